Context: an optimization exercise on an open-source flow, tuned for small area and a short achievable clock period. The choices shown serve that exercise and are no tape-out recipe.
At most, simulation tests tie the RTL to the original design; equivalence was not proved.
The runs stand in the order in which they began. Some may have run side by side, so a run need not build on the results above it, and the first need not be the original design.
Not every run is shown, and edits may drop behaviour that the tests do not exercise.
The RTL of runs 2 to 9 was laid out without a check of its function.
No activity file was given, so power comes from the tool's default toggle rates.

**design.v**
```verilog
module Decoder (
input  wire [1:0] IN ,
output reg  [3:0] OUT
);
always @(*)
  begin
  OUT = 4'b0000 ;
    case (IN)
     2'b00 : OUT = 4'b0001 ;
     2'b01 : OUT = 4'b0010 ;          
     2'b10 : OUT = 4'b0100 ;     
     2'b11 : OUT = 4'b1000 ;     
   endcase
 end 
 endmodule
module ARITHMETIC_UNIT  
#( parameter  IN_DATA_WIDTH =16 , OUT_DATA_WIDTH =32  )
(
input  wire  signed [IN_DATA_WIDTH-1:0]   A   ,
input  wire  signed [IN_DATA_WIDTH-1:0]   B   ,
input  wire         [1:0]      		      ALU_FUNC ,
input  wire                       		  CLK ,
input  wire                      		  RST ,
input  wire                       		  Arith_enable ,
output reg          [OUT_DATA_WIDTH-1:0]  Arith_OUT,
output reg                        		  Arith_Flag
);
reg  [OUT_DATA_WIDTH-1:0]  Arith_OUT_comb  ;
reg                        Arith_Flag_comb ;
   always @ (posedge CLK or negedge RST)
 begin 
   if (!RST)
     begin
      Arith_OUT  <= 'b0 ;
      Arith_Flag <= 'b0 ;		  
	 end
   else
     begin   
      Arith_OUT  <= Arith_OUT_comb ;
      Arith_Flag <= Arith_Flag_comb ;
	 end
 end
always @(*) begin
     Arith_OUT_comb = 1'b0 ;
    Arith_Flag_comb = 1'b0 ;
if(Arith_enable)
      case (ALU_FUNC)
      2'b00 : begin
              Arith_OUT_comb = A + B ;
              Arith_Flag_comb = 1'b1 ;              
		      end
      2'b01 : begin
              Arith_OUT_comb = A - B ;
              Arith_Flag_comb = 1'b1 ;           
		      end
      2'b10 : begin
              Arith_OUT_comb = A * B ;
              Arith_Flag_comb = 1'b1 ;           
		      end
      2'b11 : begin
            if (B != 0) Arith_OUT_comb = A / B ;
              Arith_Flag_comb = 1'b1 ;           
		      end
      endcase
    else 
    begin
Arith_OUT_comb = 'b0 ; 
Arith_Flag_comb = 1'b0 ;
    end
end
endmodule
module LOGIC_UNIT 
#( parameter IN_DATA_WIDTH = 16 , OUT_DATA_WIDTH = 16 )
 (
  input  wire [IN_DATA_WIDTH-1:0]  A   ,
input  wire [IN_DATA_WIDTH-1:0]  B   ,
input  wire [1:0]                ALU_FUNC ,
input  wire                      CLK ,
input  wire                      RST ,
input  wire                      Logic_enable ,
output reg [OUT_DATA_WIDTH-1:0]  Logic_OUT,
output reg                       Logic_Flag
);
reg [OUT_DATA_WIDTH-1:0]  Logic_OUT_comb  ;
reg                       Logic_Flag_comb ;
always @ (posedge CLK or negedge RST)
 begin 
   if (!RST)
     begin
      Logic_OUT  <= 'b0 ;
      Logic_Flag <= 'b0 ;	
	 end
   else
     begin   
      Logic_OUT  <= Logic_OUT_comb ;
      Logic_Flag <= Logic_Flag_comb ;
	 end
 end	 
 always @ (*)
 begin 
    Logic_OUT_comb = 1'b0 ;
    Logic_Flag_comb = 1'b0 ;
	if(Logic_enable)
      case (ALU_FUNC)
      2'b00 : begin
              Logic_OUT_comb = A & B ;
              Logic_Flag_comb = 1'b1 ;              
		      end
      2'b01 : begin
              Logic_OUT_comb = A | B ;
              Logic_Flag_comb = 1'b1 ;           
		      end
      2'b10 : begin
              Logic_OUT_comb = ~(A & B) ;
              Logic_Flag_comb = 1'b1 ;           
		      end
      2'b11 : begin
              Logic_OUT_comb = ~(A | B) ;
              Logic_Flag_comb = 1'b1 ;           
		      end
      endcase
	else
	 begin
      Logic_OUT_comb = 1'b0 ;
      Logic_Flag_comb = 1'b0 ;
     end
 end
endmodule
module SHIFT_UNIT 
#( parameter IN_DATA_WIDTH = 16 , OUT_DATA_WIDTH = 17)
(
input  wire [IN_DATA_WIDTH-1:0]  A   ,
input  wire [IN_DATA_WIDTH-1:0]  B   ,
input  wire [1:0]                ALU_FUNC ,
input  wire                      CLK ,
input  wire                      RST ,
input  wire                      Shift_enable ,
output reg  [OUT_DATA_WIDTH-1:0] Shift_OUT,
output reg                       Shift_Flag
);
reg [OUT_DATA_WIDTH-1:0]  Shift_OUT_comb  ;
reg                       Shift_Flag_comb ;
always @ (posedge CLK or negedge RST)
 begin 
   if (!RST)
     begin
      Shift_OUT  <= 'b0 ;
      Shift_Flag <= 'b0 ;	
	 end
   else
     begin   
      Shift_OUT  <= Shift_OUT_comb ;
      Shift_Flag <= Shift_Flag_comb ;
	 end
 end	
always @ (*)
 begin 
    Shift_OUT_comb = 1'b0 ;
    Shift_Flag_comb = 1'b0 ;
	if(Shift_enable)
      case (ALU_FUNC)
      2'b00 : begin
              Shift_OUT_comb = A >> 1  ;
              Shift_Flag_comb = 1'b1 ;              
		      end
      2'b01 : begin
              Shift_OUT_comb = A << 1 ;
              Shift_Flag_comb = 1'b1 ;           
		      end
      2'b10 : begin
              Shift_OUT_comb = B >> 1 ;
              Shift_Flag_comb = 1'b1 ;           
		      end
      2'b11 : begin
              Shift_OUT_comb = B << 1 ;
              Shift_Flag_comb = 1'b1 ;           
		      end
      endcase
	else
	 begin
      Shift_OUT_comb = 'b0 ;
      Shift_Flag_comb = 1'b0 ;
     end
 end
 endmodule
module CMP_UNIT 
#(parameter IN_DATA_WIDTH = 16 , OUT_DATA_WIDTH = 2)
(
input  wire [IN_DATA_WIDTH-1:0]   A   ,
input  wire [IN_DATA_WIDTH-1:0]   B   ,
input  wire [1:0]                 ALU_FUNC ,
input  wire                       CLK ,
input  wire                       RST ,
input  wire                       CMP_enable ,
output reg  [OUT_DATA_WIDTH-1:0]  CMP_OUT ,
output reg                        CMP_Flag
);
reg [OUT_DATA_WIDTH-1:0]  CMP_OUT_comb  ;
reg                       CMP_Flag_comb ;
always @ (posedge CLK or negedge RST)
 begin 
   if (!RST)
     begin
      CMP_OUT  <= 'b0 ;
      CMP_Flag <= 'b0 ;	
	 end
   else
     begin   
      CMP_OUT  <= CMP_OUT_comb ;
      CMP_Flag <= CMP_Flag_comb ;
	 end
 end	
 always @(*) begin
    CMP_OUT_comb = 1'b0 ;
    CMP_Flag_comb = 1'b0 ;
    if(CMP_enable)
      case (ALU_FUNC)
      2'b00 : begin
              CMP_OUT_comb = 'b0  ;
              CMP_Flag_comb = 1'b1 ;              
		      end
      2'b01 : begin
              CMP_Flag_comb = 1'b1 ;  
              if (A==B)
                CMP_OUT_comb = 'b1;
              else
                CMP_OUT_comb = 'b0;			  
		      end
      2'b10 : begin
              CMP_Flag_comb = 1'b1 ;  
              if (A>B)
                CMP_OUT_comb = 'b10;
              else
                CMP_OUT_comb = 'b0;			  
		      end
      2'b11 : begin
              CMP_Flag_comb = 1'b1 ; 
              if (A<B)
                CMP_OUT_comb = 'b11;
              else
                CMP_OUT_comb = 'b0;			  
		      end
      endcase
	else
	 begin
      CMP_OUT_comb = 'b0 ;
      CMP_Flag_comb = 1'b0 ;
     end
 end
endmodule
module ALU_TOP
#( parameter OP_DATA_WIDTH = 16 ,
             Arith_OUT_WIDTH = OP_DATA_WIDTH + OP_DATA_WIDTH ,
             Logic_OUT_WIDTH = OP_DATA_WIDTH ,
             Shift_OUT_WIDTH = OP_DATA_WIDTH + 1 ,
             CMP_OUT_WIDTH = 2 
)
 (
    input  wire [OP_DATA_WIDTH-1:0]    A   ,
input  wire [OP_DATA_WIDTH-1:0]    B   ,
input  wire [3:0]                  ALU_FUNC ,
input  wire                        CLK ,
input  wire                        RST ,
output wire [Arith_OUT_WIDTH-1:0]  Arith_OUT,
output wire                        Arith_Flag,
output wire [Logic_OUT_WIDTH-1:0]  Logic_OUT,
output wire                        Logic_Flag,
output wire [Shift_OUT_WIDTH-1:0]  Shift_OUT,
output wire                        Shift_Flag,
output wire [CMP_OUT_WIDTH-1:0]    CMP_OUT,
output wire                        CMP_Flag
);
wire                  CMP_enable ;
wire                  Shift_enable ;
wire                  Logic_enable ;
wire                  Arith_enable ;
Decoder U0 (
.IN(ALU_FUNC[3:2]), 
.OUT({Shift_enable,CMP_enable,Logic_enable,Arith_enable})
);
ARITHMETIC_UNIT # ( .IN_DATA_WIDTH(OP_DATA_WIDTH), .OUT_DATA_WIDTH(Arith_OUT_WIDTH)) U0_ARITHMETIC_UNIT (
.A(A),
.B(B),
.ALU_FUNC(ALU_FUNC[1:0]),
.CLK(CLK),
.RST(RST),
.Arith_enable(Arith_enable),
.Arith_OUT(Arith_OUT),
.Arith_Flag(Arith_Flag)
);
LOGIC_UNIT # ( .IN_DATA_WIDTH(OP_DATA_WIDTH), .OUT_DATA_WIDTH(Logic_OUT_WIDTH)) U0_LOGIC_UNIT (
.A(A),
.B(B),
.ALU_FUNC(ALU_FUNC[1:0]),
.CLK(CLK),
.RST(RST),
.Logic_enable(Logic_enable),
.Logic_OUT(Logic_OUT),
.Logic_Flag(Logic_Flag)
);
SHIFT_UNIT # ( .IN_DATA_WIDTH(OP_DATA_WIDTH), .OUT_DATA_WIDTH(Shift_OUT_WIDTH)) U0_SHIFT_UNIT (
.A(A),
.B(B),
.ALU_FUNC(ALU_FUNC[1:0]),
.CLK(CLK),
.RST(RST),
.Shift_enable(Shift_enable),
.Shift_OUT(Shift_OUT),
.Shift_Flag(Shift_Flag)
);
CMP_UNIT # ( .IN_DATA_WIDTH(OP_DATA_WIDTH), .OUT_DATA_WIDTH(CMP_OUT_WIDTH)) U0_CMP_UNIT (
.A(A),
.B(B),
.ALU_FUNC(ALU_FUNC[1:0]),
.CLK(CLK),
.RST(RST),
.CMP_enable(CMP_enable),
.CMP_OUT(CMP_OUT),
.CMP_Flag(CMP_Flag)
);
endmodule
```
**run.sh**
```bash
#!/bin/bash
# synth_recipe.tcl (not shown) runs the flow's synth.tcl, then flattens the netlist and writes it again
# the make line also repeats each setting of config.mk as NAME=value (left out here)
make -C /OpenROAD-flow-scripts/flow DESIGN_CONFIG=/design/flow/config.mk WORK_HOME=/design/flow/orfs CLKGATE_MAP_FILE= SYNTH_SCRIPT=/design/flow/synth_recipe.tcl finish
```
**config.mk**
```make
export PLATFORM = sky130hd
export DESIGN_NAME = ALU_TOP
export DESIGN_NICKNAME = ALU_TOP
export VERILOG_FILES = /design/flow/design.v
export SDC_FILE = /design/flow/constraint.sdc
export NUM_CORES = 4
export LEC_CHECK = 0
export CAP_MARGIN = 20
export CORE_MARGIN = 2
export CORE_UTILIZATION = 40
export SLEW_MARGIN = 20
```
**constraint.sdc**
```tcl
create_clock -name core_clock -period 90.0 [get_ports {CLK}]
set_input_delay 18.0000 -clock core_clock [delete_from_list [all_inputs] [get_ports {CLK}]]
set_output_delay 18.0000 -clock core_clock [all_outputs]
set_load 0.01 [all_outputs]
```
==> results by group, run 1 <==
Outcome
  – Status: no timing/DRC/antenna violations

Cells and area
  – Share of post-route cells with drive strength above 1: a little under an eighth
  – Area grow syn2layout: 15.67%
  – # diodes: 0
  – Final #Nets: 7320
  – Non-Filler Instances: 7837

Worst setup path
  – CP required: around 90 ns
  – Crit-path max cell delay: about 0.66 ns
  – Slowest cell on crit path: or4b_2
  – Top Family by Delay on Critical Path: compound AO/OA/AOI/OAI gates
  – CP most frequent cell: ha_1
  – Critical path buffers and inverters: 38
  – Critical Path Fanout Max: 24
  – CP Capture Type: flip-flop
  – CP startpoint kind: input port
  – CP Data Arrival Time: 87.03 ns
  – Worst Setup Path Type: input port to flip-flop

Clock tree
  – CTS tree: yes
  – Clock sinks: a little over 70
  – Clk slew on worst S/H paths: ~0.070 ns
  – # H-tree levels: 3
  – Clock Path Buffers: 2
  – Root Buffer: clkbuf_16
  – Cts bufs inserted: 9

Global route
  – Met1 usage: 44.00%
  – Most used routing layer: met2
  – Initial antenna violation count: 1
  – GR Layer Usage met3: 3.039%
  – Total track usage: 31.51%
  – Grt met2 use: 50.64%
  – First-pass GRT wire length: 274.9 mm
  – Largest net degree at the start of global routing: 57
  – Vias in the first global route: about 45000
  – Gr ovfl total: 0

Timing
  – Final period utilization: a little over nine tenths
  – Slew Limit Fails: 0
  – Final Hold Vio Count: 0
  – Normalized max-slew margin: 23.59%
  – F_max: about 12 MHz
  – Setup Viol. Count Final: 0
  – Pin slew with the least headroom to its limit: 1.138 ns
  – Fin crit period: approximately 87 ns
  – Hold slack: 17.58 ns

Synthesis
  – Most common cell in the netlist: ha_1
  – Yosys reg bits: 71
  – Ys async rst share: 100.0%
  – Synth cell types: 116
  – Mapped Avg Cell Area: roughly 7.4 µm²
  – Synth Instances: roughly 6000
  – Synth area leader: ha_1
  – Area of the mapped netlist: 0.04409 mm²
  – Register area share after synthesis: 4.030%
  – Post-synth EDFFs: 0
  – Yosys warnings: 5
  – Most common flop cell mapped by yosys: dfrtp_1
  – Commonest cells in the netlist: 662 x ha_1, 605 x nor2_1, 577 x nand2_1
  – Synth top area cells: ha_1 19%, fa_1 12%, xnor2_1 6.2%
  – Synth top area share: about a fifth

Place
  – Port buffer count: approximately 110
  – Placed wire-length estimate: 146.5 mm
  – DP Cell Count: 7788
  – Placer Congestion: around 1.0

Detailed routing
  – Drt first pass iters: 6
  – DR WL/cell: between 20 and 25 µm
  – Starting DRC count in detailed routing: 4703
  – Routed Antenna Nets: 0
  – DR DRC count: 0
  – Post-DR vias/cell: approximately 6
  – Vias: roughly 47000
  – Final wirelength: 182.5 mm

Floorplan
  – Initial Util: 40.39%
  – FP Rows: 121
  – Core Footprint: roughly 0.11 mm²
  – Ports: ~110
  – Die H: 336 µm
  – Die span in x: approximately 340 µm
  – Full die area: 0.1129 mm²

Job
  – Max Cap Viol: 0

Worst hold path
  – Worst Hold Class: input port to asynchronous set/reset pin
## kinds of logic after synthesis
| family | after synthesis | share of synthesized area [%] |
|---|---|---|
| buffers and inverters | 706 | 6.099 |
| flip-flops | 71 | 4.030 |
| adder cells (fa/ha/maj) | 926 | 30.77 |
| AND/OR/NAND/NOR | 1945 | 20.66 |
| XOR/XNOR | 455 | 9.039 |
| multiplexers | 97 | 2.744 |
| AO/OA/AOI/OAI | 1748 | 26.64 |
| other | 2 | 0.01703 |
## how the worst max path moves through the flow
stage | from | end | slack [ns] | cells past startpoint
after floorplan | B[1] | U0_ARITHMETIC_UNIT.Arith_OUT[31] | 0.07 | 328
after global placement | B[5] | U0_ARITHMETIC_UNIT.Arith_OUT[8] | -1.81 | 295
after detailed placement | B[2] | U0_ARITHMETIC_UNIT.Arith_OUT[8] | -2.37 | 296
after CTS | B[5] | U0_ARITHMETIC_UNIT.Arith_OUT[20] | 0.005 | 302
after global routing | B[1] | U0_ARITHMETIC_UNIT.Arith_OUT[31] | -0.53 | 314
final | B[1] | U0_ARITHMETIC_UNIT.Arith_OUT[6] | 3.23 | 307
## what timing repair did
action                                  4_1_cts  5_1_grt
resized for setup                            28      193
pin swaps                                     2       27
setup buffers                                 5       27
endpoints found under the setup margin       32       32
gates cloned                                  0        1
hold buffers                                  0        0
## metrics by stage
| step | area, µm² | utilization [%] | setup slack [ns] | TNS [ns] |
|---|---|---|---|---|
| detailed placement | 49370 | 45.23 | -2.375 | -52.64 |
| global placement | 49370 | 45.23 | -1.812 | -30.80 |
| global route | 51000 | 46.72 | -0.5306 | -9.882 |
| CTS | 49830 | 45.65 | 0.005265 | 0 |
| floorplan | 44690 | - | 0.06798 | 0 |
| finish | 51000 | 46.72 | 3.233 | 0 |
## layout by cell type, fill, tap and decap left out, types with 55 or more instances in the layout
master | Yosys | layout
a31oi_1 | 76 | 68
xnor2_1 | 310 | 299
dfrtp_1 | 71 | 71
o21ai_0 | 276 | 262
o211ai_1 | 62 | 62
and3_1 | 56 | 55
inv_1 | 473 | 470
or3_1 | 71 | 71
nor3_1 | 141 | 133
xor2_1 | 145 | 145
nor2b_1 | 71 | 71
clkdlybuf4s50_1 | 0 | 101
nand2_1 | 577 | 571
nand3_1 | 127 | 123
nor2_1 | 605 | 590
conb_1 | 2 | 152
a21oi_1 | 464 | 441
fa_1 | 264 | 264
a21o_1 | 174 | 174
buf_4 | 3 | 338
o21a_1 | 133 | 129
ha_1 | 662 | 658
## final cells by class
type | instances | area [µm²]
clock buffer | 12 | 266.5
clock inverter | 4 | 51.30
fill | 11143 | 58160
inverter | 488 | 1836
multi-input combinational | 5324 | 41380
sequential | 71 | 1777
tap | 1476 | 1847
timing repair buffer | 462 | 3839
## registers in the layout, indices dropped and copies added (netlist names)
| name | cells |
|---|---|
| U0_ARITHMETIC_UNIT.Arith_OUT | 32 |
| U0_SHIFT_UNIT.Shift_OUT | 17 |
| U0_LOGIC_UNIT.Logic_OUT | 16 |
| U0_CMP_UNIT.CMP_OUT | 2 |
| U0_ARITHMETIC_UNIT.Arith_Flag | 1 |
| U0_CMP_UNIT.CMP_Flag | 1 |
| U0_LOGIC_UNIT.Logic_Flag | 1 |
| U0_SHIFT_UNIT.Shift_Flag | 1 |
## metal layers
metal  wire, µm  share of wire (%)  vias up
li1           -                  -    22035
met1      80710                 44    22662
met2      80610                 44     1953
met3      13640                7.5      339
met4       7572                4.1        0
met5          0                  0        -
Power of run 1 is not shown: default switching activity piles up to over one toggle a cycle in this logic, so the estimate is an artifact.
==> run 2, diff against run 1 <==
==> design.v (replaced) <==
module Decoder (
  input  wire [1:0] IN,
  output wire [3:0] OUT
);
assign OUT = {IN[1] & IN[0], IN[1] & ~IN[0], ~IN[1] & IN[0], ~IN[1] & ~IN[0]};
endmodule
module ARITHMETIC_UNIT (
  input  wire [15:0] A,
  input  wire [15:0] B,
  input  wire [1:0]  ALU_FUNC,
  input  wire        CLK,
  input  wire        RST,
  input  wire        Arith_enable,
  output reg  [31:0] Arith_OUT,
  output reg         Arith_Flag
);
wire        sub = ALU_FUNC[0];
wire [16:0] sum = {A[15], A} + ({B[15], B} ^ {17{sub}}) + {16'b0, sub};
wire [31:0] prod;
MUL16 u_mul (.A(A), .B(B), .P(prod));
wire        sa = A[15];
wire        sb = B[15];
wire [15:0] ua = sa ? -A : A;
wire [15:0] bx = sb ? B : ~B;
wire        ci = ~sb;
wire [15:0] uq;
wire [16*16-1:0] rem;    
genvar k;
generate
  for (k = 15; k >= 0; k = k - 1) begin : row
    localparam W = 16 - k;
    wire [W-1:0] p;
    if (k == 15) begin : first
      assign p = ua[15];
    end else begin : next
      assign p = {rem[16*(k+1) +: W-1], ua[k]};
    end
    wire [W:0] s = {1'b0, p} + {1'b0, bx[W-1:0]} + {{W{1'b0}}, ci};
    wire hi;
    if (k == 0) begin : nohi
      assign hi = 1'b1;
    end else begin : yeshi
      assign hi = &bx[15:W];
    end
    assign uq[k] = s[W] & hi;
    assign rem[16*k +: W] = uq[k] ? s[W-1:0] : p;
    if (W < 16) begin : pad
      assign rem[16*k+W +: 16-W] = {16-W{1'b0}};
    end
  end
endgenerate
wire [16:0] q  = (sa ^ sb) ? -{1'b0, uq} : {1'b0, uq};
wire        bz = (B == 16'b0);
reg  [31:0] r;
always @(*)
  case (ALU_FUNC)
    2'b00, 2'b01: r = {{15{sum[16]}}, sum};
    2'b10:        r = prod;
    2'b11:        r = bz ? 32'b0 : {{15{q[16]}}, q};
  endcase
always @(posedge CLK or negedge RST)
  if (!RST) begin
    Arith_OUT  <= 32'b0;
    Arith_Flag <= 1'b0;
  end else begin
    Arith_OUT  <= Arith_enable ? r : 32'b0;
    Arith_Flag <= Arith_enable;
  end
endmodule
module MUL16 (
  input  wire [15:0] A,
  input  wire [15:0] B,
  output wire [31:0] P
);
wire pp_0_0 = ~(A[0] & B[0]);
wire pp_0_1 = ~(A[0] & B[1]);
wire pp_0_2 = ~(A[0] & B[2]);
wire pp_0_3 = ~(A[0] & B[3]);
wire pp_0_4 = ~(A[0] & B[4]);
wire pp_0_5 = ~(A[0] & B[5]);
wire pp_0_6 = ~(A[0] & B[6]);
wire pp_0_7 = ~(A[0] & B[7]);
wire pp_0_8 = ~(A[0] & B[8]);
wire pp_0_9 = ~(A[0] & B[9]);
wire pp_0_10 = ~(A[0] & B[10]);
wire pp_0_11 = ~(A[0] & B[11]);
wire pp_0_12 = ~(A[0] & B[12]);
wire pp_0_13 = ~(A[0] & B[13]);
wire pp_0_14 = ~(A[0] & B[14]);
wire pp_0_15 = A[0] & B[15];
wire pp_1_0 = ~(A[1] & B[0]);
wire pp_1_1 = ~(A[1] & B[1]);
wire pp_1_2 = ~(A[1] & B[2]);
wire pp_1_3 = ~(A[1] & B[3]);
wire pp_1_4 = ~(A[1] & B[4]);
wire pp_1_5 = ~(A[1] & B[5]);
wire pp_1_6 = ~(A[1] & B[6]);
wire pp_1_7 = ~(A[1] & B[7]);
wire pp_1_8 = ~(A[1] & B[8]);
wire pp_1_9 = ~(A[1] & B[9]);
wire pp_1_10 = ~(A[1] & B[10]);
wire pp_1_11 = ~(A[1] & B[11]);
wire pp_1_12 = ~(A[1] & B[12]);
wire pp_1_13 = ~(A[1] & B[13]);
wire pp_1_14 = ~(A[1] & B[14]);
wire pp_1_15 = A[1] & B[15];
wire pp_2_0 = ~(A[2] & B[0]);
wire pp_2_1 = ~(A[2] & B[1]);
wire pp_2_2 = ~(A[2] & B[2]);
wire pp_2_3 = ~(A[2] & B[3]);
wire pp_2_4 = ~(A[2] & B[4]);
wire pp_2_5 = ~(A[2] & B[5]);
wire pp_2_6 = ~(A[2] & B[6]);
wire pp_2_7 = ~(A[2] & B[7]);
wire pp_2_8 = ~(A[2] & B[8]);
wire pp_2_9 = ~(A[2] & B[9]);
wire pp_2_10 = ~(A[2] & B[10]);
wire pp_2_11 = ~(A[2] & B[11]);
wire pp_2_12 = ~(A[2] & B[12]);
wire pp_2_13 = ~(A[2] & B[13]);
wire pp_2_14 = ~(A[2] & B[14]);
wire pp_2_15 = A[2] & B[15];
wire pp_3_0 = ~(A[3] & B[0]);
wire pp_3_1 = ~(A[3] & B[1]);
wire pp_3_2 = ~(A[3] & B[2]);
wire pp_3_3 = ~(A[3] & B[3]);
wire pp_3_4 = ~(A[3] & B[4]);
wire pp_3_5 = ~(A[3] & B[5]);
wire pp_3_6 = ~(A[3] & B[6]);
wire pp_3_7 = ~(A[3] & B[7]);
wire pp_3_8 = ~(A[3] & B[8]);
wire pp_3_9 = ~(A[3] & B[9]);
wire pp_3_10 = ~(A[3] & B[10]);
wire pp_3_11 = ~(A[3] & B[11]);
wire pp_3_12 = ~(A[3] & B[12]);
wire pp_3_13 = ~(A[3] & B[13]);
wire pp_3_14 = ~(A[3] & B[14]);
wire pp_3_15 = A[3] & B[15];
wire pp_4_0 = ~(A[4] & B[0]);
wire pp_4_1 = ~(A[4] & B[1]);
wire pp_4_2 = ~(A[4] & B[2]);
wire pp_4_3 = ~(A[4] & B[3]);
wire pp_4_4 = ~(A[4] & B[4]);
wire pp_4_5 = ~(A[4] & B[5]);
wire pp_4_6 = ~(A[4] & B[6]);
wire pp_4_7 = ~(A[4] & B[7]);
wire pp_4_8 = ~(A[4] & B[8]);
wire pp_4_9 = ~(A[4] & B[9]);
wire pp_4_10 = ~(A[4] & B[10]);
wire pp_4_11 = ~(A[4] & B[11]);
wire pp_4_12 = ~(A[4] & B[12]);
wire pp_4_13 = ~(A[4] & B[13]);
wire pp_4_14 = ~(A[4] & B[14]);
wire pp_4_15 = A[4] & B[15];
wire pp_5_0 = ~(A[5] & B[0]);
wire pp_5_1 = ~(A[5] & B[1]);
wire pp_5_2 = ~(A[5] & B[2]);
wire pp_5_3 = ~(A[5] & B[3]);
wire pp_5_4 = ~(A[5] & B[4]);
wire pp_5_5 = ~(A[5] & B[5]);
wire pp_5_6 = ~(A[5] & B[6]);
wire pp_5_7 = ~(A[5] & B[7]);
wire pp_5_8 = ~(A[5] & B[8]);
wire pp_5_9 = ~(A[5] & B[9]);
wire pp_5_10 = ~(A[5] & B[10]);
wire pp_5_11 = ~(A[5] & B[11]);
wire pp_5_12 = ~(A[5] & B[12]);
wire pp_5_13 = ~(A[5] & B[13]);
wire pp_5_14 = ~(A[5] & B[14]);
wire pp_5_15 = A[5] & B[15];
wire pp_6_0 = ~(A[6] & B[0]);
wire pp_6_1 = ~(A[6] & B[1]);
wire pp_6_2 = ~(A[6] & B[2]);
wire pp_6_3 = ~(A[6] & B[3]);
wire pp_6_4 = ~(A[6] & B[4]);
wire pp_6_5 = ~(A[6] & B[5]);
wire pp_6_6 = ~(A[6] & B[6]);
wire pp_6_7 = ~(A[6] & B[7]);
wire pp_6_8 = ~(A[6] & B[8]);
wire pp_6_9 = ~(A[6] & B[9]);
wire pp_6_10 = ~(A[6] & B[10]);
wire pp_6_11 = ~(A[6] & B[11]);
wire pp_6_12 = ~(A[6] & B[12]);
wire pp_6_13 = ~(A[6] & B[13]);
wire pp_6_14 = ~(A[6] & B[14]);
wire pp_6_15 = A[6] & B[15];
wire pp_7_0 = ~(A[7] & B[0]);
wire pp_7_1 = ~(A[7] & B[1]);
wire pp_7_2 = ~(A[7] & B[2]);
wire pp_7_3 = ~(A[7] & B[3]);
wire pp_7_4 = ~(A[7] & B[4]);
wire pp_7_5 = ~(A[7] & B[5]);
wire pp_7_6 = ~(A[7] & B[6]);
wire pp_7_7 = ~(A[7] & B[7]);
wire pp_7_8 = ~(A[7] & B[8]);
wire pp_7_9 = ~(A[7] & B[9]);
wire pp_7_10 = ~(A[7] & B[10]);
wire pp_7_11 = ~(A[7] & B[11]);
wire pp_7_12 = ~(A[7] & B[12]);
wire pp_7_13 = ~(A[7] & B[13]);
wire pp_7_14 = ~(A[7] & B[14]);
wire pp_7_15 = A[7] & B[15];
wire pp_8_0 = ~(A[8] & B[0]);
wire pp_8_1 = ~(A[8] & B[1]);
wire pp_8_2 = ~(A[8] & B[2]);
wire pp_8_3 = ~(A[8] & B[3]);
wire pp_8_4 = ~(A[8] & B[4]);
wire pp_8_5 = ~(A[8] & B[5]);
wire pp_8_6 = ~(A[8] & B[6]);
wire pp_8_7 = ~(A[8] & B[7]);
wire pp_8_8 = ~(A[8] & B[8]);
wire pp_8_9 = ~(A[8] & B[9]);
wire pp_8_10 = ~(A[8] & B[10]);
wire pp_8_11 = ~(A[8] & B[11]);
wire pp_8_12 = ~(A[8] & B[12]);
wire pp_8_13 = ~(A[8] & B[13]);
wire pp_8_14 = ~(A[8] & B[14]);
wire pp_8_15 = A[8] & B[15];
wire pp_9_0 = ~(A[9] & B[0]);
wire pp_9_1 = ~(A[9] & B[1]);
wire pp_9_2 = ~(A[9] & B[2]);
wire pp_9_3 = ~(A[9] & B[3]);
wire pp_9_4 = ~(A[9] & B[4]);
wire pp_9_5 = ~(A[9] & B[5]);
wire pp_9_6 = ~(A[9] & B[6]);
wire pp_9_7 = ~(A[9] & B[7]);
wire pp_9_8 = ~(A[9] & B[8]);
wire pp_9_9 = ~(A[9] & B[9]);
wire pp_9_10 = ~(A[9] & B[10]);
wire pp_9_11 = ~(A[9] & B[11]);
wire pp_9_12 = ~(A[9] & B[12]);
wire pp_9_13 = ~(A[9] & B[13]);
wire pp_9_14 = ~(A[9] & B[14]);
wire pp_9_15 = A[9] & B[15];
wire pp_10_0 = ~(A[10] & B[0]);
wire pp_10_1 = ~(A[10] & B[1]);
wire pp_10_2 = ~(A[10] & B[2]);
wire pp_10_3 = ~(A[10] & B[3]);
wire pp_10_4 = ~(A[10] & B[4]);
wire pp_10_5 = ~(A[10] & B[5]);
wire pp_10_6 = ~(A[10] & B[6]);
wire pp_10_7 = ~(A[10] & B[7]);
wire pp_10_8 = ~(A[10] & B[8]);
wire pp_10_9 = ~(A[10] & B[9]);
wire pp_10_10 = ~(A[10] & B[10]);
wire pp_10_11 = ~(A[10] & B[11]);
wire pp_10_12 = ~(A[10] & B[12]);
wire pp_10_13 = ~(A[10] & B[13]);
wire pp_10_14 = ~(A[10] & B[14]);
wire pp_10_15 = A[10] & B[15];
wire pp_11_0 = ~(A[11] & B[0]);
wire pp_11_1 = ~(A[11] & B[1]);
wire pp_11_2 = ~(A[11] & B[2]);
wire pp_11_3 = ~(A[11] & B[3]);
wire pp_11_4 = ~(A[11] & B[4]);
wire pp_11_5 = ~(A[11] & B[5]);
wire pp_11_6 = ~(A[11] & B[6]);
wire pp_11_7 = ~(A[11] & B[7]);
wire pp_11_8 = ~(A[11] & B[8]);
wire pp_11_9 = ~(A[11] & B[9]);
wire pp_11_10 = ~(A[11] & B[10]);
wire pp_11_11 = ~(A[11] & B[11]);
wire pp_11_12 = ~(A[11] & B[12]);
wire pp_11_13 = ~(A[11] & B[13]);
wire pp_11_14 = ~(A[11] & B[14]);
wire pp_11_15 = A[11] & B[15];
wire pp_12_0 = ~(A[12] & B[0]);
wire pp_12_1 = ~(A[12] & B[1]);
wire pp_12_2 = ~(A[12] & B[2]);
wire pp_12_3 = ~(A[12] & B[3]);
wire pp_12_4 = ~(A[12] & B[4]);
wire pp_12_5 = ~(A[12] & B[5]);
wire pp_12_6 = ~(A[12] & B[6]);
wire pp_12_7 = ~(A[12] & B[7]);
wire pp_12_8 = ~(A[12] & B[8]);
wire pp_12_9 = ~(A[12] & B[9]);
wire pp_12_10 = ~(A[12] & B[10]);
wire pp_12_11 = ~(A[12] & B[11]);
wire pp_12_12 = ~(A[12] & B[12]);
wire pp_12_13 = ~(A[12] & B[13]);
wire pp_12_14 = ~(A[12] & B[14]);
wire pp_12_15 = A[12] & B[15];
wire pp_13_0 = ~(A[13] & B[0]);
wire pp_13_1 = ~(A[13] & B[1]);
wire pp_13_2 = ~(A[13] & B[2]);
wire pp_13_3 = ~(A[13] & B[3]);
wire pp_13_4 = ~(A[13] & B[4]);
wire pp_13_5 = ~(A[13] & B[5]);
wire pp_13_6 = ~(A[13] & B[6]);
wire pp_13_7 = ~(A[13] & B[7]);
wire pp_13_8 = ~(A[13] & B[8]);
wire pp_13_9 = ~(A[13] & B[9]);
wire pp_13_10 = ~(A[13] & B[10]);
wire pp_13_11 = ~(A[13] & B[11]);
wire pp_13_12 = ~(A[13] & B[12]);
wire pp_13_13 = ~(A[13] & B[13]);
wire pp_13_14 = ~(A[13] & B[14]);
wire pp_13_15 = A[13] & B[15];
wire pp_14_0 = ~(A[14] & B[0]);
wire pp_14_1 = ~(A[14] & B[1]);
wire pp_14_2 = ~(A[14] & B[2]);
wire pp_14_3 = ~(A[14] & B[3]);
wire pp_14_4 = ~(A[14] & B[4]);
wire pp_14_5 = ~(A[14] & B[5]);
wire pp_14_6 = ~(A[14] & B[6]);
wire pp_14_7 = ~(A[14] & B[7]);
wire pp_14_8 = ~(A[14] & B[8]);
wire pp_14_9 = ~(A[14] & B[9]);
wire pp_14_10 = ~(A[14] & B[10]);
wire pp_14_11 = ~(A[14] & B[11]);
wire pp_14_12 = ~(A[14] & B[12]);
wire pp_14_13 = ~(A[14] & B[13]);
wire pp_14_14 = ~(A[14] & B[14]);
wire pp_14_15 = A[14] & B[15];
wire pp_15_0 = A[15] & B[0];
wire pp_15_1 = A[15] & B[1];
wire pp_15_2 = A[15] & B[2];
wire pp_15_3 = A[15] & B[3];
wire pp_15_4 = A[15] & B[4];
wire pp_15_5 = A[15] & B[5];
wire pp_15_6 = A[15] & B[6];
wire pp_15_7 = A[15] & B[7];
wire pp_15_8 = A[15] & B[8];
wire pp_15_9 = A[15] & B[9];
wire pp_15_10 = A[15] & B[10];
wire pp_15_11 = A[15] & B[11];
wire pp_15_12 = A[15] & B[12];
wire pp_15_13 = A[15] & B[13];
wire pp_15_14 = A[15] & B[14];
wire pp_15_15 = ~(A[15] & B[15]);
wire hs0 = ~(pp_0_13 ^ pp_1_12);
wire hc0 = pp_0_13 | pp_1_12;
wire fs1 = pp_0_14 ^ pp_1_13 ^ pp_2_12;
wire fc1 = (pp_0_14 & pp_1_13) | (pp_0_14 & pp_2_12) | (pp_1_13 & pp_2_12);
wire hs2 = ~(pp_3_11 ^ pp_4_10);
wire hc2 = pp_3_11 | pp_4_10;
wire fs3 = pp_0_15 ^ pp_1_14 ^ pp_2_13;
wire fc3 = (pp_0_15 & pp_1_14) | (pp_0_15 & pp_2_13) | (pp_1_14 & pp_2_13);
wire fs4 = pp_3_12 ^ pp_4_11 ^ pp_5_10;
wire fc4 = (pp_3_12 & pp_4_11) | (pp_3_12 & pp_5_10) | (pp_4_11 & pp_5_10);
wire hs5 = ~(pp_6_9 ^ pp_7_8);
wire hc5 = pp_6_9 | pp_7_8;
wire fs6 = pp_1_15 ^ pp_2_14 ^ pp_3_13;
wire fc6 = (pp_1_15 & pp_2_14) | (pp_1_15 & pp_3_13) | (pp_2_14 & pp_3_13);
wire fs7 = pp_4_12 ^ pp_5_11 ^ pp_6_10;
wire fc7 = (pp_4_12 & pp_5_11) | (pp_4_12 & pp_6_10) | (pp_5_11 & pp_6_10);
wire fs8 = pp_7_9 ^ pp_8_8 ^ pp_9_7;
wire fc8 = (pp_7_9 & pp_8_8) | (pp_7_9 & pp_9_7) | (pp_8_8 & pp_9_7);
wire fs9 = pp_2_15 ^ pp_3_14 ^ pp_4_13;
wire fc9 = (pp_2_15 & pp_3_14) | (pp_2_15 & pp_4_13) | (pp_3_14 & pp_4_13);
wire fs10 = pp_5_12 ^ pp_6_11 ^ pp_7_10;
wire fc10 = (pp_5_12 & pp_6_11) | (pp_5_12 & pp_7_10) | (pp_6_11 & pp_7_10);
wire fs11 = pp_3_15 ^ pp_4_14 ^ pp_5_13;
wire fc11 = (pp_3_15 & pp_4_14) | (pp_3_15 & pp_5_13) | (pp_4_14 & pp_5_13);
wire hs12 = ~(pp_0_9 ^ pp_1_8);
wire hc12 = pp_0_9 | pp_1_8;
wire fs13 = pp_0_10 ^ pp_1_9 ^ pp_2_8;
wire fc13 = (pp_0_10 & pp_1_9) | (pp_0_10 & pp_2_8) | (pp_1_9 & pp_2_8);
wire hs14 = ~(pp_3_7 ^ pp_4_6);
wire hc14 = pp_3_7 | pp_4_6;
wire fs15 = pp_0_11 ^ pp_1_10 ^ pp_2_9;
wire fc15 = (pp_0_11 & pp_1_10) | (pp_0_11 & pp_2_9) | (pp_1_10 & pp_2_9);
wire fs16 = pp_3_8 ^ pp_4_7 ^ pp_5_6;
wire fc16 = (pp_3_8 & pp_4_7) | (pp_3_8 & pp_5_6) | (pp_4_7 & pp_5_6);
wire hs17 = ~(pp_6_5 ^ pp_7_4);
wire hc17 = pp_6_5 | pp_7_4;
wire fs18 = pp_0_12 ^ pp_1_11 ^ pp_2_10;
wire fc18 = (pp_0_12 & pp_1_11) | (pp_0_12 & pp_2_10) | (pp_1_11 & pp_2_10);
wire fs19 = pp_3_9 ^ pp_4_8 ^ pp_5_7;
wire fc19 = (pp_3_9 & pp_4_8) | (pp_3_9 & pp_5_7) | (pp_4_8 & pp_5_7);
wire fs20 = pp_6_6 ^ pp_7_5 ^ pp_8_4;
wire fc20 = (pp_6_6 & pp_7_5) | (pp_6_6 & pp_8_4) | (pp_7_5 & pp_8_4);
wire hs21 = ~(pp_9_3 ^ pp_10_2);
wire hc21 = pp_9_3 | pp_10_2;
wire fs22 = pp_2_11 ^ pp_3_10 ^ pp_4_9;
wire fc22 = (pp_2_11 & pp_3_10) | (pp_2_11 & pp_4_9) | (pp_3_10 & pp_4_9);
wire fs23 = pp_5_8 ^ pp_6_7 ^ pp_7_6;
wire fc23 = (pp_5_8 & pp_6_7) | (pp_5_8 & pp_7_6) | (pp_6_7 & pp_7_6);
wire fs24 = pp_8_5 ^ pp_9_4 ^ pp_10_3;
wire fc24 = (pp_8_5 & pp_9_4) | (pp_8_5 & pp_10_3) | (pp_9_4 & pp_10_3);
wire fs25 = pp_11_2 ^ pp_12_1 ^ pp_13_0;
wire fc25 = (pp_11_2 & pp_12_1) | (pp_11_2 & pp_13_0) | (pp_12_1 & pp_13_0);
wire fs26 = pp_5_9 ^ pp_6_8 ^ pp_7_7;
wire fc26 = (pp_5_9 & pp_6_8) | (pp_5_9 & pp_7_7) | (pp_6_8 & pp_7_7);
wire fs27 = pp_8_6 ^ pp_9_5 ^ pp_10_4;
wire fc27 = (pp_8_6 & pp_9_5) | (pp_8_6 & pp_10_4) | (pp_9_5 & pp_10_4);
wire fs28 = pp_11_3 ^ pp_12_2 ^ pp_13_1;
wire fc28 = (pp_11_3 & pp_12_2) | (pp_11_3 & pp_13_1) | (pp_12_2 & pp_13_1);
wire fs29 = pp_14_0 ^ fs1 ^ hs2;
wire fc29 = (pp_14_0 & fs1) | (pp_14_0 & hs2) | (fs1 & hs2);
wire fs30 = pp_8_7 ^ pp_9_6 ^ pp_10_5;
wire fc30 = (pp_8_7 & pp_9_6) | (pp_8_7 & pp_10_5) | (pp_9_6 & pp_10_5);
wire fs31 = pp_11_4 ^ pp_12_3 ^ pp_13_2;
wire fc31 = (pp_11_4 & pp_12_3) | (pp_11_4 & pp_13_2) | (pp_12_3 & pp_13_2);
wire fs32 = pp_14_1 ^ pp_15_0 ^ fs3;
wire fc32 = (pp_14_1 & pp_15_0) | (pp_14_1 & fs3) | (pp_15_0 & fs3);
wire fs33 = fs4 ^ hs5 ^ fc1;
wire fc33 = (fs4 & hs5) | (fs4 & fc1) | (hs5 & fc1);
wire fs34 = pp_10_6 ^ pp_11_5 ^ pp_12_4;
wire fc34 = (pp_10_6 & pp_11_5) | (pp_10_6 & pp_12_4) | (pp_11_5 & pp_12_4);
wire fs35 = pp_13_3 ^ pp_14_2 ^ pp_15_1;
wire fc35 = (pp_13_3 & pp_14_2) | (pp_13_3 & pp_15_1) | (pp_14_2 & pp_15_1);
wire fs36 = 1'b0 ^ fs6 ^ fs7;
wire fc36 = (1'b0 & fs6) | (1'b0 & fs7) | (fs6 & fs7);
wire fs37 = fs8 ^ fc3 ^ fc4;
wire fc37 = (fs8 & fc3) | (fs8 & fc4) | (fc3 & fc4);
wire fs38 = pp_8_9 ^ pp_9_8 ^ pp_10_7;
wire fc38 = (pp_8_9 & pp_9_8) | (pp_8_9 & pp_10_7) | (pp_9_8 & pp_10_7);
wire fs39 = pp_11_6 ^ pp_12_5 ^ pp_13_4;
wire fc39 = (pp_11_6 & pp_12_5) | (pp_11_6 & pp_13_4) | (pp_12_5 & pp_13_4);
wire fs40 = pp_14_3 ^ pp_15_2 ^ fs9;
wire fc40 = (pp_14_3 & pp_15_2) | (pp_14_3 & fs9) | (pp_15_2 & fs9);
wire fs41 = fs10 ^ fc6 ^ fc7;
wire fc41 = (fs10 & fc6) | (fs10 & fc7) | (fc6 & fc7);
wire fs42 = pp_6_12 ^ pp_7_11 ^ pp_8_10;
wire fc42 = (pp_6_12 & pp_7_11) | (pp_6_12 & pp_8_10) | (pp_7_11 & pp_8_10);
wire fs43 = pp_9_9 ^ pp_10_8 ^ pp_11_7;
wire fc43 = (pp_9_9 & pp_10_8) | (pp_9_9 & pp_11_7) | (pp_10_8 & pp_11_7);
wire fs44 = pp_12_6 ^ pp_13_5 ^ pp_14_4;
wire fc44 = (pp_12_6 & pp_13_5) | (pp_12_6 & pp_14_4) | (pp_13_5 & pp_14_4);
wire fs45 = pp_15_3 ^ fs11 ^ fc9;
wire fc45 = (pp_15_3 & fs11) | (pp_15_3 & fc9) | (fs11 & fc9);
wire fs46 = pp_4_15 ^ pp_5_14 ^ pp_6_13;
wire fc46 = (pp_4_15 & pp_5_14) | (pp_4_15 & pp_6_13) | (pp_5_14 & pp_6_13);
wire fs47 = pp_7_12 ^ pp_8_11 ^ pp_9_10;
wire fc47 = (pp_7_12 & pp_8_11) | (pp_7_12 & pp_9_10) | (pp_8_11 & pp_9_10);
wire fs48 = pp_10_9 ^ pp_11_8 ^ pp_12_7;
wire fc48 = (pp_10_9 & pp_11_8) | (pp_10_9 & pp_12_7) | (pp_11_8 & pp_12_7);
wire fs49 = pp_13_6 ^ pp_14_5 ^ pp_15_4;
wire fc49 = (pp_13_6 & pp_14_5) | (pp_13_6 & pp_15_4) | (pp_14_5 & pp_15_4);
wire fs50 = pp_5_15 ^ pp_6_14 ^ pp_7_13;
wire fc50 = (pp_5_15 & pp_6_14) | (pp_5_15 & pp_7_13) | (pp_6_14 & pp_7_13);
wire fs51 = pp_8_12 ^ pp_9_11 ^ pp_10_10;
wire fc51 = (pp_8_12 & pp_9_11) | (pp_8_12 & pp_10_10) | (pp_9_11 & pp_10_10);
wire fs52 = pp_11_9 ^ pp_12_8 ^ pp_13_7;
wire fc52 = (pp_11_9 & pp_12_8) | (pp_11_9 & pp_13_7) | (pp_12_8 & pp_13_7);
wire fs53 = pp_6_15 ^ pp_7_14 ^ pp_8_13;
wire fc53 = (pp_6_15 & pp_7_14) | (pp_6_15 & pp_8_13) | (pp_7_14 & pp_8_13);
wire fs54 = pp_9_12 ^ pp_10_11 ^ pp_11_10;
wire fc54 = (pp_9_12 & pp_10_11) | (pp_9_12 & pp_11_10) | (pp_10_11 & pp_11_10);
wire fs55 = pp_7_15 ^ pp_8_14 ^ pp_9_13;
wire fc55 = (pp_7_15 & pp_8_14) | (pp_7_15 & pp_9_13) | (pp_8_14 & pp_9_13);
wire hs56 = ~(pp_0_6 ^ pp_1_5);
wire hc56 = pp_0_6 | pp_1_5;
wire fs57 = pp_0_7 ^ pp_1_6 ^ pp_2_5;
wire fc57 = (pp_0_7 & pp_1_6) | (pp_0_7 & pp_2_5) | (pp_1_6 & pp_2_5);
wire hs58 = ~(pp_3_4 ^ pp_4_3);
wire hc58 = pp_3_4 | pp_4_3;
wire fs59 = pp_0_8 ^ pp_1_7 ^ pp_2_6;
wire fc59 = (pp_0_8 & pp_1_7) | (pp_0_8 & pp_2_6) | (pp_1_7 & pp_2_6);
wire fs60 = pp_3_5 ^ pp_4_4 ^ pp_5_3;
wire fc60 = (pp_3_5 & pp_4_4) | (pp_3_5 & pp_5_3) | (pp_4_4 & pp_5_3);
wire hs61 = ~(pp_6_2 ^ pp_7_1);
wire hc61 = pp_6_2 | pp_7_1;
wire fs62 = pp_2_7 ^ pp_3_6 ^ pp_4_5;
wire fc62 = (pp_2_7 & pp_3_6) | (pp_2_7 & pp_4_5) | (pp_3_6 & pp_4_5);
wire fs63 = pp_5_4 ^ pp_6_3 ^ pp_7_2;
wire fc63 = (pp_5_4 & pp_6_3) | (pp_5_4 & pp_7_2) | (pp_6_3 & pp_7_2);
wire fs64 = pp_8_1 ^ pp_9_0 ^ hs12;
wire fc64 = (pp_8_1 & pp_9_0) | (pp_8_1 & hs12) | (pp_9_0 & hs12);
wire fs65 = pp_5_5 ^ pp_6_4 ^ pp_7_3;
wire fc65 = (pp_5_5 & pp_6_4) | (pp_5_5 & pp_7_3) | (pp_6_4 & pp_7_3);
wire fs66 = pp_8_2 ^ pp_9_1 ^ pp_10_0;
wire fc66 = (pp_8_2 & pp_9_1) | (pp_8_2 & pp_10_0) | (pp_9_1 & pp_10_0);
wire fs67 = fs13 ^ hs14 ^ hc12;
wire fc67 = (fs13 & hs14) | (fs13 & hc12) | (hs14 & hc12);
wire fs68 = pp_8_3 ^ pp_9_2 ^ pp_10_1;
wire fc68 = (pp_8_3 & pp_9_2) | (pp_8_3 & pp_10_1) | (pp_9_2 & pp_10_1);
wire fs69 = pp_11_0 ^ fs15 ^ fs16;
wire fc69 = (pp_11_0 & fs15) | (pp_11_0 & fs16) | (fs15 & fs16);
wire fs70 = hs17 ^ fc13 ^ hc14;
wire fc70 = (hs17 & fc13) | (hs17 & hc14) | (fc13 & hc14);
wire fs71 = pp_11_1 ^ pp_12_0 ^ fs18;
wire fc71 = (pp_11_1 & pp_12_0) | (pp_11_1 & fs18) | (pp_12_0 & fs18);
wire fs72 = fs19 ^ fs20 ^ hs21;
wire fc72 = (fs19 & fs20) | (fs19 & hs21) | (fs20 & hs21);
wire fs73 = fc15 ^ fc16 ^ hc17;
wire fc73 = (fc15 & fc16) | (fc15 & hc17) | (fc16 & hc17);
wire fs74 = hs0 ^ fs22 ^ fs23;
wire fc74 = (hs0 & fs22) | (hs0 & fs23) | (fs22 & fs23);
wire fs75 = fs24 ^ fs25 ^ fc18;
wire fc75 = (fs24 & fs25) | (fs24 & fc18) | (fs25 & fc18);
wire fs76 = fc19 ^ fc20 ^ hc21;
wire fc76 = (fc19 & fc20) | (fc19 & hc21) | (fc20 & hc21);
wire fs77 = hc0 ^ fs26 ^ fs27;
wire fc77 = (hc0 & fs26) | (hc0 & fs27) | (fs26 & fs27);
wire fs78 = fs28 ^ fs29 ^ fc22;
wire fc78 = (fs28 & fs29) | (fs28 & fc22) | (fs29 & fc22);
wire fs79 = fc23 ^ fc24 ^ fc25;
wire fc79 = (fc23 & fc24) | (fc23 & fc25) | (fc24 & fc25);
wire fs80 = hc2 ^ fs30 ^ fs31;
wire fc80 = (hc2 & fs30) | (hc2 & fs31) | (fs30 & fs31);
wire fs81 = fs32 ^ fs33 ^ fc26;
wire fc81 = (fs32 & fs33) | (fs32 & fc26) | (fs33 & fc26);
wire fs82 = fc27 ^ fc28 ^ fc29;
wire fc82 = (fc27 & fc28) | (fc27 & fc29) | (fc28 & fc29);
wire fs83 = hc5 ^ fs34 ^ fs35;
wire fc83 = (hc5 & fs34) | (hc5 & fs35) | (fs34 & fs35);
wire fs84 = fs36 ^ fs37 ^ fc30;
wire fc84 = (fs36 & fs37) | (fs36 & fc30) | (fs37 & fc30);
wire fs85 = fc31 ^ fc32 ^ fc33;
wire fc85 = (fc31 & fc32) | (fc31 & fc33) | (fc32 & fc33);
wire fs86 = fc8 ^ fs38 ^ fs39;
wire fc86 = (fc8 & fs38) | (fc8 & fs39) | (fs38 & fs39);
wire fs87 = fs40 ^ fs41 ^ fc34;
wire fc87 = (fs40 & fs41) | (fs40 & fc34) | (fs41 & fc34);
wire fs88 = fc35 ^ fc36 ^ fc37;
wire fc88 = (fc35 & fc36) | (fc35 & fc37) | (fc36 & fc37);
wire fs89 = fc10 ^ fs42 ^ fs43;
wire fc89 = (fc10 & fs42) | (fc10 & fs43) | (fs42 & fs43);
wire fs90 = fs44 ^ fs45 ^ fc38;
wire fc90 = (fs44 & fs45) | (fs44 & fc38) | (fs45 & fc38);
wire fs91 = fc39 ^ fc40 ^ fc41;
wire fc91 = (fc39 & fc40) | (fc39 & fc41) | (fc40 & fc41);
wire fs92 = fc11 ^ fs46 ^ fs47;
wire fc92 = (fc11 & fs46) | (fc11 & fs47) | (fs46 & fs47);
wire fs93 = fs48 ^ fs49 ^ fc42;
wire fc93 = (fs48 & fs49) | (fs48 & fc42) | (fs49 & fc42);
wire fs94 = fc43 ^ fc44 ^ fc45;
wire fc94 = (fc43 & fc44) | (fc43 & fc45) | (fc44 & fc45);
wire fs95 = pp_14_6 ^ pp_15_5 ^ fs50;
wire fc95 = (pp_14_6 & pp_15_5) | (pp_14_6 & fs50) | (pp_15_5 & fs50);
wire fs96 = fs51 ^ fs52 ^ fc46;
wire fc96 = (fs51 & fs52) | (fs51 & fc46) | (fs52 & fc46);
wire fs97 = fc47 ^ fc48 ^ fc49;
wire fc97 = (fc47 & fc48) | (fc47 & fc49) | (fc48 & fc49);
wire fs98 = pp_12_9 ^ pp_13_8 ^ pp_14_7;
wire fc98 = (pp_12_9 & pp_13_8) | (pp_12_9 & pp_14_7) | (pp_13_8 & pp_14_7);
wire fs99 = pp_15_6 ^ fs53 ^ fs54;
wire fc99 = (pp_15_6 & fs53) | (pp_15_6 & fs54) | (fs53 & fs54);
wire fs100 = fc50 ^ fc51 ^ fc52;
wire fc100 = (fc50 & fc51) | (fc50 & fc52) | (fc51 & fc52);
wire fs101 = pp_10_12 ^ pp_11_11 ^ pp_12_10;
wire fc101 = (pp_10_12 & pp_11_11) | (pp_10_12 & pp_12_10) | (pp_11_11 & pp_12_10);
wire fs102 = pp_13_9 ^ pp_14_8 ^ pp_15_7;
wire fc102 = (pp_13_9 & pp_14_8) | (pp_13_9 & pp_15_7) | (pp_14_8 & pp_15_7);
wire fs103 = fs55 ^ fc53 ^ fc54;
wire fc103 = (fs55 & fc53) | (fs55 & fc54) | (fc53 & fc54);
wire fs104 = pp_8_15 ^ pp_9_14 ^ pp_10_13;
wire fc104 = (pp_8_15 & pp_9_14) | (pp_8_15 & pp_10_13) | (pp_9_14 & pp_10_13);
wire fs105 = pp_11_12 ^ pp_12_11 ^ pp_13_10;
wire fc105 = (pp_11_12 & pp_12_11) | (pp_11_12 & pp_13_10) | (pp_12_11 & pp_13_10);
wire fs106 = pp_14_9 ^ pp_15_8 ^ fc55;
wire fc106 = (pp_14_9 & pp_15_8) | (pp_14_9 & fc55) | (pp_15_8 & fc55);
wire fs107 = pp_9_15 ^ pp_10_14 ^ pp_11_13;
wire fc107 = (pp_9_15 & pp_10_14) | (pp_9_15 & pp_11_13) | (pp_10_14 & pp_11_13);
wire fs108 = pp_12_12 ^ pp_13_11 ^ pp_14_10;
wire fc108 = (pp_12_12 & pp_13_11) | (pp_12_12 & pp_14_10) | (pp_13_11 & pp_14_10);
wire fs109 = pp_10_15 ^ pp_11_14 ^ pp_12_13;
wire fc109 = (pp_10_15 & pp_11_14) | (pp_10_15 & pp_12_13) | (pp_11_14 & pp_12_13);
wire hs110 = ~(pp_0_4 ^ pp_1_3);
wire hc110 = pp_0_4 | pp_1_3;
wire fs111 = pp_0_5 ^ pp_1_4 ^ pp_2_3;
wire fc111 = (pp_0_5 & pp_1_4) | (pp_0_5 & pp_2_3) | (pp_1_4 & pp_2_3);
wire hs112 = ~(pp_3_2 ^ pp_4_1);
wire hc112 = pp_3_2 | pp_4_1;
wire fs113 = pp_2_4 ^ pp_3_3 ^ pp_4_2;
wire fc113 = (pp_2_4 & pp_3_3) | (pp_2_4 & pp_4_2) | (pp_3_3 & pp_4_2);
wire fs114 = pp_5_1 ^ pp_6_0 ^ hs56;
wire fc114 = (pp_5_1 & pp_6_0) | (pp_5_1 & hs56) | (pp_6_0 & hs56);
wire fs115 = pp_5_2 ^ pp_6_1 ^ pp_7_0;
wire fc115 = (pp_5_2 & pp_6_1) | (pp_5_2 & pp_7_0) | (pp_6_1 & pp_7_0);
wire fs116 = fs57 ^ hs58 ^ hc56;
wire fc116 = (fs57 & hs58) | (fs57 & hc56) | (hs58 & hc56);
wire fs117 = pp_8_0 ^ fs59 ^ fs60;
wire fc117 = (pp_8_0 & fs59) | (pp_8_0 & fs60) | (fs59 & fs60);
wire fs118 = hs61 ^ fc57 ^ hc58;
wire fc118 = (hs61 & fc57) | (hs61 & hc58) | (fc57 & hc58);
wire fs119 = fs62 ^ fs63 ^ fs64;
wire fc119 = (fs62 & fs63) | (fs62 & fs64) | (fs63 & fs64);
wire fs120 = fc59 ^ fc60 ^ hc61;
wire fc120 = (fc59 & fc60) | (fc59 & hc61) | (fc60 & hc61);
wire fs121 = fs65 ^ fs66 ^ fs67;
wire fc121 = (fs65 & fs66) | (fs65 & fs67) | (fs66 & fs67);
wire fs122 = fc62 ^ fc63 ^ fc64;
wire fc122 = (fc62 & fc63) | (fc62 & fc64) | (fc63 & fc64);
wire fs123 = fs68 ^ fs69 ^ fs70;
wire fc123 = (fs68 & fs69) | (fs68 & fs70) | (fs69 & fs70);
wire fs124 = fc65 ^ fc66 ^ fc67;
wire fc124 = (fc65 & fc66) | (fc65 & fc67) | (fc66 & fc67);
wire fs125 = fs71 ^ fs72 ^ fs73;
wire fc125 = (fs71 & fs72) | (fs71 & fs73) | (fs72 & fs73);
wire fs126 = fc68 ^ fc69 ^ fc70;
wire fc126 = (fc68 & fc69) | (fc68 & fc70) | (fc69 & fc70);
wire fs127 = fs74 ^ fs75 ^ fs76;
wire fc127 = (fs74 & fs75) | (fs74 & fs76) | (fs75 & fs76);
wire fs128 = fc71 ^ fc72 ^ fc73;
wire fc128 = (fc71 & fc72) | (fc71 & fc73) | (fc72 & fc73);
wire fs129 = fs77 ^ fs78 ^ fs79;
wire fc129 = (fs77 & fs78) | (fs77 & fs79) | (fs78 & fs79);
wire fs130 = fc74 ^ fc75 ^ fc76;
wire fc130 = (fc74 & fc75) | (fc74 & fc76) | (fc75 & fc76);
wire fs131 = fs80 ^ fs81 ^ fs82;
wire fc131 = (fs80 & fs81) | (fs80 & fs82) | (fs81 & fs82);
wire fs132 = fc77 ^ fc78 ^ fc79;
wire fc132 = (fc77 & fc78) | (fc77 & fc79) | (fc78 & fc79);
wire fs133 = fs83 ^ fs84 ^ fs85;
wire fc133 = (fs83 & fs84) | (fs83 & fs85) | (fs84 & fs85);
wire fs134 = fc80 ^ fc81 ^ fc82;
wire fc134 = (fc80 & fc81) | (fc80 & fc82) | (fc81 & fc82);
wire fs135 = fs86 ^ fs87 ^ fs88;
wire fc135 = (fs86 & fs87) | (fs86 & fs88) | (fs87 & fs88);
wire fs136 = fc83 ^ fc84 ^ fc85;
wire fc136 = (fc83 & fc84) | (fc83 & fc85) | (fc84 & fc85);
wire fs137 = fs89 ^ fs90 ^ fs91;
wire fc137 = (fs89 & fs90) | (fs89 & fs91) | (fs90 & fs91);
wire fs138 = fc86 ^ fc87 ^ fc88;
wire fc138 = (fc86 & fc87) | (fc86 & fc88) | (fc87 & fc88);
wire fs139 = fs92 ^ fs93 ^ fs94;
wire fc139 = (fs92 & fs93) | (fs92 & fs94) | (fs93 & fs94);
wire fs140 = fc89 ^ fc90 ^ fc91;
wire fc140 = (fc89 & fc90) | (fc89 & fc91) | (fc90 & fc91);
wire fs141 = fs95 ^ fs96 ^ fs97;
wire fc141 = (fs95 & fs96) | (fs95 & fs97) | (fs96 & fs97);
wire fs142 = fc92 ^ fc93 ^ fc94;
wire fc142 = (fc92 & fc93) | (fc92 & fc94) | (fc93 & fc94);
wire fs143 = fs98 ^ fs99 ^ fs100;
wire fc143 = (fs98 & fs99) | (fs98 & fs100) | (fs99 & fs100);
wire fs144 = fc95 ^ fc96 ^ fc97;
wire fc144 = (fc95 & fc96) | (fc95 & fc97) | (fc96 & fc97);
wire fs145 = fs101 ^ fs102 ^ fs103;
wire fc145 = (fs101 & fs102) | (fs101 & fs103) | (fs102 & fs103);
wire fs146 = fc98 ^ fc99 ^ fc100;
wire fc146 = (fc98 & fc99) | (fc98 & fc100) | (fc99 & fc100);
wire fs147 = fs104 ^ fs105 ^ fs106;
wire fc147 = (fs104 & fs105) | (fs104 & fs106) | (fs105 & fs106);
wire fs148 = fc101 ^ fc102 ^ fc103;
wire fc148 = (fc101 & fc102) | (fc101 & fc103) | (fc102 & fc103);
wire fs149 = pp_15_9 ^ fs107 ^ fs108;
wire fc149 = (pp_15_9 & fs107) | (pp_15_9 & fs108) | (fs107 & fs108);
wire fs150 = fc104 ^ fc105 ^ fc106;
wire fc150 = (fc104 & fc105) | (fc104 & fc106) | (fc105 & fc106);
wire fs151 = pp_13_12 ^ pp_14_11 ^ pp_15_10;
wire fc151 = (pp_13_12 & pp_14_11) | (pp_13_12 & pp_15_10) | (pp_14_11 & pp_15_10);
wire fs152 = fs109 ^ fc107 ^ fc108;
wire fc152 = (fs109 & fc107) | (fs109 & fc108) | (fc107 & fc108);
wire fs153 = pp_11_15 ^ pp_12_14 ^ pp_13_13;
wire fc153 = (pp_11_15 & pp_12_14) | (pp_11_15 & pp_13_13) | (pp_12_14 & pp_13_13);
wire fs154 = pp_14_12 ^ pp_15_11 ^ fc109;
wire fc154 = (pp_14_12 & pp_15_11) | (pp_14_12 & fc109) | (pp_15_11 & fc109);
wire fs155 = pp_12_15 ^ pp_13_14 ^ pp_14_13;
wire fc155 = (pp_12_15 & pp_13_14) | (pp_12_15 & pp_14_13) | (pp_13_14 & pp_14_13);
wire hs156 = ~(pp_0_3 ^ pp_1_2);
wire hc156 = pp_0_3 | pp_1_2;
wire fs157 = pp_2_2 ^ pp_3_1 ^ pp_4_0;
wire fc157 = (pp_2_2 & pp_3_1) | (pp_2_2 & pp_4_0) | (pp_3_1 & pp_4_0);
wire fs158 = pp_5_0 ^ fs111 ^ hs112;
wire fc158 = (pp_5_0 & fs111) | (pp_5_0 & hs112) | (fs111 & hs112);
wire fs159 = fs113 ^ fs114 ^ fc111;
wire fc159 = (fs113 & fs114) | (fs113 & fc111) | (fs114 & fc111);
wire fs160 = fs115 ^ fs116 ^ fc113;
wire fc160 = (fs115 & fs116) | (fs115 & fc113) | (fs116 & fc113);
wire fs161 = fs117 ^ fs118 ^ fc115;
wire fc161 = (fs117 & fs118) | (fs117 & fc115) | (fs118 & fc115);
wire fs162 = fs119 ^ fs120 ^ fc117;
wire fc162 = (fs119 & fs120) | (fs119 & fc117) | (fs120 & fc117);
wire fs163 = fs121 ^ fs122 ^ fc119;
wire fc163 = (fs121 & fs122) | (fs121 & fc119) | (fs122 & fc119);
wire fs164 = fs123 ^ fs124 ^ fc121;
wire fc164 = (fs123 & fs124) | (fs123 & fc121) | (fs124 & fc121);
wire fs165 = fs125 ^ fs126 ^ fc123;
wire fc165 = (fs125 & fs126) | (fs125 & fc123) | (fs126 & fc123);
wire fs166 = fs127 ^ fs128 ^ fc125;
wire fc166 = (fs127 & fs128) | (fs127 & fc125) | (fs128 & fc125);
wire fs167 = fs129 ^ fs130 ^ fc127;
wire fc167 = (fs129 & fs130) | (fs129 & fc127) | (fs130 & fc127);
wire fs168 = fs131 ^ fs132 ^ fc129;
wire fc168 = (fs131 & fs132) | (fs131 & fc129) | (fs132 & fc129);
wire fs169 = fs133 ^ fs134 ^ fc131;
wire fc169 = (fs133 & fs134) | (fs133 & fc131) | (fs134 & fc131);
wire fs170 = fs135 ^ fs136 ^ fc133;
wire fc170 = (fs135 & fs136) | (fs135 & fc133) | (fs136 & fc133);
wire fs171 = fs137 ^ fs138 ^ fc135;
wire fc171 = (fs137 & fs138) | (fs137 & fc135) | (fs138 & fc135);
wire fs172 = fs139 ^ fs140 ^ fc137;
wire fc172 = (fs139 & fs140) | (fs139 & fc137) | (fs140 & fc137);
wire fs173 = fs141 ^ fs142 ^ fc139;
wire fc173 = (fs141 & fs142) | (fs141 & fc139) | (fs142 & fc139);
wire fs174 = fs143 ^ fs144 ^ fc141;
wire fc174 = (fs143 & fs144) | (fs143 & fc141) | (fs144 & fc141);
wire fs175 = fs145 ^ fs146 ^ fc143;
wire fc175 = (fs145 & fs146) | (fs145 & fc143) | (fs146 & fc143);
wire fs176 = fs147 ^ fs148 ^ fc145;
wire fc176 = (fs147 & fs148) | (fs147 & fc145) | (fs148 & fc145);
wire fs177 = fs149 ^ fs150 ^ fc147;
wire fc177 = (fs149 & fs150) | (fs149 & fc147) | (fs150 & fc147);
wire fs178 = fs151 ^ fs152 ^ fc149;
wire fc178 = (fs151 & fs152) | (fs151 & fc149) | (fs152 & fc149);
wire fs179 = fs153 ^ fs154 ^ fc151;
wire fc179 = (fs153 & fs154) | (fs153 & fc151) | (fs154 & fc151);
wire fs180 = pp_15_12 ^ fs155 ^ fc153;
wire fc180 = (pp_15_12 & fs155) | (pp_15_12 & fc153) | (fs155 & fc153);
wire fs181 = pp_13_15 ^ pp_14_14 ^ pp_15_13;
wire fc181 = (pp_13_15 & pp_14_14) | (pp_13_15 & pp_15_13) | (pp_14_14 & pp_15_13);
wire hs182 = ~(pp_0_2 ^ pp_1_1);
wire hc182 = pp_0_2 | pp_1_1;
wire fs183 = pp_2_1 ^ pp_3_0 ^ hs156;
wire fc183 = (pp_2_1 & pp_3_0) | (pp_2_1 & hs156) | (pp_3_0 & hs156);
wire fs184 = hs110 ^ fs157 ^ hc156;
wire fc184 = (hs110 & fs157) | (hs110 & hc156) | (fs157 & hc156);
wire fs185 = hc110 ^ fs158 ^ fc157;
wire fc185 = (hc110 & fs158) | (hc110 & fc157) | (fs158 & fc157);
wire fs186 = hc112 ^ fs159 ^ fc158;
wire fc186 = (hc112 & fs159) | (hc112 & fc158) | (fs159 & fc158);
wire fs187 = fc114 ^ fs160 ^ fc159;
wire fc187 = (fc114 & fs160) | (fc114 & fc159) | (fs160 & fc159);
wire fs188 = fc116 ^ fs161 ^ fc160;
wire fc188 = (fc116 & fs161) | (fc116 & fc160) | (fs161 & fc160);
wire fs189 = fc118 ^ fs162 ^ fc161;
wire fc189 = (fc118 & fs162) | (fc118 & fc161) | (fs162 & fc161);
wire fs190 = fc120 ^ fs163 ^ fc162;
wire fc190 = (fc120 & fs163) | (fc120 & fc162) | (fs163 & fc162);
wire fs191 = fc122 ^ fs164 ^ fc163;
wire fc191 = (fc122 & fs164) | (fc122 & fc163) | (fs164 & fc163);
wire fs192 = fc124 ^ fs165 ^ fc164;
wire fc192 = (fc124 & fs165) | (fc124 & fc164) | (fs165 & fc164);
wire fs193 = fc126 ^ fs166 ^ fc165;
wire fc193 = (fc126 & fs166) | (fc126 & fc165) | (fs166 & fc165);
wire fs194 = fc128 ^ fs167 ^ fc166;
wire fc194 = (fc128 & fs167) | (fc128 & fc166) | (fs167 & fc166);
wire fs195 = fc130 ^ fs168 ^ fc167;
wire fc195 = (fc130 & fs168) | (fc130 & fc167) | (fs168 & fc167);
wire fs196 = fc132 ^ fs169 ^ fc168;
wire fc196 = (fc132 & fs169) | (fc132 & fc168) | (fs169 & fc168);
wire fs197 = fc134 ^ fs170 ^ fc169;
wire fc197 = (fc134 & fs170) | (fc134 & fc169) | (fs170 & fc169);
wire fs198 = fc136 ^ fs171 ^ fc170;
wire fc198 = (fc136 & fs171) | (fc136 & fc170) | (fs171 & fc170);
wire fs199 = fc138 ^ fs172 ^ fc171;
wire fc199 = (fc138 & fs172) | (fc138 & fc171) | (fs172 & fc171);
wire fs200 = fc140 ^ fs173 ^ fc172;
wire fc200 = (fc140 & fs173) | (fc140 & fc172) | (fs173 & fc172);
wire fs201 = fc142 ^ fs174 ^ fc173;
wire fc201 = (fc142 & fs174) | (fc142 & fc173) | (fs174 & fc173);
wire fs202 = fc144 ^ fs175 ^ fc174;
wire fc202 = (fc144 & fs175) | (fc144 & fc174) | (fs175 & fc174);
wire fs203 = fc146 ^ fs176 ^ fc175;
wire fc203 = (fc146 & fs176) | (fc146 & fc175) | (fs176 & fc175);
wire fs204 = fc148 ^ fs177 ^ fc176;
wire fc204 = (fc148 & fs177) | (fc148 & fc176) | (fs177 & fc176);
wire fs205 = fc150 ^ fs178 ^ fc177;
wire fc205 = (fc150 & fs178) | (fc150 & fc177) | (fs178 & fc177);
wire fs206 = fc152 ^ fs179 ^ fc178;
wire fc206 = (fc152 & fs179) | (fc152 & fc178) | (fs179 & fc178);
wire fs207 = fc154 ^ fs180 ^ fc179;
wire fc207 = (fc154 & fs180) | (fc154 & fc179) | (fs180 & fc179);
wire fs208 = fc155 ^ fs181 ^ fc180;
wire fc208 = (fc155 & fs181) | (fc155 & fc180) | (fs181 & fc180);
wire fs209 = pp_14_15 ^ pp_15_14 ^ fc181;
wire fc209 = (pp_14_15 & pp_15_14) | (pp_14_15 & fc181) | (pp_15_14 & fc181);
wire [31:0] X = {1'b0, pp_15_15, fs209, fs208, fs207, fs206, fs205, fs204, fs203, fs202, fs201, fs200, fs199, fs198, fs197, fs196, fs195, fs194, fs193, fs192, fs191, fs190, fs189, fs188, fs187, fs186, fs185, fs184, fs183, pp_2_0, pp_0_1, pp_0_0};
wire [31:0] Y = {1'b1, fc209, fc208, fc207, fc206, fc205, fc204, fc203, fc202, fc201, fc200, fc199, fc198, fc197, fc196, fc195, fc194, fc193, fc192, fc191, fc190, fc189, fc188, fc187, fc186, fc185, fc184, fc183, hc182, hs182, pp_1_0, 1'b1};
wire [32:0] rc;
assign rc[0] = 1'b1;
genvar k;
generate for (k = 0; k < 32; k = k + 1) begin : rca
  assign P[k] = ~(X[k] ^ Y[k] ^ rc[k]);
  assign rc[k+1] = (X[k] & Y[k]) | (X[k] & rc[k]) | (Y[k] & rc[k]);
end endgenerate
endmodule
module LOGIC_UNIT (
  input  wire [15:0] A,
  input  wire [15:0] B,
  input  wire [1:0]  ALU_FUNC,
  input  wire        CLK,
  input  wire        RST,
  input  wire        Logic_enable,
  output reg  [15:0] Logic_OUT,
  output reg         Logic_Flag
);
wire [15:0] r = (ALU_FUNC[0] ? (A | B) : (A & B)) ^ {16{ALU_FUNC[1]}};
always @(posedge CLK or negedge RST)
  if (!RST) begin
    Logic_OUT  <= 16'b0;
    Logic_Flag <= 1'b0;
  end else begin
    Logic_OUT  <= Logic_enable ? r : 16'b0;
    Logic_Flag <= Logic_enable;
  end
endmodule
module SHIFT_UNIT (
  input  wire [15:0] A,
  input  wire [15:0] B,
  input  wire [1:0]  ALU_FUNC,
  input  wire        CLK,
  input  wire        RST,
  input  wire        Shift_enable,
  output reg  [16:0] Shift_OUT,
  output reg         Shift_Flag
);
wire [15:0] x = ALU_FUNC[1] ? B : A;
wire [16:0] r = ALU_FUNC[0] ? {x, 1'b0} : {2'b0, x[15:1]};
always @(posedge CLK or negedge RST)
  if (!RST) begin
    Shift_OUT  <= 17'b0;
    Shift_Flag <= 1'b0;
  end else begin
    Shift_OUT  <= Shift_enable ? r : 17'b0;
    Shift_Flag <= Shift_enable;
  end
endmodule
module CMP_UNIT (
  input  wire [15:0] A,
  input  wire [15:0] B,
  input  wire [1:0]  ALU_FUNC,
  input  wire        CLK,
  input  wire        RST,
  input  wire        CMP_enable,
  output reg  [1:0]  CMP_OUT,
  output reg         CMP_Flag
);
wire eq = (A == B);
wire lt = (A < B);
wire gt = ~eq & ~lt;
reg [1:0] r;
always @(*)
  case (ALU_FUNC)
    2'b00: r = 2'b00;
    2'b01: r = {1'b0, eq};
    2'b10: r = {gt, 1'b0};
    2'b11: r = {lt, lt};
  endcase
always @(posedge CLK or negedge RST)
  if (!RST) begin
    CMP_OUT  <= 2'b0;
    CMP_Flag <= 1'b0;
  end else begin
    CMP_OUT  <= CMP_enable ? r : 2'b0;
    CMP_Flag <= CMP_enable;
  end
endmodule
module ALU_TOP (
  input  wire [15:0] A,
  input  wire [15:0] B,
  input  wire [3:0]  ALU_FUNC,
  input  wire        CLK,
  input  wire        RST,
  output wire [31:0] Arith_OUT,
  output wire        Arith_Flag,
  output wire [15:0] Logic_OUT,
  output wire        Logic_Flag,
  output wire [16:0] Shift_OUT,
  output wire        Shift_Flag,
  output wire [1:0]  CMP_OUT,
  output wire        CMP_Flag
);
wire Arith_enable, Logic_enable, CMP_enable, Shift_enable;
Decoder U0 (.IN(ALU_FUNC[3:2]), .OUT({Shift_enable, CMP_enable, Logic_enable, Arith_enable}));
ARITHMETIC_UNIT U0_ARITHMETIC_UNIT (.A(A), .B(B), .ALU_FUNC(ALU_FUNC[1:0]), .CLK(CLK), .RST(RST),
  .Arith_enable(Arith_enable), .Arith_OUT(Arith_OUT), .Arith_Flag(Arith_Flag));
LOGIC_UNIT U0_LOGIC_UNIT (.A(A), .B(B), .ALU_FUNC(ALU_FUNC[1:0]), .CLK(CLK), .RST(RST),
  .Logic_enable(Logic_enable), .Logic_OUT(Logic_OUT), .Logic_Flag(Logic_Flag));
SHIFT_UNIT U0_SHIFT_UNIT (.A(A), .B(B), .ALU_FUNC(ALU_FUNC[1:0]), .CLK(CLK), .RST(RST),
  .Shift_enable(Shift_enable), .Shift_OUT(Shift_OUT), .Shift_Flag(Shift_Flag));
CMP_UNIT U0_CMP_UNIT (.A(A), .B(B), .ALU_FUNC(ALU_FUNC[1:0]), .CLK(CLK), .RST(RST),
  .CMP_enable(CMP_enable), .CMP_OUT(CMP_OUT), .CMP_Flag(CMP_Flag));
endmodule
--- a/config.mk
+++ b/config.mk
@@ -5,6 +5,7 @@
 export SDC_FILE = /design/flow/constraint.sdc
 export NUM_CORES = 4
 export LEC_CHECK = 0
+export ABC_AREA = 1
 export CAP_MARGIN = 20
 export CORE_MARGIN = 2
 export CORE_UTILIZATION = 40
==> results by group, run 2 <==
Worst setup path
  – Crit-path max cell delay: 0.85 ns (+0.19 ns)
  – Critical path buffers and inverters: 26 (-32%)
  – CP Data Arrival Time: 52.29 ns (-34.74 ns)
  – CP most frequent cell: nand2_1
  – Worst Setup Path Type: input port to flip-flop
  – CP startpoint kind: input port
  – Slowest cell on crit path: o41ai_4
  – CP required: 90.20 ns (-0.06 ns)
  – CP Capture Type: flip-flop
  – Top Family by Delay on Critical Path: compound AO/OA/AOI/OAI gates
  – Critical Path Fanout Max: 25 (+4.2%)

Clock tree
  – Post_cts resized: 0 (-100%)
  – Clock Path Buffers: 2 (unchanged)
  – Root Buffer: clkbuf_16
  – Hold-fix buffers, CTS: 0 (unchanged)
  – CTS tree: yes
  – Clock sinks: 71 (unchanged)
  – # H-tree levels: 3 (unchanged)
  – Clk slew on worst S/H paths: 0.06 ns (about the same)
  – Cts bufs inserted: 9 (unchanged)
  – Post-CTS Setup Inserts: 0 (-5)

Synthesis
  – Yosys reg bits: 71 (unchanged)
  – Yosys warnings: 4 (-1)
  – Most common cell in the netlist: nand2_1
  – Synth area leader: fa_1
  – Synth Instances: 2592 (-56%)
  – Synth top area cells: fa_1 25%, ha_1 13%, nand2_1 12%
  – Mapped Avg Cell Area: 7.413 µm² (about the same)
  – Commonest cells in the netlist: 589 x nand2_1, 516 x inv_1, 239 x fa_1
  – Register area share after synthesis: 9.247% (+5.2 points)
  – Area of the mapped netlist: 0.01921 mm² (-56%)
  – Synth cell types: 64 (-45%)
  – Most common flop cell mapped by yosys: dfrtp_1
  – Synth top area share: 24.90% (+6.1 points)
  – Ys async rst share: 100.0% (unchanged)
  – Post-synth EDFFs: 0 (unchanged)

Timing
  – Final Hold Vio Count: 0 (unchanged)
  – Final period utilization: 57.88% (-39 points)
  – Slew Limit Fails: 0 (unchanged)
  – Unrepaired setup endpoints after global routing: no
  – Fin crit period: 52.09 ns (-34.68 ns)
  – Setup Viol. Count Final: 0 (unchanged)
  – Pin slew with the least headroom to its limit: 1.028 ns (-0.1103 ns)
  – Setup TNS: 0 ns (unchanged)
  – F_max: 19.20 MHz (+67%)
  – Normalized max-slew margin: 31.49% (+7.9 points)

Cells and area
  – Multi-input gate area: 0.01490 mm² (-64%)
  – Most frequent cells in the layout: 589 x nand2_1, 516 x inv_1, 239 x fa_1, 200 x ha_1, 148 x a21oi_1
  – # diodes: 0 (unchanged)
  – Largest register FFs: 32 (unchanged)
  – Fillers: 4797 (-57%)
  – Final #Nets: 3123 (-57%)
  – Share of post-route cells with drive strength above 1: 7.393% (-4.2 points)
  – Regs by FF count: U0_ARITHMETIC_UNIT.Arith_OUT x32, U0_SHIFT_UNIT.Shift_OUT x17, U0_LOGIC_UNIT.Logic_OUT x16
  – Most common cell after layout, fill and taps aside: nand2_1
  – Storage cell area: 0.001777 mm² (unchanged)
  – Area grow syn2layout: 10.28%
  – Top reg by flops: U0_ARITHMETIC_UNIT.Arith_OUT

Pwr
  – Total Power: between 0.4 and 0.5 mW
  – Leakage: 11.82 nW
  – Power per cell area: 22.04 mW/mm²
  – Max VDD drop: between 20 and 25 µV

Floorplan
  – Core Footprint: 0.04755 mm² (-56%)
  – Initial Util: 40.41% (about the same)
  – Ports: 109 (unchanged)
  – Die H: 223.2 µm (-34%)
  – Full die area: 0.04980 mm² (-56%)
  – Die span in x: 223.2 µm (-34%)
  – FP Rows: 80 (-34%)

Detailed routing
  – Routed Antenna Nets: 0 (unchanged)
  – Drt first pass iters: 5 (-1)
  – Final wirelength: 63.80 mm (-65%)
  – DR WL/cell: 19.53 µm (-16%)
  – Vias: 17338 (-63%)
  – DR DRC count: 0 (unchanged)
  – Starting DRC count in detailed routing: 1361 (-71%)
  – Post-DR vias/cell: 5.309 (-11%)

Global route
  – Total track usage: 26.37% (-5.1 points)
  – Largest net degree at the start of global routing: 72 (+26%)
  – Vias in the first global route: 18197 (-59%)
  – Gr ovfl total: 0 (unchanged)
  – First-pass GRT wire length: 101.2 mm (-63%)
  – Initial antenna violation count: 0 (-1)

Outcome
  – Status: no timing/DRC/antenna violations

Place
  – Port buffer count: 108 (unchanged)
  – Placer Congestion: 0.9434 (-5.8%)
  – Placed wire-length estimate: 48.13 mm (-67%)

Worst hold path
  – Worst Hold Class: input port to asynchronous set/reset pin

Job
  – Max Cap Viol: 0 (unchanged)
## run 2: cell count changes in the layout (fill, tap and decap cells not counted), moves of 152 or more
| cell | change |
|---|---|
| nor2_1 | -489 |
| conb_1 | -152 |
| a21oi_1 | -293 |
| o21ai_0 | -152 |
| ha_1 | -458 |
| a21o_1 | -171 |
| xnor2_1 | -252 |
| buf_4 | -290 |
## run 2: area by class of cell
type / count / area share, %
Clock buffer: 10 / 1.128
Sequential cell: 71 / 8.385
Tap cell: 615 / 3.632
Timing Repair Buffer: 155 / 6.684
Multi-Input combinational cell: 1872 / 70.30
Clock inverter: 6 / 0.3543
Inverter: 537 / 9.519
## run 2: path summary, 6_finish.rpt
check | slack [ns] | to | from | cells after the start
setup / recovery | 37.91 | U0_ARITHMETIC_UNIT.Arith_OUT[24] | A[0] | 192
hold / removal | 17.80 | U0_LOGIC_UNIT.Logic_OUT[5] | RST | 1
max in group asynchronous | 71.53 | U0_ARITHMETIC_UNIT.Arith_OUT[28] | RST | 1
min in group core_clock | 18.25 | U0_LOGIC_UNIT.Logic_Flag | ALU_FUNC[2] | 3
## run 2: metal layers
metal	track usage (%)	part of all wire, %	vias up
met4	11.67	4.4	0
met5	0	0	-
met2	45.17	47	649
met1	33.41	41	8436
met3	3.213	6.7	154
li1	-	-	8099
## run 2: cells by family (layout without fill, tap and decap cells)
family | after synthesis | count (layout) | synth area share, %
DFF | 71 | 71 | 9.247
buffers and inverters | 649 | 708 | 13.29
adders and majority gates | 439 | 439 | 37.92
and+or+nand+nor | 864 | 864 | 19.27
AOI/OAI and AO/OA | 422 | 422 | 13.18
xor gates and xnor gates | 147 | 147 | 7.091
## run 2: per-stage QoR
stage | setup WS (ns) | hold slack, ns | util, % | std cells | area [µm²]
floorplan | 44.80 | 17.70 | - | 2592 | 19210
global placement | 38.92 | 18.22 | 43.90 | 3250 | 20870
detailed placement | 37.87 | 18.22 | 43.91 | 3250 | 20880
CTS | 38.16 | 17.81 | 44.57 | 3266 | 21190
global route | 33.90 | 17.86 | 44.57 | 3266 | 21190
finish | 37.91 | 17.80 | 44.57 | 3266 | 21190
## run 2: report_power, final
| part | internal (mW) | total, mW | switching, mW |
|---|---|---|---|
| clock network | 0.0227 | 0.0400 | 0.0173 |
| logic | 0.162 | 0.389 | 0.227 |
| registers | 0.0360 | 0.0381 | 0.00205 |
==> run 3, diff against run 2 <==
--- a/config.mk
+++ b/config.mk
@@ -8,5 +8,6 @@
 export ABC_AREA = 1
 export CAP_MARGIN = 20
 export CORE_MARGIN = 2
-export CORE_UTILIZATION = 40
+export CORE_UTILIZATION = 60
+export PLACE_DENSITY = 0.7
 export SLEW_MARGIN = 20
==> results by group, run 3 <==
Outcome
  – Status: no timing/DRC/antenna violations

Detailed routing
  – Routed Antenna Nets: 0 (unchanged)
  – DR WL/cell: 19.57 µm (+0.17%)
  – DR DRC count: 0 (unchanged)
  – Drt first pass iters: 6 (+1)
  – Final wirelength: 59.66 mm (-6.5%)
  – Vias: 17380 (+0.24%)
  – Post-DR vias/cell: 5.700 (+7.4%)
  – Starting DRC count in detailed routing: 1470 (+8.0%)

Synthesis
  – Yosys warnings: 4 (unchanged)
  – Post-synth EDFFs: 0 (unchanged)
  – Register area share after synthesis: 9.247% (unchanged)
  – Synth top area share: 24.90% (unchanged)
  – Synth top area cells: fa_1 25%, ha_1 13%, nand2_1 12%
  – Most common cell in the netlist: nand2_1
  – Commonest cells in the netlist: 589 x nand2_1, 516 x inv_1, 239 x fa_1
  – Ys async rst share: 100.0% (unchanged)
  – Area of the mapped netlist: 0.01921 mm² (unchanged)
  – Synth area leader: fa_1
  – Synth cell types: 64 (unchanged)
  – Yosys reg bits: 71 (unchanged)
  – Mapped Avg Cell Area: 7.413 µm² (unchanged)
  – Most common flop cell mapped by yosys: dfrtp_1
  – Synth Instances: 2592 (unchanged)

Timing
  – F_max: 19.20 MHz (about the same)
  – Setup TNS: 0 ns (unchanged)
  – Normalized max-slew margin: 24.33% (-7.2 points)
  – Slew Limit Fails: 0 (unchanged)
  – Final period utilization: 57.88% (about the same)
  – Final Hold Vio Count: 0 (unchanged)
  – Hold slack: 17.77 ns (-0.02500 ns)
  – Fin crit period: 52.09 ns (+0.0008000 ns)
  – Setup Viol. Count Final: 0 (unchanged)
  – Unrepaired setup endpoints after global routing: no
  – Pin slew with the least headroom to its limit: 1.131 ns (+0.1035 ns)

Worst setup path
  – CP Data Arrival Time: 52.27 ns (-0.02 ns)
  – Worst Setup Path Type: input port to flip-flop
  – Critical Path Fanout Max: 25 (unchanged)
  – Slowest cell on crit path: o41ai_4
  – Crit-path max cell delay: 0.93 ns (+0.08 ns)
  – CP Capture Type: flip-flop
  – CP required: 90.18 ns (-0.02 ns)
  – CP most frequent cell: nand2_1
  – CP startpoint kind: input port

Floorplan
  – Die H: 183.0 µm (-18%)
  – FP Rows: 65 (-19%)
  – Core Footprint: 0.03156 mm² (-34%)
  – Die span in x: 183.0 µm (-18%)
  – Ports: 109 (unchanged)
  – Initial Util: 60.89% (+20 points)
  – Full die area: 0.03347 mm² (-33%)

Global route
  – Vias in the first global route: 17698 (-2.7%)
  – Initial antenna violation count: 0 (unchanged)
  – Largest net degree at the start of global routing: 72 (unchanged)
  – Gr ovfl total: 0 (unchanged)
  – Total track usage: 37.03% (+11 points)
  – First-pass GRT wire length: 95.28 mm (-5.8%)

Cells and area
  – Largest register FFs: 32 (unchanged)
  – # diodes: 0 (unchanged)
  – Share of post-route cells with drive strength above 1: 7.178% (-0.22 points)
  – Area grow syn2layout: 8.654%
  – Regs by FF count: U0_ARITHMETIC_UNIT.Arith_OUT x32, U0_SHIFT_UNIT.Shift_OUT x17, U0_LOGIC_UNIT.Logic_OUT x16
  – Top reg by flops: U0_ARITHMETIC_UNIT.Arith_OUT
  – Most frequent cells in the layout: 589 x nand2_1, 516 x inv_1, 239 x fa_1, 200 x ha_1, 148 x a21oi_1
  – Most common cell after layout, fill and taps aside: nand2_1
  – Final #Nets: 3119 (-0.13%)

Clock tree
  – # H-tree levels: 3 (unchanged)
  – Root Buffer: clkbuf_16
  – Clk slew on worst S/H paths: 0.07 ns (about the same)
  – Post-CTS Setup Inserts: 0 (unchanged)
  – Cts bufs inserted: 9 (unchanged)
  – Hold-fix buffers, CTS: 0 (unchanged)
  – Clock Path Buffers: 2 (unchanged)
  – Post_cts resized: 0 (unchanged)
  – CTS tree: yes
  – Clock sinks: 71 (unchanged)

Pwr
  – Leakage: 11.79 nW (-0.26%)
  – Power per cell area: 21.12 mW/mm² (-4.2%)
  – Psw: 0.2280 mW (-7.5%)
  – Switching Share: 51.71% (-1.1 points)
  – Comb pwr share: 82.6% (-0.7 points)
  – Pint: 0.2129 mW (-3.4%)
  – Clk pwr share: 8.8% (+0.2 points)
  – Max VDD drop: 30.75 µV (+45%)
  – Sequential Power Share: 8.6% (+0.5 points)
  – Total Power: 0.4410 mW (-5.6%)

Worst hold path
  – Worst Hold Class: input port to asynchronous set/reset pin

Place
  – Placer Congestion: 0.9334 (-1.1%)
  – Placed wire-length estimate: 44.91 mm (-6.7%)
  – Port buffer count: 108 (unchanged)

Job
  – Max Cap Viol: 0 (unchanged)
run 3: worst max-delay path by stage:
| stage | start | to | slack, ns | depth (start not counted) |
|---|---|---|---|---|
| 5_1_grt | A[1] | U0_ARITHMETIC_UNIT.Arith_OUT[21] | 33.96 | 192 |
| 3_5_place_dp | A[1] | U0_ARITHMETIC_UNIT.Arith_OUT[27] | 38.03 | 190 |
| 2_1_floorplan | B[15] | U0_ARITHMETIC_UNIT.Arith_OUT[21] | 44.80 | 188 |
| 3_3_place_gp | A[1] | U0_ARITHMETIC_UNIT.Arith_OUT[23] | 39.25 | 191 |
| 6_report | A[0] | U0_ARITHMETIC_UNIT.Arith_OUT[21] | 37.91 | 190 |
| 4_1_cts | A[1] | U0_ARITHMETIC_UNIT.Arith_OUT[21] | 38.30 | 190 |
run 3: power by group through the flow:
stage               Sequential [mW]  Clock (mW)  Combinational (mW)
finish                       0.0377      0.0390               0.364
global route                 0.0380      0.0408               0.412
CTS                          0.0378      0.0394               0.362
detailed placement           0.0383           0               0.360
global placement             0.0384           0               0.351
floorplan                    0.0398           0               0.252
run 3: cell type report:
class,instances,area (µm²)
timing repair buffer,151,1386
fill,2801,10680
clock buffer,9,225.2
sequential,71,1777
multi-input combinational,1872,14880
tap,402,503.0
clock inverter,7,85.08
inverter,537,2017
run 3: kinds of logic (layout without fill, tap and decap cells):
family,count (synthesis),after routing,share of synthesized area (%)
AND/OR/NAND/NOR,864,864,19.27
buffers and inverters,649,704,13.29
adder cells (fa/ha/maj),439,439,37.92
AO/OA/AOI/OAI,422,422,13.18
XOR/XNOR,147,147,7.091
flip-flops,71,71,9.247
run 3: through the flow:
step | cell area (µm²) | worst slack, ns | utilization (%) | std cells
floorplan | 19210 | 44.80 | - | 2592
global placement | 20570 | 39.25 | 65.18 | 3033
detailed placement | 20570 | 38.03 | 65.18 | 3033
CTS | 20880 | 38.30 | 66.16 | 3049
global route | 20880 | 33.96 | 66.16 | 3049
finish | 20880 | 37.91 | 66.16 | 3049
run 3: layer usage:
metal / GRT usage [%] / part of all wire (%) / vias up
li1: - / - / 8107
met1: 48.59 / 40 / 8309
met5: 0 / 0 / -
met2: 62.39 / 47 / 781
met3: 4.865 / 7.9 / 183
met4: 14.75 / 4.4 / 0
run 3: worst max-delay path, delay by kind of cell:
family                   cells  cell delay, ns
XOR/XNOR                    10            2.16
AND/OR/NAND/NOR             72           10.45
AO/OA/AOI/OAI               67           12.13
buffers and inverters       24            3.71
adder cells (fa/ha/maj)     17            5.73
==> run 4, diff against run 3 <==
--- a/config.mk
+++ b/config.mk
@@ -8,6 +8,6 @@
 export ABC_AREA = 1
 export CAP_MARGIN = 20
 export CORE_MARGIN = 2
-export CORE_UTILIZATION = 60
-export PLACE_DENSITY = 0.7
+export CORE_UTILIZATION = 75
+export PLACE_DENSITY = 0.85
 export SLEW_MARGIN = 20
==> results by group, run 4 <==
Outcome
  – Status: no timing/DRC/antenna violations

Global route
  – Gr ovfl total: 0 (unchanged)
  – Vias in the first global route: 19589 (+11%)
  – Total track usage: 49.26% (+12 points)
  – First-pass GRT wire length: 100.8 mm (+5.8%)
  – Initial antenna violation count: 2 (+2)
  – Largest net degree at the start of global routing: 72 (unchanged)

Cells and area
  – Top reg by flops: U0_ARITHMETIC_UNIT.Arith_OUT
  – Most frequent cells in the layout: 589 x nand2_1, 516 x inv_1, 239 x fa_1, 200 x ha_1, 148 x a21oi_1
  – Area grow syn2layout: 8.114%
  – Share of post-route cells with drive strength above 1: 7.181% (about the same)
  – Post-layout util: 82.50% (+16 points)
  – Final #Nets: 3118 (-0.032%)
  – Most common cell after layout, fill and taps aside: nand2_1
  – Regs by FF count: U0_ARITHMETIC_UNIT.Arith_OUT x32, U0_SHIFT_UNIT.Shift_OUT x17, U0_LOGIC_UNIT.Logic_OUT x16
  – Fillers: 1634 (-42%)
  – Largest register FFs: 32 (unchanged)

Timing
  – Setup TNS: 0 ns (unchanged)
  – Setup Viol. Count Final: 0 (unchanged)
  – Slew Limit Fails: 0 (unchanged)
  – F_max: 19.25 MHz (+0.27%)
  – Hold slack: 17.80 ns (+0.02740 ns)
  – Pin slew with the least headroom to its limit: 1.012 ns (-0.1190 ns)
  – Unrepaired setup endpoints after global routing: no
  – Final period utilization: 57.72% (-0.16 points)
  – Fin crit period: 51.95 ns (-0.1399 ns)
  – Final Hold Vio Count: 0 (unchanged)
  – Normalized max-slew margin: 32.27% (+7.9 points)

Worst setup path
  – CP Data Arrival Time: 52.16 ns (-0.11 ns)
  – Slowest cell on crit path: a211oi_1
  – Worst Setup Path Type: input port to flip-flop
  – Critical Path Fanout Max: 25 (unchanged)
  – Crit-path max cell delay: 0.57 ns (-0.36 ns)
  – CP required: 90.21 ns (+0.03 ns)
  – CP startpoint kind: input port
  – Critical path launch point: A[0]
  – CP Capture Type: flip-flop
  – CP most frequent cell: nand2_1

Floorplan
  – Core Footprint: 0.02518 mm² (-20%)
  – Full die area: 0.02692 mm² (-20%)
  – Initial Util: 76.30% (+15 points)
  – Ports: 109 (unchanged)
  – Die span in x: 164.1 µm (-10%)
  – FP Rows: 58 (-11%)
  – Die H: 164.1 µm (-10%)

Place
  – Port buffer count: 108 (unchanged)
  – Placer Congestion: 0.9836 (+5.4%)
  – Placed wire-length estimate: 46.77 mm (+4.2%)

Synthesis
  – Yosys reg bits: 71 (unchanged)
  – Post-synth EDFFs: 0 (unchanged)
  – Ys async rst share: 100.0% (unchanged)
  – Mapped Avg Cell Area: 7.413 µm² (unchanged)
  – Commonest cells in the netlist: 589 x nand2_1, 516 x inv_1, 239 x fa_1
  – Most common cell in the netlist: nand2_1
  – Register area share after synthesis: 9.247% (unchanged)
  – Synth Instances: 2592 (unchanged)
  – Synth area leader: fa_1
  – Synth cell types: 64 (unchanged)
  – Synth top area share: 24.90% (unchanged)
  – Yosys warnings: 4 (unchanged)
  – Synth top area cells: fa_1 25%, ha_1 13%, nand2_1 12%
  – Area of the mapped netlist: 0.01921 mm² (unchanged)
  – Most common flop cell mapped by yosys: dfrtp_1

Detailed routing
  – Starting DRC count in detailed routing: 2280 (+55%)
  – Routed Antenna Nets: 0 (unchanged)
  – Final wirelength: 64.60 mm (+8.3%)
  – DR DRC count: 0 (unchanged)
  – DR WL/cell: 21.70 µm (+11%)
  – Vias: 18805 (+8.2%)
  – Drt first pass iters: 7 (+1)
  – Post-DR vias/cell: 6.317 (+11%)

Clock tree
  – CTS tree: yes
  – Post_cts resized: 0 (unchanged)
  – Cts bufs inserted: 9 (unchanged)
  – Root Buffer: clkbuf_16
  – Clock sinks: 71 (unchanged)
  – Post-CTS Setup Inserts: 0 (unchanged)
  – Clock Path Buffers: 2 (unchanged)
  – # H-tree levels: 3 (unchanged)
  – Clk slew on worst S/H paths: 0.06 ns (about the same)
  – Hold-fix buffers, CTS: 0 (unchanged)

Pwr
  – Leakage: 11.78 nW (about the same)
  – Power per cell area: 21.91 mW/mm² (+3.8%)
  – Max VDD drop: 31.22 µV (+1.5%)

Worst hold path
  – Worst Hold Class: input port to asynchronous set/reset pin

Job
  – Max Cap Viol: 0 (unchanged)
[run 4: changes by cell type in the layout (fill, tap and decap cells not counted)]
| cell | change |
|---|---|
| buf_4 | -1 |
| clkinv_2 | +2 |
| clkinv_4 | +1 |
| diode_2 | +1 |
| inv_6 | -1 |
| inv_8 | -2 |
| o21ai_1 | -1 |
| o21ai_2 | +1 |
[run 4: logic make-up (layout without fill, tap and decap cells)]
family | after synthesis | in the layout | share of synthesized area [%]
flops | 71 | 71 | 9.247
other cells | 0 | 1 | 0
xor+xnor | 147 | 147 | 7.091
compound gates | 422 | 422 | 13.18
simple gates | 864 | 864 | 19.27
buf+inv | 649 | 703 | 13.29
fa+ha+maj | 439 | 439 | 37.92
[run 4: path summary, 6_finish.rpt]
| kind | to | slack [ns] |
|---|---|---|
| hold / removal | U0_CMP_UNIT.CMP_OUT[0] | 17.80 |
| max in group asynchronous | U0_LOGIC_UNIT.Logic_OUT[10] | 71.53 |
| setup / recovery | U0_ARITHMETIC_UNIT.Arith_OUT[14] | 38.05 |
| min in group core_clock | U0_LOGIC_UNIT.Logic_Flag | 18.33 |
[run 4: metrics by stage]
step	cell area, µm²	setup WS (ns)	std cells	power, mW
after floorplan	19210	44.80	2592	0.2920
after global placement	20460	39.52	2959	0.3776
after detailed placement	20470	37.95	2959	0.3971
after CTS	20760	38.22	2975	0.4422
after global routing	20770	34.57	2976	0.4886
final	20770	38.05	2977	0.4553
[run 4: area by class of cell]
| cell class | instances | area [µm²] | area share, % |
|---|---|---|---|
| Tap cell | 330 | 412.9 | 1.988 |
| Antenna cell | 1 | 2.502 | 0.01205 |
| Inverter | 537 | 2017 | 9.709 |
| Clock buffer | 9 | 225.2 | 1.084 |
| Clock inverter | 7 | 72.57 | 0.3493 |
| Timing Repair Buffer | 150 | 1379 | 6.637 |
| Sequential cell | 71 | 1777 | 8.553 |
| Multi-Input combinational cell | 1872 | 14890 | 71.67 |
[run 4: worst max-delay path, delay by kind of cell]
family                     cells  cell delay, ns
AOI/OAI and AO/OA             68           11.98
and+or+nand+nor               74           10.47
xor gates and xnor gates       9            2.03
adders and majority gates     17            5.65
buffers and inverters         26            3.95
[run 4: power breakdown]
group          total (mW)  internal [mW]  switching, mW
Combinational       0.379          0.158          0.221
Clock              0.0378         0.0215         0.0163
Sequential         0.0381         0.0360        0.00208
[run 4: layer usage]
layer	wire [µm]	up-vias	GRT usage (%)
met3	8475	545	12.22
met5	20	-	0
li1	-	8100	-
met2	29040	1518	79.25
met4	6047	4	37.00
met1	21020	8638	56.93
==> run 5, diff against run 4 <==
==> design.v (replaced) <==
module Decoder (
  input  wire [1:0] IN,
  output wire [3:0] OUT
);
assign OUT = {IN[1] & IN[0], IN[1] & ~IN[0], ~IN[1] & IN[0], ~IN[1] & ~IN[0]};
endmodule
module ARITHMETIC_UNIT (
  input  wire [15:0] A,
  input  wire [15:0] B,
  input  wire [1:0]  ALU_FUNC,
  input  wire        CLK,
  input  wire        RST,
  input  wire        Arith_enable,
  output reg  [31:0] Arith_OUT,
  output reg         Arith_Flag
);
wire        sub = ALU_FUNC[0];
wire [16:0] sum = {A[15], A} + ({B[15], B} ^ {17{sub}}) + {16'b0, sub};
wire [31:0] prod;
MUL16 u_mul (.A(A), .B(B), .P(prod));
wire        sa = A[15];
wire        sb = B[15];
wire [15:0] ua = sa ? -A : A;
wire [15:0] bx = sb ? B : ~B;
wire        ci = ~sb;
wire [15:0] uq;
wire [16*16-1:0] rem;    
genvar k;
generate
  for (k = 15; k >= 0; k = k - 1) begin : row
    localparam W = 16 - k;
    wire [W-1:0] p;
    if (k == 15) begin : first
      assign p = ua[15];
    end else begin : next
      assign p = {rem[16*(k+1) +: W-1], ua[k]};
    end
    wire [W:0] s = {1'b0, p} + {1'b0, bx[W-1:0]} + {{W{1'b0}}, ci};
    wire hi;
    if (k == 0) begin : nohi
      assign hi = 1'b1;
    end else begin : yeshi
      assign hi = &bx[15:W];
    end
    assign uq[k] = s[W] & hi;
    assign rem[16*k +: W] = uq[k] ? s[W-1:0] : p;
    if (W < 16) begin : pad
      assign rem[16*k+W +: 16-W] = {16-W{1'b0}};
    end
  end
endgenerate
wire [16:0] q  = (sa ^ sb) ? -{1'b0, uq} : {1'b0, uq};
wire        bz = (B == 16'b0);
reg  [31:0] r;
always @(*)
  case (ALU_FUNC)
    2'b00, 2'b01: r = {{15{sum[16]}}, sum};
    2'b10:        r = prod;
    2'b11:        r = bz ? 32'b0 : {{15{q[16]}}, q};
  endcase
always @(posedge CLK or negedge RST)
  if (!RST) begin
    Arith_OUT  <= 32'b0;
    Arith_Flag <= 1'b0;
  end else begin
    Arith_OUT  <= Arith_enable ? r : 32'b0;
    Arith_Flag <= Arith_enable;
  end
endmodule
module MUL16 (
  input  wire [15:0] A,
  input  wire [15:0] B,
  output wire [31:0] P
);
wire one0 = B[0] ^ 1'b0;
wire two0 = (B[1] & ~B[0] & ~1'b0) | (~B[1] & B[0] & 1'b0);
wire neg0 = B[1];
wire pp0_0 = ((one0 & A[0]) | (two0 & 1'b0)) ^ neg0;
wire pp0_1 = ((one0 & A[1]) | (two0 & A[0])) ^ neg0;
wire pp0_2 = ((one0 & A[2]) | (two0 & A[1])) ^ neg0;
wire pp0_3 = ((one0 & A[3]) | (two0 & A[2])) ^ neg0;
wire pp0_4 = ((one0 & A[4]) | (two0 & A[3])) ^ neg0;
wire pp0_5 = ((one0 & A[5]) | (two0 & A[4])) ^ neg0;
wire pp0_6 = ((one0 & A[6]) | (two0 & A[5])) ^ neg0;
wire pp0_7 = ((one0 & A[7]) | (two0 & A[6])) ^ neg0;
wire pp0_8 = ((one0 & A[8]) | (two0 & A[7])) ^ neg0;
wire pp0_9 = ((one0 & A[9]) | (two0 & A[8])) ^ neg0;
wire pp0_10 = ((one0 & A[10]) | (two0 & A[9])) ^ neg0;
wire pp0_11 = ((one0 & A[11]) | (two0 & A[10])) ^ neg0;
wire pp0_12 = ((one0 & A[12]) | (two0 & A[11])) ^ neg0;
wire pp0_13 = ((one0 & A[13]) | (two0 & A[12])) ^ neg0;
wire pp0_14 = ((one0 & A[14]) | (two0 & A[13])) ^ neg0;
wire pp0_15 = ((one0 & A[15]) | (two0 & A[14])) ^ neg0;
wire pp0_16 = ((one0 & A[15]) | (two0 & A[15])) ^ neg0;
wire one1 = B[2] ^ B[1];
wire two1 = (B[3] & ~B[2] & ~B[1]) | (~B[3] & B[2] & B[1]);
wire neg1 = B[3];
wire pp1_0 = ((one1 & A[0]) | (two1 & 1'b0)) ^ neg1;
wire pp1_1 = ((one1 & A[1]) | (two1 & A[0])) ^ neg1;
wire pp1_2 = ((one1 & A[2]) | (two1 & A[1])) ^ neg1;
wire pp1_3 = ((one1 & A[3]) | (two1 & A[2])) ^ neg1;
wire pp1_4 = ((one1 & A[4]) | (two1 & A[3])) ^ neg1;
wire pp1_5 = ((one1 & A[5]) | (two1 & A[4])) ^ neg1;
wire pp1_6 = ((one1 & A[6]) | (two1 & A[5])) ^ neg1;
wire pp1_7 = ((one1 & A[7]) | (two1 & A[6])) ^ neg1;
wire pp1_8 = ((one1 & A[8]) | (two1 & A[7])) ^ neg1;
wire pp1_9 = ((one1 & A[9]) | (two1 & A[8])) ^ neg1;
wire pp1_10 = ((one1 & A[10]) | (two1 & A[9])) ^ neg1;
wire pp1_11 = ((one1 & A[11]) | (two1 & A[10])) ^ neg1;
wire pp1_12 = ((one1 & A[12]) | (two1 & A[11])) ^ neg1;
wire pp1_13 = ((one1 & A[13]) | (two1 & A[12])) ^ neg1;
wire pp1_14 = ((one1 & A[14]) | (two1 & A[13])) ^ neg1;
wire pp1_15 = ((one1 & A[15]) | (two1 & A[14])) ^ neg1;
wire pp1_16 = ((one1 & A[15]) | (two1 & A[15])) ^ neg1;
wire one2 = B[4] ^ B[3];
wire two2 = (B[5] & ~B[4] & ~B[3]) | (~B[5] & B[4] & B[3]);
wire neg2 = B[5];
wire pp2_0 = ((one2 & A[0]) | (two2 & 1'b0)) ^ neg2;
wire pp2_1 = ((one2 & A[1]) | (two2 & A[0])) ^ neg2;
wire pp2_2 = ((one2 & A[2]) | (two2 & A[1])) ^ neg2;
wire pp2_3 = ((one2 & A[3]) | (two2 & A[2])) ^ neg2;
wire pp2_4 = ((one2 & A[4]) | (two2 & A[3])) ^ neg2;
wire pp2_5 = ((one2 & A[5]) | (two2 & A[4])) ^ neg2;
wire pp2_6 = ((one2 & A[6]) | (two2 & A[5])) ^ neg2;
wire pp2_7 = ((one2 & A[7]) | (two2 & A[6])) ^ neg2;
wire pp2_8 = ((one2 & A[8]) | (two2 & A[7])) ^ neg2;
wire pp2_9 = ((one2 & A[9]) | (two2 & A[8])) ^ neg2;
wire pp2_10 = ((one2 & A[10]) | (two2 & A[9])) ^ neg2;
wire pp2_11 = ((one2 & A[11]) | (two2 & A[10])) ^ neg2;
wire pp2_12 = ((one2 & A[12]) | (two2 & A[11])) ^ neg2;
wire pp2_13 = ((one2 & A[13]) | (two2 & A[12])) ^ neg2;
wire pp2_14 = ((one2 & A[14]) | (two2 & A[13])) ^ neg2;
wire pp2_15 = ((one2 & A[15]) | (two2 & A[14])) ^ neg2;
wire pp2_16 = ((one2 & A[15]) | (two2 & A[15])) ^ neg2;
wire one3 = B[6] ^ B[5];
wire two3 = (B[7] & ~B[6] & ~B[5]) | (~B[7] & B[6] & B[5]);
wire neg3 = B[7];
wire pp3_0 = ((one3 & A[0]) | (two3 & 1'b0)) ^ neg3;
wire pp3_1 = ((one3 & A[1]) | (two3 & A[0])) ^ neg3;
wire pp3_2 = ((one3 & A[2]) | (two3 & A[1])) ^ neg3;
wire pp3_3 = ((one3 & A[3]) | (two3 & A[2])) ^ neg3;
wire pp3_4 = ((one3 & A[4]) | (two3 & A[3])) ^ neg3;
wire pp3_5 = ((one3 & A[5]) | (two3 & A[4])) ^ neg3;
wire pp3_6 = ((one3 & A[6]) | (two3 & A[5])) ^ neg3;
wire pp3_7 = ((one3 & A[7]) | (two3 & A[6])) ^ neg3;
wire pp3_8 = ((one3 & A[8]) | (two3 & A[7])) ^ neg3;
wire pp3_9 = ((one3 & A[9]) | (two3 & A[8])) ^ neg3;
wire pp3_10 = ((one3 & A[10]) | (two3 & A[9])) ^ neg3;
wire pp3_11 = ((one3 & A[11]) | (two3 & A[10])) ^ neg3;
wire pp3_12 = ((one3 & A[12]) | (two3 & A[11])) ^ neg3;
wire pp3_13 = ((one3 & A[13]) | (two3 & A[12])) ^ neg3;
wire pp3_14 = ((one3 & A[14]) | (two3 & A[13])) ^ neg3;
wire pp3_15 = ((one3 & A[15]) | (two3 & A[14])) ^ neg3;
wire pp3_16 = ((one3 & A[15]) | (two3 & A[15])) ^ neg3;
wire one4 = B[8] ^ B[7];
wire two4 = (B[9] & ~B[8] & ~B[7]) | (~B[9] & B[8] & B[7]);
wire neg4 = B[9];
wire pp4_0 = ((one4 & A[0]) | (two4 & 1'b0)) ^ neg4;
wire pp4_1 = ((one4 & A[1]) | (two4 & A[0])) ^ neg4;
wire pp4_2 = ((one4 & A[2]) | (two4 & A[1])) ^ neg4;
wire pp4_3 = ((one4 & A[3]) | (two4 & A[2])) ^ neg4;
wire pp4_4 = ((one4 & A[4]) | (two4 & A[3])) ^ neg4;
wire pp4_5 = ((one4 & A[5]) | (two4 & A[4])) ^ neg4;
wire pp4_6 = ((one4 & A[6]) | (two4 & A[5])) ^ neg4;
wire pp4_7 = ((one4 & A[7]) | (two4 & A[6])) ^ neg4;
wire pp4_8 = ((one4 & A[8]) | (two4 & A[7])) ^ neg4;
wire pp4_9 = ((one4 & A[9]) | (two4 & A[8])) ^ neg4;
wire pp4_10 = ((one4 & A[10]) | (two4 & A[9])) ^ neg4;
wire pp4_11 = ((one4 & A[11]) | (two4 & A[10])) ^ neg4;
wire pp4_12 = ((one4 & A[12]) | (two4 & A[11])) ^ neg4;
wire pp4_13 = ((one4 & A[13]) | (two4 & A[12])) ^ neg4;
wire pp4_14 = ((one4 & A[14]) | (two4 & A[13])) ^ neg4;
wire pp4_15 = ((one4 & A[15]) | (two4 & A[14])) ^ neg4;
wire pp4_16 = ((one4 & A[15]) | (two4 & A[15])) ^ neg4;
wire one5 = B[10] ^ B[9];
wire two5 = (B[11] & ~B[10] & ~B[9]) | (~B[11] & B[10] & B[9]);
wire neg5 = B[11];
wire pp5_0 = ((one5 & A[0]) | (two5 & 1'b0)) ^ neg5;
wire pp5_1 = ((one5 & A[1]) | (two5 & A[0])) ^ neg5;
wire pp5_2 = ((one5 & A[2]) | (two5 & A[1])) ^ neg5;
wire pp5_3 = ((one5 & A[3]) | (two5 & A[2])) ^ neg5;
wire pp5_4 = ((one5 & A[4]) | (two5 & A[3])) ^ neg5;
wire pp5_5 = ((one5 & A[5]) | (two5 & A[4])) ^ neg5;
wire pp5_6 = ((one5 & A[6]) | (two5 & A[5])) ^ neg5;
wire pp5_7 = ((one5 & A[7]) | (two5 & A[6])) ^ neg5;
wire pp5_8 = ((one5 & A[8]) | (two5 & A[7])) ^ neg5;
wire pp5_9 = ((one5 & A[9]) | (two5 & A[8])) ^ neg5;
wire pp5_10 = ((one5 & A[10]) | (two5 & A[9])) ^ neg5;
wire pp5_11 = ((one5 & A[11]) | (two5 & A[10])) ^ neg5;
wire pp5_12 = ((one5 & A[12]) | (two5 & A[11])) ^ neg5;
wire pp5_13 = ((one5 & A[13]) | (two5 & A[12])) ^ neg5;
wire pp5_14 = ((one5 & A[14]) | (two5 & A[13])) ^ neg5;
wire pp5_15 = ((one5 & A[15]) | (two5 & A[14])) ^ neg5;
wire pp5_16 = ((one5 & A[15]) | (two5 & A[15])) ^ neg5;
wire one6 = B[12] ^ B[11];
wire two6 = (B[13] & ~B[12] & ~B[11]) | (~B[13] & B[12] & B[11]);
wire neg6 = B[13];
wire pp6_0 = ((one6 & A[0]) | (two6 & 1'b0)) ^ neg6;
wire pp6_1 = ((one6 & A[1]) | (two6 & A[0])) ^ neg6;
wire pp6_2 = ((one6 & A[2]) | (two6 & A[1])) ^ neg6;
wire pp6_3 = ((one6 & A[3]) | (two6 & A[2])) ^ neg6;
wire pp6_4 = ((one6 & A[4]) | (two6 & A[3])) ^ neg6;
wire pp6_5 = ((one6 & A[5]) | (two6 & A[4])) ^ neg6;
wire pp6_6 = ((one6 & A[6]) | (two6 & A[5])) ^ neg6;
wire pp6_7 = ((one6 & A[7]) | (two6 & A[6])) ^ neg6;
wire pp6_8 = ((one6 & A[8]) | (two6 & A[7])) ^ neg6;
wire pp6_9 = ((one6 & A[9]) | (two6 & A[8])) ^ neg6;
wire pp6_10 = ((one6 & A[10]) | (two6 & A[9])) ^ neg6;
wire pp6_11 = ((one6 & A[11]) | (two6 & A[10])) ^ neg6;
wire pp6_12 = ((one6 & A[12]) | (two6 & A[11])) ^ neg6;
wire pp6_13 = ((one6 & A[13]) | (two6 & A[12])) ^ neg6;
wire pp6_14 = ((one6 & A[14]) | (two6 & A[13])) ^ neg6;
wire pp6_15 = ((one6 & A[15]) | (two6 & A[14])) ^ neg6;
wire pp6_16 = ((one6 & A[15]) | (two6 & A[15])) ^ neg6;
wire one7 = B[14] ^ B[13];
wire two7 = (B[15] & ~B[14] & ~B[13]) | (~B[15] & B[14] & B[13]);
wire neg7 = B[15];
wire pp7_0 = ((one7 & A[0]) | (two7 & 1'b0)) ^ neg7;
wire pp7_1 = ((one7 & A[1]) | (two7 & A[0])) ^ neg7;
wire pp7_2 = ((one7 & A[2]) | (two7 & A[1])) ^ neg7;
wire pp7_3 = ((one7 & A[3]) | (two7 & A[2])) ^ neg7;
wire pp7_4 = ((one7 & A[4]) | (two7 & A[3])) ^ neg7;
wire pp7_5 = ((one7 & A[5]) | (two7 & A[4])) ^ neg7;
wire pp7_6 = ((one7 & A[6]) | (two7 & A[5])) ^ neg7;
wire pp7_7 = ((one7 & A[7]) | (two7 & A[6])) ^ neg7;
wire pp7_8 = ((one7 & A[8]) | (two7 & A[7])) ^ neg7;
wire pp7_9 = ((one7 & A[9]) | (two7 & A[8])) ^ neg7;
wire pp7_10 = ((one7 & A[10]) | (two7 & A[9])) ^ neg7;
wire pp7_11 = ((one7 & A[11]) | (two7 & A[10])) ^ neg7;
wire pp7_12 = ((one7 & A[12]) | (two7 & A[11])) ^ neg7;
wire pp7_13 = ((one7 & A[13]) | (two7 & A[12])) ^ neg7;
wire pp7_14 = ((one7 & A[14]) | (two7 & A[13])) ^ neg7;
wire pp7_15 = ((one7 & A[15]) | (two7 & A[14])) ^ neg7;
wire pp7_16 = ((one7 & A[15]) | (two7 & A[15])) ^ neg7;
wire hs0 = pp0_10 ^ pp1_8;
wire hc0 = pp0_10 & pp1_8;
wire hs1 = pp0_11 ^ pp1_9;
wire hc1 = pp0_11 & pp1_9;
wire fs2 = pp0_12 ^ pp1_10 ^ pp2_8;
wire fc2 = (pp0_12 & pp1_10) | (pp0_12 & pp2_8) | (pp1_10 & pp2_8);
wire hs3 = pp3_6 ^ pp4_4;
wire hc3 = pp3_6 & pp4_4;
wire fs4 = pp0_13 ^ pp1_11 ^ pp2_9;
wire fc4 = (pp0_13 & pp1_11) | (pp0_13 & pp2_9) | (pp1_11 & pp2_9);
wire hs5 = pp3_7 ^ pp4_5;
wire hc5 = pp3_7 & pp4_5;
wire fs6 = pp0_14 ^ pp1_12 ^ pp2_10;
wire fc6 = (pp0_14 & pp1_12) | (pp0_14 & pp2_10) | (pp1_12 & pp2_10);
wire fs7 = pp3_8 ^ pp4_6 ^ pp5_4;
wire fc7 = (pp3_8 & pp4_6) | (pp3_8 & pp5_4) | (pp4_6 & pp5_4);
wire hs8 = pp6_2 ^ pp7_0;
wire hc8 = pp6_2 & pp7_0;
wire fs9 = pp0_15 ^ pp1_13 ^ pp2_11;
wire fc9 = (pp0_15 & pp1_13) | (pp0_15 & pp2_11) | (pp1_13 & pp2_11);
wire fs10 = pp3_9 ^ pp4_7 ^ pp5_5;
wire fc10 = (pp3_9 & pp4_7) | (pp3_9 & pp5_5) | (pp4_7 & pp5_5);
wire hs11 = pp6_3 ^ pp7_1;
wire hc11 = pp6_3 & pp7_1;
wire fs12 = ~pp0_16 ^ pp1_14 ^ pp2_12;
wire fc12 = (~pp0_16 & pp1_14) | (~pp0_16 & pp2_12) | (pp1_14 & pp2_12);
wire fs13 = pp3_10 ^ pp4_8 ^ pp5_6;
wire fc13 = (pp3_10 & pp4_8) | (pp3_10 & pp5_6) | (pp4_8 & pp5_6);
wire fs14 = pp6_4 ^ pp7_2 ^ 1'b1;
wire fc14 = (pp6_4 & pp7_2) | (pp6_4 & 1'b1) | (pp7_2 & 1'b1);
wire fs15 = pp1_15 ^ pp2_13 ^ pp3_11;
wire fc15 = (pp1_15 & pp2_13) | (pp1_15 & pp3_11) | (pp2_13 & pp3_11);
wire fs16 = pp4_9 ^ pp5_7 ^ pp6_5;
wire fc16 = (pp4_9 & pp5_7) | (pp4_9 & pp6_5) | (pp5_7 & pp6_5);
wire hs17 = pp7_3 ^ 1'b1;
wire hc17 = pp7_3 & 1'b1;
wire fs18 = ~pp1_16 ^ pp2_14 ^ pp3_12;
wire fc18 = (~pp1_16 & pp2_14) | (~pp1_16 & pp3_12) | (pp2_14 & pp3_12);
wire fs19 = pp4_10 ^ pp5_8 ^ pp6_6;
wire fc19 = (pp4_10 & pp5_8) | (pp4_10 & pp6_6) | (pp5_8 & pp6_6);
wire fs20 = pp2_15 ^ pp3_13 ^ pp4_11;
wire fc20 = (pp2_15 & pp3_13) | (pp2_15 & pp4_11) | (pp3_13 & pp4_11);
wire hs21 = pp5_9 ^ pp6_7;
wire hc21 = pp5_9 & pp6_7;
wire fs22 = ~pp2_16 ^ pp3_14 ^ pp4_12;
wire fc22 = (~pp2_16 & pp3_14) | (~pp2_16 & pp4_12) | (pp3_14 & pp4_12);
wire hs23 = pp3_15 ^ pp4_13;
wire hc23 = pp3_15 & pp4_13;
wire hs24 = pp0_6 ^ pp1_4;
wire hc24 = pp0_6 & pp1_4;
wire hs25 = pp0_7 ^ pp1_5;
wire hc25 = pp0_7 & pp1_5;
wire fs26 = pp0_8 ^ pp1_6 ^ pp2_4;
wire fc26 = (pp0_8 & pp1_6) | (pp0_8 & pp2_4) | (pp1_6 & pp2_4);
wire hs27 = pp3_2 ^ pp4_0;
wire hc27 = pp3_2 & pp4_0;
wire fs28 = pp0_9 ^ pp1_7 ^ pp2_5;
wire fc28 = (pp0_9 & pp1_7) | (pp0_9 & pp2_5) | (pp1_7 & pp2_5);
wire hs29 = pp3_3 ^ pp4_1;
wire hc29 = pp3_3 & pp4_1;
wire fs30 = pp2_6 ^ pp3_4 ^ pp4_2;
wire fc30 = (pp2_6 & pp3_4) | (pp2_6 & pp4_2) | (pp3_4 & pp4_2);
wire fs31 = pp5_0 ^ neg5 ^ hs0;
wire fc31 = (pp5_0 & neg5) | (pp5_0 & hs0) | (neg5 & hs0);
wire fs32 = pp2_7 ^ pp3_5 ^ pp4_3;
wire fc32 = (pp2_7 & pp3_5) | (pp2_7 & pp4_3) | (pp3_5 & pp4_3);
wire fs33 = pp5_1 ^ hs1 ^ hc0;
wire fc33 = (pp5_1 & hs1) | (pp5_1 & hc0) | (hs1 & hc0);
wire fs34 = pp5_2 ^ pp6_0 ^ neg6;
wire fc34 = (pp5_2 & pp6_0) | (pp5_2 & neg6) | (pp6_0 & neg6);
wire fs35 = fs2 ^ hs3 ^ hc1;
wire fc35 = (fs2 & hs3) | (fs2 & hc1) | (hs3 & hc1);
wire fs36 = pp5_3 ^ pp6_1 ^ fs4;
wire fc36 = (pp5_3 & pp6_1) | (pp5_3 & fs4) | (pp6_1 & fs4);
wire fs37 = hs5 ^ fc2 ^ hc3;
wire fc37 = (hs5 & fc2) | (hs5 & hc3) | (fc2 & hc3);
wire fs38 = neg7 ^ fs6 ^ fs7;
wire fc38 = (neg7 & fs6) | (neg7 & fs7) | (fs6 & fs7);
wire fs39 = hs8 ^ fc4 ^ hc5;
wire fc39 = (hs8 & fc4) | (hs8 & hc5) | (fc4 & hc5);
wire fs40 = fs9 ^ fs10 ^ hs11;
wire fc40 = (fs9 & fs10) | (fs9 & hs11) | (fs10 & hs11);
wire fs41 = fc6 ^ fc7 ^ hc8;
wire fc41 = (fc6 & fc7) | (fc6 & hc8) | (fc7 & hc8);
wire fs42 = fs12 ^ fs13 ^ fs14;
wire fc42 = (fs12 & fs13) | (fs12 & fs14) | (fs13 & fs14);
wire fs43 = fc9 ^ fc10 ^ hc11;
wire fc43 = (fc9 & fc10) | (fc9 & hc11) | (fc10 & hc11);
wire fs44 = fs15 ^ fs16 ^ hs17;
wire fc44 = (fs15 & fs16) | (fs15 & hs17) | (fs16 & hs17);
wire fs45 = fc12 ^ fc13 ^ fc14;
wire fc45 = (fc12 & fc13) | (fc12 & fc14) | (fc13 & fc14);
wire fs46 = pp7_4 ^ fs18 ^ fs19;
wire fc46 = (pp7_4 & fs18) | (pp7_4 & fs19) | (fs18 & fs19);
wire fs47 = fc15 ^ fc16 ^ hc17;
wire fc47 = (fc15 & fc16) | (fc15 & hc17) | (fc16 & hc17);
wire fs48 = pp7_5 ^ 1'b1 ^ fs20;
wire fc48 = (pp7_5 & 1'b1) | (pp7_5 & fs20) | (1'b1 & fs20);
wire fs49 = hs21 ^ fc18 ^ fc19;
wire fc49 = (hs21 & fc18) | (hs21 & fc19) | (fc18 & fc19);
wire fs50 = pp5_10 ^ pp6_8 ^ pp7_6;
wire fc50 = (pp5_10 & pp6_8) | (pp5_10 & pp7_6) | (pp6_8 & pp7_6);
wire fs51 = fs22 ^ fc20 ^ hc21;
wire fc51 = (fs22 & fc20) | (fs22 & hc21) | (fc20 & hc21);
wire fs52 = pp5_11 ^ pp6_9 ^ pp7_7;
wire fc52 = (pp5_11 & pp6_9) | (pp5_11 & pp7_7) | (pp6_9 & pp7_7);
wire fs53 = 1'b1 ^ hs23 ^ fc22;
wire fc53 = (1'b1 & hs23) | (1'b1 & fc22) | (hs23 & fc22);
wire fs54 = ~pp3_16 ^ pp4_14 ^ pp5_12;
wire fc54 = (~pp3_16 & pp4_14) | (~pp3_16 & pp5_12) | (pp4_14 & pp5_12);
wire fs55 = pp6_10 ^ pp7_8 ^ hc23;
wire fc55 = (pp6_10 & pp7_8) | (pp6_10 & hc23) | (pp7_8 & hc23);
wire fs56 = pp4_15 ^ pp5_13 ^ pp6_11;
wire fc56 = (pp4_15 & pp5_13) | (pp4_15 & pp6_11) | (pp5_13 & pp6_11);
wire hs57 = pp7_9 ^ 1'b1;
wire hc57 = pp7_9 & 1'b1;
wire fs58 = ~pp4_16 ^ pp5_14 ^ pp6_12;
wire fc58 = (~pp4_16 & pp5_14) | (~pp4_16 & pp6_12) | (pp5_14 & pp6_12);
wire hs59 = pp5_15 ^ pp6_13;
wire hc59 = pp5_15 & pp6_13;
wire hs60 = pp0_4 ^ pp1_2;
wire hc60 = pp0_4 & pp1_2;
wire hs61 = pp0_5 ^ pp1_3;
wire hc61 = pp0_5 & pp1_3;
wire fs62 = pp2_2 ^ pp3_0 ^ neg3;
wire fc62 = (pp2_2 & pp3_0) | (pp2_2 & neg3) | (pp3_0 & neg3);
wire fs63 = pp2_3 ^ pp3_1 ^ hs25;
wire fc63 = (pp2_3 & pp3_1) | (pp2_3 & hs25) | (pp3_1 & hs25);
wire fs64 = neg4 ^ fs26 ^ hs27;
wire fc64 = (neg4 & fs26) | (neg4 & hs27) | (fs26 & hs27);
wire fs65 = fs28 ^ hs29 ^ fc26;
wire fc65 = (fs28 & hs29) | (fs28 & fc26) | (hs29 & fc26);
wire fs66 = fs30 ^ fs31 ^ fc28;
wire fc66 = (fs30 & fs31) | (fs30 & fc28) | (fs31 & fc28);
wire fs67 = fs32 ^ fs33 ^ fc30;
wire fc67 = (fs32 & fs33) | (fs32 & fc30) | (fs33 & fc30);
wire fs68 = fs34 ^ fs35 ^ fc32;
wire fc68 = (fs34 & fs35) | (fs34 & fc32) | (fs35 & fc32);
wire fs69 = fs36 ^ fs37 ^ fc34;
wire fc69 = (fs36 & fs37) | (fs36 & fc34) | (fs37 & fc34);
wire fs70 = fs38 ^ fs39 ^ fc36;
wire fc70 = (fs38 & fs39) | (fs38 & fc36) | (fs39 & fc36);
wire fs71 = fs40 ^ fs41 ^ fc38;
wire fc71 = (fs40 & fs41) | (fs40 & fc38) | (fs41 & fc38);
wire fs72 = fs42 ^ fs43 ^ fc40;
wire fc72 = (fs42 & fs43) | (fs42 & fc40) | (fs43 & fc40);
wire fs73 = fs44 ^ fs45 ^ fc42;
wire fc73 = (fs44 & fs45) | (fs44 & fc42) | (fs45 & fc42);
wire fs74 = fs46 ^ fs47 ^ fc44;
wire fc74 = (fs46 & fs47) | (fs46 & fc44) | (fs47 & fc44);
wire fs75 = fs48 ^ fs49 ^ fc46;
wire fc75 = (fs48 & fs49) | (fs48 & fc46) | (fs49 & fc46);
wire fs76 = fs50 ^ fs51 ^ fc48;
wire fc76 = (fs50 & fs51) | (fs50 & fc48) | (fs51 & fc48);
wire fs77 = fs52 ^ fs53 ^ fc50;
wire fc77 = (fs52 & fs53) | (fs52 & fc50) | (fs53 & fc50);
wire fs78 = fs54 ^ fs55 ^ fc52;
wire fc78 = (fs54 & fs55) | (fs54 & fc52) | (fs55 & fc52);
wire fs79 = fs56 ^ hs57 ^ fc54;
wire fc79 = (fs56 & hs57) | (fs56 & fc54) | (hs57 & fc54);
wire fs80 = pp7_10 ^ fs58 ^ fc56;
wire fc80 = (pp7_10 & fs58) | (pp7_10 & fc56) | (fs58 & fc56);
wire fs81 = pp7_11 ^ 1'b1 ^ hs59;
wire fc81 = (pp7_11 & 1'b1) | (pp7_11 & hs59) | (1'b1 & hs59);
wire fs82 = ~pp5_16 ^ pp6_14 ^ pp7_12;
wire fc82 = (~pp5_16 & pp6_14) | (~pp5_16 & pp7_12) | (pp6_14 & pp7_12);
wire hs83 = pp6_15 ^ pp7_13;
wire hc83 = pp6_15 & pp7_13;
wire hs84 = pp0_2 ^ pp1_0;
wire hc84 = pp0_2 & pp1_0;
wire hs85 = pp0_3 ^ pp1_1;
wire hc85 = pp0_3 & pp1_1;
wire fs86 = pp2_0 ^ neg2 ^ hs60;
wire fc86 = (pp2_0 & neg2) | (pp2_0 & hs60) | (neg2 & hs60);
wire fs87 = pp2_1 ^ hs61 ^ hc60;
wire fc87 = (pp2_1 & hs61) | (pp2_1 & hc60) | (hs61 & hc60);
wire fs88 = hs24 ^ fs62 ^ hc61;
wire fc88 = (hs24 & fs62) | (hs24 & hc61) | (fs62 & hc61);
wire fs89 = hc24 ^ fs63 ^ fc62;
wire fc89 = (hc24 & fs63) | (hc24 & fc62) | (fs63 & fc62);
wire fs90 = hc25 ^ fs64 ^ fc63;
wire fc90 = (hc25 & fs64) | (hc25 & fc63) | (fs64 & fc63);
wire fs91 = hc27 ^ fs65 ^ fc64;
wire fc91 = (hc27 & fs65) | (hc27 & fc64) | (fs65 & fc64);
wire fs92 = hc29 ^ fs66 ^ fc65;
wire fc92 = (hc29 & fs66) | (hc29 & fc65) | (fs66 & fc65);
wire fs93 = fc31 ^ fs67 ^ fc66;
wire fc93 = (fc31 & fs67) | (fc31 & fc66) | (fs67 & fc66);
wire fs94 = fc33 ^ fs68 ^ fc67;
wire fc94 = (fc33 & fs68) | (fc33 & fc67) | (fs68 & fc67);
wire fs95 = fc35 ^ fs69 ^ fc68;
wire fc95 = (fc35 & fs69) | (fc35 & fc68) | (fs69 & fc68);
wire fs96 = fc37 ^ fs70 ^ fc69;
wire fc96 = (fc37 & fs70) | (fc37 & fc69) | (fs70 & fc69);
wire fs97 = fc39 ^ fs71 ^ fc70;
wire fc97 = (fc39 & fs71) | (fc39 & fc70) | (fs71 & fc70);
wire fs98 = fc41 ^ fs72 ^ fc71;
wire fc98 = (fc41 & fs72) | (fc41 & fc71) | (fs72 & fc71);
wire fs99 = fc43 ^ fs73 ^ fc72;
wire fc99 = (fc43 & fs73) | (fc43 & fc72) | (fs73 & fc72);
wire fs100 = fc45 ^ fs74 ^ fc73;
wire fc100 = (fc45 & fs74) | (fc45 & fc73) | (fs74 & fc73);
wire fs101 = fc47 ^ fs75 ^ fc74;
wire fc101 = (fc47 & fs75) | (fc47 & fc74) | (fs75 & fc74);
wire fs102 = fc49 ^ fs76 ^ fc75;
wire fc102 = (fc49 & fs76) | (fc49 & fc75) | (fs76 & fc75);
wire fs103 = fc51 ^ fs77 ^ fc76;
wire fc103 = (fc51 & fs77) | (fc51 & fc76) | (fs77 & fc76);
wire fs104 = fc53 ^ fs78 ^ fc77;
wire fc104 = (fc53 & fs78) | (fc53 & fc77) | (fs78 & fc77);
wire fs105 = fc55 ^ fs79 ^ fc78;
wire fc105 = (fc55 & fs79) | (fc55 & fc78) | (fs79 & fc78);
wire fs106 = hc57 ^ fs80 ^ fc79;
wire fc106 = (hc57 & fs80) | (hc57 & fc79) | (fs80 & fc79);
wire fs107 = fc58 ^ fs81 ^ fc80;
wire fc107 = (fc58 & fs81) | (fc58 & fc80) | (fs81 & fc80);
wire fs108 = hc59 ^ fs82 ^ fc81;
wire fc108 = (hc59 & fs82) | (hc59 & fc81) | (fs82 & fc81);
wire fs109 = 1'b1 ^ hs83 ^ fc82;
wire fc109 = (1'b1 & hs83) | (1'b1 & fc82) | (hs83 & fc82);
wire fs110 = ~pp6_16 ^ pp7_14 ^ hc83;
wire fc110 = (~pp6_16 & pp7_14) | (~pp6_16 & hc83) | (pp7_14 & hc83);
wire hs111 = pp7_15 ^ 1'b1;
wire hc111 = pp7_15 & 1'b1;
wire [31:0] X = {1'b1, ~pp7_16, hs111, fs110, fs109, fs108, fs107, fs106, fs105, fs104, fs103, fs102, fs101, fs100, fs99, fs98, fs97, fs96, fs95, fs94, fs93, fs92, fs91, fs90, fs89, fs88, fs87, fs86, hs85, neg1, pp0_1, pp0_0};
wire [31:0] Y = {1'b0, hc111, fc110, fc109, fc108, fc107, fc106, fc105, fc104, fc103, fc102, fc101, fc100, fc99, fc98, fc97, fc96, fc95, fc94, fc93, fc92, fc91, fc90, fc89, fc88, fc87, fc86, hc85, hc84, hs84, 1'b0, neg0};
wire [32:0] rc;
assign rc[0] = 1'b0;
genvar k;
generate for (k = 0; k < 32; k = k + 1) begin : rca
  assign P[k] = X[k] ^ Y[k] ^ rc[k];
  assign rc[k+1] = (X[k] & Y[k]) | (X[k] & rc[k]) | (Y[k] & rc[k]);
end endgenerate
endmodule
module LOGIC_UNIT (
  input  wire [15:0] A,
  input  wire [15:0] B,
  input  wire [1:0]  ALU_FUNC,
  input  wire        CLK,
  input  wire        RST,
  input  wire        Logic_enable,
  output reg  [15:0] Logic_OUT,
  output reg         Logic_Flag
);
wire [15:0] r = (ALU_FUNC[0] ? (A | B) : (A & B)) ^ {16{ALU_FUNC[1]}};
always @(posedge CLK or negedge RST)
  if (!RST) begin
    Logic_OUT  <= 16'b0;
    Logic_Flag <= 1'b0;
  end else begin
    Logic_OUT  <= Logic_enable ? r : 16'b0;
    Logic_Flag <= Logic_enable;
  end
endmodule
module SHIFT_UNIT (
  input  wire [15:0] A,
  input  wire [15:0] B,
  input  wire [1:0]  ALU_FUNC,
  input  wire        CLK,
  input  wire        RST,
  input  wire        Shift_enable,
  output reg  [16:0] Shift_OUT,
  output reg         Shift_Flag
);
wire [15:0] x = ALU_FUNC[1] ? B : A;
wire [16:0] r = ALU_FUNC[0] ? {x, 1'b0} : {2'b0, x[15:1]};
always @(posedge CLK or negedge RST)
  if (!RST) begin
    Shift_OUT  <= 17'b0;
    Shift_Flag <= 1'b0;
  end else begin
    Shift_OUT  <= Shift_enable ? r : 17'b0;
    Shift_Flag <= Shift_enable;
  end
endmodule
module CMP_UNIT (
  input  wire [15:0] A,
  input  wire [15:0] B,
  input  wire [1:0]  ALU_FUNC,
  input  wire        CLK,
  input  wire        RST,
  input  wire        CMP_enable,
  output reg  [1:0]  CMP_OUT,
  output reg         CMP_Flag
);
wire eq = (A == B);
wire lt = (A < B);
wire gt = ~eq & ~lt;
reg [1:0] r;
always @(*)
  case (ALU_FUNC)
    2'b00: r = 2'b00;
    2'b01: r = {1'b0, eq};
    2'b10: r = {gt, 1'b0};
    2'b11: r = {lt, lt};
  endcase
always @(posedge CLK or negedge RST)
  if (!RST) begin
    CMP_OUT  <= 2'b0;
    CMP_Flag <= 1'b0;
  end else begin
    CMP_OUT  <= CMP_enable ? r : 2'b0;
    CMP_Flag <= CMP_enable;
  end
endmodule
module ALU_TOP (
  input  wire [15:0] A,
  input  wire [15:0] B,
  input  wire [3:0]  ALU_FUNC,
  input  wire        CLK,
  input  wire        RST,
  output wire [31:0] Arith_OUT,
  output wire        Arith_Flag,
  output wire [15:0] Logic_OUT,
  output wire        Logic_Flag,
  output wire [16:0] Shift_OUT,
  output wire        Shift_Flag,
  output wire [1:0]  CMP_OUT,
  output wire        CMP_Flag
);
wire Arith_enable, Logic_enable, CMP_enable, Shift_enable;
Decoder U0 (.IN(ALU_FUNC[3:2]), .OUT({Shift_enable, CMP_enable, Logic_enable, Arith_enable}));
ARITHMETIC_UNIT U0_ARITHMETIC_UNIT (.A(A), .B(B), .ALU_FUNC(ALU_FUNC[1:0]), .CLK(CLK), .RST(RST),
  .Arith_enable(Arith_enable), .Arith_OUT(Arith_OUT), .Arith_Flag(Arith_Flag));
LOGIC_UNIT U0_LOGIC_UNIT (.A(A), .B(B), .ALU_FUNC(ALU_FUNC[1:0]), .CLK(CLK), .RST(RST),
  .Logic_enable(Logic_enable), .Logic_OUT(Logic_OUT), .Logic_Flag(Logic_Flag));
SHIFT_UNIT U0_SHIFT_UNIT (.A(A), .B(B), .ALU_FUNC(ALU_FUNC[1:0]), .CLK(CLK), .RST(RST),
  .Shift_enable(Shift_enable), .Shift_OUT(Shift_OUT), .Shift_Flag(Shift_Flag));
CMP_UNIT U0_CMP_UNIT (.A(A), .B(B), .ALU_FUNC(ALU_FUNC[1:0]), .CLK(CLK), .RST(RST),
  .CMP_enable(CMP_enable), .CMP_OUT(CMP_OUT), .CMP_Flag(CMP_Flag));
endmodule
==> flow/run.sh (new file) <==
#!/bin/bash
# Standard layout, with the timing repair asked to leave extra setup slack.
set -euo pipefail
bash standard.sh SETUP_SLACK_MARGIN=44 finish > flow_standard.log 2>&1
==> standard.sh (new file) <==
#!/bin/bash
# synth_recipe.tcl (not shown) runs the flow's synth.tcl, then flattens the netlist and writes it again
# the make line also repeats each setting of config.mk as NAME=value (left out here)
make -C /OpenROAD-flow-scripts/flow DESIGN_CONFIG=/design/flow/config.mk WORK_HOME=/design/flow/orfs CLKGATE_MAP_FILE= SYNTH_SCRIPT=/design/flow/synth_recipe.tcl "${@:-finish}"
--- a/config.mk
+++ b/config.mk
@@ -8,6 +8,6 @@
 export ABC_AREA = 1
 export CAP_MARGIN = 20
 export CORE_MARGIN = 2
-export CORE_UTILIZATION = 75
-export PLACE_DENSITY = 0.85
+export CORE_UTILIZATION = 60
+export PLACE_DENSITY = 0.7
 export SLEW_MARGIN = 20
removed: run.sh
==> results by group, run 5 <==
Floorplan
  – Die H: 175.5 µm (+6.9%)
  – Die span in x: 175.5 µm (+6.9%)
  – Ports: 109 (unchanged)
  – FP Rows: 62 (+6.9%)
  – Initial Util: 61.12% (-15 points)
  – Full die area: 0.03078 mm² (+14%)
  – Core Footprint: 0.02886 mm² (+15%)

Worst setup path
  – Slowest cell on crit path: fa_2
  – Critical Path Fanout Max: 17 (-32%)
  – CP startpoint kind: input port
  – CP Data Arrival Time: 44.52 ns (-7.64 ns)
  – CP most frequent cell: nand2_1
  – Worst Setup Path Type: input port to flip-flop
  – CP required: 90.20 ns (about the same)
  – Crit-path max cell delay: 0.43 ns (-0.14 ns)
  – CP Capture Type: flip-flop

Global route
  – Vias in the first global route: 16971 (-13%)
  – First-pass GRT wire length: 92.40 mm (-8.3%)
  – Largest net degree at the start of global routing: 72 (unchanged)
  – Total track usage: 38.45% (-11 points)
  – Gr ovfl total: 0 (unchanged)
  – Initial antenna violation count: 0 (-2)

Timing
  – Unrepaired setup endpoints after global routing: no
  – Final period utilization: 49.25% (-8.5 points)
  – Slew Limit Fails: 0 (unchanged)
  – Pin slew with the least headroom to its limit: 1.032 ns (+0.01954 ns)
  – Hold slack: 17.78 ns (-0.02500 ns)
  – F_max: 22.56 MHz (+17%)
  – Fin crit period: 44.32 ns (-7.628 ns)
  – Setup Viol. Count Final: 0 (unchanged)
  – Setup TNS: 0 ns (unchanged)
  – Normalized max-slew margin: 31.14% (-1.1 points)
  – Final Hold Vio Count: 0 (unchanged)

Synthesis
  – Synth cell types: 67 (+4.7%)
  – Post-synth EDFFs: 0 (unchanged)
  – Synth area leader: ha_1
  – Ys async rst share: 100.0% (unchanged)
  – Most common flop cell mapped by yosys: dfrtp_1
  – Synth top area cells: ha_1 15%, fa_1 14%, xor2_1 11%
  – Area of the mapped netlist: 0.01764 mm² (-8.2%)
  – Synth top area share: 14.97% (-9.9 points)
  – Register area share after synthesis: 10.07% (+0.83 points)
  – Yosys reg bits: 71 (unchanged)
  – Most common cell in the netlist: nand2_1
  – Yosys warnings: 4 (unchanged)
  – Mapped Avg Cell Area: 7.538 µm² (+1.7%)
  – Synth Instances: 2340 (-9.7%)
  – Commonest cells in the netlist: 358 x nand2_1, 277 x inv_1, 220 x xor2_1

Place
  – Port buffer count: 108 (unchanged)
  – Placed wire-length estimate: 43.38 mm (-7.3%)
  – Placer Congestion: 0.9721 (-1.2%)

Cells and area
  – Area grow syn2layout: 17.22%
  – Regs by FF count: U0_ARITHMETIC_UNIT.Arith_OUT x32, U0_SHIFT_UNIT.Shift_OUT x17, U0_LOGIC_UNIT.Logic_OUT x16
  – # diodes: 0 (-1)
  – Most frequent cells in the layout: 344 x nand2_1, 268 x inv_1, 212 x xor2_1, 203 x ha_1, 150 x a21oi_1
  – Final #Nets: 2860 (-8.3%)
  – Post-layout util: 71.64% (-11 points)
  – Share of post-route cells with drive strength above 1: 16.31% (+9.1 points)
  – Most common cell after layout, fill and taps aside: nand2_1
  – Top reg by flops: U0_ARITHMETIC_UNIT.Arith_OUT
  – Fillers: 2429 (+49%)
  – Multi-input gate area: 0.01468 mm² (-1.4%)
  – Storage cell area: 0.001777 mm² (unchanged)
  – Largest register FFs: 32 (unchanged)

Outcome
  – Status: no timing/DRC/antenna violations

Pwr
  – Sequential Power Share: 7.6% (-0.8 points)
  – Comb pwr share: 85.0% (+1.7 points)
  – Max VDD drop: 92.97 µV (+200%)
  – Leakage: 10.26 nW (-13%)
  – Psw: 0.2688 mW (+12%)
  – Power per cell area: 24.02 mW/mm² (+9.6%)
  – Pint: 0.2279 mW (+5.7%)
  – Switching Share: 54.12% (+1.5 points)
  – Clk pwr share: 7.4% (-0.9 points)

Clock tree
  – Cts bufs inserted: 9 (unchanged)
  – # H-tree levels: 3 (unchanged)
  – Clk slew on worst S/H paths: 0.07 ns (about the same)
  – Clock sinks: 71 (unchanged)
  – CTS tree: yes
  – Root Buffer: clkbuf_16
  – Clock Path Buffers: 2 (unchanged)

Detailed routing
  – Routed Antenna Nets: 0 (unchanged)
  – Vias: 17486 (-7.0%)
  – Post-DR vias/cell: 6.084 (-3.7%)
  – Drt first pass iters: 7 (unchanged)
  – DR DRC count: 0 (unchanged)
  – Starting DRC count in detailed routing: 1819 (-20%)
  – Final wirelength: 60.11 mm (-7.0%)
  – DR WL/cell: 20.91 µm (-3.6%)

Worst hold path
  – Worst Hold Class: input port to asynchronous set/reset pin

Job
  – Max Cap Viol: 0 (unchanged)
==> run 5: worst paths after layout <==
check / startpoint / to / slack (ns)
min in group core_clock: A[1] / U0_SHIFT_UNIT.Shift_OUT[0] / 18.19
worst max-delay path: B[15] / U0_ARITHMETIC_UNIT.Arith_OUT[20] / 45.68
worst min-delay path: RST / U0_LOGIC_UNIT.Logic_OUT[7] / 17.78
max in group asynchronous: RST / U0_ARITHMETIC_UNIT.Arith_Flag / 71.62
==> run 5: per-layer routing <==
| layer | track usage [%] | up-vias | part of all wire (%) | wire length, µm |
|---|---|---|---|---|
| li1 | - | 8048 | - | - |
| met1 | 52.62 | 8273 | 41 | 24460 |
| met2 | 59.30 | 951 | 44 | 26310 |
| met3 | 8.095 | 212 | 11 | 6644 |
| met4 | 15.63 | 2 | 4.4 | 2649 |
| met5 | 0.8013 | - | 0.057 | 34 |
==> run 5: area by class of cell <==
| class | count | share of cell area, % |
|---|---|---|
| Clock buffer | 9 | 1.089 |
| Clock inverter | 7 | 0.3086 |
| Inverter | 319 | 6.233 |
| Multi-Input combinational cell | 1847 | 70.98 |
| Sequential cell | 71 | 8.594 |
| Tap cell | 384 | 2.324 |
| Timing Repair Buffer | 233 | 10.38 |
| Timing Repair inverter | 4 | 0.08473 |
==> run 5: timing repair <==
action                     4_1_cts  5_1_grt
resized for setup               83      147
buffers inserted                33       52
hold buffers                     0        0
cloned                           6        4
setup endpoints to repair       32       32
pin swaps                       16       51
==> run 5: cells by family (layout without fill, tap and decap cells) <==
| family | Yosys count | after routing | share of synthesized area (%) |
|---|---|---|---|
| AOI/OAI and AO/OA | 560 | 560 | 18.78 |
| xor gates and xnor gates | 278 | 278 | 14.53 |
| adders and majority gates | 337 | 337 | 29.27 |
| buffers and inverters | 426 | 572 | 10.33 |
| DFF | 71 | 71 | 10.07 |
| muxes | 3 | 3 | 0.1703 |
| and+or+nand+nor | 665 | 669 | 16.85 |
==> run 5: power groups by stage <==
stage	Sequential, mW	Clock, mW	Combinational (mW)
global route	0.0379	0.0384	0.472
CTS	0.0378	0.0366	0.402
detailed placement	0.0384	0	0.394
floorplan	0.0392	0	0.257
finish	0.0377	0.0366	0.422
global placement	0.0383	0	0.391
==> run 5: worst max-delay path, delay by kind of cell <==
family | cells | cell delay, ns
AOI/OAI and AO/OA | 57 | 7.81
adders and majority gates | 17 | 5.76
xor gates and xnor gates | 10 | 1.66
and+or+nand+nor | 83 | 8.76
buffers and inverters | 23 | 2.49
==> run 5: metrics by stage <==
| step | setup WS [ns] | power, mW | cells | cell area [µm²] |
|---|---|---|---|---|
| floorplan | 45.99 | 0.2959 | 2340 | 17640 |
| global placement | 40.09 | 0.4291 | 2763 | 18860 |
| detailed placement | 38.99 | 0.4322 | 2763 | 18860 |
| CTS | 44.05 | 0.4767 | 2818 | 19720 |
| global route | 43.77 | 0.5486 | 2874 | 20670 |
| finish | 45.68 | 0.4967 | 2874 | 20670 |
==> run 6, diff against run 5 <==
==> run.sh (new file) <==
#!/bin/bash
# synth_recipe.tcl (not shown) runs the flow's synth.tcl, then flattens the netlist and writes it again
# the make line also repeats each setting of config.mk as NAME=value (left out here)
make -C /OpenROAD-flow-scripts/flow DESIGN_CONFIG=/design/flow/config.mk WORK_HOME=/design/flow/orfs CLKGATE_MAP_FILE= SYNTH_SCRIPT=/design/flow/synth_recipe.tcl finish
removed: flow/run.sh
removed: standard.sh
==> results by group, run 6 <==
Timing
  – Fin crit period: 51.20 ns (+6.880 ns)
  – F_max: 19.53 MHz (-13%)
  – Slew Limit Fails: 0 (unchanged)
  – Final period utilization: 56.89% (+7.6 points)
  – Final Hold Vio Count: 0 (unchanged)
  – Hold slack: 17.79 ns (+0.01270 ns)
  – Setup TNS: 0 ns (unchanged)
  – Setup Viol. Count Final: 0 (unchanged)
  – Normalized max-slew margin: 25.82% (-5.3 points)
  – Pin slew with the least headroom to its limit: 1.113 ns (+0.08097 ns)
  – Unrepaired setup endpoints after global routing: no

Synthesis
  – Synth Instances: 2340 (unchanged)
  – Synth top area share: 14.97% (unchanged)
  – Most common cell in the netlist: nand2_1
  – Post-synth EDFFs: 0 (unchanged)
  – Yosys reg bits: 71 (unchanged)
  – Most common flop cell mapped by yosys: dfrtp_1
  – Register area share after synthesis: 10.07% (unchanged)
  – Commonest cells in the netlist: 358 x nand2_1, 277 x inv_1, 220 x xor2_1
  – Synth area leader: ha_1
  – Synth cell types: 67 (unchanged)
  – Yosys warnings: 4 (unchanged)
  – Mapped Avg Cell Area: 7.538 µm² (unchanged)
  – Ys async rst share: 100.0% (unchanged)
  – Synth top area cells: ha_1 15%, fa_1 14%, xor2_1 11%
  – Area of the mapped netlist: 0.01764 mm² (unchanged)

Floorplan
  – Initial Util: 61.12% (unchanged)
  – Ports: 109 (unchanged)
  – Full die area: 0.03078 mm² (unchanged)
  – Die H: 175.5 µm (unchanged)
  – Core Footprint: 0.02886 mm² (unchanged)
  – Die span in x: 175.5 µm (unchanged)
  – FP Rows: 62 (unchanged)

Detailed routing
  – Post-DR vias/cell: 6.076 (-0.13%)
  – Vias: 16886 (-3.4%)
  – Starting DRC count in detailed routing: 1629 (-10%)
  – Drt first pass iters: 6 (-1)
  – Routed Antenna Nets: 0 (unchanged)
  – DR DRC count: 0 (unchanged)
  – Final wirelength: 56.79 mm (-5.5%)
  – DR WL/cell: 20.44 µm (-2.3%)

Pwr
  – Sequential Power Share: 8.0% (+0.4 points)
  – Pint: 0.2149 mW (-5.7%)
  – Leakage: 9.519 nW (-7.2%)
  – Max VDD drop: 92.94 µV (about the same)
  – Comb pwr share: 84.3% (-0.7 points)
  – Psw: 0.2580 mW (-4.0%)
  – Total Power: 0.4729 mW (-4.8%)
  – Clk pwr share: 7.7% (+0.3 points)
  – Power per cell area: 24.69 mW/mm² (+2.8%)
  – Switching Share: 54.56% (+0.44 points)

Cells and area
  – Regs by FF count: U0_ARITHMETIC_UNIT.Arith_OUT x32, U0_SHIFT_UNIT.Shift_OUT x17, U0_LOGIC_UNIT.Logic_OUT x16
  – Multi-input gate area: 0.01404 mm² (-4.3%)
  – Storage cell area: 0.001777 mm² (unchanged)
  – Most frequent cells in the layout: 358 x nand2_1, 277 x inv_1, 220 x xor2_1, 211 x ha_1, 157 x a21oi_1
  – Fillers: 2592 (+6.7%)
  – # diodes: 0 (unchanged)
  – Top reg by flops: U0_ARITHMETIC_UNIT.Arith_OUT
  – Area grow syn2layout: 8.576%
  – Share of post-route cells with drive strength above 1: 8.225% (-8.1 points)
  – Most common cell after layout, fill and taps aside: nand2_1
  – Final #Nets: 2765 (-3.3%)
  – Non-Filler Instances: 2779 (-3.3%)
  – Largest register FFs: 32 (unchanged)

Clock tree
  – Clock sinks: 71 (unchanged)
  – Clock Path Buffers: 2 (unchanged)
  – Post-CTS Setup Inserts: 0 (-100%)
  – CTS tree: yes
  – Post_cts resized: 0 (-100%)
  – Cts bufs inserted: 9 (unchanged)
  – Clk slew on worst S/H paths: 0.07 ns (about the same)
  – # H-tree levels: 3 (unchanged)
  – Hold-fix buffers, CTS: 0 (unchanged)
  – Root Buffer: clkbuf_16

Outcome
  – Status: no timing/DRC/antenna violations

Worst setup path
  – Critical Path Fanout Max: 26 (+9)
  – CP Capture Type: flip-flop
  – Slowest cell on crit path: and3_1
  – CP most frequent cell: nand2_1
  – Crit-path max cell delay: 0.75 ns (+0.32 ns)
  – Worst Setup Path Type: input port to flip-flop
  – CP startpoint kind: input port
  – CP Data Arrival Time: 51.44 ns (+6.92 ns)
  – CP required: 90.24 ns (+0.04 ns)

Place
  – Placed wire-length estimate: 43.38 mm (unchanged)
  – Port buffer count: 108 (unchanged)
  – Placer Congestion: 0.9721 (unchanged)
  – DP Cell Count: 2763 (unchanged)

Global route
  – Total track usage: 37.34% (-1.1 points)
  – Gr ovfl total: 0 (unchanged)
  – Vias in the first global route: 16507 (-2.7%)
  – Largest net degree at the start of global routing: 72 (unchanged)
  – First-pass GRT wire length: 90.03 mm (-2.6%)
  – Initial antenna violation count: 0 (unchanged)

Job
  – Max Cap Viol: 0 (unchanged)

Worst hold path
  – Worst Hold Class: input port to asynchronous set/reset pin
run 6: cell counts after synthesis:
No cell type changed its count.
run 6: final timing paths:
| kind | start | to | slack [ns] | depth (start not counted) |
|---|---|---|---|---|
| setup / recovery | A[1] | U0_ARITHMETIC_UNIT.Arith_OUT[12] | 38.80 | 196 |
| hold / removal | RST | U0_LOGIC_UNIT.Logic_OUT[7] | 17.79 | 1 |
| max in group asynchronous | RST | U0_ARITHMETIC_UNIT.Arith_Flag | 71.61 | 1 |
| min in group core_clock | ALU_FUNC[1] | U0_LOGIC_UNIT.Logic_OUT[12] | 18.29 | 3 |
run 6: area by class of cell:
type	count	share of cell area, %
Tap cell	384	2.509
Sequential cell	71	9.277
Clock inverter	7	0.3332
Inverter	319	6.305
Multi-Input combinational cell	1843	73.33
Clock buffer	9	1.176
Timing Repair Buffer	146	7.069
run 6: through the flow:
step                      setup slack (ns)  util (%)  cell area, µm²
after floorplan                      45.99         -           17640
after global placement               40.09     65.35           18860
after detailed placement             38.99     65.36           18860
final                                38.80     66.36           19150
after CTS                            39.23     66.36           19150
after global routing                 35.22     66.36           19150
run 6: metal layers:
| metal | vias up | track usage, % | share of wire [%] |
|---|---|---|---|
| met3 | 172 | 6.753 | 9.9 |
| met1 | 8041 | 51.66 | 42 |
| met5 | - | 0 | 0 |
| met2 | 832 | 58.32 | 44 |
| li1 | 7841 | - | - |
| met4 | 0 | 14.15 | 4.1 |
run 6: cell families (layout without fill, tap and decap cells):
kind of cell | count (synthesis) | count (layout) | synth area share, %
buffers and inverters | 426 | 481 | 10.33
XOR/XNOR | 278 | 278 | 14.53
multiplexers | 3 | 3 | 0.1703
adder cells (fa/ha/maj) | 337 | 337 | 29.27
AND/OR/NAND/NOR | 665 | 665 | 16.85
flip-flops | 71 | 71 | 10.07
AO/OA/AOI/OAI | 560 | 560 | 18.78
run 6: power by group through the flow:
stage          Clock [mW]  Sequential [mW]  Combinational (mW)
2_1_floorplan           0           0.0392               0.257
3_3_place_gp            0           0.0383               0.391
3_5_place_dp            0           0.0384               0.394
4_1_cts            0.0366           0.0378               0.396
5_1_grt            0.0383           0.0379               0.449
6_report           0.0364           0.0377               0.399
run 6: critical path, delay by kind of cell:
family / cells / cell delay, ns
AND/OR/NAND/NOR: 85 / 12.35
AO/OA/AOI/OAI: 59 / 8.30
adder cells (fa/ha/maj): 17 / 5.87
buffers and inverters: 24 / 4.71
XOR/XNOR: 11 / 2.14
==> run 7, diff against run 6 <==
--- a/design.v
+++ b/design.v
@@ -18,38 +18,8 @@
 wire [16:0] sum = {A[15], A} + ({B[15], B} ^ {17{sub}}) + {16'b0, sub};
 wire [31:0] prod;
 MUL16 u_mul (.A(A), .B(B), .P(prod));
-wire        sa = A[15];
-wire        sb = B[15];
-wire [15:0] ua = sa ? -A : A;
-wire [15:0] bx = sb ? B : ~B;
-wire        ci = ~sb;
-wire [15:0] uq;
-wire [16*16-1:0] rem;    
-genvar k;
-generate
-  for (k = 15; k >= 0; k = k - 1) begin : row
-    localparam W = 16 - k;
-    wire [W-1:0] p;
-    if (k == 15) begin : first
-      assign p = ua[15];
-    end else begin : next
-      assign p = {rem[16*(k+1) +: W-1], ua[k]};
-    end
-    wire [W:0] s = {1'b0, p} + {1'b0, bx[W-1:0]} + {{W{1'b0}}, ci};
-    wire hi;
-    if (k == 0) begin : nohi
-      assign hi = 1'b1;
-    end else begin : yeshi
-      assign hi = &bx[15:W];
-    end
-    assign uq[k] = s[W] & hi;
-    assign rem[16*k +: W] = uq[k] ? s[W-1:0] : p;
-    if (W < 16) begin : pad
-      assign rem[16*k+W +: 16-W] = {16-W{1'b0}};
-    end
-  end
-endgenerate
-wire [16:0] q  = (sa ^ sb) ? -{1'b0, uq} : {1'b0, uq};
+wire [16:0] q;
+DIV16 u_div (.A(A), .B(B), .Q(q));
 wire        bz = (B == 16'b0);
 reg  [31:0] r;
 always @(*)
@@ -466,6 +436,44 @@
   assign rc[k+1] = (X[k] & Y[k]) | (X[k] & rc[k]) | (Y[k] & rc[k]);
 end endgenerate
 endmodule
+module DIV16 (
+  input  wire [15:0] A,
+  input  wire [15:0] B,
+  output wire [16:0] Q
+);
+wire        sa = A[15];
+wire        sb = B[15];
+wire [15:0] ua = sa ? -A : A;
+wire [15:0] bx = sb ? B : ~B;
+wire        ci = ~sb;
+wire [15:0] uq;
+wire [16*16-1:0] rem;    
+genvar k;
+generate
+  for (k = 15; k >= 0; k = k - 1) begin : row
+    localparam W = 16 - k;
+    wire [W-1:0] p;
+    if (k == 15) begin : first
+      assign p = ua[15];
+    end else begin : next
+      assign p = {rem[16*(k+1) +: W-1], ua[k]};
+    end
+    wire [W:0] s = {1'b0, p} + {1'b0, bx[W-1:0]} + {{W{1'b0}}, ci};
+    wire hi;
+    if (k == 0) begin : nohi
+      assign hi = 1'b1;
+    end else begin : yeshi
+      assign hi = &bx[15:W];
+    end
+    assign uq[k] = s[W] & hi;
+    assign rem[16*k +: W] = uq[k] ? s[W-1:0] : p;
+    if (W < 16) begin : pad
+      assign rem[16*k+W +: 16-W] = {16-W{1'b0}};
+    end
+  end
+endgenerate
+assign Q = (sa ^ sb) ? -{1'b0, uq} : {1'b0, uq};
+endmodule
 module LOGIC_UNIT (
   input  wire [15:0] A,
   input  wire [15:0] B,
==> flow/run.sh (new file) <==
#!/bin/bash
# Standard layout, with the timing repair asked to leave extra setup slack.
set -euo pipefail
bash standard.sh SETUP_SLACK_MARGIN=48 finish > flow_standard.log 2>&1
==> standard.sh (new file) <==
#!/bin/bash
# synth_recipe.tcl (not shown) runs the flow's synth.tcl, then flattens the netlist and writes it again
# the make line also repeats each setting of config.mk as NAME=value (left out here)
make -C /OpenROAD-flow-scripts/flow DESIGN_CONFIG=/design/flow/config.mk WORK_HOME=/design/flow/orfs CLKGATE_MAP_FILE= SYNTH_SCRIPT=/design/flow/synth_recipe.tcl "${@:-finish}"
removed: run.sh
==> results by group, run 7 <==
Floorplan
  – Full die area: 0.03049 mm² (-0.97%)
  – FP Rows: 62 (unchanged)
  – Ports: 109 (unchanged)
  – Die span in x: 174.6 µm (-0.48%)
  – Die H: 174.6 µm (-0.48%)
  – Initial Util: 60.85% (-0.28 points)
  – Core Footprint: 0.02870 mm² (-0.54%)

Place
  – Setup WS pre-CTS: 41.24 ns (+2.246 ns)
  – Port buffer count: 108 (unchanged)
  – Placer Congestion: 0.9749 (+0.29%)
  – Placed wire-length estimate: 43.43 mm (+0.12%)

Global route
  – Initial antenna violation count: 4 (+4)
  – Gr ovfl total: 0 (unchanged)
  – Vias in the first global route: 19222 (+16%)
  – Largest net degree at the start of global routing: 65 (-9.7%)
  – First-pass GRT wire length: 103.0 mm (+14%)
  – Total track usage: 43.00% (+5.7 points)

Worst setup path
  – CP Data Arrival Time: 45.79 ns (-5.65 ns)
  – CP startpoint kind: input port
  – Critical Path Fanout Max: 11 (-58%)
  – CP most frequent cell: nand2_2
  – Crit-path max cell delay: 0.52 ns (-0.23 ns)
  – Slowest cell on crit path: inv_1
  – CP required: 90.21 ns (-0.03 ns)
  – Worst Setup Path Type: input port to flip-flop
  – CP Capture Type: flip-flop

Outcome
  – Status: no timing/DRC/antenna violations

Clock tree
  – CTS tree: yes
  – # H-tree levels: 3 (unchanged)
  – Clock Path Buffers: 2 (unchanged)
  – Cts bufs inserted: 9 (unchanged)
  – Clock sinks: 71 (unchanged)
  – Clk slew on worst S/H paths: 0.06 ns (about the same)
  – Root Buffer: clkbuf_16

Detailed routing
  – Drt first pass iters: 9 (+3)
  – Vias: 19914 (+18%)
  – Routed Antenna Nets: 0 (unchanged)
  – Post-DR vias/cell: 6.540 (+7.6%)
  – DR WL/cell: 24.03 µm (+18%)
  – Starting DRC count in detailed routing: 2491 (+53%)
  – Final wirelength: 73.16 mm (+29%)
  – DR DRC count: 0 (unchanged)

Timing
  – Unrepaired setup endpoints after global routing: yes
  – Final period utilization: 50.65% (-6.2 points)
  – Slew Limit Fails: 0 (unchanged)
  – F_max: 21.94 MHz (+12%)
  – Final Hold Vio Count: 0 (unchanged)
  – Fin crit period: 45.58 ns (-5.621 ns)
  – Pin slew with the least headroom to its limit: 1.019 ns (-0.09385 ns)
  – Setup TNS: 0 ns (unchanged)
  – Normalized max-slew margin: 32.00% (+6.2 points)
  – Setup Viol. Count Final: 0 (unchanged)
  – Setup slack after layout: 44.42 ns (+5.621 ns)

Cells and area
  – Most frequent cells in the layout: 302 x nand2_1, 265 x buf_4, 263 x inv_1, 212 x xor2_1, 177 x ha_1
  – Share of post-route cells with drive strength above 1: 28.07% (+20 points)
  – Area grow syn2layout: 33.92%
  – Top reg by flops: U0_ARITHMETIC_UNIT.Arith_OUT
  – Fillers: 1784 (-31%)
  – Largest register FFs: 32 (unchanged)
  – Most common cell after layout, fill and taps aside: nand2_1
  – Final #Nets: 3028 (+9.5%)
  – Regs by FF count: U0_ARITHMETIC_UNIT.Arith_OUT x32, U0_SHIFT_UNIT.Shift_OUT x17, U0_LOGIC_UNIT.Logic_OUT x16

Pwr
  – Sequential Power Share: 6.2% (-1.8 points)
  – Switching Share: 53.05% (-1.5 points)
  – Leakage: 11.35 nW (+19%)
  – Power per cell area: 25.45 mW/mm² (+3.1%)
  – Pint: 0.2794 mW (+30%)
  – Max VDD drop: 86.75 µV (-6.7%)
  – Psw: 0.3158 mW (+22%)
  – Clk pwr share: 6.1% (-1.6 points)
  – Comb pwr share: 87.6% (+3.3 points)

Synthesis
  – Commonest cells in the netlist: 355 x nand2_1, 282 x inv_1, 226 x xor2_1
  – Synth top area cells: ha_1 15%, fa_1 14%, xor2_1 11%
  – Area of the mapped netlist: 0.01746 mm² (-0.99%)
  – Most common cell in the netlist: nand2_1
  – Synth area leader: ha_1
  – Mapped Avg Cell Area: 7.463 µm² (-0.99%)
  – Synth top area share: 15.12% (+0.15 points)
  – Most common flop cell mapped by yosys: dfrtp_1
  – Register area share after synthesis: 10.17% (+0.10 points)
  – Ys async rst share: 100.0% (unchanged)
  – Post-synth EDFFs: 0 (unchanged)
  – Yosys warnings: 4 (unchanged)
  – Synth cell types: 62 (-7.5%)
  – Yosys reg bits: 71 (unchanged)
  – Synth Instances: 2340 (unchanged)

Worst hold path
  – Worst Hold Class: input port to asynchronous set/reset pin

Job
  – Max Cap Viol: 0 (unchanged)
-- run 7: final timing paths --
| path | start | end | slack [ns] | cells after the start |
|---|---|---|---|---|
| setup / recovery | B[10] | U0_ARITHMETIC_UNIT.Arith_OUT[26] | 44.42 | 183 |
| hold / removal | RST | U0_ARITHMETIC_UNIT.Arith_OUT[18] | 17.47 | 1 |
| max in group asynchronous | RST | U0_ARITHMETIC_UNIT.Arith_OUT[24] | 71.43 | 2 |
| min in group core_clock | A[1] | U0_SHIFT_UNIT.Shift_OUT[0] | 18.12 | 3 |
-- run 7: stage by stage --
step	instances	area [µm²]	hold slack, ns	power [mW]	utilization [%]
finish	3045	23390	17.47	0.5952	81.48
global route	3045	23390	17.48	0.6355	81.48
CTS	2987	22340	17.47	0.5354	77.83
detailed placement	2758	19140	17.84	0.4462	66.69
global placement	2758	19140	17.84	0.4419	66.69
floorplan	2340	17910	17.70	0.3034	-
-- run 7: logic make-up (layout without fill, tap and decap cells) --
group | count (synthesis) | in the layout | share of synthesized area [%]
and+or+nand+nor | 638 | 641 | 16.12
AOI/OAI and AO/OA | 579 | 579 | 19.63
buffers and inverters | 434 | 749 | 10.06
adders and majority gates | 337 | 337 | 29.56
xor gates and xnor gates | 278 | 278 | 14.29
DFF | 71 | 71 | 10.17
muxes | 3 | 3 | 0.1720
other | 0 | 3 | 0
-- run 7: metal layers --
layer	up-vias	wire [µm]	share of wire [%]	GRT usage (%)
met4	2	6687	9.1	30.17
met5	-	16	0.022	0
li1	8395	-	-	-
met2	1617	33490	46	73.61
met3	621	8678	12	6.876
met1	9279	24290	33	49.21
-- run 7: final cells by class --
class / count / area, µm² / share of cell area, %
diodes: 3 / 7.507 / 0.03210
clock buffers: 10 / 229.0 / 0.9790
clock inverters: 6 / 68.82 / 0.2942
inverters: 323 / 1323 / 5.655
multi-input cells: 1838 / 15760 / 67.40
flip-flops and latches: 71 / 1777 / 7.597
well taps: 384 / 480.5 / 2.054
repair buffers: 409 / 3730 / 15.95
repair inverters: 1 / 8.758 / 0.03745
-- run 7: repair_timing --
item,CTS,global route
cloned,8,0
buffers inserted,205,55
resized for setup,323,139
pin swaps,143,165
hold buffers,0,0
endpoints found under the setup margin,32,32
-- run 7: worst max-delay path: cells and delay by family --
kind,cells,cell delay [ns]
compound gates,57,8.78
fa+ha+maj,16,4.89
xor+xnor,7,1.29
simple gates,67,7.82
buf+inv,36,4.85
-- run 7: power groups by stage --
stage	logic [mW]	clock network [mW]	registers, mW
finish	0.522	0.0366	0.0371
global route	0.560	0.0380	0.0373
CTS	0.462	0.0365	0.0370
detailed placement	0.409	0	0.0375
global placement	0.404	0	0.0376
floorplan	0.264	0	0.0392
==> run 8, diff against run 7 <==
==> flow/run.sh (replaced) <==
#!/bin/bash
# Standard layout, with the timing repair asked to leave extra setup slack.
set -euo pipefail
bash standard.sh SETUP_SLACK_MARGIN=52 finish > flow_standard.log 2>&1
==> results by group, run 8 <==
Outcome
  – Status: no timing/DRC/antenna violations

Floorplan
  – FP Rows: 62 (unchanged)
  – Die H: 174.6 µm (unchanged)
  – Core Footprint: 0.02870 mm² (unchanged)
  – Initial Util: 60.85% (unchanged)
  – Ports: 109 (unchanged)
  – Die span in x: 174.6 µm (unchanged)
  – Full die area: 0.03049 mm² (unchanged)

Global route
  – Largest net degree at the start of global routing: 66 (+1.5%)
  – First-pass GRT wire length: 104.3 mm (+1.3%)
  – Gr ovfl total: 0 (unchanged)
  – Total track usage: 44.00% (+1.0 points)
  – Vias in the first global route: 19444 (+1.2%)
  – Initial antenna violation count: 14 (+10)

Pwr
  – Leakage: 11.63 nW (+2.5%)
  – Power per cell area: 26.42 mW/mm² (+3.8%)
  – Total Power: 0.6300 mW (+5.8%)
  – Max VDD drop: 72.04 µV (-17%)

Place
  – Placed wire-length estimate: 44.08 mm (+1.5%)
  – Port buffer count: 108 (unchanged)
  – Post-DP Area: 0.01918 mm² (+0.20%)
  – Placer Congestion: 0.9485 (-2.7%)
  – DP Cell Count: 2762 (+0.15%)

Timing
  – Final Hold Vio Count: 0 (unchanged)
  – Slew Limit Fails: 0 (unchanged)
  – Normalized max-slew margin: 15.37% (-17 points)
  – F_max: 20.60 MHz (-6.1%)
  – Final period utilization: 53.93% (+3.3 points)
  – Setup Viol. Count Final: 0 (unchanged)
  – Pin slew with the least headroom to its limit: 1.267 ns (+0.2480 ns)
  – Fin crit period: 48.53 ns (+2.950 ns)
  – Unrepaired setup endpoints after global routing: yes
  – Setup TNS: 0 ns (unchanged)

Cells and area
  – Final #Nets: 3069 (+1.4%)
  – Largest register FFs: 32 (unchanged)
  – Share of post-route cells with drive strength above 1: 29.79% (+1.7 points)
  – Most common cell after layout, fill and taps aside: buf_4
  – Area grow syn2layout: 36.53%
  – Regs by FF count: U0_ARITHMETIC_UNIT.Arith_OUT x32, U0_SHIFT_UNIT.Shift_OUT x17, U0_LOGIC_UNIT.Logic_OUT x16
  – Most frequent cells in the layout: 307 x buf_4, 303 x nand2_1, 264 x inv_1, 212 x xor2_1, 177 x ha_1
  – Storage cell area: 0.001777 mm² (unchanged)
  – Fillers: 1625 (-8.9%)
  – Final Instance Area: 0.02384 mm² (+2.0%)
  – Top reg by flops: U0_ARITHMETIC_UNIT.Arith_OUT
  – Non-Filler Instances: 3088 (+1.4%)
  – Multi-input gate area: 0.01586 mm² (+0.60%)

Clock tree
  – Cts bufs inserted: 9 (unchanged)
  – Clock Path Buffers: 2 (unchanged)
  – Clk slew on worst S/H paths: 0.06 ns (about the same)
  – Root Buffer: clkbuf_16
  – Clock sinks: 71 (unchanged)
  – # H-tree levels: 3 (unchanged)
  – Hold-fix buffers, CTS: 0 (unchanged)
  – CTS tree: yes

Worst setup path
  – Top Family by Delay on Critical Path: compound AO/OA/AOI/OAI gates
  – Critical path launch point: B[15]
  – Critical path buffers and inverters: 33 (-8.3%)
  – Worst Setup Path Type: input port to flip-flop
  – CP required: 90.22 ns (about the same)
  – Slowest cell on crit path: xnor2_4
  – CP startpoint kind: input port
  – Crit-path max cell delay: 0.81 ns (+0.29 ns)
  – Critical Path Fanout Max: 11 (unchanged)
  – CP Data Arrival Time: 48.75 ns (+2.96 ns)
  – CP Capture Type: flip-flop

Synthesis
  – Area of the mapped netlist: 0.01746 mm² (unchanged)
  – Mapped Avg Cell Area: 7.463 µm² (unchanged)
  – Register area share after synthesis: 10.17% (unchanged)
  – Yosys reg bits: 71 (unchanged)
  – Most common cell in the netlist: nand2_1
  – Ys async rst share: 100.0% (unchanged)
  – Synth top area cells: ha_1 15%, fa_1 14%, xor2_1 11%
  – Synth cell types: 62 (unchanged)
  – Most common flop cell mapped by yosys: dfrtp_1
  – Post-synth EDFFs: 0 (unchanged)
  – Yosys warnings: 4 (unchanged)
  – Commonest cells in the netlist: 355 x nand2_1, 282 x inv_1, 226 x xor2_1
  – Synth Instances: 2340 (unchanged)
  – Synth top area share: 15.12% (unchanged)
  – Synth area leader: ha_1

Detailed routing
  – Drt first pass iters: 9 (unchanged)
  – DR WL/cell: 27.53 µm (+15%)
  – Post-DR vias/cell: 6.890 (+5.3%)
  – Routed Antenna Nets: 0 (unchanged)
  – Vias: 21275 (+6.8%)
  – DR DRC count: 0 (unchanged)
  – Final wirelength: 85.01 mm (+16%)
  – Starting DRC count in detailed routing: 3429 (+38%)

Worst hold path
  – Worst Hold Class: input port to asynchronous set/reset pin

Job
  – Max Cap Viol: 0 (unchanged)
run 8: cell families (layout without fill, tap and decap cells):
kind of cell    count (synthesis)  after routing  share of synthesized area [%]
fa+ha+maj                     337            337                          29.56
other cells                     0              5                              0
mux                             3              3                         0.1720
compound gates                579            579                          19.63
flops                          71             71                          10.17
xor+xnor                      278            278                          14.29
simple gates                  638            641                          16.12
buf+inv                       434            790                          10.06
run 8: cell type report:
class	count	share of cell area [%]
Sequential cell	71	7.451
Timing Repair Buffer	450	16.96
Timing Repair inverter	1	0.03673
Multi-Input combinational cell	1838	66.51
Clock buffer	10	0.9603
Antenna cell	5	0.05247
Tap cell	384	2.015
Clock inverter	6	0.3883
Inverter	323	5.620
run 8: metrics by stage:
step	hold slack (ns)	worst slack, ns	util (%)
final	17.46	41.47	83.07
after floorplan	17.70	47.24	-
after detailed placement	17.84	41.12	66.82
after global placement	17.84	42.18	66.82
after CTS	17.47	47.17	78.93
after global routing	17.47	40.46	83.06
run 8: final timing paths:
path / to / slack (ns) / cells after the start
setup / recovery: U0_ARITHMETIC_UNIT.Arith_OUT[31] / 41.47 / 187
hold / removal: U0_ARITHMETIC_UNIT.Arith_OUT[19] / 17.46 / 1
max in group asynchronous: U0_ARITHMETIC_UNIT.Arith_OUT[26] / 71.42 / 2
min in group core_clock: U0_SHIFT_UNIT.Shift_OUT[2] / 18.10 / 3
run 8: metal layers:
layer / up-vias / GRT usage, % / routed length, µm
met5: - / 0 / 566
met4: 24 / 32.08 / 9914
met3: 1046 / 8.464 / 13560
met2: 2091 / 74.62 / 34970
met1: 9625 / 49.56 / 26000
li1: 8489 / - / -
run 8: repair_timing:
item / 4_1_cts / 5_1_grt
endpoints found under the setup margin: 32 / 32
gates cloned: 8 / 0
resized for setup: 330 / 148
buffers inserted: 235 / 62
pin swaps: 141 / 167
run 8: report_power, final:
part	switching, mW	total (mW)	internal, mW	leakage (nW)
clock network	0.0154	0.0399	0.0245	0.150
registers	0.00158	0.0372	0.0356	0.954
logic	0.323	0.553	0.230	10.5
==> run 9, diff against run 8 <==
==> flow/run.sh (replaced) <==
#!/bin/bash
# Standard layout without the full/half-adder extraction step of synthesis,
# with the timing repair asked to leave extra setup slack.
set -euo pipefail
bash standard.sh ADDER_MAP_FILE= SETUP_SLACK_MARGIN=52 finish > flow_standard.log 2>&1
==> results by group, run 9 <==
Outcome
  – Status: no timing/DRC/antenna violations

Timing
  – Normalized max-slew margin: 22.66% (+7.3 points)
  – Setup TNS: 0 ns (unchanged)
  – Setup slack after layout: 53.88 ns (+12.41 ns)
  – Final Hold Vio Count: 0 (unchanged)
  – Hold slack: 17.79 ns (+0.3263 ns)
  – F_max: 27.69 MHz (+34%)
  – Fin crit period: 36.12 ns (-12.41 ns)
  – Pin slew with the least headroom to its limit: 1.156 ns (-0.1109 ns)
  – Unrepaired setup endpoints after global routing: no
  – Final period utilization: 40.13% (-14 points)
  – Slew Limit Fails: 0 (unchanged)
  – Setup Viol. Count Final: 0 (unchanged)

Clock tree
  – Clock sinks: 71 (unchanged)
  – Clk slew on worst S/H paths: 0.07 ns (about the same)
  – CTS tree: yes
  – Hold-fix buffers, CTS: 0 (unchanged)
  – Clock Path Buffers: 2 (unchanged)
  – Root Buffer: clkbuf_16
  – Cts bufs inserted: 9 (unchanged)
  – # H-tree levels: 3 (unchanged)

Detailed routing
  – Post-DR vias/cell: 5.650 (-18%)
  – Routed Antenna Nets: 0 (unchanged)
  – Starting DRC count in detailed routing: 2490 (-27%)
  – DR DRC count: 0 (unchanged)
  – DR WL/cell: 17.40 µm (-37%)
  – Final wirelength: 80.84 mm (-4.9%)
  – Drt first pass iters: 14 (+5)
  – Vias: 26254 (+23%)

Worst setup path
  – CP Data Arrival Time: 36.37 ns (-12.38 ns)
  – Crit-path max cell delay: 0.42 ns (-0.39 ns)
  – CP Capture Type: flip-flop
  – Slowest cell on crit path: clkdlybuf4s50_1
  – Critical Path Fanout Max: 32 (+21)
  – CP required: 90.25 ns (+0.03 ns)
  – CP startpoint kind: input port
  – Worst Setup Path Type: input port to flip-flop
  – CP most frequent cell: nand2_1

Place
  – Placed wire-length estimate: 61.61 mm (+40%)
  – Port buffer count: 108 (unchanged)
  – DP Cell Count: 4615 (+67%)
  – Setup WS pre-CTS: 51.38 ns (+10.26 ns)
  – Post-DP Area: 0.02345 mm² (+22%)
  – Placer Congestion: 1.028 (+8.3%)

Cells and area
  – Storage cell area: 0.001777 mm² (unchanged)
  – Area grow syn2layout: 6.223%
  – Most common cell after layout, fill and taps aside: nand2_1
  – Final Instance Area: 0.02407 mm² (+0.95%)
  – Share of post-route cells with drive strength above 1: 14.47% (-15 points)
  – Non-Filler Instances: 4647 (+50%)
  – Most frequent cells in the layout: 1354 x nand2_1, 456 x inv_1, 390 x nand3_1, 300 x nor2_1, 254 x xor2_1
  – Multi-input gate area: 0.01786 mm² (+13%)
  – Fillers: 3892 (+140%)
  – Final #Nets: 4167 (+36%)
  – Top reg by flops: U0_ARITHMETIC_UNIT.Arith_OUT
  – Regs by FF count: U0_ARITHMETIC_UNIT.Arith_OUT x32, U0_SHIFT_UNIT.Shift_OUT x17, U0_LOGIC_UNIT.Logic_OUT x16
  – Largest register FFs: 32 (unchanged)
  – Post-layout util: 64.36% (-19 points)

Floorplan
  – Die span in x: 198.3 µm (+14%)
  – Initial Util: 60.59% (-0.26 points)
  – Die H: 198.3 µm (+14%)
  – FP Rows: 71 (+15%)
  – Core Footprint: 0.03740 mm² (+30%)
  – Ports: 109 (unchanged)
  – Full die area: 0.03934 mm² (+29%)

Synthesis
  – Register area share after synthesis: 7.841% (-2.3 points)
  – Synth cell types: 70 (+13%)
  – Synth top area share: 22.43% (+7.3 points)
  – Ys async rst share: 100.0% (unchanged)
  – Post-synth EDFFs: 0 (unchanged)
  – Synth area leader: nand2_1
  – Most common cell in the netlist: nand2_1
  – Yosys warnings: 4 (unchanged)
  – Most common flop cell mapped by yosys: dfrtp_1
  – Synth top area cells: nand2_1 22%, xor2_1 9.8%, nand3_1 8.6%
  – Area of the mapped netlist: 0.02266 mm² (+30%)
  – Yosys reg bits: 71 (unchanged)
  – Synth Instances: 4107 (+76%)
  – Mapped Avg Cell Area: 5.518 µm² (-26%)
  – Commonest cells in the netlist: 1354 x nand2_1, 458 x inv_1, 390 x nand3_1

Worst hold path
  – Worst Hold Class: input port to asynchronous set/reset pin

Global route
  – Initial antenna violation count: 2 (-12)
  – Vias in the first global route: 23713 (+22%)
  – Gr ovfl total: 0 (unchanged)
  – Largest net degree at the start of global routing: 72 (+9.1%)
  – Total track usage: 40.39% (-3.6 points)
  – First-pass GRT wire length: 124.3 mm (+19%)

Pwr
  – Power per cell area: 19.94 mW/mm² (-25%)
  – Max VDD drop: 34.85 µV (-52%)
  – Total Power: 0.4799 mW (-24%)
  – Leakage: 13.61 nW (+17%)

Job
  – Max Cap Viol: 0 (unchanged)
## run 9: cell count changes after synthesis, sizes merged, moves of 31 or more
cell and delta:
fa -126, nor2 +236, inv +178, nand2 +1243
ha -211, nand3 +389, or2 +35, clkbuf +44
o21bai -31, o21ai -44
## run 9: worst max path at each step
stage               start  slack [ns]                               end  cells past startpoint
finish              B[15]       53.88  U0_ARITHMETIC_UNIT.Arith_OUT[29]                    135
global route        B[15]       52.07  U0_ARITHMETIC_UNIT.Arith_OUT[20]                    146
CTS                 B[15]       52.09  U0_ARITHMETIC_UNIT.Arith_OUT[22]                    141
detailed placement  B[15]       51.38  U0_ARITHMETIC_UNIT.Arith_OUT[22]                    139
global placement    B[15]       51.61  U0_ARITHMETIC_UNIT.Arith_OUT[16]                    138
floorplan           B[10]       58.02  U0_ARITHMETIC_UNIT.Arith_OUT[30]                    141
## run 9: kinds of logic after synthesis
family	count (synthesis)	share of synthesized area [%]
DFF	71	7.841
buffers and inverters	669	14.18
AOI/OAI and AO/OA	509	13.05
and+or+nand+nor	2556	53.21
adders and majority gates	1	0.04417
xor gates and xnor gates	301	11.67
## run 9: routing by layer
layer | global-route usage, % | share of wire (%)
met4 | 25.59 | 6.9
met3 | 6.166 | 9.4
met5 | 0 | 0
met2 | 67.63 | 45
met1 | 48.32 | 39
## run 9: cell type report
type	instances	share of cell area, %
repair buffers	163	6.310
well taps	511	2.656
clock buffers	9	0.9356
multi-input cells	3370	74.18
flip-flops and latches	71	7.381
diodes	2	0.02079
repair inverters	2	0.04158
clock inverters	7	0.3535
inverters	512	8.119
## run 9: power by group
part           internal (mW)  switching, mW  total (mW)
clock network         0.0221         0.0174      0.0395
logic                  0.136          0.268       0.404
registers             0.0349        0.00133      0.0363
## run 9: repair_timing
action / 4_1_cts / 5_1_grt
setup buffers: 0 / 9
pin swaps: 0 / 4
gates resized for setup: 2 / 32
cloned: 0 / 5
endpoints found under the setup margin: 17 / 32
## run 9: critical path: cells and delay by family
family                 cells  cell delay [ns]
AO/OA/AOI/OAI              8             1.90
buffers and inverters     16             2.77
AND/OR/NAND/NOR          111            13.59

-- static timing again, ports no longer ideal --
How much do the figures lean on ideal ports? The routed layouts below were timed once more, with nothing changed but the port constraints. Step 1: set_driving_cell puts a clkbuf_16 on CLK and a buf_2 on each other input, an assumption about the parent block. Step 2, shift: input delay + t, output delay - t, t = (earliest + latest rising clock arrival at the registers) / 2. This alone moves slack from input paths to output paths. Slacks: ideal / step 1 / step 2; pairs: ideal / step 1.
run	shift t [ns]	setup slack, ns	hold slack, ns	worst data-port slew with drivers (ns)	pins driven straight from the clock port
run 1	0.430	3.233 / 3.259 / 2.829	17.576 / 17.546 / 17.976	0.07	1
run 2	0.420	37.909 / 37.932 / 37.512	17.799 / 17.780 / 18.200	0.04	1
run 3	0.396	37.908 / 37.922 / 37.526	17.774 / 17.772 / 18.168	0.04	1
run 4	0.403	38.048 / 38.061 / 37.658	17.801 / 17.778 / 18.182	0.04	1
run 5	0.393	45.676 / 45.700 / 45.307	17.776 / 17.757 / 18.150	0.05	1
run 6	0.390	38.796 / 38.810 / 38.421	17.789 / 17.769 / 18.159	0.05	1
run 7	0.395	44.418 / 44.435 / 44.041	17.473 / 17.460 / 17.854	0.10	1
run 8	0.407	41.467 / 41.497 / 41.090	17.461 / 17.441 / 17.848	0.14	1
run 9	0.408	53.880 / 53.905 / 53.497	17.788 / 17.767 / 18.175	0.08	1
After both steps every run listed still meets setup and hold. For run 1, which loses most, drivers alone change the setup slack by +0.026 ns; drivers and shift together by -0.404 ns.
